This is an optimization exercise on Yosys and OpenROAD, whose aim is a short achievable clock period and few clock cycles, not a production implementation. Where RTL was checked, it was by simulation tests only, not by an equivalence proof against the original. The runs stand in the order in which they began. Some may have run side by side, so a run need not build on the results above it, and the first need not be the original design. Not every run is shown, and edits may drop behaviour that the tests do not exercise. Function not checked in runs 2, 3 and 5: the RTL went through the layout flow alone. No activity file was given, so power comes from the tool's default toggle rates.

[flow/design.v]
`timescale 1ns/1ns
module mux2x1( a, b, out, sel );
    input a, b, sel;
    output out;
    assign out = sel ? a : b;
endmodule
module mux2( sel, a, b, out );
    parameter bitwidth = 32 ;
    input  sel; 
    input  [bitwidth-1:0] a, b;
    output [bitwidth-1:0] out;
    assign out = sel ? a : b;
endmodule
module mux3( sel, a, b, c, out );
    parameter bitwidth = 32 ;
    input  [1:0]  sel; 
    input  [bitwidth-1:0] a, b, c;
    output [bitwidth-1:0] out;
    assign out = sel == 0 ? a : sel == 1 ? b : c;
endmodule
module add32(a, b, result);
    input  [31:0] a, b;
    output [31:0] result;
    assign result = a + b;
endmodule
module sign_extend( immed_in, ext_immed_out );
	input  [15:0] immed_in;
	output [31:0] ext_immed_out;
	assign ext_immed_out = { { 16{immed_in[15]} }, immed_in };
endmodule
module reg32(clk, rst, d_in, d_out );
    input  clk, rst;
    input  [31:0] d_in;
    output reg [31:0] d_out;
    always @(posedge clk) begin
        if (rst)
            d_out <= 32'b0;
      else 
            d_out <= d_in;
    end
endmodule
module ALU_Slice( a, b, cin, cout, inv, ctl, out );
    input a, b, cin, inv;
    input [2:0] ctl;
    output cout, out;
    wire and_out, or_out, fa_out;
    wire bx, e1, e2, e3;
    parameter ALU_add = 3'b010;
    parameter ALU_sub = 3'b110;
    parameter ALU_and = 3'b000;
    parameter ALU_or = 3'b001;
    parameter ALU_slt = 3'b111;
    and (and_out, a, b);
    or (or_out, a, b);
    xor (bx, b, inv);
    xor (e1, a, bx);
    and (e2, a, bx);
    and (e3, e1, cin);
    or (cout, e2, e3);
    xor (fa_out, e1, cin);
    assign out = ctl[1] ? fa_out : (ctl[0] ? or_out : and_out);
endmodule
`timescale 1ns/1ns
module Shifter( a, b, result );
    input [31:0] a, b;
    output [31:0] result;     
    wire[31:0] w[0:5];
    assign w[0] = a;
    genvar i, j;
    for( i = 0 ; i < 5 ; i = i + 1 ) begin
        for( j = 2**i-1 ; j >= 0 ; j = j - 1 )  
            mux2x1 mux( .a(1'b0), .b(w[i][j]), .out(w[i+1][j]), .sel(b[i]) );
        for( j = 2**i ; j < 32 ; j = j + 1 )
            mux2x1 mux( .a(w[i][j-2**i]), .b(w[i][j]), .out(w[i+1][j]), .sel(b[i]) );
    end
    assign result = w[5] ;  
endmodule
module ALU( ctl, a, b, result, zero );
    input [2:0]   ctl ;
    input [31:0]  a, b ;
    output [31:0] result ;
    output zero ;
    wire [31:0] c, ALUOut, ShifterOut;
    wire inv;
    parameter ALU_sll = 3'b011;
    parameter ALU_add = 3'b010;
    parameter ALU_sub = 3'b110;
    parameter ALU_and = 3'b000;
    parameter ALU_or = 3'b001;
    parameter ALU_slt = 3'b111;
    assign inv = (ctl == ALU_sub || ctl == ALU_slt);
    genvar i;
    ALU_Slice slice( .a(a[0]), .b(b[0]), .cin(inv), .cout(c[0]), .ctl(ctl), .out(ALUOut[0]), .inv(inv) );
    for(i = 1 ; i<32 ; i=i+1)
        ALU_Slice slice( .a(a[i]), .b(b[i]), .cin(c[i-1]), .cout(c[i]), .ctl(ctl), .out(ALUOut[i]), .inv(inv) );
    Shifter shifter( .a(a), .b(b), .result(ShifterOut) );
    assign result = ( ctl == ALU_sll ? ShifterOut :
                      ctl == ALU_slt ? {31'b0, ALUOut[31]} : ALUOut); 
    assign zero = (result == 32'b0);
endmodule
module alu_ctl(ALUOp, Funct, ALUOperation, DIVU, ALUSEL);
    input  [1:0] ALUOp;
    input  [5:0] Funct;
    output reg DIVU;
    output reg [1:0] ALUSEL;
    output reg [2:0] ALUOperation;
    parameter F_sll = 6'd0;
    parameter F_mfhi = 6'd10;
    parameter F_mflo = 6'd12;
    parameter F_divu = 6'd27;
    parameter F_add = 6'd32;
    parameter F_sub = 6'd34;
    parameter F_and = 6'd36;
    parameter F_or = 6'd37;
    parameter F_slt = 6'd42;
    parameter ALU_sll = 3'b011;
    parameter ALU_add = 3'b010;
    parameter ALU_sub = 3'b110;
    parameter ALU_and = 3'b000;
    parameter ALU_or = 3'b001;
    parameter ALU_slt = 3'b111;
    always @(*) begin
        ALUSEL = 2;
        DIVU = 1'b0;
        ALUOperation = ALU_and;
        case (ALUOp)
        2'b00 : ALUOperation = ALU_add;
        2'b01 : ALUOperation = ALU_sub;
        2'b11 : ALUOperation = ALU_or ;
        2'b10 : case (Funct)
                F_sll : ALUOperation = ALU_sll;
                F_add : ALUOperation = ALU_add;
                F_sub : ALUOperation = ALU_sub;
                F_and : ALUOperation = ALU_and;
                F_or : ALUOperation = ALU_or;
                F_slt : ALUOperation = ALU_slt;
                F_divu: DIVU = 1;
                F_mfhi: ALUSEL = 0;
                F_mflo: ALUSEL = 1;
                default : ALUOperation = ALU_and;
                endcase
        default ALUOperation = ALU_and;
        endcase
    end
endmodule
module control( opcode, RegDst, ALUSrc, MemtoReg, RegWrite, 
                MemRead, MemWrite, Branch, Jump, ALUOp, bne);
    input  [5:0] opcode;
    output reg RegDst, ALUSrc, MemtoReg, RegWrite, MemRead, MemWrite, Branch, Jump, bne;
    output reg [1:0] ALUOp;
    parameter R_FORMAT = 6'd0;
    parameter LW = 6'd35;
    parameter SW = 6'd43;
    parameter BEQ = 6'd4;
    parameter BNE = 6'd5;    
    parameter ORI = 6'd13;
	parameter J = 6'd2;
	parameter NOP = 6'd63;
    always @(*) begin
        case ( opcode )
            R_FORMAT : 
            begin
                RegDst = 1'b1; ALUSrc = 1'b0; MemtoReg = 1'b0; RegWrite = 1'b1; MemRead = 1'b0; 
                MemWrite = 1'b0; Branch = 1'b0; Jump = 1'b0; ALUOp = 2'b10; bne = 1'd0 ;
            end
            LW :
            begin
                RegDst = 1'b0; ALUSrc = 1'b1; MemtoReg = 1'b1; RegWrite = 1'b1; MemRead = 1'b1; 
                MemWrite = 1'b0; Branch = 1'b0; Jump = 1'b0; ALUOp = 2'b00; bne = 1'd0 ;
            end
            SW :
            begin
                RegDst = 1'b0; ALUSrc = 1'b1; MemtoReg = 1'b0; RegWrite = 1'b0; MemRead = 1'b0; 
                MemWrite = 1'b1; Branch = 1'b0; Jump = 1'b0; ALUOp = 2'b00; bne = 1'd0;
            end
            ORI :
            begin
                RegDst = 1'b0; ALUSrc = 1'b1; MemtoReg = 1'b0; RegWrite = 1'b1; MemRead = 1'b0; 
                MemWrite = 1'b0; Branch = 1'b0; Jump = 1'b0; ALUOp = 2'b11; bne = 1'd0;
            end
            BEQ :
            begin
                RegDst = 1'b0; ALUSrc = 1'b0; MemtoReg = 1'b0; RegWrite = 1'b0; MemRead = 1'b0; 
                MemWrite = 1'b0; Branch = 1'b1; Jump = 1'b0; ALUOp = 2'b01; bne = 1'd0;
            end
            BNE :
            begin
                RegDst = 1'b0; ALUSrc = 1'b0; MemtoReg = 1'b0; RegWrite = 1'b0; MemRead = 1'b0; 
                MemWrite = 1'b0; Branch = 1'b1; Jump = 1'b0; ALUOp = 2'b01; bne = 1'd1 ;
            end
            J :
            begin
                RegDst = 1'b0; ALUSrc = 1'b0; MemtoReg = 1'b0; RegWrite = 1'b0; MemRead = 1'b0; 
                MemWrite = 1'b0; Branch = 1'b0; Jump = 1'b1; ALUOp = 2'b01; bne = 1'd0 ;
            end
            NOP :
            begin
                RegDst=1'b0; ALUSrc=1'b0; MemtoReg=1'b0; RegWrite=1'b0; MemRead=1'b0; 
                MemWrite=1'b0; Branch=1'b0; Jump = 1'b0; ALUOp = 2'b00;  bne = 1'd0 ;
            end
            default
            begin
                RegDst=1'b0; ALUSrc=1'b0; MemtoReg=1'b0; RegWrite=1'b0; MemRead=1'b0; 
                MemWrite=1'b0; Branch=1'b0; Jump = 1'b0; ALUOp = 2'b00;  bne = 1'd0 ;
            end
        endcase
    end
endmodule
module Divider( clk, rst, a, b, result );
    input  clk, rst ;
    input  [31:0] a ;
    input  [31:0] b ;
    output [63:0] result ;
    reg [31:0] REM;
    reg [31:0] QUO;
    reg [31:0] div;
    reg [5:0]  counter;
    wire [32:0] part;
    wire [32:0] diff;
    assign part = {REM, QUO[31]};
    assign diff = part - {1'b0, div};
    always @( posedge clk ) begin
        if ( rst ) begin
            REM <= 32'd0;
            QUO <= a;
            div <= b;
            counter <= 6'd32;
        end
        else if ( counter != 6'd0 ) begin
            if ( part >= {1'b0, div} ) begin
                REM <= diff[31:0];
                QUO <= {QUO[30:0], 1'b1};
            end
            else begin
                REM <= part[31:0];
                QUO <= {QUO[30:0], 1'b0};
            end
            counter <= counter - 6'd1;
        end
    end
    assign result = {REM, QUO};
endmodule
module HiLo( clk, DivAns, HiOut, LoOut );
    input clk ;
    input [63:0] DivAns ;
    output [31:0] HiOut, LoOut ;
    reg [63:0] REM;
    always@( posedge clk )
        REM <= DivAns;
    assign HiOut = REM[63:32];
    assign LoOut = REM[31:0];
endmodule
module Hazard( clk, rst, stay, instr, instr_out );
    input clk, rst;
    input [31:0] instr;
    output [31:0] instr_out;
    output stay;
    reg [5:0] counter;
    reg [5:0] bubbles;
    wire [5:0] opcode;
    wire [5:0] funct;
    wire issue;
    assign opcode = instr[31:26];
    assign funct = instr[5:0];
    parameter instr_NOP = 32'hFC000000;
    always @(*) begin
        if (opcode == 6'd2 || opcode == 6'd4 || opcode == 6'd5)       
            bubbles = 6'd3;
        else if (opcode == 6'd0 && funct == 6'd27)                   
            bubbles = 6'd34;
        else if (opcode == 6'd0 || opcode == 6'd35 || opcode == 6'd13)  
            bubbles = 6'd3;
        else
            bubbles = 6'd0;
    end
    assign issue = (counter == 6'd0);
    assign instr_out = issue ? instr : instr_NOP;
    assign stay = ~issue;
    always @(posedge clk) begin
        if (rst)
            counter <= 6'd0;
        else if (issue)
            counter <= bubbles;
        else
            counter <= counter - 6'd1;
    end
endmodule
module reg_file(clk, RegWrite, RN1, RN2, WN, WD, RD1, RD2);
    input  clk, RegWrite;
    input  [4:0] RN1, RN2, WN;
    input  [31:0] WD;
    output [31:0] RD1, RD2; 
    wire[4:0] RN1, RN2;
    reg [31:0] RD1, RD2;
    reg [31:0] file_array[31:1];
    always @(*) begin
      RD1 = (RN1 == 5'd0) ? 32'd0 : file_array[RN1];
    end
    always @(*) begin
      RD2 = (RN2 == 5'd0) ? 32'd0 : file_array[RN2];
    end
    always @(posedge clk)
        if(RegWrite && WN != 0)
            file_array[WN] <= WD;
endmodule 
module reg_IF_ID( clk, rst, pc_incr, instr, pc_incr_out, instr_out );  
	input   clk, rst ;
	input  [31:0] pc_incr, instr;
    output reg [31:0] pc_incr_out, instr_out;
	always @(posedge clk)begin
		if (rst) begin
			pc_incr_out <= 32'd0;
			instr_out <= 32'd0;
		end
		else begin
			pc_incr_out <= pc_incr;
			instr_out <= instr;
		end
	end
endmodule
module reg_ID_EX( opcode, clk, rst, RegDst, ALUSrc, ALUOp, MemRead, MemWrite, Branch, MemtoReg, RegWrite, bne,
                  rfile_rd1, rfile_rd2, ext_immed, rt, rd, pc_incr,
                   opcode_out, RegDst_out, ALUSrc_out, ALUOp_out, MemRead_out, MemWrite_out, Branch_out, MemtoReg_out,RegWrite_out, bne_out,
                  rfile_rd1_out , rfile_rd2_out, ext_immed_out, rt_out, rd_out, pc_incr_out );
  input clk, rst, RegDst, ALUSrc, MemRead, MemWrite, Branch, MemtoReg, RegWrite, bne;
  input [1:0]  ALUOp;
  input [4:0]  rt, rd ;
  input [31:0] ext_immed, rfile_rd1, rfile_rd2, pc_incr ;  
  input[5:0] opcode;
  output reg [5:0] opcode_out;
  output reg RegDst_out, ALUSrc_out, MemRead_out, MemWrite_out, Branch_out, MemtoReg_out, RegWrite_out, bne_out;  
  output reg [1:0]  ALUOp_out;
  output reg [4:0] rt_out, rd_out ;
  output reg [31:0] ext_immed_out, rfile_rd1_out, rfile_rd2_out, pc_incr_out ;
    always @(posedge clk) begin
		if (rst) begin
			pc_incr_out <= 32'd0;
      opcode_out <= 6'd0;
            RegDst_out <= RegDst;
            ALUSrc_out <= 0;
            ALUOp_out <= 2'd0;
            MemWrite_out <=0;
            Branch_out <= 0;
            MemRead_out <= 0;
            MemtoReg_out <= 0;
            RegWrite_out <= 0;
            ext_immed_out <= 32;
            rt_out <= 5'd0;
            rd_out <= 5'd0;
            rfile_rd1_out <= 32'd0;
            rfile_rd2_out <= 32'd0;
            bne_out <= 1'd0;
		end
        else begin
  opcode_out <= opcode;
            RegDst_out <= RegDst;
            ALUSrc_out <= ALUSrc;
            ALUOp_out <= ALUOp;
            MemRead_out <= MemRead;
            MemWrite_out <= MemWrite;
            Branch_out <= Branch;
            MemtoReg_out <= MemtoReg;
            RegWrite_out <= RegWrite;
            ext_immed_out <= ext_immed;
            rt_out <= rt;
            rd_out <= rd;
            rfile_rd1_out <= rfile_rd1;
            rfile_rd2_out <= rfile_rd2;
            pc_incr_out <= pc_incr;  
            bne_out <= bne;
        end
	end
endmodule
module reg_EX_MEM( opcode, funct, clk,reset, 
                   RW, MtoR, MR, MW, Branch, bne,  
                   ext_immed, zero, aluANS, rd2, WN,b_tgt,   
                   opcode_out, funct_out, RW_out, MtoR_out, MR_out, MW_out, Branch_out, bne_out,  
                   ext_immed_out, zero_out, aluANS_out, rd2_out, WN_out, b_tgt_out );  
	input  clk,reset, bne;
	input RW, MtoR, MR, MW, Branch ;
  input[31:0] ext_immed, aluANS, rd2, b_tgt ;
  input[4:0] WN;
  input[5:0] funct, opcode ;
	input zero;
  output reg [5:0] funct_out, opcode_out ;
	output  RW_out, MtoR_out, MR_out, MW_out, Branch_out, bne_out;
    output[31:0] ext_immed_out, aluANS_out, rd2_out, b_tgt_out ;
    output[4:0] WN_out;
	output zero_out;
	reg  RW_out, MtoR_out, MR_out, MW_out, Branch_out;
	reg[31:0] ext_immed_out, aluANS_out, rd2_out, b_tgt_out;
  reg[4:0] WN_out;
  reg zero_out, bne_out ;  
    always @( posedge clk ) begin  
        opcode_out <= 5'd0;
        if(reset) begin
      funct_out <= 5'd0;
			ext_immed_out <=32'd0;
			zero_out <=1'd0;
			aluANS_out <=32'd0;
			rd2_out <=32'd0;
			WN_out <=5'd0;
			RW_out <=1'd0;
			MtoR_out <=1'd0;
			MR_out <=1'd0;
			MW_out <=1'd0;
            Branch_out <= 32'd0;
            bne_out <= 1'd0;
            b_tgt_out <= 1'd0;
		end
		else begin
      opcode_out <= opcode;
      funct_out <= funct;
			ext_immed_out<= ext_immed;
			zero_out<=zero;
			aluANS_out<=aluANS;
			rd2_out<=rd2;
			WN_out<=WN;
			RW_out<=RW;
			MtoR_out<=MtoR;
			MR_out<=MR;
			MW_out<=MW;
			Branch_out<=Branch;
            bne_out <= bne;
            b_tgt_out <= b_tgt;
		end
	end
endmodule
module reg_MEM_WB( opcode, funct, clk, rst, regWrite, memtoReg, dataMemrd, ALU_result, WN,
                   opcode_out, funct_out, regWrite_out, memtoReg_out, dataMemrd_out, ALU_result_out, WN_out) ;
    input clk, rst, regWrite, memtoReg ;
    input [4:0] WN;
    input [31:0] dataMemrd, ALU_result; 
  input[5:0] funct, opcode;
    output regWrite_out, memtoReg_out ;
    output [4:0] WN_out ;
    output [31:0] dataMemrd_out, ALU_result_out ;
  output reg [5:0] funct_out, opcode_out;
    reg  regWrite_out, memtoReg_out ;
    reg [4:0] WN_out ;
    reg [31:0] dataMemrd_out, ALU_result_out ;
    always@(posedge clk )begin
        if ( rst ) begin
          opcode_out <= 5'd0;
          funct_out <= 5'd0;
            regWrite_out <= 0;
            memtoReg_out <= 0; 
            dataMemrd_out <= 32'd0;
            ALU_result_out <= 32'd0;
            WN_out <= 5'd0;
        end 
        else begin
          opcode_out <= opcode;
            funct_out <= funct;
            regWrite_out <= regWrite;
            memtoReg_out <= memtoReg;
            dataMemrd_out <= dataMemrd;
            ALU_result_out <= ALU_result;
            WN_out <= WN;
        end
    end  
endmodule
    module mips_pipeline(clk, rst, imem_addr, imem_rdata, dmem_addr, dmem_wdata, dmem_we, dmem_rdata);
    input clk, rst;
    output [31:0] imem_addr;
    input  [31:0] imem_rdata;
    output [31:0] dmem_addr, dmem_wdata;
    output dmem_we;
    input  [31:0] dmem_rdata;
    wire [31:0] pc, pc_incr, ID_pc_incr, pc_next, dmem_rdata_w, jump_addr, branch_addr, wd;
    wire [31:0] instr, ID_instr, IF_instr;
    wire [31:0] alu_b, b_tgt, EX_b_tgt;
    wire RegWrite, Branch, PCSrc, RegDst, MemtoReg, MemRead, MemWrite, ALUSrc, Zero, Jump, bne, ID_RegWrite;
    wire [1:0] ALUOp;
    wire [2:0] Operation;
    reg32 PC( .clk(clk), .rst(rst), .d_in(pc_next), .d_out(pc) );
    wire stay;
    wire[31:0] pc_add;
    assign imem_addr = pc;
    assign IF_instr = imem_rdata;
    Hazard hazard( .clk(clk), .rst(rst), .stay(stay), .instr(IF_instr), .instr_out(instr) );
    add32 PCADD( .a(pc), .b(32'd4), .result(pc_incr) );  
    mux2 #(32) STMUX( .sel(stay), .a(pc), .b(pc_incr), .out(pc_add) );
    mux2 #(32) PCMUX( .sel(PCSrc), .a(b_tgt), .b(pc_add), .out(branch_addr) );
    mux2 #(32) JMUX( .sel(Jump), .a(jump_addr), .b(branch_addr), .out(pc_next) );
      reg_IF_ID REG_IF_ID( .clk(clk), .rst(rst), .pc_incr(pc_incr), .instr(instr), .pc_incr_out(ID_pc_incr),   .instr_out(ID_instr));
    wire [1:0] EX_ALUOp;
    wire [5:0] opcode;
    wire [4:0] rs, rt, rd, wn;
    wire [15:0] immed;
    wire [25:0] jumpoffset;
    wire [31:0] ext_immed, EX_pc_incr, EX_instr;
    wire [31:0] rd1, rd2;
    wire ID_MemWrite, EX_RegDst, EX_ALUSrc, EX_MemRead, EX_MemWrite, EX_Branch, EX_MemtoReg, EX_RegWrite;
    assign opcode = ID_instr[31:26];
    assign rs = ID_instr[25:21];
    assign rt = ID_instr[20:16];
    assign rd = ID_instr[15:11];
    assign immed = ID_instr[15:0];
    assign jumpoffset = ID_instr[25:0];
    assign jump_addr = { ID_pc_incr[31:28], jumpoffset, 2'b00 };
    sign_extend SignExtend( .immed_in(immed), .ext_immed_out(ext_immed) );
	reg_file RegFile( .clk(clk), .RegWrite(RegWrite), .RN1(rs), .RN2(rt), .WN(wn), 
					  .WD(wd), .RD1(rd1), .RD2(rd2) );
    control CTL(.opcode(opcode), .RegDst(RegDst), .ALUSrc(ALUSrc), .MemtoReg(MemtoReg), 
                .RegWrite(ID_RegWrite), .MemRead(MemRead), .MemWrite(ID_MemWrite), .Branch(Branch), 
              .Jump(Jump), .ALUOp(ALUOp), .bne(bne));
      wire [5:0] EX_opcode;
    wire EX_bne;
    wire [4:0]  EX_wn, EX_rd, EX_rt;
    wire [31:0] EX_ext_immed, EX_rd1, EX_rd2;
      reg_ID_EX REG_ID_EX(.opcode(opcode), .clk(clk), .rst(rst), .RegDst(RegDst), .ALUSrc(ALUSrc), .ALUOp(ALUOp), .MemRead(MemRead), .MemWrite(ID_MemWrite), .Branch(Branch), .MemtoReg(MemtoReg), .RegWrite(ID_RegWrite), .bne(bne), .rfile_rd1(rd1), .rfile_rd2(rd2), .ext_immed(ext_immed), .rt(rt), .rd(rd), .pc_incr(ID_pc_incr),
                         .opcode_out(EX_opcode),.RegDst_out(EX_RegDst), .ALUSrc_out(EX_ALUSrc), .ALUOp_out(EX_ALUOp), 
                         .MemRead_out(EX_MemRead), .MemWrite_out(EX_MemWrite), .Branch_out(EX_Branch),     
                         .MemtoReg_out(EX_MemtoReg),.RegWrite_out(EX_RegWrite), 
                        .bne_out(EX_bne) , .rfile_rd1_out(EX_rd1), .rfile_rd2_out(EX_rd2),   .ext_immed_out(EX_ext_immed), 
                         .rt_out(EX_rt), .rd_out(EX_rd), .pc_incr_out(EX_pc_incr) );
    wire MEM_zero, MEM_bne, DIVU ;
    wire [1:0] ALUSEL;
    wire [5:0] MEM_funct, funct, MEM_opcode;
    wire [4:0] MEM_shamt, shamt, MEM_wn;
    wire [31:0] MEM_ext_immed, MEM_pc_incr, MEM_instr;  
    wire [31:0] MEM_rd1, MEM_rd2, MEM_aluANS, MEM_result ;  
    wire MEM_RegDst, MEM_ALUSrc, MEM_MemRead, MEM_MemWrite, MEM_Branch, MEM_MemtoReg;
    wire [63:0] div_out ;
    wire [31:0] hi, lo, alu_out;
    wire [31:0] result, b_offset; 
    assign funct = EX_ext_immed[5:0]; 
    assign shamt = EX_ext_immed[10:6];
    assign b_offset = EX_ext_immed << 2;  
      add32 BRADD( .a(EX_pc_incr), .b(b_offset), .result(EX_b_tgt) ); 
    mux2 #(32) ALUMUX( .sel(EX_ALUSrc), .a(EX_ext_immed), .b(EX_rd2), .out(alu_b) );  
    alu_ctl ALUCTL( .ALUOp(EX_ALUOp), .Funct(funct), .ALUOperation(Operation), .DIVU(DIVU), .ALUSEL(ALUSEL) );  
    Divider divider( .clk(clk), .rst(DIVU), .a(EX_rd1), .b(EX_rd2), .result(div_out) );
    HiLo HILO( .clk(clk), .DivAns(div_out), .HiOut(hi), .LoOut(lo) );
      ALU alu( .ctl(Operation), .a(EX_rd1), .b(alu_b), .result(alu_out), .zero(Zero)); 
      mux3 ALURMUX( .sel(ALUSEL), .a(hi), .b(lo), .c(alu_out), .out(result) );     
      mux2 #(5)  RFMUX( .sel(EX_RegDst), .a(EX_rd), .b(EX_rt), .out(EX_wn) );  
      reg_EX_MEM REG_EX_MEM( .opcode(EX_opcode), .funct(funct),  .clk (clk) , .reset(rst), .RW(EX_RegWrite), .MtoR(EX_MemtoReg), .MR(EX_MemRead), .MW(EX_MemWrite),.Branch(EX_Branch), .bne(EX_bne), .ext_immed(EX_ext_immed), .zero(Zero), .rd2(EX_rd2), .WN(EX_wn), .aluANS(result), .b_tgt(EX_b_tgt), 
                            .opcode_out(MEM_opcode), .funct_out(MEM_funct), .RW_out(MEM_RegWrite), .MtoR_out(MEM_MemtoReg), .MR_out(MEM_MemRead), .MW_out(MEM_MemWrite), .Branch_out(MEM_Branch), .bne_out(MEM_bne),                       .ext_immed_out(MEM_ext_immed), .zero_out(MEM_zero), .aluANS_out(MEM_result), .rd2_out(MEM_rd2), .WN_out(MEM_wn), .b_tgt_out(b_tgt) ) ;
    wire[5:0]  WB_opcode;
    wire[31:0] WB_dataMemrd, WB_result;
    wire WB_Branch, WB_MemtoReg, MEM_cmp;
    wire [4:0] MUX;
      wire [5:0] WB_funct;
    xor (MEM_cmp, MEM_bne, MEM_zero);
    and BRAND(PCSrc, MEM_cmp, MEM_Branch);
      assign dmem_addr = MEM_result;
      assign dmem_wdata = MEM_rd2;
      assign dmem_we = MEM_MemWrite;
      assign dmem_rdata_w = dmem_rdata;
      reg_MEM_WB REG_MEM_WB( .opcode(MEM_opcode), .funct(MEM_funct), .clk(clk), .rst(rst), .regWrite(MEM_RegWrite), .memtoReg(MEM_MemtoReg), .dataMemrd(dmem_rdata_w), .ALU_result(MEM_result), .WN(MEM_wn), .opcode_out(WB_opcode), .funct_out(WB_funct), .regWrite_out(RegWrite), .memtoReg_out(WB_MemtoReg), .dataMemrd_out(WB_dataMemrd), .ALU_result_out(WB_result), .WN_out(wn) ) ;
    mux2 #(32) WRMUX(  .sel(WB_MemtoReg), .a(WB_dataMemrd), .b(WB_result), .out(wd) );  
endmodule
[flow/run.sh]
#!/bin/bash
# synth_recipe.tcl (not shown) runs the flow's synth.tcl, then flattens the netlist and writes it again
# the make line also repeats each setting of config.mk as NAME=value (left out here)
make -C /OpenROAD-flow-scripts/flow DESIGN_CONFIG=/design/flow/config.mk WORK_HOME=/design/flow/orfs CLKGATE_MAP_FILE= SYNTH_SCRIPT=/design/flow/synth_recipe.tcl finish
[flow/config.mk]
export PLATFORM = sky130hd
export DESIGN_NAME = mips_pipeline
export DESIGN_NICKNAME = mips_pipeline
export VERILOG_FILES = /design/flow/design.v
export SDC_FILE = /design/flow/constraint.sdc
export NUM_CORES = 4
export LEC_CHECK = 0
export CAP_MARGIN = 20
export CORE_MARGIN = 2
export CORE_UTILIZATION = 40
export PLACE_DENSITY = 0.6
export SLEW_MARGIN = 20
[flow/constraint.sdc]
create_clock -name core_clock -period 15.0 [get_ports {clk}]
set_input_delay 3.0000 -clock core_clock [delete_from_list [all_inputs] [get_ports {clk}]]
set_output_delay 3.0000 -clock core_clock [all_outputs]
set_load 0.01 [all_outputs]
==> results.txt, run 1 <==
The run finished with no timing, DRC or antenna violations. The total of buffers placed on input and output ports is 162. The die area came out at 182000 µm². The top cell type's share of synthesized area is 0.4440. The number of antenna violations at the first check in global routing came out at 5. The number of max-capacitance violations reported is 0. The max-slew violation count is 0.

The number of post-CTS setup repair buffers came out at 0. The worst hold path cell count came out at 0. The via count of the first global-routing pass came out at 44900.

The number of H-tree levels came out at 4. The slew of the pin with the lowest slew margin came out at 1.190 ns. Clock tree synthesis found a total of 1564 sinks. The count of pins on the block boundary is 163. The initial DRC count came out at 4808. The number of hold violations in the final report came to 0. The leading register cell type out of synthesis is sky130_fd_sc_hd__edfxtp_1. The HPWL after detailed placement is 138100 µm.

The headroom to the max-slew limit is 0.1843. The count of flip-flops with a built-in enable after synthesis is 1056. After clock tree synthesis, the clock-pin slew on the worst setup and hold paths is 0.06 ns. The via total after detailed routing came out at 45430. The worst setup path is launched from a register. In this run the critical register-to-register path is captured at REG_EX_MEM.aluANS_out[0]$_SDFF_PP0_.

The summed instance area of the synthesized netlist came out at 71420 µm². In the synthesized netlist, the number of instances is 5028. The number of cells on the worst reg-to-reg path is 42. The total congestion overflow came out at 0.

The data arrival at the endpoint of the critical path came out at 15.22 ns. The total routing usage reported by global routing came out at 0.2482. The filler cell count is 15460. The largest fanout of any net on the critical path came out at 2. The number of remaining DRC errors came out at 0.

In this run the power spent charging and discharging nets is 0.004119 W. In this run the critical register-to-register path is launched from REG_ID_EX.ALUOp_out[0]$_SDFF_PP0_. The placement-stage worst setup slack came out at -0.3909 ns. For the worst-skew pair, the clock arrives at the later sink with an insertion delay of 0.84 ns.

The ratio of cells with drive above 1 in the final layout is 0.1885. The path with the worst hold slack has its endpoint at HILO.REM[3]$_DFF_P_. For flop-to-flop paths, the worst setup slack is 0.47 ns. The per-instance average area after synthesis came out at 14.21 µm². The launch instance of the worst min-delay path is divider.QUO[3]$_DFFE_PP_.

After detailed routing, the average wire length per cell comes to 29.70 µm. Dividing the final minimum period by the clock period gives 0.9684. The vertical die dimension came out at 426.6 µm. Grouping stages by cell kind, the critical path spends the most delay in adder cells. The worst IR drop on VDD is 0.1110 mV.

The register with the most flip-flops in the layout has 992 of them. The weighted congestion at the end of routability-driven global placement came out at 0.9219. The final hold slack is 0.3512 ns. The smallest clock period supported by the final layout is computed as 14.53 ns. The portion of total power attributed to sequential cells is 0.430.

The min-delay analysis places its worst path in the category register to register. STA classifies the critical path endpoint as a register. In this run the power density over the cells is 158.1 nW/µm². Setup violations remaining at the end of the flow were counted as 0.

The largest net degree at the start of global routing came out at 174. After the flow finishes, the layout carries non-filler instances totaling 7618. The critical path is of the register to register type. The biggest area contributor in the post-synthesis netlist is sky130_fd_sc_hd__edfxtp_1. Of the synthesized area, sequential elements account for 0.5864.

Yosys printed 13 warnings. The number of buffer and inverter instances along the worst setup path came out at 0. The cell internal power dissipation is 0.008747 W. Of the total power, the share spent switching nets is 0.3201. Setup repair after global routing left no endpoint under its margin. The slowest library cell on the worst path is sky130_fd_sc_hd__or4_4.

Based on the critical path, the design can be clocked at up to 68.84 MHz. The number of detailed-route iterations in the first pass is 8. The via-per-instance ratio came out at 5.964. The final worst-path setup slack came out at 0.4738 ns. The first global-routing pass estimated 324400 µm of wire. The count of nets left with antenna violations once routing finished came out at 0. Data on the critical path is required at its endpoint by 15.69 ns.

The site row count came out at 155. The unique cell type count in the Yosys netlist is 85. The core box area came out at 177800 µm². Ranked by total cell area, the synthesized netlist is headed by sky130_fd_sc_hd__edfxtp_1, sky130_fd_sc_hd__mux4_2, sky130_fd_sc_hd__dfxtp_1. Between clock sinks in the finished design, the worst skew comes to 0.05628 ns.

The maximum single-stage delay on the critical path came out at 0.56 ns. The aggregate routed wire length is 226200 µm. TritonCTS built the clock tree. By instance count, the cell type seen most on the critical path is sky130_fd_sc_hd__fa_2. After detailed placement, the design holds a cell count of 7314. The root buffer cell is sky130_fd_sc_hd__clkbuf_16. The part of the total power dissipated in combinational logic came out at 0.255. The post-layout net count came out at 5291. For this run, asynchronously set or reset flops after synthesis account for 0.

The post-synthesis register bit count came out at 1564. The initial cell density of the core came out at 0.4016. In this run the static leakage power is 26.77 nW. The clock network fraction of total power came out at 0.315. TritonCTS created 164 clock buffers. Relative to the synthesized area, the layout overhead comes to 13.90%. The horizontal die dimension came out at 426.6 µm. The maximum number of buffers from clock root to sink came out at 3.
[power by group through the flow]
stage | registers [W] | logic, W | clock network [W]
6_report | 0.00554 | 0.00328 | 0.00405
2_1_floorplan | 0.00535 | 0.00225 | 0
4_1_cts | 0.00553 | 0.00326 | 0.00410
3_3_place_gp | 0.00562 | 0.00323 | 0
5_1_grt | 0.00557 | 0.00353 | 0.00427
3_5_place_dp | 0.00561 | 0.00325 | 0
[repair_timing]
| item | CTS | global route |
|---|---|---|
| setup endpoints to repair | 3 | 3 |
| hold buffers | 0 | 0 |
| cloned | 0 | 0 |
| resized for setup | 8 | 9 |
| pin swaps | 3 | 4 |
[per-stage QoR]
stage          total power [W]  instance area (µm²)  setup TNS [ns]  utilization
2_1_floorplan         0.007596                71490               0            -
3_3_place_gp          0.008853                75980         -0.7051       0.4272
3_5_place_dp          0.008860                75980         -0.9800       0.4272
4_1_cts                0.01290                81300               0       0.4572
5_1_grt                0.01337                81340               0       0.4574
6_report               0.01287                81350               0       0.4574
[cell type report]
type                            count  area, µm²  area share
Multi-Input combinational cell   3034      28330      0.3482
Clock inverter                     68      739.5    0.009090
Tap cell                         2355       2947     0.03622
Timing Repair Buffer              274       2517     0.03095
Inverter                           87      326.6    0.004014
Sequential cell                  1564      41920      0.5153
Antenna cell                        5      12.51   0.0001538
Clock buffer                      231       4561     0.05606
[cell families (layout without fill, tap and decap cells)]
group | after synthesis | count (layout) | synth area share
mux | 841 | 841 | 0.2072
flops | 1564 | 1564 | 0.5864
buf+inv | 430 | 660 | 0.02326
fa+ha+maj | 118 | 118 | 0.02340
other cells | 0 | 5 | 0
compound gates | 722 | 722 | 0.06496
xor+xnor | 135 | 135 | 0.01655
simple gates | 1218 | 1218 | 0.07823
[worst reg2reg max path: cells and delay by family (launching register included)]
kind / cells / cell delay [ns]
fa+ha+maj: 30 / 12.05
simple gates: 4 / 0.78
compound gates: 3 / 0.45
xor+xnor: 3 / 0.42
mux: 2 / 0.41
flops: 1 / 0.31
[synth_stat cells, types with 72 or more instances]
cell type and number:
sky130_fd_sc_hd__a21oi_1 239, sky130_fd_sc_hd__buf_1 72, sky130_fd_sc_hd__clkbuf_1 253, sky130_fd_sc_hd__dfxtp_1 508
sky130_fd_sc_hd__edfxtp_1 1056, sky130_fd_sc_hd__inv_1 86, sky130_fd_sc_hd__mux2i_1 295, sky130_fd_sc_hd__mux4_2 505
sky130_fd_sc_hd__nand2_1 307, sky130_fd_sc_hd__nor2_1 476, sky130_fd_sc_hd__nor2b_1 163, sky130_fd_sc_hd__o21ai_0 128
sky130_fd_sc_hd__xnor2_1 74
[how the worst max path moves through the flow]
stage / start / endpoint / slack [ns] / cells after the start
6_report: REG_ID_EX.ALUOp_out[0]$_SDFF_PP0_ / REG_EX_MEM.aluANS_out[0]$_SDFF_PP0_ / 0.47 / 42
5_1_grt: REG_ID_EX.ALUOp_out[0]$_SDFF_PP0_ / REG_EX_MEM.zero_out$_SDFF_PP0_ / 0.04 / 42
4_1_cts: REG_ID_EX.ALUOp_out[0]$_SDFF_PP0_ / REG_EX_MEM.zero_out$_SDFF_PP0_ / 0.05 / 42
3_5_place_dp: REG_ID_EX.ALUOp_out[0]$_SDFF_PP0_ / REG_EX_MEM.zero_out$_SDFF_PP0_ / -0.39 / 40
3_3_place_gp: REG_ID_EX.ALUOp_out[0]$_SDFF_PP0_ / REG_EX_MEM.zero_out$_SDFF_PP0_ / -0.28 / 40
2_1_floorplan: REG_ID_EX.ALUSrc_out$_SDFF_PP0_ / REG_EX_MEM.zero_out$_SDFF_PP0_ / 0.05 / 44
[routing by layer]
layer / global-route usage / up-vias / routed length, µm
met3: 0.04160 / 458 / 15640
li1: - / 19550 / -
met4: 0.1020 / 4 / 9950
met1: 0.3325 / 23620 / 92110
met5: 0 / - / 27
met2: 0.4016 / 1807 / 108500
[cells in the final DEF (no fill, tap or decap), types with 39 or more instances in the layout]
cell type                         count
sky130_fd_sc_hd__inv_1               84
sky130_fd_sc_hd__ha_1                68
sky130_fd_sc_hd__clkdlybuf4s50_1    161
sky130_fd_sc_hd__a21oi_1            239
sky130_fd_sc_hd__mux2i_1            294
sky130_fd_sc_hd__nor2_1             442
sky130_fd_sc_hd__o211ai_1            44
sky130_fd_sc_hd__edfxtp_1          1056
sky130_fd_sc_hd__clkbuf_16          168
sky130_fd_sc_hd__nor2b_1            162
sky130_fd_sc_hd__buf_4              108
sky130_fd_sc_hd__nor3_1              47
sky130_fd_sc_hd__clkbuf_1            51
sky130_fd_sc_hd__a211oi_1            63
sky130_fd_sc_hd__dfxtp_1            496
sky130_fd_sc_hd__xnor2_1             73
sky130_fd_sc_hd__nand2_1            306
sky130_fd_sc_hd__mux2_2              39
sky130_fd_sc_hd__xor2_1              60
sky130_fd_sc_hd__nand3_1             61
sky130_fd_sc_hd__o21ai_0            127
sky130_fd_sc_hd__mux4_2             505
sky130_fd_sc_hd__a221oi_1            41
Testbench counts, summed over its fixed seeds: cycles 447,743.
==> inputs of run 2 (changes only) <==
==> flow/design.v (replaced) <==
module Divider(clk, rst, start, a, b, busy, hi, lo);
    parameter STEPS = 2;
    localparam N = 16 / STEPS;
    input clk, rst, start;
    input [31:0] a, b;
    output reg busy;
    output [31:0] hi, lo;
    reg [31:0] R, Q, D;
    reg [33:0] D3;
    reg [4:0]  cnt;
    reg [31:0] r, q;
    reg [33:0] x;
    reg [34:0] s1, s2, s3;
    integer i;
    always @(*) begin
        r = R;
        q = Q;
        for (i = 0; i < STEPS; i = i + 1) begin
            x  = {r, q[31:30]};
            s1 = {1'b0, x} - {3'b0, D};
            s2 = {1'b0, x} - {2'b0, D, 1'b0};
            s3 = {1'b0, x} - {1'b0, D3};
            if (!s3[34])      begin r = s3[31:0]; q = {q[29:0], 2'd3}; end
            else if (!s2[34]) begin r = s2[31:0]; q = {q[29:0], 2'd2}; end
            else if (!s1[34]) begin r = s1[31:0]; q = {q[29:0], 2'd1}; end
            else              begin r = x[31:0];  q = {q[29:0], 2'd0}; end
        end
    end
    always @(posedge clk) begin
        if (rst)
            busy <= 1'b0;
        else if (start)
            busy <= 1'b1;
        else if (busy && cnt == 5'd1)
            busy <= 1'b0;
        if (start) begin
            R   <= 32'd0;
            Q   <= a;
            D   <= b;
            D3  <= {2'b0, b} + {1'b0, b, 1'b0};
            cnt <= N;
        end
        else if (busy) begin
            R   <= r;
            Q   <= q;
            cnt <= cnt - 5'd1;
        end
    end
    assign hi = R;
    assign lo = Q;
endmodule
module mips_pipeline(clk, rst, imem_addr, imem_rdata, dmem_addr, dmem_wdata, dmem_we, dmem_rdata);
    input clk, rst;
    output [31:0] imem_addr;
    input  [31:0] imem_rdata;
    output [31:0] dmem_addr, dmem_wdata;
    output dmem_we;
    input  [31:0] dmem_rdata;
    reg  [31:2] pc;
    reg         id_valid;
    reg  [31:0] id_instr;
    reg  [31:2] id_pc4;
    reg         ex_we, ex_lw, ex_sw, ex_beq, ex_bne, ex_pred, ex_divu;
    reg  [4:0]  ex_dst;
    reg  [31:0] ex_a, ex_b, ex_t;
    reg         ex_fa_mem, ex_fa_wb, ex_fb_mem, ex_fb_wb, ex_ft_mem, ex_ft_wb;
    reg         ex_op_add, ex_op_sub, ex_op_and, ex_op_or, ex_op_slt, ex_op_sll;
    reg  [31:2] ex_alt;
    reg         mem_we, mem_lw, mem_sw;
    reg  [4:0]  mem_dst;
    reg  [31:0] mem_res, mem_st;
    reg         wb_we;
    reg  [4:0]  wb_dst;
    reg  [31:0] wb_val;
    reg  [31:0] rf [1:31];
    wire [31:2] pc4 = pc + 30'd1;
    assign imem_addr = {pc, 2'b00};
    wire [5:0]  op  = id_instr[31:26];
    wire [4:0]  rs  = id_instr[25:21];
    wire [4:0]  rt  = id_instr[20:16];
    wire [4:0]  rd  = id_instr[15:11];
    wire [5:0]  fn  = id_instr[5:0];
    wire [31:0] simm = {{16{id_instr[15]}}, id_instr[15:0]};
    wire is_r   = (op == 6'd0);
    wire r_sll  = is_r & (fn == 6'd0);
    wire r_mfhi = is_r & (fn == 6'd10);
    wire r_mflo = is_r & (fn == 6'd12);
    wire r_divu = is_r & (fn == 6'd27);
    wire r_add  = is_r & (fn == 6'd32);
    wire r_sub  = is_r & (fn == 6'd34);
    wire r_and  = is_r & (fn == 6'd36);
    wire r_or   = is_r & (fn == 6'd37);
    wire r_slt  = is_r & (fn == 6'd42);
    wire i_j    = (op == 6'd2);
    wire i_beq  = (op == 6'd4);
    wire i_bne  = (op == 6'd5);
    wire i_ori  = (op == 6'd13);
    wire i_lw   = (op == 6'd35);
    wire i_sw   = (op == 6'd43);
    wire r_alu   = r_sll | r_add | r_sub | r_and | r_or | r_slt;
    wire wr_rd   = r_alu | r_mfhi | r_mflo;
    wire wr_rt   = i_ori | i_lw;
    wire [4:0] dst = wr_rd ? rd : rt;
    wire id_we   = id_valid & (wr_rd | wr_rt) & (dst != 5'd0);
    wire use_rs  = r_alu | r_divu | i_ori | i_lw | i_sw | i_beq | i_bne;
    wire use_rt  = r_alu | r_divu | i_sw | i_beq | i_bne;
    wire use_imm = i_ori | i_lw | i_sw;
    wire is_br   = i_beq | i_bne;
    wire pred    = is_br & id_instr[15];             
    wire [31:0] rf_rs = (rs == 5'd0) ? 32'd0 : (wb_we && wb_dst == rs) ? wb_val : rf[rs];
    wire [31:0] rf_rt = (rt == 5'd0) ? 32'd0 : (wb_we && wb_dst == rt) ? wb_val : rf[rt];
    wire fa_mem = use_rs & ex_we  & (ex_dst  == rs);
    wire fa_wb  = use_rs & mem_we & (mem_dst == rs) & ~fa_mem;
    wire ft_mem = use_rt & ex_we  & (ex_dst  == rt);
    wire ft_wb  = use_rt & mem_we & (mem_dst == rt) & ~ft_mem;
    wire        div_busy;
    wire [31:0] hi, lo;
    wire load_use = ex_lw & ((use_rs & ex_dst == rs) | (use_rt & ex_dst == rt));
    wire div_wait = (r_mfhi | r_mflo) & (div_busy | ex_divu);
    wire stall    = id_valid & (load_use | div_wait);
    wire [31:2] br_target = id_pc4 + simm[29:0];
    wire [31:2] id_target = i_j ? {id_pc4[31:28], id_instr[25:0]} : br_target;
    wire id_redirect = id_valid & (i_j | pred);
    wire [31:0] a = ex_fa_mem ? mem_res : ex_fa_wb ? wb_val : ex_a;
    wire [31:0] b = ex_fb_mem ? mem_res : ex_fb_wb ? wb_val : ex_b;
    wire [31:0] t = ex_ft_mem ? mem_res : ex_ft_wb ? wb_val : ex_t;
    wire [31:0] sum  = a + b;
    wire [31:0] diff = a - b;
    wire [31:0] shl  = a << b[4:0];
    wire [31:0] res  = ({32{ex_op_add}} & sum)
                     | ({32{ex_op_sub}} & diff)
                     | ({32{ex_op_and}} & (a & b))
                     | ({32{ex_op_or}}  & (a | b))
                     | ({32{ex_op_sll}} & shl)
                     | {31'd0, ex_op_slt & diff[31]};
    wire eq = (a == t);
    wire mispredict = ((ex_beq & eq) | (ex_bne & ~eq)) ^ ex_pred & (ex_beq | ex_bne);
    Divider divider(.clk(clk), .rst(rst), .start(ex_divu), .a(a), .b(t),
                    .busy(div_busy), .hi(hi), .lo(lo));
    assign dmem_addr  = mem_res;
    assign dmem_wdata = mem_st;
    assign dmem_we    = mem_sw;
    always @(posedge clk) begin
        if (rst)
            pc <= 30'd0;
        else if (mispredict)
            pc <= ex_alt;
        else if (stall)
            pc <= pc;
        else if (id_redirect)
            pc <= id_target;
        else
            pc <= pc4;
        if (rst || mispredict || (id_redirect && !stall))
            id_valid <= 1'b0;
        else if (!stall) begin
            id_valid <= 1'b1;
            id_instr <= imem_rdata;
            id_pc4   <= pc4;
        end
        if (rst || mispredict || stall || !id_valid) begin
            ex_we <= 1'b0; ex_lw <= 1'b0; ex_sw <= 1'b0;
            ex_beq <= 1'b0; ex_bne <= 1'b0; ex_divu <= 1'b0;
        end
        else begin
            ex_we <= id_we; ex_lw <= i_lw; ex_sw <= i_sw;
            ex_beq <= i_beq; ex_bne <= i_bne; ex_divu <= r_divu;
        end
        ex_pred   <= pred;
        ex_dst    <= dst;
        ex_a      <= r_mfhi ? hi : r_mflo ? lo : rf_rs;
        ex_b      <= use_imm ? simm : rf_rt;
        ex_t      <= rf_rt;
        ex_fa_mem <= fa_mem;
        ex_fa_wb  <= fa_wb;
        ex_fb_mem <= ft_mem & ~use_imm;
        ex_fb_wb  <= ft_wb & ~use_imm;
        ex_ft_mem <= ft_mem;
        ex_ft_wb  <= ft_wb;
        ex_op_add <= r_add | i_lw | i_sw;
        ex_op_sub <= r_sub;
        ex_op_and <= r_and;
        ex_op_or  <= r_or | i_ori | r_mfhi | r_mflo;
        ex_op_slt <= r_slt;
        ex_op_sll <= r_sll;
        ex_alt    <= pred ? id_pc4 : br_target;
        if (rst) begin
            mem_we <= 1'b0; mem_lw <= 1'b0; mem_sw <= 1'b0;
        end
        else begin
            mem_we <= ex_we; mem_lw <= ex_lw; mem_sw <= ex_sw;
        end
        mem_dst <= ex_dst;
        mem_res <= res;
        mem_st  <= t;
        if (rst)
            wb_we <= 1'b0;
        else
            wb_we <= mem_we;
        wb_dst <= mem_dst;
        wb_val <= mem_lw ? dmem_rdata : mem_res;
        if (wb_we)
            rf[wb_dst] <= wb_val;
    end
endmodule
==> run 2 against run 1 <==
Effect of this change:
- synthesized cell count up 37%
- cell count up 30%
- wire length up 32%
- hold slack better by 0.040 ns
- die area up 19%
- global-route usage up 2.3 points
- critical endpoint is now divider.R[21]$_SDFFE_PP0P_
- largest power group unchanged
==> results.txt, run 2 <==
The leakage power total came out at 34.08 nW (was 26.77 nW). The global-route wire length before repair came out at 428700 µm (was 324400 µm). The number of H-tree levels is 4 (unchanged).

The maximum number of buffers from clock root to sink is 3 (unchanged). The count of pins on the block boundary is 163 (unchanged). The cell total after placement came out at 9606 (was 7314).

The area growth from synthesis to layout is 12.63% (was 13.90%). The number of buffers inserted for hold repair after clock tree synthesis is 0 (unchanged). Most area-consuming cells after synthesis: sky130_fd_sc_hd__edfxtp_1, sky130_fd_sc_hd__mux4_2, sky130_fd_sc_hd__dfxtp_1 (unchanged). The weighted congestion at the end of routability-driven global placement came to 0.9845 (was 0.9219).

The startpoint kind of the worst setup timing path is a register (unchanged). The root buffer cell was sky130_fd_sc_hd__clkbuf_16 (unchanged). The largest net degree at the start of global routing is 150 (was 174). The most common cell after layout, fill and taps aside is sky130_fd_sc_hd__edfxtp_1 (unchanged). The required arrival time at the worst endpoint is 15.69 ns (about the same).

The number of sinks handled by clock tree synthesis is 1490 (was 1564). The dominant cell type by area after synthesis was sky130_fd_sc_hd__edfxtp_1 (unchanged). The aggregate routed wire length came out at 299700 µm (was 226200 µm). The worst IR drop on VDD is 0.1329 mV (was 0.1110 mV). The wire length per cell after detailed routing came out at 30.21 µm (was 29.70 µm). The post-route cell area is 95820 µm² (was 81350 µm²). The final critical-path share of the clock period came out at 0.5897 (was 0.9684). The vertical die dimension came out at 465.2 µm (was 426.6 µm).

The depth of the most critical reg-to-reg path was 26 (was 42). The post-synthesis register bit count came to 1490 (was 1564). The path class of the lowest-slack min-delay path is register to register (unchanged). The final instance count without filler cells came out at 9922 (was 7618). The worst hold path cell count is 0 (unchanged).

The remaining antenna violation count came out at 0 (unchanged). The share of the yosys chip area belonging to registers came to 0.4860 (was 0.5864). The number of post-CTS setup repair buffers came out at 0 (unchanged). The total setup violations reported at the end of the flow was 0 (unchanged). The cell area reported after detailed placement is 90310 µm² (was 75980 µm²). The worst setup skew after layout was 0.06075 ns (was 0.05628 ns). The initial DRC count came out at 8018 (was 4808). The via total after detailed routing is 62060 (was 45430). The total power density per cell area was 128.5 nW/µm² (was 158.1 nW/µm²). The headroom to the max-slew limit was 0.1902 (was 0.1843). Status: timing/DRC/antenna clean (unchanged). The number of gates resized after cts came out at 0 (was 8). The horizontal die dimension came to 465.2 µm (was 426.6 µm). The synthesis warning total is 2 (was 13).

The via-per-instance ratio is 6.255 (was 5.964). The clock period minus worst slack came out at 8.846 ns (was 14.53 ns). The initial cell density of the core came out at 0.4019 (was 0.4016). The total congestion overflow came out at 0 (unchanged).

The number of hold violations in the final report came out at 0 (unchanged). The aggregate negative setup slack came to 0 ns (unchanged). The filler cell count is 18980 (was 15460). The proportion of synthesized flip-flops having asynchronous set or reset is 0 (unchanged).

The number of detailed-route iterations in the first pass is 6 (was 8). The critical path endpoint category is a register (unchanged). The most repeated cell in the gate-level netlist after synthesis is sky130_fd_sc_hd__edfxtp_1 (unchanged). The post-layout net count came out at 7384 (was 5291).

The site row count came out at 169 (was 155). The unique cell type count in the Yosys netlist came out at 94 (was 85). The slew of the pin with the lowest slew margin came out at 1.207 ns (was 1.190 ns). The max-slew violation count came out at 0 (unchanged). The number of buffers created by CTS is 166 (was 164).

The via count of the first global-routing pass came to 59900 (was 44900). The count of flip-flops with a built-in enable after synthesis came out at 1151 (was 1056). The number of antenna violations at the first check in global routing came to 17 (was 5). The clock transition time at the flip-flop clock pins of the worst setup and hold paths came out at 0.06 ns (about the same). The CTS tree is yes (unchanged).

The flip-flop count of the largest register, all copies and words added came out at 992 (unchanged). Top cells by count, synth: sky130_fd_sc_hd__edfxtp_1, sky130_fd_sc_hd__mux4_2, sky130_fd_sc_hd__nand2_1 (was sky130_fd_sc_hd__edfxtp_1, sky130_fd_sc_hd__dfxtp_1, sky130_fd_sc_hd__mux4_2). The largest fanout of any net on the critical path was 29 (was 2). The highest clock frequency the design can meet is 113.1 MHz (was 68.84 MHz). The critical path start-end classification is register to register (unchanged). The number of remaining DRC errors came to 0 (unchanged). Setup repair after global routing missed its margin: false (unchanged). The core box area came to 211700 µm² (was 177800 µm²).

The worst-skew pair later-pin latency is 0.84 ns (about the same). The summed instance area of the synthesized netlist came to 85080 µm² (was 71420 µm²). The ratio of cells with drive above 1 in the final layout is 0.1712 (was 0.1885). The number of standard cells after synthesis was 6864 (was 5028). The top cell type's share of synthesized area came to 0.4063 (was 0.4440).

The number of max-capacitance violations reported is 0 (unchanged). The HPWL after detailed placement came out at 199000 µm (was 138100 µm). The data arrival at the endpoint of the critical path was 9.54 ns (was 15.22 ns).

The total routing usage reported by global routing came out at 0.2710 (was 0.2482). The die area is 216400 µm² (was 182000 µm²). The per-instance average area after synthesis was 12.39 µm² (was 14.21 µm²). The leading register cell type out of synthesis is sky130_fd_sc_hd__edfxtp_1 (unchanged). Commonest cells after routing, fill and taps aside: sky130_fd_sc_hd__edfxtp_1, sky130_fd_sc_hd__mux4_2, sky130_fd_sc_hd__nand2_1 (was sky130_fd_sc_hd__edfxtp_1, sky130_fd_sc_hd__mux4_2, sky130_fd_sc_hd__dfxtp_1). The total of buffers placed on input and output ports came out at 160 (was 162).
run 2: power breakdown:
group          switching (W)  internal [W]
combinational        0.00197       0.00113
clock                0.00180       0.00235
sequential          0.000199       0.00486
total                0.00397       0.00835
run 2: worst paths after layout:
path | startpoint | to | slack [ns]
hold / removal | ex_dst[1]$_DFF_P_ | mem_dst[1]$_DFF_P_ | 0.39
setup reg to reg | divider.Q[30]$_DFFE_PN_ | divider.R[21]$_SDFFE_PP0P_ | 6.15
setup / recovery | divider.Q[30]$_DFFE_PN_ | divider.R[21]$_SDFFE_PP0P_ | 6.15
hold reg to reg | ex_dst[1]$_DFF_P_ | mem_dst[1]$_DFF_P_ | 0.39
run 2: cell families (layout without fill, tap and decap cells):
kind of cell    Yosys count  count (layout)  share of synthesized area
compound gates         1670            1670                     0.1276
flops                  1490            1490                     0.4860
simple gates           1434            1434                    0.07502
mux                     955             955                     0.1963
buf+inv                 646             874                    0.02925
fa+ha+maj               365             365                    0.05456
xor+xnor                303             303                    0.03119
other cells               1              10                 0.00004408
run 2: layer usage:
| metal | track usage | part of all wire |
|---|---|---|
| met1 | 0.3754 | 0.41 |
| met2 | 0.4136 | 0.45 |
| met3 | 0.05425 | 0.098 |
| met4 | 0.1173 | 0.046 |
| met5 | 0 | 0.00018 |
run 2: final cells by class:
| class | instances | area (µm²) | area share |
|---|---|---|---|
| Antenna cell | 8 | 20.02 | 0.0002089 |
| Clock buffer | 207 | 4423 | 0.04616 |
| Clock inverter | 101 | 1064 | 0.01110 |
| Inverter | 239 | 898.4 | 0.009375 |
| Multi-Input combinational cell | 4729 | 41590 | 0.4341 |
| Sequential cell | 1490 | 41400 | 0.4321 |
| Tap cell | 2821 | 3530 | 0.03684 |
| Timing Repair Buffer | 327 | 2888 | 0.03014 |
run 2: per-stage QoR:
stage                     hold WS (ns)  utilization  setup slack (ns)  power, W
final                           0.3913       0.4527             6.154   0.01232
after global routing            0.4071       0.4527             5.770   0.01273
after CTS                       0.3901       0.4526             6.342   0.01229
after detailed placement        0.3826       0.4267             6.400  0.008162
after global placement          0.3907       0.4266             6.426  0.008132
after floorplan                 0.3730            -             8.338  0.006960
run 2: worst max-delay path, stage by stage, from the launching register on:
cell and delay [ns]:
sky130_fd_sc_hd__edfxtp_1 0.45, sky130_fd_sc_hd__inv_1 0.09, sky130_fd_sc_hd__ha_1 0.25, sky130_fd_sc_hd__fa_1 0.24, sky130_fd_sc_hd__nor2b_1 0.07, sky130_fd_sc_hd__o31a_1 0.32
sky130_fd_sc_hd__o41ai_4 0.39, sky130_fd_sc_hd__o21ai_2 0.16, sky130_fd_sc_hd__o21a_1 0.29, sky130_fd_sc_hd__o2111a_1 0.28, sky130_fd_sc_hd__nor2_1 0.83, sky130_fd_sc_hd__o21ai_0 0.19
sky130_fd_sc_hd__o21ai_0 0.20, sky130_fd_sc_hd__mux2i_1 0.20, sky130_fd_sc_hd__ha_1 0.40, sky130_fd_sc_hd__o21ai_0 0.23, sky130_fd_sc_hd__a21oi_1 0.14, sky130_fd_sc_hd__o2111ai_1 0.44
sky130_fd_sc_hd__a21oi_1 0.24, sky130_fd_sc_hd__o21ai_0 0.43, sky130_fd_sc_hd__o211ai_1 0.34, sky130_fd_sc_hd__nand3_1 0.19, sky130_fd_sc_hd__a31o_2 0.17, sky130_fd_sc_hd__nand2_2 0.55
sky130_fd_sc_hd__nor2_2 1.11, sky130_fd_sc_hd__o211ai_1 0.19, sky130_fd_sc_hd__a311oi_1 0.29
==> inputs of run 3 (changes only) <==
--- a/flow/design.v
+++ b/flow/design.v
@@ -60,6 +60,11 @@
     reg         id_valid;
     reg  [31:0] id_instr;
     reg  [31:2] id_pc4;
+    reg         id_bp;           
+    reg  [3:0]  btb_v;
+    reg  [31:2] btb_tag [0:3];
+    reg  [31:2] btb_tgt [0:3];
+    reg  [1:0]  btb_ptr;
     reg         ex_we, ex_lw, ex_sw, ex_beq, ex_bne, ex_pred, ex_divu;
     reg  [4:0]  ex_dst;
     reg  [31:0] ex_a, ex_b, ex_t;
@@ -75,6 +80,17 @@
     reg  [31:0] rf [1:31];
     wire [31:2] pc4 = pc + 30'd1;
     assign imem_addr = {pc, 2'b00};
+    reg  [3:0]  btb_hit_i;
+    reg  [31:2] btb_pc;
+    integer k;
+    always @(*) begin
+        btb_pc = 30'd0;
+        for (k = 0; k < 4; k = k + 1) begin
+            btb_hit_i[k] = btb_v[k] & (btb_tag[k] == pc);
+            btb_pc = btb_pc | ({30{btb_hit_i[k]}} & btb_tgt[k]);
+        end
+    end
+    wire btb_hit = |btb_hit_i;
     wire [5:0]  op  = id_instr[31:26];
     wire [4:0]  rs  = id_instr[25:21];
     wire [4:0]  rt  = id_instr[20:16];
@@ -120,7 +136,9 @@
     wire stall    = id_valid & (load_use | div_wait);
     wire [31:2] br_target = id_pc4 + simm[29:0];
     wire [31:2] id_target = i_j ? {id_pc4[31:28], id_instr[25:0]} : br_target;
-    wire id_redirect = id_valid & (i_j | pred);
+    wire id_taken    = i_j | pred;
+    wire id_redirect = id_valid & (id_taken ^ id_bp);
+    wire [31:2] id_next = id_bp ? id_pc4 : id_target;
     wire [31:0] a = ex_fa_mem ? mem_res : ex_fa_wb ? wb_val : ex_a;
     wire [31:0] b = ex_fb_mem ? mem_res : ex_fb_wb ? wb_val : ex_b;
     wire [31:0] t = ex_ft_mem ? mem_res : ex_ft_wb ? wb_val : ex_t;
@@ -148,15 +166,28 @@
         else if (stall)
             pc <= pc;
         else if (id_redirect)
-            pc <= id_target;
+            pc <= id_next;
+        else if (btb_hit)
+            pc <= btb_pc;
         else
             pc <= pc4;
+        if (rst) begin
+            btb_v   <= 4'd0;
+            btb_ptr <= 2'd0;
+        end
+        else if (id_redirect && id_taken && !stall && !mispredict) begin
+            btb_v[btb_ptr]   <= 1'b1;
+            btb_tag[btb_ptr] <= id_pc4 - 30'd1;
+            btb_tgt[btb_ptr] <= id_target;
+            btb_ptr          <= btb_ptr + 2'd1;
+        end
         if (rst || mispredict || (id_redirect && !stall))
             id_valid <= 1'b0;
         else if (!stall) begin
             id_valid <= 1'b1;
             id_instr <= imem_rdata;
             id_pc4   <= pc4;
+            id_bp    <= btb_hit;
         end
         if (rst || mispredict || stall || !id_valid) begin
             ex_we <= 1'b0; ex_lw <= 1'b0; ex_sw <= 1'b0;
==> flow/flow/run.sh (new file) <==
#!/bin/bash
set -euo pipefail
bash standard.sh SETUP_SLACK_MARGIN=${FLOW_SETUP_MARGIN:-11} finish > standard_flow.log 2>&1
==> flow/standard.sh (new file) <==
#!/bin/bash
# synth_recipe.tcl (not shown) runs the flow's synth.tcl, then flattens the netlist and writes it again
# the make line also repeats each setting of config.mk as NAME=value (left out here)
make -C /OpenROAD-flow-scripts/flow DESIGN_CONFIG=/design/flow/config.mk WORK_HOME=/design/flow/orfs CLKGATE_MAP_FILE= SYNTH_SCRIPT=/design/flow/synth_recipe.tcl "${@:-finish}"
--- a/flow/config.mk
+++ b/flow/config.mk
@@ -5,6 +5,7 @@
 export SDC_FILE = /design/flow/constraint.sdc
 export NUM_CORES = 4
 export LEC_CHECK = 0
+export ABC_CLOCK_PERIOD_IN_PS = 4000
 export CAP_MARGIN = 20
 export CORE_MARGIN = 2
 export CORE_UTILIZATION = 40
removed: flow/run.sh
==> run 3 against run 2 <==
Effect of this change:
- still clean on timing, DRC and antenna
- wire length increased by 28%
- sequential cell count increased by 247
- setup slack improved by 2.4 ns
- critical endpoint is now divider.R[25]$_SDFFE_PP0P_
- largest power group unchanged
- highest routed layer unchanged
==> results.txt, run 3 <==
The total routing usage reported by global routing is 0.3040 (was 0.2710). The top cell type's share of synthesized area came out at 0.4326 (was 0.4063). The worst IR drop on VDD was 0.1092 mV (was 0.1329 mV). The via total after detailed routing is 74010 (was 62060). The number of buffers inserted for hold repair after clock tree synthesis was 0 (unchanged). The unique cell type count in the Yosys netlist is 115 (was 94).

The ratio of cells with drive above 1 in the final layout was 0.2855 (was 0.1712). The remaining antenna violation count came out at 0 (unchanged). The flip-flop count of the largest register, all copies and words added came out at 992 (unchanged). The required arrival time at the worst endpoint is 15.75 ns (was 15.69 ns).

Most area-consuming cells after synthesis: sky130_fd_sc_hd__edfxtp_1, sky130_fd_sc_hd__mux4_2, sky130_fd_sc_hd__dfxtp_1 (unchanged). The count of flip-flops with a built-in enable after synthesis is 1392 (was 1151). The largest net degree at the start of global routing is 136 (was 150).

The highest clock frequency the design can meet came out at 155.9 MHz (was 113.1 MHz). The horizontal die dimension came out at 495.5 µm (was 465.2 µm). The met2 layer wire length in the routed design is 174100 µm (was 134200 µm). The number of standard cells after synthesis came out at 7758 (was 6864). The post-synthesis register bit count came out at 1737 (was 1490).

The slowest library cell on the worst path was sky130_fd_sc_hd__edfxtp_1 (was sky130_fd_sc_hd__nor2_2). The share of the yosys chip area belonging to registers is 0.5040 (was 0.4860). The area growth from synthesis to layout is 22.63% (was 12.63%). The leading register cell type out of synthesis is sky130_fd_sc_hd__edfxtp_1 (unchanged).

The summed instance area of the synthesized netlist came to 96640 µm² (was 85080 µm²). The data arrival at the endpoint of the critical path came to 7.16 ns (was 9.54 ns). The aggregate routed wire length came out at 383000 µm (was 299700 µm).

The most repeated cell in the gate-level netlist after synthesis is sky130_fd_sc_hd__edfxtp_1 (unchanged). Setup repair after global routing missed its margin: true (was false). The global-route wire length before repair came out at 533200 µm (was 428700 µm). The total power density per cell area is 124.6 nW/µm² (was 128.5 nW/µm²). The initial cell density of the core came out at 0.4021 (was 0.4019). The most used cell along the critical path is sky130_fd_sc_hd__a21oi_4 (was sky130_fd_sc_hd__o21ai_0). The critical path start-end classification is register to register (unchanged). The proportion of synthesized flip-flops having asynchronous set or reset came out at 0 (unchanged). The number of detailed-route iterations in the first pass came out at 6 (unchanged).

The die area came to 245500 µm² (was 216400 µm²). The maximum single-stage delay on the critical path came out at 0.47 ns (was 1.11 ns). Status: timing/DRC/antenna clean (unchanged). The headroom to the max-slew limit is 0.2326 (was 0.1902).

The final hold slack came to 0.3993 ns (was 0.3913 ns). The max-slew violation count is 0 (unchanged). The number of buffers created by CTS is 189 (was 166). The most common cell after layout, fill and taps aside was sky130_fd_sc_hd__edfxtp_1 (unchanged). The leakage power total is 42.51 nW (was 34.08 nW). The post-layout net count came out at 8753 (was 7384). The HPWL after detailed placement came out at 240700 µm (was 199000 µm). The synthesis warning total came out at 2 (unchanged). The total of buffers placed on input and output ports is 160 (unchanged).

The core box area is 240300 µm² (was 211700 µm²). The wire length per cell after detailed routing came out at 32.78 µm (was 30.21 µm). Commonest cells after routing, fill and taps aside: sky130_fd_sc_hd__edfxtp_1, sky130_fd_sc_hd__mux4_2, sky130_fd_sc_hd__nand2_1 (unchanged). The largest fanout of any net on the critical path came out at 6 (was 29).

The initial DRC count is 9789 (was 8018). The vertical die dimension is 495.5 µm (was 465.2 µm). The aggregate negative setup slack came out at 0 ns (unchanged). The post-route met1 wirelength came out at 146100 µm (was 122300 µm).

The number of max-capacitance violations reported is 0 (unchanged). The met3 wire length is 37120 µm (was 29510 µm). The final critical-path share of the clock period is 0.4275 (was 0.5897). The total setup violations reported at the end of the flow came out at 0 (unchanged). The dominant cell type by area after synthesis is sky130_fd_sc_hd__edfxtp_1 (unchanged).

The number of antenna violations at the first check in global routing came out at 24 (was 17). The number of H-tree levels is 4 (unchanged). The slew of the pin with the lowest slew margin was 1.151 ns (was 1.207 ns). The area taken by multi-input logic gates was 48880 µm² (was 41590 µm²).

The clock transition time at the flip-flop clock pins of the worst setup and hold paths is 0.06 ns (about the same). The via-per-instance ratio is 6.335 (was 6.255). The area used by sequential logic in the layout came to 49100 µm² (was 41400 µm²). The filler cell count came out at 20720 (was 18980). Top cells by count, synth: sky130_fd_sc_hd__edfxtp_1, sky130_fd_sc_hd__mux4_2, sky130_fd_sc_hd__nor2_1 (was sky130_fd_sc_hd__edfxtp_1, sky130_fd_sc_hd__mux4_2, sky130_fd_sc_hd__nand2_1). The maximum number of buffers from clock root to sink is 3 (unchanged). The CTS tree is yes (unchanged). The worst setup skew after layout is 0.1052 ns (was 0.06075 ns). The number of buffer and inverter instances along the worst setup path came to 6 (was 1). The number of sinks handled by clock tree synthesis is 1737 (was 1490). The clock period minus worst slack came to 6.412 ns (was 8.846 ns). The via count of the first global-routing pass was 70950 (was 59900).

The worst-skew pair later-pin latency came out at 0.92 ns (was 0.84 ns). The root buffer cell is sky130_fd_sc_hd__clkbuf_16 (unchanged). The number of remaining DRC errors came out at 0 (unchanged). The kind of cell adding the most delay to the critical path is compound AO/OA/AOI/OAI gates (unchanged).

The count of pins on the block boundary came out at 163 (unchanged). The total congestion overflow is 0 (unchanged). The per-instance average area after synthesis came out at 12.46 µm² (was 12.39 µm²). The critical path endpoint category is a register (unchanged).

The weighted congestion at the end of routability-driven global placement is 0.9681 (was 0.9845). The startpoint kind of the worst setup timing path was a register (unchanged). The number of hold violations in the final report is 0 (unchanged).

The site row count came out at 180 (was 169). The highest routing layer actually used is met5 (unchanged). The path class of the lowest-slack min-delay path is register to register (unchanged).
-- run 3: cell type report --
type / instances / share of cell area
antenna: 13 / 0.0002745
clock buffer: 228 / 0.04280
clock inverter: 130 / 0.01221
inverter: 289 / 0.009608
multi-input combinational: 5285 / 0.4124
sequential: 1737 / 0.4144
tap: 3185 / 0.03363
timing repair buffer: 813 / 0.07459
timing repair inverter: 2 / 0.00008447
-- run 3: cell families (layout without fill, tap and decap cells) --
group | Yosys count | in the layout | share of synthesized area
and+or+nand+nor | 1697 | 1714 | 0.08122
other | 1 | 15 | 0.00003881
buffers and inverters | 754 | 1462 | 0.03044
DFF | 1737 | 1737 | 0.5040
xor gates and xnor gates | 431 | 431 | 0.03906
muxes | 960 | 960 | 0.1721
AOI/OAI and AO/OA | 1808 | 1808 | 0.1244
adders and majority gates | 370 | 370 | 0.04868
-- run 3: worst register-to-register path: cells and delay by family, from the launching register on --
| family | cells | cell delay, ns |
|---|---|---|
| DFF | 1 | 0.47 |
| buffers and inverters | 6 | 0.83 |
| and+or+nand+nor | 4 | 0.45 |
| xor gates and xnor gates | 1 | 0.13 |
| adders and majority gates | 3 | 0.77 |
| AOI/OAI and AO/OA | 16 | 3.68 |
-- run 3: final timing paths --
check                     startpoint                         end  slack [ns]  cells past startpoint
max          divider.Q[31]$_DFFE_PN_  divider.R[25]$_SDFFE_PP0P_        8.59                     30
min               mem_dst[3]$_DFF_P_           wb_dst[3]$_DFF_P_        0.40                      0
max reg2reg  divider.Q[31]$_DFFE_PN_  divider.R[25]$_SDFFE_PP0P_        8.59                     30
min reg2reg       mem_dst[3]$_DFF_P_           wb_dst[3]$_DFF_P_        0.40                      0
-- run 3: timing repair --
| item | CTS | global route |
|---|---|---|
| gates cloned | 38 | 10 |
| hold endpoints to repair | 0 | 0 |
| buffers inserted | 295 | 132 |
| endpoints found under the setup margin | 672 | 526 |
| resized for setup | 1206 | 277 |
| pin swaps | 157 | 168 |
-- run 3: metal layers --
metal | global-route usage | vias up
met1 | 0.3973 | 37460
met3 | 0.05932 | 990
li1 | - | 31240
met4 | 0.1692 | 12
met5 | 0 | -
met2 | 0.4751 | 4300
-- run 3: where the power goes --
group,internal (W),switching [W],leakage (nW)
clock,0.00274,0.00213,3.16
sequential,0.00564,0.000268,15.6
combinational,0.00162,0.00236,23.7
total,0.0100,0.00476,42.5
-- run 3: through the flow --
stage	util	area, µm²	total power (W)	instances	setup WS, ns
global placement	0.4271	102600	0.009036	10830	6.886
global route	0.4931	118500	0.01518	11680	8.512
detailed placement	0.4273	102700	0.009064	10840	6.828
CTS	0.4813	115700	0.01444	11530	8.843
finish	0.4931	118500	0.01476	11680	8.588
floorplan	-	97290	0.007789	7759	9.517
==> inputs of run 4 (changes only) <==
--- a/flow/design.v
+++ b/flow/design.v
@@ -1,5 +1,5 @@
 module Divider(clk, rst, start, a, b, busy, hi, lo);
-    parameter STEPS = 2;
+    parameter STEPS = 1;
     localparam N = 16 / STEPS;
     input clk, rst, start;
     input [31:0] a, b;
==> run 4 against run 3 <==
Effect of this change:
- critical endpoint is now imem_addr[6]
- cell count fell by 9.8%
- first-iteration DRC count decreased by 14%
- sequential share of layout area up 3.4 points
- global-route usage decreased by 2.9 points
- clock-buffer cell count is 15 lower
- synthesized area down 5.1%
- final area down 7.5%
- setup slack better by 2.0 ns
- register-to-register slack improved by 2.3 ns
- hold slack got worse by 0.0080 ns
==> results.txt, run 4 <==
The total congestion overflow came to 0 (unchanged). The unique cell type count in the Yosys netlist was 115 (unchanged). The area growth from synthesis to layout came out at 19.55% (was 22.63%). The wire length per cell after detailed routing came out at 31.50 µm (was 32.78 µm). The max-slew violation count was 0 (unchanged). Setup repair after global routing missed its margin: true (unchanged).

The area taken by multi-input logic gates is 42450 µm² (was 48880 µm²). The share of the yosys chip area belonging to registers came out at 0.5314 (was 0.5040). The count of flip-flops with a built-in enable after synthesis was 1392 (unchanged). The per-instance average area after synthesis came out at 13.16 µm² (was 12.46 µm²). The horizontal die dimension is 482.7 µm (was 495.5 µm).

The worst hold path cell count came to 0 (unchanged). The initial DRC count came out at 8412 (was 9789). The startpoint kind of the worst setup timing path is a register (unchanged). The total routing usage reported by global routing is 0.2747 (was 0.3040). The summed instance area of the synthesized netlist came out at 91660 µm² (was 96640 µm²).

The number of remaining DRC errors was 0 (unchanged). The number of max-capacitance violations reported is 0 (unchanged). The highest clock frequency the design can meet came to 226.3 MHz (was 155.9 MHz). The number of detailed-route iterations in the first pass is 9 (was 6). The number of H-tree levels is 4 (unchanged). The required arrival time at the worst endpoint is 12.00 ns (was 15.75 ns).

The number of hold violations in the final report is 0 (unchanged). The number of standard cells after synthesis came out at 6963 (was 7758). The weighted congestion at the end of routability-driven global placement came out at 0.9522 (was 0.9681). The number of buffers inserted for hold repair after clock tree synthesis is 0 (unchanged). The worst-skew pair later-pin latency came to 0.87 ns (was 0.92 ns).

The largest net degree at the start of global routing came to 126 (was 136). The die area is 233000 µm² (was 245500 µm²). The maximum number of buffers from clock root to sink was 3 (unchanged). The most common cell after layout, fill and taps aside was sky130_fd_sc_hd__edfxtp_1 (unchanged).

The CTS tree is yes (unchanged). The dominant cell type by area after synthesis is sky130_fd_sc_hd__edfxtp_1 (unchanged). The total power consumption of the routed design is 0.01458 W (was 0.01476 W). The total power density per cell area came out at 133.0 nW/µm² (was 124.6 nW/µm²). The core box area is 227700 µm² (was 240300 µm²). The area used by sequential logic in the layout came to 49140 µm² (was 49100 µm²). The global-route wire length before repair was 461300 µm (was 533200 µm). The initial cell density of the core was 0.4025 (was 0.4021).

The leading register cell type out of synthesis is sky130_fd_sc_hd__edfxtp_1 (unchanged). The final critical-path share of the clock period came to 0.2946 (was 0.4275). The aggregate negative setup slack is 0 ns (unchanged).

The clock period minus worst slack is 4.419 ns (was 6.412 ns). The top cell type's share of synthesized area is 0.4560 (was 0.4326). The final instance count without filler cells came out at 10540 (was 11680). The path class of the lowest-slack min-delay path is register to register (unchanged). The aggregate routed wire length was 331900 µm (was 383000 µm). The synthesis warning total came to 2 (unchanged). The ratio of cells with drive above 1 in the final layout came to 0.2742 (was 0.2855). The post-synthesis register bit count is 1737 (unchanged). The total setup violations reported at the end of the flow is 0 (unchanged). The HPWL after detailed placement is 203500 µm (was 240700 µm). The count of pins on the block boundary came to 163 (unchanged). The site row count came out at 175 (was 180). The number of buffers created by CTS came out at 184 (was 189). Commonest cells after routing, fill and taps aside: sky130_fd_sc_hd__edfxtp_1, sky130_fd_sc_hd__mux4_2, sky130_fd_sc_hd__nand2_1 (unchanged). The root buffer cell was sky130_fd_sc_hd__clkbuf_16 (unchanged). The number of antenna violations at the first check in global routing came out at 10 (was 24). The slew of the pin with the lowest slew margin came out at 1.169 ns (was 1.151 ns). The largest fanout of any net on the critical path was 5 (was 6).

The headroom to the max-slew limit is 0.2126 (was 0.2326). The critical path endpoint category is a primary output (was register). The post-route cell area came out at 109600 µm² (was 118500 µm²).

The depth of the most critical reg-to-reg path is 15 (was 30). The total of buffers placed on input and output ports was 160 (unchanged). The via total after detailed routing came to 65790 (was 74010).

Top cells by count, synth: sky130_fd_sc_hd__edfxtp_1, sky130_fd_sc_hd__mux4_2, sky130_fd_sc_hd__nand2_1 (was sky130_fd_sc_hd__edfxtp_1, sky130_fd_sc_hd__mux4_2, sky130_fd_sc_hd__nor2_1). The vertical die dimension was 482.7 µm (was 495.5 µm). The via count of the first global-routing pass is 63130 (was 70950). The clock transition time at the flip-flop clock pins of the worst setup and hold paths was 0.06 ns (about the same). The proportion of synthesized flip-flops having asynchronous set or reset came to 0 (unchanged).

The remaining antenna violation count came out at 0 (unchanged). The cell total after placement came out at 9838 (was 10840). The most repeated cell in the gate-level netlist after synthesis was sky130_fd_sc_hd__edfxtp_1 (unchanged). The via-per-instance ratio was 6.244 (was 6.335). The flip-flop count of the largest register, all copies and words added is 992 (unchanged). The worst IR drop on VDD came out at 0.08980 mV (was 0.1092 mV).

Status: timing/DRC/antenna clean (unchanged). The leakage power total came out at 38.23 nW (was 42.51 nW). The post-layout net count was 7705 (was 8753). The filler cell count is 19570 (was 20720).

The number of sinks handled by clock tree synthesis came to 1737 (unchanged). Most area-consuming cells after synthesis: sky130_fd_sc_hd__edfxtp_1, sky130_fd_sc_hd__mux4_2, sky130_fd_sc_hd__dfxtp_1 (unchanged). The worst setup skew after layout is 0.07677 ns (was 0.1052 ns). The data arrival at the endpoint of the critical path is 1.42 ns (was 7.16 ns). The critical path start-end classification is register to primary output (was register to register). The cell area reported after detailed placement came to 96660 µm² (was 102700 µm²).
==> run 4: area by class of cell <==
cell class              instances  share of cell area
clock buffers                 213             0.04358
diodes                          4          0.00009134
flip-flops and latches       1737              0.4484
clock inverters               127             0.01311
inverters                     248            0.008780
well taps                    3009             0.03436
repair inverters                1          0.00006851
multi-input cells            4556              0.3874
repair buffers                641             0.06428
==> run 4: path summary, 6_finish.rpt <==
| check | start | slack (ns) | end |
|---|---|---|---|
| worst min register to register | mem_dst[3]$_DFF_P_ | 0.39 | wb_dst[3]$_DFF_P_ |
| worst min-delay path | mem_dst[3]$_DFF_P_ | 0.39 | wb_dst[3]$_DFF_P_ |
| worst max-delay path | pc[6]$_SDFFE_PP0P_ | 10.58 | imem_addr[6] |
| worst max register to register | ex_fb_wb$_DFF_P_ | 10.91 | mem_res[31]$_DFF_P_ |
==> run 4: worst max-delay path, cell delays in order (launching register included) <==
cell                      delay [ns]
sky130_fd_sc_hd__dfxtp_2        0.32
sky130_fd_sc_hd__buf_8          0.13
sky130_fd_sc_hd__buf_6          0.12
==> run 4: layer usage <==
metal,part of all wire,GRT usage,vias to the layer above
met3,0.092,0.04577,713
met4,0.052,0.1225,2
met2,0.47,0.4383,3673
li1,-,-,27880
met5,0.000060,0,-
met1,0.39,0.3695,33520
==> run 4: through the flow <==
stage / hold WS (ns) / utilization / setup slack, ns
final: 0.3914 / 0.4812 / 10.58
after floorplan: 0.3730 / - / 10.84
after global placement: 0.3858 / 0.4245 / 9.219
after detailed placement: 0.3857 / 0.4245 / 9.331
after global routing: 0.4019 / 0.4812 / 10.55
after CTS: 0.3904 / 0.4691 / 10.52
==> run 4: what timing repair did <==
action / 4_1_cts / 5_1_grt
cloned: 29 / 24
setup buffers: 176 / 124
setup endpoints to repair: 611 / 497
pin swaps: 59 / 101
resized for setup: 982 / 267
==> run 4: logic make-up (layout without fill, tap and decap cells) <==
logic type               Yosys count  after routing  synth area share
buffers and inverters            690           1230           0.03127
other                              1              6        0.00004091
flip-flops                      1737           1737            0.5314
AO/OA/AOI/OAI                   1450           1450            0.1048
adder cells (fa/ha/maj)          270            270           0.03743
AND/OR/NAND/NOR                 1479           1498           0.07632
XOR/XNOR                         393            393           0.03763
multiplexers                     943            943            0.1811
==> run 4: power breakdown <==
part / internal (W) / leakage, nW / switching (W)
clock network: 0.00268 / 3.00 / 0.00202
logic: 0.00171 / 19.5 / 0.00234
registers: 0.00553 / 15.7 / 0.000285
total: 0.00992 / 38.2 / 0.00465
Testbench counts for the RTL of run 4, summed over its fixed seeds: cycles 134,033.
==> inputs of run 5 (changes only) <==
--- a/flow/design.v
+++ b/flow/design.v
@@ -60,11 +60,7 @@
     reg         id_valid;
     reg  [31:0] id_instr;
     reg  [31:2] id_pc4;
-    reg         id_bp;           
-    reg  [3:0]  btb_v;
-    reg  [31:2] btb_tag [0:3];
-    reg  [31:2] btb_tgt [0:3];
-    reg  [1:0]  btb_ptr;
+    reg         id_pred;         
     reg         ex_we, ex_lw, ex_sw, ex_beq, ex_bne, ex_pred, ex_divu;
     reg  [4:0]  ex_dst;
     reg  [31:0] ex_a, ex_b, ex_t;
@@ -80,17 +76,11 @@
     reg  [31:0] rf [1:31];
     wire [31:2] pc4 = pc + 30'd1;
     assign imem_addr = {pc, 2'b00};
-    reg  [3:0]  btb_hit_i;
-    reg  [31:2] btb_pc;
-    integer k;
-    always @(*) begin
-        btb_pc = 30'd0;
-        for (k = 0; k < 4; k = k + 1) begin
-            btb_hit_i[k] = btb_v[k] & (btb_tag[k] == pc);
-            btb_pc = btb_pc | ({30{btb_hit_i[k]}} & btb_tgt[k]);
-        end
-    end
-    wire btb_hit = |btb_hit_i;
+    wire [5:0]  f_op    = imem_rdata[31:26];
+    wire        f_j     = (f_op == 6'd2);
+    wire        f_pred  = ((f_op == 6'd4) | (f_op == 6'd5)) & imem_rdata[15];
+    wire [31:2] f_btgt  = pc4 + {{14{imem_rdata[15]}}, imem_rdata[15:0]};
+    wire [31:2] f_next  = f_j ? {pc4[31:28], imem_rdata[25:0]} : f_pred ? f_btgt : pc4;
     wire [5:0]  op  = id_instr[31:26];
     wire [4:0]  rs  = id_instr[25:21];
     wire [4:0]  rt  = id_instr[20:16];
@@ -122,7 +112,7 @@
     wire use_rt  = r_alu | r_divu | i_sw | i_beq | i_bne;
     wire use_imm = i_ori | i_lw | i_sw;
     wire is_br   = i_beq | i_bne;
-    wire pred    = is_br & id_instr[15];             
+    wire pred    = id_pred;
     wire [31:0] rf_rs = (rs == 5'd0) ? 32'd0 : (wb_we && wb_dst == rs) ? wb_val : rf[rs];
     wire [31:0] rf_rt = (rt == 5'd0) ? 32'd0 : (wb_we && wb_dst == rt) ? wb_val : rf[rt];
     wire fa_mem = use_rs & ex_we  & (ex_dst  == rs);
@@ -135,10 +125,6 @@
     wire div_wait = (r_mfhi | r_mflo) & (div_busy | ex_divu);
     wire stall    = id_valid & (load_use | div_wait);
     wire [31:2] br_target = id_pc4 + simm[29:0];
-    wire [31:2] id_target = i_j ? {id_pc4[31:28], id_instr[25:0]} : br_target;
-    wire id_taken    = i_j | pred;
-    wire id_redirect = id_valid & (id_taken ^ id_bp);
-    wire [31:2] id_next = id_bp ? id_pc4 : id_target;
     wire [31:0] a = ex_fa_mem ? mem_res : ex_fa_wb ? wb_val : ex_a;
     wire [31:0] b = ex_fb_mem ? mem_res : ex_fb_wb ? wb_val : ex_b;
     wire [31:0] t = ex_ft_mem ? mem_res : ex_ft_wb ? wb_val : ex_t;
@@ -165,29 +151,15 @@
             pc <= ex_alt;
         else if (stall)
             pc <= pc;
-        else if (id_redirect)
-            pc <= id_next;
-        else if (btb_hit)
-            pc <= btb_pc;
         else
-            pc <= pc4;
-        if (rst) begin
-            btb_v   <= 4'd0;
-            btb_ptr <= 2'd0;
-        end
-        else if (id_redirect && id_taken && !stall && !mispredict) begin
-            btb_v[btb_ptr]   <= 1'b1;
-            btb_tag[btb_ptr] <= id_pc4 - 30'd1;
-            btb_tgt[btb_ptr] <= id_target;
-            btb_ptr          <= btb_ptr + 2'd1;
-        end
-        if (rst || mispredict || (id_redirect && !stall))
+            pc <= f_next;
+        if (rst || mispredict)
             id_valid <= 1'b0;
         else if (!stall) begin
             id_valid <= 1'b1;
             id_instr <= imem_rdata;
             id_pc4   <= pc4;
-            id_bp    <= btb_hit;
+            id_pred  <= f_pred;
         end
         if (rst || mispredict || stall || !id_valid) begin
             ex_we <= 1'b0; ex_lw <= 1'b0; ex_sw <= 1'b0;
--- a/flow/config.mk
+++ b/flow/config.mk
@@ -8,6 +8,8 @@
 export ABC_CLOCK_PERIOD_IN_PS = 4000
 export CAP_MARGIN = 20
 export CORE_MARGIN = 2
-export CORE_UTILIZATION = 40
-export PLACE_DENSITY = 0.6
+export CORE_UTILIZATION = 65
+export CTS_CLUSTER_DIAMETER = 80
+export CTS_CLUSTER_SIZE = 30
+export PLACE_DENSITY = 0.75
 export SLEW_MARGIN = 20
==> run 5 against run 4 <==
Effect of this change:
- still clean on timing, DRC and antenna
- maximum frequency is 13% lower
- combinational power is 33% lower
- sequential power is 14% lower
- global-route usage is 17 points higher
==> results.txt, run 5 <==
The compound-cell area share of the yosys netlist came out at 0.1171 (was 0.1048). The die area was 128400 µm² (was 233000 µm²). The post-route met1 wirelength came out at 96530 µm (was 129900 µm). The number of detailed-route iterations in the first pass is 6 (was 9).

The aggregate negative setup slack came out at 0 ns (unchanged). Commonest cells after routing, fill and taps aside: sky130_fd_sc_hd__edfxtp_1, sky130_fd_sc_hd__mux4_2, sky130_fd_sc_hd__nand2_1 (unchanged). The worst IR drop on VDD came out at 0.09520 mV (was 0.08980 mV). The top cell type's share of synthesized area came out at 0.4239 (was 0.4560). The leading register cell type out of synthesis is sky130_fd_sc_hd__edfxtp_1 (unchanged).

The slowest library cell on the worst path is sky130_fd_sc_hd__or4_1 (was sky130_fd_sc_hd__dfxtp_2). Setup repair after global routing missed its margin: true (unchanged). The critical path start-end classification is input port to register (was register to primary output). The slew of the pin with the lowest slew margin came to 1.208 ns (was 1.169 ns). The met3 wire length is 34280 µm (was 30400 µm). The total congestion overflow is 0 (unchanged).

The terminating pin of the worst hold path is wb_dst[2]$_DFF_P_ (was wb_dst[3]$_DFF_P_). The via-per-instance ratio is 7.414 (was 6.244). The aggregate routed wire length is 287700 µm (was 331900 µm). Top cells by count, synth: sky130_fd_sc_hd__edfxtp_1, sky130_fd_sc_hd__mux4_2, sky130_fd_sc_hd__nor2_1 (was sky130_fd_sc_hd__edfxtp_1, sky130_fd_sc_hd__mux4_2, sky130_fd_sc_hd__nand2_1). The maximum number of buffers from clock root to sink is 3 (unchanged). The dominant cell type by area after synthesis is sky130_fd_sc_hd__edfxtp_1 (unchanged).

The summed instance area of the synthesized netlist is 81610 µm² (was 91660 µm²). The data arrival at the endpoint of the critical path is 5.67 ns (was 1.42 ns). The number of remaining DRC errors is 0 (unchanged).

Critical-path cell list: buf_8, ha_4, fa_2, a211oi_4, o21ai_2, nand4bb_1, a21oi_2, a211o_1, a31oi_4, a21oi_2, or4_1, a32o_1 (was buf_8, buf_6). The combinational family with the most area after synthesis was multiplexers (unchanged). The capture point of the worst reg-to-reg path is pc[31]$_SDFFE_PP0P_ (was mem_res[31]$_DFF_P_). The net switching power is 0.003313 W (was 0.004653 W).

The initial DRC count is 8990 (was 8412). The core box area came out at 125100 µm² (was 227700 µm²). The cell total after placement came out at 7906 (was 9838). The leakage power total is 33.44 nW (was 38.23 nW).

Status: timing/DRC/antenna clean (unchanged). The required arrival time at the worst endpoint is 15.60 ns (was 12.00 ns). The highest clock frequency the design can meet came out at 197.1 MHz (was 226.3 MHz). The worst setup skew after layout is 0.08595 ns (was 0.07677 ns).

The headroom to the max-slew limit came out at 0.1859 (was 0.2126). The site row count came out at 130 (was 175). The remaining antenna violation count came to 0 (unchanged).

The vertical die dimension is 358.3 µm (was 482.7 µm). The number of buffers inserted for hold repair after clock tree synthesis came out at 0 (unchanged). The critical path endpoint category is a register (was primary output). The post-layout net count is 6937 (was 7705). The clock transition time at the flip-flop clock pins of the worst setup and hold paths came out at 0.11 ns (was 0.06 ns).

The via total after detailed routing came out at 61380 (was 65790). The count of flip-flops with a built-in enable after synthesis is 1152 (was 1392). The count of pins on the block boundary is 163 (unchanged).

The synthesized-area fraction occupied by xor and xnor cells was 0.02544 (was 0.03763). The total of buffers placed on input and output ports is 160 (unchanged). The number of sinks handled by clock tree synthesis came out at 1491 (was 1737).

The max-slew violation count is 0 (unchanged). The ratio of cells with drive above 1 in the final layout came out at 0.2597 (was 0.2742). The largest net degree at the start of global routing came to 117 (was 126). The portion of total power attributed to sequential cells is 0.489 (was 0.399). The clock network fraction of total power is 0.244 (was 0.323).

The worst-skew pair later-pin latency is 0.76 ns (was 0.87 ns). The met2 layer wire length in the routed design came out at 131400 µm (was 154400 µm). The total power density per cell area came to 110.0 nW/µm² (was 133.0 nW/µm²).

The share of the yosys chip area belonging to registers came to 0.5071 (was 0.5314). In this design, the critical path's most frequently occurring cell is sky130_fd_sc_hd__a21oi_2. Most area-consuming cells after synthesis: sky130_fd_sc_hd__edfxtp_1, sky130_fd_sc_hd__mux4_2, sky130_fd_sc_hd__dfxtp_1 (unchanged). The number of H-tree levels was 3 (was 4). The most common cell after layout, fill and taps aside is sky130_fd_sc_hd__edfxtp_1 (unchanged). The proportion of synthesized flip-flops having asynchronous set or reset is 0 (unchanged). The worst hold path cell count is 0 (unchanged). The total setup violations reported at the end of the flow came to 0 (unchanged). The post-route cell area is 92540 µm² (was 109600 µm²). The net switching share of the total power came out at 0.3255 (was 0.3192). The kind of cell adding the most delay to the critical path was compound AO/OA/AOI/OAI gates (was flip-flops). The clock period minus worst slack was 5.073 ns (was 4.419 ns). The post-synthesis register bit count came out at 1491 (was 1737).

The global-route wire length before repair was 405500 µm (was 461300 µm). The simple-gate share of the synthesized area is 0.07056 (was 0.07632). The number of buffers created by CTS was 76 (was 184). The fraction of the core area covered by cells at the end of the flow is 0.7398 (was 0.4812). The startpoint of the worst register-to-register path is pc[2]$_SDFFE_PP0P_ (was ex_fb_wb$_DFF_P_).

The highest routing layer actually used was met5 (unchanged). The number of antenna violations at the first check in global routing is 9 (was 10). The slack of the worst reg-to-reg path is 10.52 ns (was 10.91 ns). The unique cell type count in the Yosys netlist was 102 (was 115). The via count of the first global-routing pass is 59030 (was 63130). The flip-flop count of the largest register, all copies and words added came out at 992 (unchanged).

The cell area reported after detailed placement was 85360 µm² (was 96660 µm²). The maximum single-stage delay on the critical path came out at 0.40 ns (was 0.32 ns). The wire length per cell after detailed routing is 34.75 µm (was 31.50 µm). The depth of the most critical reg-to-reg path is 15 (unchanged). The start point of the critical path was imem_rdata[0] (was pc[6]$_SDFFE_PP0P_). The final instance count without filler cells is 8279 (was 10540). The number of hold violations in the final report came to 0 (unchanged).

The horizontal die dimension is 358.3 µm (was 482.7 µm). The final critical-path share of the clock period is 0.3382 (was 0.2946). The HPWL after detailed placement was 178300 µm (was 203500 µm). The launch instance of the worst min-delay path was mem_dst[2]$_DFF_P_ (was mem_dst[3]$_DFF_P_).

The multiplexer fraction of the synthesized cell area came out at 0.2031 (was 0.1811). The most repeated cell in the gate-level netlist after synthesis is sky130_fd_sc_hd__edfxtp_1 (unchanged). The number of buffer and inverter instances along the worst setup path is 1 (was 2). The area growth from synthesis to layout came to 13.39% (was 19.55%). The number of standard cells after synthesis is 6345 (was 6963). The per-instance average area after synthesis came out at 12.86 µm² (was 13.16 µm²). The synthesis warning total came out at 2 (unchanged).

The CTS tree is yes (unchanged). The part of the total power dissipated in combinational logic is 0.267 (was 0.279). The adder-cell share of the synthesized area came to 0.04597 (was 0.03743). The largest fanout of any net on the critical path was 3 (was 5). The cell internal power dissipation is 0.006866 W (was 0.009923 W). The initial cell density of the core came out at 0.6524 (was 0.4025). The startpoint kind of the worst setup timing path is an input port (was register).

The path class of the lowest-slack min-delay path is register to register (unchanged). The total routing usage reported by global routing is 0.4405 (was 0.2747). The weighted congestion at the end of routability-driven global placement is 1.025 (was 0.9522). The root buffer cell was sky130_fd_sc_hd__clkbuf_16 (unchanged). The number of max-capacitance violations reported was 0 (unchanged).
## run 5: layout make-up
cell class                      count  area (µm²)
Clock buffer                       82        1924
Inverter                          252        1008
Timing Repair inverter              3       31.28
Antenna cell                        7       17.52
Timing Repair Buffer              535        5374
Clock inverter                     42       528.0
Multi-Input combinational cell   4217       39810
Sequential cell                  1491       41780
Fill cell                        7970       32550
Tap cell                         1650        2064
## run 5: layer usage
layer | GRT usage | vias up
met4 | 0.3204 | 12
met5 | 0 | -
li1 | - | 25140
met3 | 0.1012 | 1155
met1 | 0.5514 | 30250
met2 | 0.6790 | 4819
## run 5: worst max path at each step
stage                                      to  depth (start not counted)
after floorplan           pc[30]$_SDFFE_PP0P_                         11
after global placement    pc[30]$_SDFFE_PP0P_                          9
after detailed placement  pc[30]$_SDFFE_PP0P_                         12
after CTS                 pc[30]$_SDFFE_PP0P_                         12
after global routing      pc[30]$_SDFFE_PP0P_                         12
final                     pc[30]$_SDFFE_PP0P_                         12
## run 5: power by group through the flow
| stage | clock network (W) | logic, W | registers, W |
|---|---|---|---|
| floorplan | 0 | 0.00149 | 0.00497 |
| global placement | 0 | 0.00220 | 0.00508 |
| detailed placement | 0 | 0.00223 | 0.00508 |
| CTS | 0.00248 | 0.00244 | 0.00497 |
| global route | 0.00260 | 0.00285 | 0.00498 |
| finish | 0.00249 | 0.00272 | 0.00497 |
## run 5: stage by stage
step	worst slack [ns]	hold WS (ns)	total power [W]
CTS	10.03	0.4028	0.009889
global placement	8.601	0.3859	0.007280
global route	9.853	0.4142	0.01043
finish	9.927	0.4045	0.01018
floorplan	9.649	0.3730	0.006457
detailed placement	8.553	0.3844	0.007305
## run 5: what timing repair did
action                                  CTS  global route
cloned                                   13             4
hold endpoints to repair                  0             0
resized for setup                       973           221
buffers inserted                        138            87
endpoints found under the setup margin  347           269
pin swaps                                81           119
## run 5: kinds of logic (layout without fill, tap and decap cells)
logic type / Yosys count / after routing
xor+xnor: 237 / 237
mux: 956 / 956
buf+inv: 638 / 914
compound gates: 1460 / 1460
flops: 1491 / 1491
other cells: 1 / 9
fa+ha+maj: 295 / 295
simple gates: 1267 / 1267
==> inputs of run 6 (changes only) <==
==> flow/design.v (replaced) <==
module add32 #(parameter W = 32) (a, b, cin, s, co);
    input  [W-1:0] a, b;
    input          cin;
    output [W-1:0] s;
    output         co;
    reg [W-1:0] p, G, P;
    integer i, d;
    always @(*) begin
        p = a ^ b;
        G = a & b;
        P = p;
        G[0] = G[0] | (p[0] & cin);
        for (d = 1; d < W; d = d * 2)
            for (i = W - 1; i >= d; i = i - 1) begin
                G[i] = G[i] | (P[i] & G[i - d]);
                P[i] = P[i] & P[i - d];
            end
    end
    assign s  = p ^ {G[W-2:0], cin};
    assign co = G[W-1];
endmodule
module Divider(clk, rst, start, a, b, busy, hi, lo);
    input clk, rst, start;
    input [31:0] a, b;
    output reg busy;
    output [31:0] hi, lo;
    reg [31:0] R;
    reg [32:0] Q;
    reg [34:0] M1, M3, M5, M7;
    reg [3:0]  cnt;
    reg        prep;
    wire [34:0] m [1:7];
    assign m[1] = M1;
    assign m[2] = {M1[33:0], 1'b0};
    assign m[3] = M3;
    assign m[4] = {M1[32:0], 2'b0};
    assign m[5] = M5;
    assign m[6] = {M3[33:0], 1'b0};
    assign m[7] = M7;
    wire [34:0] x = {R, Q[32:30]};
    wire [34:0] diff [1:7];
    wire [7:1]  cout;
    genvar gk;
    generate
        for (gk = 1; gk < 8; gk = gk + 1) begin : step
            add32 #(35) SUB(.a(x), .b(~m[gk]), .cin(1'b1), .s(diff[gk]), .co(cout[gk]));
        end
    endgenerate
    reg  [7:0]  ge;
    reg  [31:0] r_n;
    reg  [2:0]  q_n;
    integer k;
    always @(*) begin
        ge[0] = 1'b1;
        for (k = 1; k < 8; k = k + 1)
            ge[k] = cout[k];           
        r_n = ge[1] ? 32'd0 : x[31:0];
        q_n = 3'd0;
        for (k = 1; k < 8; k = k + 1) begin
            if (ge[k] & ~((k < 7) ? ge[k + 1] : 1'b0)) begin
                r_n = r_n | diff[k][31:0];
                q_n = q_n | k[2:0];
            end
        end
    end
    always @(posedge clk) begin
        if (rst)
            busy <= 1'b0;
        else if (start)
            busy <= 1'b1;
        else if (busy && cnt == 4'd1)
            busy <= 1'b0;
        if (start) begin
            R    <= 32'd0;
            Q    <= {1'b0, a};
            M1   <= {3'd0, b};
            cnt  <= 4'd12;
            prep <= 1'b1;
        end
        else if (busy) begin
            if (prep) begin
                M3   <= M1 + {M1[33:0], 1'b0};
                M5   <= M1 + {M1[32:0], 2'b0};
                M7   <= {M1[31:0], 3'b0} - M1;
                prep <= 1'b0;
            end
            else begin
                R <= r_n;
                Q <= {Q[29:0], q_n};
            end
            cnt <= cnt - 4'd1;
        end
    end
    assign hi = R;
    assign lo = Q[31:0];
endmodule
module mips_pipeline(clk, rst, imem_addr, imem_rdata, dmem_addr, dmem_wdata, dmem_we, dmem_rdata);
    input clk, rst;
    output [31:0] imem_addr;
    input  [31:0] imem_rdata;
    output [31:0] dmem_addr, dmem_wdata;
    output dmem_we;
    input  [31:0] dmem_rdata;
    localparam D_ALUR = 0, D_MFHI = 1, D_MFLO = 2, D_DIVU = 3, D_ORI = 4, D_LW = 5, D_SW = 6,
               D_BEQ = 7, D_BNE = 8, D_J = 9, D_ADD = 10, D_SUB = 11, D_AND = 12, D_OR = 13,
               D_SLT = 14, D_SLL = 15, D_URS = 16, D_URT = 17, D_IMM = 18, D_WR = 19;
    function [19:0] dec;
        input [31:0] w;
        reg [5:0] op, fn;
        reg r, sll, mfhi, mflo, divu, add, sub, aand, oor, slt, ori, lw, sw, beq, bne, j, alur;
        begin
            op = w[31:26];
            fn = w[5:0];
            r    = (op == 6'd0);
            sll  = r & (fn == 6'd0);
            mfhi = r & (fn == 6'd10);
            mflo = r & (fn == 6'd12);
            divu = r & (fn == 6'd27);
            add  = r & (fn == 6'd32);
            sub  = r & (fn == 6'd34);
            aand = r & (fn == 6'd36);
            oor  = r & (fn == 6'd37);
            slt  = r & (fn == 6'd42);
            j    = (op == 6'd2);
            beq  = (op == 6'd4);
            bne  = (op == 6'd5);
            ori  = (op == 6'd13);
            lw   = (op == 6'd35);
            sw   = (op == 6'd43);
            alur = sll | add | sub | aand | oor | slt;
            dec = 20'd0;
            dec[D_ALUR] = alur;
            dec[D_MFHI] = mfhi;
            dec[D_MFLO] = mflo;
            dec[D_DIVU] = divu;
            dec[D_ORI]  = ori;
            dec[D_LW]   = lw;
            dec[D_SW]   = sw;
            dec[D_BEQ]  = beq;
            dec[D_BNE]  = bne;
            dec[D_J]    = j;
            dec[D_ADD]  = add | lw | sw;
            dec[D_SUB]  = sub;
            dec[D_AND]  = aand;
            dec[D_OR]   = oor | ori | mfhi | mflo;
            dec[D_SLT]  = slt;
            dec[D_SLL]  = sll;
            dec[D_URS]  = alur | divu | ori | lw | sw | beq | bne;
            dec[D_URT]  = alur | divu | sw | beq | bne;
            dec[D_IMM]  = ori | lw | sw;
            dec[D_WR]   = alur | mfhi | mflo | ori | lw;
        end
    endfunction
    function [4:0] dstof;
        input [31:0] w;
        input [19:0] d;
        begin
            if (!d[D_WR])
                dstof = 5'd0;
            else if (d[D_ORI] | d[D_LW])
                dstof = w[20:16];
            else
                dstof = w[15:11];
        end
    endfunction
    localparam [29:0] PF_WIN = 30'd16;
    reg  [31:2] pc, fa;
    reg         flush_q;
    reg         fq_v;           
    reg  [31:2] fq_a;
    reg  [31:0] fq_w;
    reg  [31:0] pc_oh0, pc_oh1;     
    reg  [31:0] ic_v;
    reg  [31:7] ic_tag  [0:31];
    reg  [31:0] ic_data [0:31];
    reg  [31:2] ic_tgt  [0:31];     
    reg  [12:0] ic_pd   [0:31];     
    localparam P_URS = 5, P_URT = 6, P_OK1 = 7, P_MEM = 8, P_BR = 9, P_P = 10, P_J = 11, P_WR = 12;
    reg         id_v0, id_v1, id_p0, id_p1;
    reg  [31:0] id_i0, id_i1;
    reg  [31:2] id_pc1, id_pc2;
    reg         ex_we0, ex_lw0, ex_sw, ex_beq0, ex_bne0, ex_p0, ex_divu;
    reg         ex_we1, ex_lw1, ex_beq1, ex_bne1, ex_p1, ex_mem1;
    reg  [31:0] ex_ma, ex_mimm, ex_ms;    
    reg  [3:0]  ex_fma, ex_fms;
    reg  [4:0]  ex_dst0, ex_dst1;
    reg  [31:0] ex_a0, ex_b0, ex_t0, ex_a1, ex_b1, ex_t1;
    reg  [3:0]  ex_fa0, ex_fb0, ex_ft0, ex_fa1, ex_fb1, ex_ft1;
    reg  [5:0]  ex_op0, ex_op1;      
    reg  [31:2] ex_alt;         
    reg         mem_we0, mem_lw0, mem_sw, mem_we1, mem_lw1;
    reg  [4:0]  mem_dst0, mem_dst1;
    reg  [31:0] mem_res0, mem_res1, mem_addr, mem_st;
    reg         wb_we0, wb_we1;
    reg  [4:0]  wb_dst0, wb_dst1;
    reg  [31:0] wb_val0, wb_val1;
    reg  [31:0] rf [1:31];
    wire [31:2] pc4 = pc + 30'd1;
    wire [31:2] pc8 = pc + 30'd2;
    assign imem_addr = {fa, 2'b00};
    reg  [31:0] w0, w1;
    reg  [31:2] tg0, tg1;
    reg  [12:0] pd0, pd1;
    reg         hit0, hit1;
    integer e;
    always @(*) begin
        w0 = 32'd0; w1 = 32'd0; tg0 = 30'd0; tg1 = 30'd0; hit0 = 1'b0; hit1 = 1'b0;
        pd0 = 13'd0; pd1 = 13'd0;
        for (e = 0; e < 32; e = e + 1) begin
            w0   = w0  | ({32{pc_oh0[e]}} & ic_data[e]);
            w1   = w1  | ({32{pc_oh1[e]}} & ic_data[e]);
            tg0  = tg0 | ({30{pc_oh0[e]}} & ic_tgt[e]);
            tg1  = tg1 | ({30{pc_oh1[e]}} & ic_tgt[e]);
            pd0  = pd0 | ({13{pc_oh0[e]}} & ic_pd[e]);
            pd1  = pd1 | ({13{pc_oh1[e]}} & ic_pd[e]);
            hit0 = hit0 | (pc_oh0[e] & ic_v[e] & (ic_tag[e] == pc[31:7]));
            hit1 = hit1 | (pc_oh1[e] & ic_v[e] & (ic_tag[e] == pc[31:7]));
        end
        hit1 = hit1 & ~pc_oh0[31];
    end
    wire        fm0  = (fa == pc);
    wire        have0 = hit0;
    wire        have1 = hit1;
    wire [5:0]  fa_ahead = fa[7:2] - pc[7:2];
    wire [31:2] fa_adv   = fa_ahead[5] ? pc : (fa_ahead < PF_WIN[5:0]) ? fa + 30'd1 : fa;
    wire        ctl0 = pd0[P_J] | pd0[P_P];             
    wire        dep  = pd0[P_WR] &
                       ((pd1[P_URS] & (w1[25:21] == pd0[4:0])) |
                        (pd1[P_URT] & (w1[20:16] == pd0[4:0])) |
                        (pd1[4:0] == pd0[4:0]));
    wire        pair = have0 & have1 & ~ctl0 & pd1[P_OK1] & ~(pd0[P_MEM] & pd1[P_MEM]) &
                       ~(pd0[P_BR] & pd1[P_BR]) & ~dep;
    wire        f_p0 = pd0[P_P];
    wire        f_p1 = pd1[P_P];
    wire        f_jump = pair ? pd1[P_J] : pd0[P_J];
    wire [31:2] f_next = pair ? ((pd1[P_J] | pd1[P_P]) ? tg1 : pc8) : (ctl0 ? tg0 : pc4);
    wire [31:2] alt  = ex_alt;
    wire        ahit0 = ic_v[alt[6:2]] & (ic_tag[alt[6:2]] == alt[31:7]);
    wire [19:0] fd = dec(fq_w);
    wire [4:0]  fdst = dstof(fq_w, fd);
    wire [12:0] f_pd;
    assign f_pd[4:0]   = fdst;
    assign f_pd[P_URS] = fd[D_URS];
    assign f_pd[P_URT] = fd[D_URT];
    assign f_pd[P_OK1] = fd[D_ALUR] | fd[D_ORI] | fd[D_BEQ] | fd[D_BNE] | fd[D_J] | fd[D_LW] | fd[D_SW];
    assign f_pd[P_MEM] = fd[D_LW] | fd[D_SW];
    assign f_pd[P_BR]  = fd[D_BEQ] | fd[D_BNE];
    assign f_pd[P_P]   = (fd[D_BEQ] | fd[D_BNE]) & fq_w[15];
    assign f_pd[P_J]   = fd[D_J];
    assign f_pd[P_WR]  = (fdst != 5'd0);
    wire [31:2] fa4 = fq_a + 30'd1;
    wire [15:0] ft_lo;
    wire        ft_c;
    add32 #(16) FTADD(.a(fa4[17:2]), .b(fq_w[15:0]), .cin(1'b0), .s(ft_lo), .co(ft_c));
    wire [13:0] ft_hi = fa4[31:18];
    wire [13:0] ft_hp, ft_hm;
    wire        ft_cp, ft_cm;
    add32 #(14) FTINC(.a(ft_hi), .b(14'd0), .cin(1'b1), .s(ft_hp), .co(ft_cp));
    add32 #(14) FTDEC(.a(ft_hi), .b(14'h3fff), .cin(1'b0), .s(ft_hm), .co(ft_cm));
    wire [13:0] ft_hi_n = (fq_w[15] == ft_c) ? ft_hi : ft_c ? ft_hp : ft_hm;
    wire [31:2] f_tgt = (fq_w[31:26] == 6'd2) ? {fa4[31:28], fq_w[25:0]} : {ft_hi_n, ft_lo};
    wire [19:0] d0 = dec(id_i0);
    wire [19:0] d1 = dec(id_i1);
    wire [4:0]  dst0 = dstof(id_i0, d0);
    wire [4:0]  dst1 = dstof(id_i1, d1);
    wire [4:0]  rs0 = id_i0[25:21], rt0 = id_i0[20:16];
    wire [4:0]  rs1 = id_i1[25:21], rt1 = id_i1[20:16];
    wire [31:0] simm0 = {{16{id_i0[15]}}, id_i0[15:0]};
    wire [31:0] simm1 = {{16{id_i1[15]}}, id_i1[15:0]};
    wire        urs0 = d0[D_URS], urt0 = d0[D_URT], urs1 = d1[D_URS], urt1 = d1[D_URT];
    function [31:0] rdp;
        input [4:0] r;
        begin
            if (r == 5'd0)
                rdp = 32'd0;
            else if (wb_we1 && wb_dst1 == r)
                rdp = wb_val1;
            else if (wb_we0 && wb_dst0 == r)
                rdp = wb_val0;
            else
                rdp = rf[r];
        end
    endfunction
    function [3:0] fsel;
        input [4:0] r;
        input u;
        reg x1, x0, m1, m0;
        begin
            x1 = u & ex_we1 & (ex_dst1 == r);
            x0 = u & ex_we0 & (ex_dst0 == r) & ~x1;
            m1 = u & mem_we1 & (mem_dst1 == r) & ~x1 & ~x0;
            m0 = u & mem_we0 & (mem_dst0 == r) & ~x1 & ~x0 & ~m1;
            fsel = {x1, x0, m1, m0};
        end
    endfunction
    wire [3:0] fa0 = fsel(rs0, urs0);
    wire [3:0] ft0 = fsel(rt0, urt0);
    wire [3:0] fa1 = fsel(rs1, urs1);
    wire [3:0] ft1 = fsel(rt1, urt1);
    wire        div_busy;
    wire [31:0] hi, lo;
    function reads;
        input [4:0] r;
        begin
            reads = (urs0 & rs0 == r) | (urt0 & rt0 == r) |
                    (id_v1 & ((urs1 & rs1 == r) | (urt1 & rt1 == r)));
        end
    endfunction
    wire load_use = (ex_lw0 & reads(ex_dst0)) | (ex_lw1 & reads(ex_dst1));
    wire msel1    = id_v1 & (d1[D_LW] | d1[D_SW]);      
    wire div_wait = (d0[D_MFHI] | d0[D_MFLO]) & (div_busy | ex_divu);
    wire stall    = id_v0 & ~flush_q & (load_use | div_wait);
    wire we0 = id_v0 & (dst0 != 5'd0);
    wire we1 = id_v1 & (dst1 != 5'd0);
    function [31:0] fwd;
        input [3:0] s;
        input [31:0] v;
        begin
            fwd = ({32{s[3]}} & mem_res1) | ({32{s[2]}} & mem_res0) |
                  ({32{s[1]}} & wb_val1)  | ({32{s[0]}} & wb_val0)  |
                  ({32{~|s}} & v);
        end
    endfunction
    function [31:0] alu;
        input [5:0] o;
        input [31:0] a, b, sum, diff;
        begin
            alu = ({32{o[5]}} & sum) |
                  ({32{o[4]}} & diff) |
                  ({32{o[3]}} & (a & b)) |
                  ({32{o[2]}} & (a | b)) |
                  {31'd0, o[1] & diff[31]} |
                  ({32{o[0]}} & (a << b[4:0]));
        end
    endfunction
    wire [31:0] a0 = fwd(ex_fa0, ex_a0);
    wire [31:0] b0 = fwd(ex_fb0, ex_b0);
    wire [31:0] t0 = fwd(ex_ft0, ex_t0);
    wire [31:0] a1 = fwd(ex_fa1, ex_a1);
    wire [31:0] b1 = fwd(ex_fb1, ex_b1);
    wire [31:0] t1 = fwd(ex_ft1, ex_t1);
    wire [31:0] ma = fwd(ex_fma, ex_ma);
    wire [31:0] ms = fwd(ex_fms, ex_ms);
    wire [31:0] maddr, sum0, diff0, sum1, diff1;
    wire        co_m, co_s0, co_d0, co_s1, co_d1;
    add32 AGU  (.a(ma), .b(ex_mimm), .cin(1'b0), .s(maddr), .co(co_m));
    add32 ADD0 (.a(a0), .b(b0),  .cin(1'b0), .s(sum0),  .co(co_s0));
    add32 SUB0 (.a(a0), .b(~b0), .cin(1'b1), .s(diff0), .co(co_d0));
    add32 ADD1 (.a(a1), .b(b1),  .cin(1'b0), .s(sum1),  .co(co_s1));
    add32 SUB1 (.a(a1), .b(~b1), .cin(1'b1), .s(diff1), .co(co_d1));
    wire [31:0] res0 = alu(ex_op0, a0, b0, sum0, diff0);
    wire [31:0] res1 = alu(ex_op1, a1, b1, sum1, diff1);
    wire eq0 = (a0 == t0);
    wire eq1 = (a1 == t1);
    wire mp0 = ~flush_q & (ex_beq0 | ex_bne0) & (((ex_beq0 & eq0) | (ex_bne0 & ~eq0)) ^ ex_p0);
    wire mp1 = ~flush_q & (ex_beq1 | ex_bne1) & (((ex_beq1 & eq1) | (ex_bne1 & ~eq1)) ^ ex_p1);
    wire mispredict = mp0 | mp1;
    Divider divider(.clk(clk), .rst(rst), .start(ex_divu & ~flush_q), .a(a0), .b(t0),
                    .busy(div_busy), .hi(hi), .lo(lo));
    assign dmem_addr  = mem_addr;
    assign dmem_wdata = mem_st;
    assign dmem_we    = mem_sw;
    wire [31:2] pc_n = rst ? 30'd0 : mispredict ? alt : (!stall && have0) ? f_next : pc;
    wire [31:0] pc_noh = 32'd1 << pc_n[6:2];
    always @(posedge clk) begin
        flush_q <= ~rst & mispredict;
        pc     <= pc_n;
        pc_oh0 <= pc_noh;
        pc_oh1 <= {pc_noh[30:0], pc_noh[31]};
        if (rst)
            fa <= 30'd0;
        else if (mispredict)
            fa <= ahit0 ? fa_adv : alt;
        else if (!stall && have0 && f_jump)
            fa <= f_next;
        else if (!have0 && !fm0 && !(fq_v && fq_a == pc))
            fa <= pc;
        else
            fa <= fa_adv;
        if (rst)
            ic_v <= 32'd0;
        else if (fq_v)
            ic_v[fq_a[6:2]] <= 1'b1;
        ic_tag[fq_a[6:2]]  <= fq_a[31:7];
        ic_data[fq_a[6:2]] <= fq_w;
        ic_tgt[fq_a[6:2]]  <= f_tgt;
        ic_pd[fq_a[6:2]]   <= f_pd;
        fq_v <= ~rst;
        fq_a <= fa;
        fq_w <= imem_rdata;
        if (rst) begin
            id_v0 <= 1'b0;
            id_v1 <= 1'b0;
        end
        else if (!stall) begin
            id_v0  <= have0;
            id_v1  <= pair;
            id_i0  <= w0;
            id_i1  <= w1;
            id_p0  <= f_p0;
            id_p1  <= f_p1;
            id_pc1 <= pc4;
            id_pc2 <= pc8;
        end
        if (rst || flush_q || stall || !id_v0) begin
            ex_we0 <= 1'b0; ex_lw0 <= 1'b0; ex_sw <= 1'b0;
            ex_beq0 <= 1'b0; ex_bne0 <= 1'b0; ex_divu <= 1'b0;
        end
        else begin
            ex_we0 <= we0; ex_lw0 <= d0[D_LW]; ex_sw <= d0[D_SW] | (id_v1 & d1[D_SW]);
            ex_beq0 <= d0[D_BEQ]; ex_bne0 <= d0[D_BNE]; ex_divu <= d0[D_DIVU];
        end
        if (rst || flush_q || stall || !id_v1) begin
            ex_we1 <= 1'b0; ex_lw1 <= 1'b0; ex_beq1 <= 1'b0; ex_bne1 <= 1'b0;
        end
        else begin
            ex_we1 <= we1; ex_lw1 <= d1[D_LW]; ex_beq1 <= d1[D_BEQ]; ex_bne1 <= d1[D_BNE];
        end
        ex_mem1 <= msel1;
        ex_ma   <= msel1 ? rdp(rs1) : rdp(rs0);
        ex_fma  <= msel1 ? fa1 : fa0;
        ex_mimm <= msel1 ? simm1 : simm0;
        ex_ms   <= msel1 ? rdp(rt1) : rdp(rt0);
        ex_fms  <= msel1 ? ft1 : ft0;
        ex_p0   <= id_p0;
        ex_p1   <= id_p1;
        ex_dst0 <= dst0;
        ex_dst1 <= dst1;
        ex_a0   <= d0[D_MFHI] ? hi : d0[D_MFLO] ? lo : rdp(rs0);
        ex_b0   <= d0[D_IMM] ? simm0 : rdp(rt0);
        ex_t0   <= rdp(rt0);
        ex_a1   <= rdp(rs1);
        ex_b1   <= d1[D_IMM] ? simm1 : rdp(rt1);
        ex_t1   <= rdp(rt1);
        ex_fa0  <= fa0;
        ex_fb0  <= d0[D_IMM] ? 4'd0 : ft0;
        ex_ft0  <= ft0;
        ex_fa1  <= fa1;
        ex_fb1  <= d1[D_IMM] ? 4'd0 : ft1;
        ex_ft1  <= ft1;
        ex_op0  <= {d0[D_ADD], d0[D_SUB], d0[D_AND], d0[D_OR], d0[D_SLT], d0[D_SLL]};
        ex_op1  <= {d1[D_ADD], d1[D_SUB], d1[D_AND], d1[D_OR], d1[D_SLT], d1[D_SLL]};
        if (id_v1 & (d1[D_BEQ] | d1[D_BNE]))
            ex_alt <= id_p1 ? id_pc2 : id_pc2 + simm1[29:0];
        else
            ex_alt <= id_p0 ? id_pc1 : id_pc1 + simm0[29:0];
        if (rst) begin
            mem_we0 <= 1'b0; mem_sw <= 1'b0; mem_we1 <= 1'b0;
        end
        else begin
            mem_we0 <= ex_we0 & ~flush_q;
            mem_sw  <= ex_sw & ~flush_q & ~(mp0 & ex_mem1);
            mem_we1 <= ex_we1 & ~flush_q & ~mp0;
        end
        mem_lw0  <= ex_lw0;
        mem_lw1  <= ex_lw1;
        mem_addr <= maddr;
        mem_dst0 <= ex_dst0;
        mem_dst1 <= ex_dst1;
        mem_res0 <= res0;
        mem_res1 <= res1;
        mem_st   <= ms;
        if (rst) begin
            wb_we0 <= 1'b0; wb_we1 <= 1'b0;
        end
        else begin
            wb_we0 <= mem_we0; wb_we1 <= mem_we1;
        end
        wb_dst0 <= mem_dst0;
        wb_dst1 <= mem_dst1;
        wb_val0 <= mem_lw0 ? dmem_rdata : mem_res0;
        wb_val1 <= mem_lw1 ? dmem_rdata : mem_res1;
        if (wb_we0)
            rf[wb_dst0] <= wb_val0;
        if (wb_we1)
            rf[wb_dst1] <= wb_val1;
    end
endmodule
--- a/flow/config.mk
+++ b/flow/config.mk
@@ -8,8 +8,7 @@
 export ABC_CLOCK_PERIOD_IN_PS = 4000
 export CAP_MARGIN = 20
 export CORE_MARGIN = 2
-export CORE_UTILIZATION = 65
-export CTS_CLUSTER_DIAMETER = 80
-export CTS_CLUSTER_SIZE = 30
-export PLACE_DENSITY = 0.75
+export CORE_UTILIZATION = 30
+export PLACE_DENSITY = 0.5
 export SLEW_MARGIN = 20
+export SYNTH_HIERARCHICAL = 1
==> run 6 against run 5 <==
Effect of this change:
- die area grew to 8.0 times the previous value
- final area grew to 4.0 times the previous value
- wire length grew to 5.7 times the previous value
- core utilization is 37 points lower
- register-to-register slack worse by 0.62 ns
- sequential cell count is 3829 higher
- largest power group is now combinational logic
- combinational power grew to 8.4 times the previous value
- clock skew is 0.063 ns higher
- clock power grew to 6.3 times the previous value
==> results.txt, run 6 <==
The per-instance average area after synthesis was 12.42 µm² (was 12.86 µm²). The leakage power total came out at 128.3 nW (was 33.44 nW). The initial cell density of the core came to 0.3005 (was 0.6524). The number of sinks handled by clock tree synthesis is 5320 (was 1491). The startpoint of the worst register-to-register path is ex_fa1[2]$_DFF_P_ (was pc[2]$_SDFFE_PP0P_).

The global-route wire length before repair was 2147000 µm (was 405500 µm). The site row count came to 370 (was 130). The via total after detailed routing is 259100 (was 61380).

The number of H-tree levels is 6 (was 3). The total setup violations reported at the end of the flow came out at 0 (unchanged). The flip-flop count of the largest register, all copies and words added came out at 1024 (was 992). The total power consumption of the routed design is 0.05744 W (was 0.01018 W). The number of remaining DRC errors is 0 (unchanged). The maximum number of buffers from clock root to sink is 5 (was 3). The slew of the pin with the lowest slew margin came out at 1.340 ns (was 1.208 ns). The total routing usage reported by global routing came to 0.3027 (was 0.4405). The horizontal die dimension is 1012 µm (was 358.3 µm). The number of detailed-route iterations in the first pass was 12 (was 6).

The number of hold violations in the final report is 0 (unchanged). The count of pins on the block boundary is 163 (unchanged). The data arrival at the endpoint of the critical path is 6.16 ns (was 5.67 ns). The weighted congestion at the end of routability-driven global placement came out at 0.9964 (was 1.025). The cell area reported after detailed placement came out at 323800 µm² (was 85360 µm²). The worst setup skew after layout is 0.1486 ns (was 0.08595 ns).

Setup repair after global routing missed its margin: true (unchanged). The total power density per cell area is 154.4 nW/µm² (was 110.0 nW/µm²). The CTS tree is yes (unchanged).

The post-route cell area is 372100 µm² (was 92540 µm²). The ratio of cells with drive above 1 in the final layout is 0.2867 (was 0.2597). The number of standard cells after synthesis came out at 24520 (was 6345). The clock period minus worst slack is 5.103 ns (was 5.073 ns). The required arrival time at the worst endpoint is 16.05 ns (was 15.60 ns). The capture point of the worst reg-to-reg path is pc_oh1[0]$_SDFF_PN0_ (was pc[31]$_SDFFE_PP0P_). The path class of the lowest-slack min-delay path is register to register (unchanged). The largest fanout of any net on the critical path is 8 (was 3). The aggregate negative setup slack came out at 0 ns (unchanged). The critical path start-end classification is register to register (was input port to register). The aggregate routed wire length was 1631000 µm (was 287700 µm). The headroom to the max-slew limit came out at 0.1001 (was 0.1859).

The startpoint kind of the worst setup timing path is a register (was input port). The met3 wire length came out at 223700 µm (was 34280 µm). The worst IR drop on VDD came to 0.1672 mV (was 0.09520 mV). The worst hold path cell count is 0 (unchanged). The post-layout net count is 25960 (was 6937). The clock transition time at the flip-flop clock pins of the worst setup and hold paths came out at 0.06 ns (was 0.11 ns). Commonest cells after routing, fill and taps aside: sky130_fd_sc_hd__edfxtp_1, sky130_fd_sc_hd__a22oi_1, sky130_fd_sc_hd__mux4_2 (was sky130_fd_sc_hd__edfxtp_1, sky130_fd_sc_hd__mux4_2, sky130_fd_sc_hd__nand2_1). The met2 layer wire length in the routed design came out at 682100 µm (was 131400 µm). The core box area came out at 1013000 µm² (was 125100 µm²). The start point of the critical path was ex_fa1[2]$_DFF_P_ (was imem_rdata[0]). The critical path endpoint category was a register (unchanged). The final worst-path setup slack came out at 9.897 ns (was 9.927 ns).

The highest clock frequency the design can meet is 196.0 MHz (was 197.1 MHz). The area growth from synthesis to layout is 22.19% (was 13.39%). The depth of the most critical reg-to-reg path is 18 (was 15).

The max-slew violation count came out at 0 (unchanged). The termination of the worst setup path was pc_oh1[0]$_SDFF_PN0_ (was pc[30]$_SDFFE_PP0P_). The via count of the first global-routing pass was 239800 (was 59030). The slowest library cell on the worst path is sky130_fd_sc_hd__nand4_1 (was sky130_fd_sc_hd__or4_1). The initial DRC count is 46690 (was 8990).

The number of buffers created by CTS is 614 (was 76). The most common cell after layout, fill and taps aside is sky130_fd_sc_hd__edfxtp_1 (unchanged). The die area came out at 1023000 µm² (was 128400 µm²). The placement-stage worst setup slack came out at 7.816 ns (was 8.553 ns). Status: timing/DRC/antenna clean (unchanged). The number of antenna violations at the first check in global routing came out at 165 (was 9).

The filler cell count came out at 96570 (was 7970). The total congestion overflow is 0 (unchanged). The final hold slack came out at 0.4018 ns (was 0.4045 ns).

The final critical-path share of the clock period came to 0.3402 (was 0.3382). The highest routing layer actually used is met5 (unchanged). The HPWL after detailed placement was 972300 µm (was 178300 µm). The largest net degree at the start of global routing came out at 82 (was 117).

Critical-path cell list: buf_12, nor4_4, buf_6, buf_6, buf_16, a211o_4, xor2_4, nand4_1, nor4_4, nand4_1, mux2i_2, a21oi_4, buf_12, buf_8, a211o_1, a21oi_4, nand3_4, nor4b_4 (was buf_8, ha_4, fa_2, a211oi_4, o21ai_2, nand4bb_1, a21oi_2, a211o_1, a31oi_4, a21oi_2, or4_1, a32o_1). The summed instance area of the synthesized netlist is 304500 µm² (was 81610 µm²). The vertical die dimension is 1012 µm (was 358.3 µm). The number of max-capacitance violations reported is 0 (unchanged).

The post-route met1 wirelength is 589200 µm (was 96530 µm). The slack of the worst reg-to-reg path is 9.90 ns (was 10.52 ns). The maximum single-stage delay on the critical path came out at 0.75 ns (was 0.40 ns). The remaining antenna violation count came out at 0 (unchanged).

The total of buffers placed on input and output ports came out at 160 (unchanged). The root buffer cell is sky130_fd_sc_hd__clkbuf_16 (unchanged). The wire length per cell after detailed routing came out at 41.47 µm (was 34.75 µm).

The synthesis warning total came out at 12 (was 2). The via-per-instance ratio is 6.588 (was 7.414). The worst-skew pair later-pin latency came out at 1.15 ns (was 0.76 ns).
[run 6: layout make-up]
cell class                      instances  area [µm²]  share of cell area
Inverter                              550        2120            0.005696
Tap cell                            13390       16760             0.04503
Clock inverter                        304        3426            0.009207
Timing Repair inverter                  3       17.52          0.00004708
Sequential cell                      5320      152100              0.4086
Clock buffer                          794       16810             0.04517
Antenna cell                          192       480.5            0.001291
Timing Repair Buffer                 2223       27680             0.07439
Multi-Input combinational cell      16550      152800              0.4105
[run 6: where the power goes]
group / internal [W] / switching (W) / total, W
clock network: 0.00896 / 0.00677 / 0.0157
logic: 0.00861 / 0.0143 / 0.0229
registers: 0.0175 / 0.00130 / 0.0188
total: 0.0351 / 0.0224 / 0.0574
[run 6: critical path: cells and delay by family (launching register included)]
family / cells / cell delay, ns
buffers and inverters: 6 / 0.85
xor gates and xnor gates: 1 / 0.22
muxes: 1 / 0.55
AOI/OAI and AO/OA: 4 / 1.03
and+or+nand+nor: 6 / 2.00
DFF: 1 / 0.42
[run 6: worst min-delay path by stage]
stage / startpoint / end
floorplan: ex_lw1$_SDFF_PP0_ / mem_lw1$_DFF_P_
global placement: ex_lw1$_SDFF_PP0_ / mem_lw1$_DFF_P_
detailed placement: ex_lw1$_SDFF_PP0_ / mem_lw1$_DFF_P_
CTS: ex_lw1$_SDFF_PP0_ / mem_lw1$_DFF_P_
global route: ex_lw1$_SDFF_PP0_ / mem_lw1$_DFF_P_
finish: ex_lw1$_SDFF_PP0_ / mem_lw1$_DFF_P_
[run 6: metrics by stage]
step,cells,utilization
CTS,38890,0.3620
detailed placement,36790,0.3195
global route,39200,0.3669
global placement,36770,0.3192
finish,39330,0.3672
floorplan,24580,-
[run 6: layer usage]
| layer | vias up | track usage |
|---|---|---|
| met3 | 5632 | 0.1026 |
| met4 | 92 | 0.1937 |
| met2 | 22520 | 0.4446 |
| met1 | 131100 | 0.3809 |
| met5 | - | 0 |
| li1 | 99730 | - |
[run 6: timing repair]
action | in CTS | in global routing
hold buffers | 0 | 0
cloned | 182 | 21
endpoints found under the setup margin | 1923 | 1121
hold endpoints to repair | 0 | 0
pin swaps | 428 | 293
gates resized for setup | 2657 | 468
setup buffers | 821 | 225
Testbench counts for the RTL of run 6, summed over its fixed seeds: cycles 94,241.
==> inputs of run 7 (changes only) <==
--- a/flow/design.v
+++ b/flow/design.v
@@ -361,7 +361,13 @@
     assign dmem_wdata = mem_st;
     assign dmem_we    = mem_sw;
     wire [31:2] pc_n = rst ? 30'd0 : mispredict ? alt : (!stall && have0) ? f_next : pc;
-    wire [31:0] pc_noh = 32'd1 << pc_n[6:2];
+    wire [31:0] oh_pc4 = pc_oh1;
+    wire [31:0] oh_pc8 = {pc_oh1[30:0], pc_oh1[31]};
+    wire [31:0] oh_tg0 = 32'd1 << tg0[6:2];
+    wire [31:0] oh_tg1 = 32'd1 << tg1[6:2];
+    wire [31:0] oh_alt = 32'd1 << alt[6:2];
+    wire [31:0] oh_fnx = pair ? ((pd1[P_J] | pd1[P_P]) ? oh_tg1 : oh_pc8) : (ctl0 ? oh_tg0 : oh_pc4);
+    wire [31:0] pc_noh = rst ? 32'd1 : mispredict ? oh_alt : (!stall && have0) ? oh_fnx : pc_oh0;
     always @(posedge clk) begin
         flush_q <= ~rst & mispredict;
         pc     <= pc_n;
--- a/flow/config.mk
+++ b/flow/config.mk
@@ -8,7 +8,7 @@
 export ABC_CLOCK_PERIOD_IN_PS = 4000
 export CAP_MARGIN = 20
 export CORE_MARGIN = 2
-export CORE_UTILIZATION = 30
-export PLACE_DENSITY = 0.5
+export CORE_UTILIZATION = 38
+export PLACE_DENSITY = 0.55
 export SLEW_MARGIN = 20
 export SYNTH_HIERARCHICAL = 1
==> run 7 against run 6 <==
Effect of this change:
- die area down 21%
- register-to-register slack improved by 0.64 ns
- largest cell class is now sequential cells
- still clean
- hold slack improved by 0.0070 ns
- synthesized area shrank 0.38%
- final area shrank 2.6%
- sequential power about the same
==> results.txt, run 7 <==
The filler cell count is 71330 (was 96570). The number of buffers created by CTS came out at 614 (unchanged). The number of sinks handled by clock tree synthesis is 5320 (unchanged). The total setup violations reported at the end of the flow came to 0 (unchanged). The remaining antenna violation count is 0 (unchanged). The slew of the pin with the lowest slew margin is 1.311 ns (was 1.340 ns).

The global-route wire length before repair is 2040000 µm (was 2147000 µm). The number of detailed-route iterations in the first pass came to 13 (was 12). The headroom to the max-slew limit came out at 0.1240 (was 0.1001). The weighted congestion at the end of routability-driven global placement is 1.016 (was 0.9964).

The synthesis warning total is 12 (unchanged). The clock transition time at the flip-flop clock pins of the worst setup and hold paths came out at 0.06 ns (about the same). The vertical die dimension came out at 897.5 µm (was 1012 µm).

The HPWL after detailed placement is 919300 µm (was 972300 µm). The via-per-instance ratio came to 7.074 (was 6.588). The net switching share of the total power was 0.3776 (was 0.3892). The portion of total power attributed to sequential cells is 0.340 (was 0.328). The startpoint kind of the worst setup timing path is a register (unchanged). The critical path start-end classification is register to primary output (was register to register).

The part of the total power dissipated in combinational logic came out at 0.373 (was 0.399). Commonest cells after routing, fill and taps aside: sky130_fd_sc_hd__edfxtp_1, sky130_fd_sc_hd__a22oi_1, sky130_fd_sc_hd__mux4_2 (unchanged). The cell internal power dissipation is 0.03420 W (was 0.03508 W). The maximum single-stage delay on the critical path is 0.35 ns (was 0.75 ns). The CTS tree is yes (unchanged). The total power consumption of the routed design came out at 0.05495 W (was 0.05744 W). The highest clock frequency the design can meet came to 206.7 MHz (was 196.0 MHz). The site row count came out at 328 (was 370).

The total power density per cell area was 151.6 nW/µm² (was 154.4 nW/µm²). The final worst-path setup slack came to 10.16 ns (was 9.897 ns). The placement-stage worst setup slack came out at 8.322 ns (was 7.816 ns).

Setup repair after global routing missed its margin: true (unchanged). The worst IR drop on VDD was 0.1927 mV (was 0.1672 mV). The post-layout net count is 25720 (was 25960). The worst-skew pair later-pin latency came out at 1.21 ns (was 1.15 ns). The number of remaining DRC errors came to 0 (unchanged). The initial DRC count is 45950 (was 46690). The max-slew violation count was 0 (unchanged).

The total congestion overflow came to 0 (unchanged). The number of buffers inserted for hold repair after clock tree synthesis is 0 (unchanged). The total of buffers placed on input and output ports came out at 160 (unchanged). The largest net degree at the start of global routing is 88 (was 82). The count of pins on the block boundary is 163 (unchanged).

The slowest library cell on the worst path is sky130_fd_sc_hd__dfxtp_2 (was sky130_fd_sc_hd__nand4_1). The final critical-path share of the clock period came out at 0.3226 (was 0.3402). The leakage power total came out at 125.8 nW (was 128.3 nW). The number of H-tree levels came to 6 (unchanged). The die area is 805500 µm² (was 1023000 µm²). The number of antenna violations at the first check in global routing came out at 152 (was 165). The core box area is 796600 µm² (was 1013000 µm²). The number of max-capacitance violations reported is 0 (unchanged). The clock period minus worst slack came out at 4.839 ns (was 5.103 ns). The number of hold violations in the final report came to 0 (unchanged). Critical-path cell list: buf_8, buf_6 (was buf_12, nor4_4, buf_6, buf_6, buf_16, a211o_4, xor2_4, nand4_1, nor4_4, nand4_1, mux2i_2, a21oi_4, buf_12, buf_8, a211o_1, a21oi_4, nand3_4, nor4b_4). The slack of the worst reg-to-reg path came out at 10.54 ns (was 9.90 ns). The per-instance average area after synthesis is 12.33 µm² (was 12.42 µm²). The aggregate routed wire length came out at 1537000 µm (was 1631000 µm). The aggregate negative setup slack is 0 ns (unchanged).

The critical path endpoint category is a primary output (was register). The clock network fraction of total power came to 0.286 (was 0.274). The most common cell after layout, fill and taps aside is sky130_fd_sc_hd__edfxtp_1 (unchanged). The worst setup skew after layout came out at 0.09894 ns (was 0.1486 ns).

The number of buffer and inverter instances along the worst setup path came out at 2 (was 6). The number of standard cells after synthesis came out at 24610 (was 24520). The horizontal die dimension is 897.5 µm (was 1012 µm).

The via count of the first global-routing pass came out at 238000 (was 239800). The ratio of cells with drive above 1 in the final layout came out at 0.2713 (was 0.2867). The wire length per cell after detailed routing came to 42.43 µm (was 41.47 µm). The path class of the lowest-slack min-delay path is register to register (unchanged). The via total after detailed routing is 256300 (was 259100).

The flip-flop count of the largest register, all copies and words added is 1024 (unchanged). The kind of cell adding the most delay to the critical path is flip-flops (was simple AND/OR/NAND/NOR gates). Status: timing/DRC/antenna clean (unchanged). The total routing usage reported by global routing is 0.3606 (was 0.3027). The data arrival at the endpoint of the critical path came to 1.84 ns (was 6.16 ns). The area growth from synthesis to layout is 19.45% (was 22.19%). The required arrival time at the worst endpoint was 12.00 ns (was 16.05 ns). The summed instance area of the synthesized netlist is 303400 µm² (was 304500 µm²).

The initial cell density of the core came out at 0.3809 (was 0.3005). The root buffer cell is sky130_fd_sc_hd__clkbuf_16 (unchanged). The maximum number of buffers from clock root to sink is 4 (was 5). The net switching power came to 0.02075 W (was 0.02236 W).

The largest fanout of any net on the critical path was 2 (was 8).
-- run 7: per-stage QoR --
stage / hold slack, ns / utilization / cell area, µm² / instances
final: 0.4088 / 0.4550 / 362400 / 36220
after detailed placement: 0.3917 / 0.3992 / 318000 / 33900
after global routing: 0.4112 / 0.4547 / 362200 / 36150
after floorplan: 0.3290 / - / 304200 / 24670
after global placement: 0.3916 / 0.3989 / 317700 / 33900
after CTS: 0.3955 / 0.4473 / 356300 / 35800
-- run 7: worst reg2reg max path, delay by kind of cell (launching register included) --
kind / cells / cell delay (ns)
XOR/XNOR: 1 / 0.23
buffers and inverters: 12 / 1.80
AND/OR/NAND/NOR: 4 / 1.05
flip-flops: 1 / 0.35
AO/OA/AOI/OAI: 4 / 0.98
-- run 7: timing repair --
item,CTS,global route
gates resized for setup,2344,587
endpoints found under the hold margin,0,0
endpoints found under the setup margin,2011,1049
cloned,120,33
pin swaps,349,293
buffers inserted,653,248
-- run 7: layout make-up --
| type | count | area, µm² | area share |
|---|---|---|---|
| flip-flops and latches | 5320 | 152100 | 0.4196 |
| multi-input cells | 16530 | 150100 | 0.4142 |
| repair buffers | 1978 | 23620 | 0.06518 |
| clock buffers | 775 | 16590 | 0.04577 |
| well taps | 10560 | 13210 | 0.03646 |
| clock inverters | 350 | 4101 | 0.01132 |
| inverters | 575 | 2322 | 0.006408 |
| diodes | 136 | 340.3 | 0.0009391 |
| repair inverters | 5 | 32.53 | 0.00008977 |
-- run 7: final timing paths --
check / start / to / cells after the start
hold / removal: mem_dst1[1]$_DFF_P_ / wb_dst1[1]$_DFF_P_ / 0
hold reg to reg: mem_dst1[1]$_DFF_P_ / wb_dst1[1]$_DFF_P_ / 0
setup reg to reg: ex_ft1[2]$_DFF_P_ / pc_oh1[2]$_SDFFE_PP0P_ / 21
setup / recovery: fa[11]$_SDFF_PP0_ / imem_addr[11] / 2
-- run 7: power groups by stage --
stage / Sequential [W] / Combinational [W] / Clock [W]
global route: 0.0187 / 0.0209 / 0.0163
global placement: 0.0190 / 0.0162 / 0
floorplan: 0.0182 / 0.0101 / 0
detailed placement: 0.0190 / 0.0162 / 0
finish: 0.0187 / 0.0205 / 0.0157
CTS: 0.0186 / 0.0187 / 0.0158
-- run 7: routing by layer --
layer  track usage  vias up  share of wire
met5      0.005873        -         0.0011
met4        0.2500      120          0.088
met3        0.1298     5795           0.14
met2        0.5170    22890           0.41
met1        0.4530   128600           0.35
li1              -    98880              -
Testbench counts for the RTL of run 7, summed over its fixed seeds: cycles 94,241.
==> inputs of run 8 (changes only) <==
--- a/flow/config.mk
+++ b/flow/config.mk
@@ -8,7 +8,7 @@
 export ABC_CLOCK_PERIOD_IN_PS = 4000
 export CAP_MARGIN = 20
 export CORE_MARGIN = 2
-export CORE_UTILIZATION = 38
-export PLACE_DENSITY = 0.55
+export CORE_UTILIZATION = 30
+export PLACE_DENSITY = 0.5
 export SLEW_MARGIN = 20
 export SYNTH_HIERARCHICAL = 1
==> run 8 against run 7 <==
Effect of this change:
- still clean on timing, DRC and antenna
- maximum frequency increased by 0.53%
- critical path depth unchanged
- hold slack got worse by 0.028 ns
- clock-buffer cell count increased by 40
- synthesized cell count unchanged
- sequential share of layout area decreased by 0.78 points
- register-to-register slack got worse by 0.10 ns
- die area increased by 27%
- setup slack improved by 0.026 ns
- critical endpoint unchanged
==> results.txt, run 8 <==
Status: timing/DRC/antenna clean (unchanged). The ratio of cells with drive above 1 in the final layout is 0.2775 (was 0.2713). The die area came out at 1019000 µm² (was 805500 µm²). The number of standard cells after synthesis came out at 24610 (unchanged). The capture point of the worst reg-to-reg path was fa[9]$_SDFF_PP0_ (was pc_oh1[2]$_SDFFE_PP0P_). The number of max-capacitance violations reported came to 0 (unchanged).

The via-per-instance ratio is 6.580 (was 7.074). The final hold slack is 0.3804 ns (was 0.4088 ns). The number of antenna violations at the first check in global routing came to 185 (was 152).

The via count of the first global-routing pass is 238000 (about the same). The wire length per cell after detailed routing came out at 40.90 µm (was 42.43 µm). The number of buffer and inverter instances along the worst setup path is 2 (unchanged).

The net switching power came to 0.02098 W (was 0.02075 W). The core box area came out at 1009000 µm² (was 796600 µm²). The initial DRC count is 44630 (was 45950). The CTS tree is yes (unchanged). The aggregate negative setup slack is 0 ns (unchanged). The HPWL after detailed placement is 941800 µm (was 919300 µm). The number of H-tree levels came out at 6 (unchanged). The area used by sequential logic in the layout came to 152100 µm² (about the same). The maximum number of buffers from clock root to sink is 5 (was 4). The leakage power total came out at 127.3 nW (was 125.8 nW). The largest net degree at the start of global routing came to 86 (was 88).

The maximum single-stage delay on the critical path was 0.35 ns (about the same). The critical path endpoint category was a primary output (unchanged). The clock transition time at the flip-flop clock pins of the worst setup and hold paths is 0.06 ns (about the same). The summed instance area of the synthesized netlist came out at 303400 µm² (unchanged). The weighted congestion at the end of routability-driven global placement came out at 0.9880 (was 1.016).

The synthesis warning total came out at 12 (unchanged). The number of detailed-route iterations in the first pass is 8 (was 13). The worst hold path cell count is 0 (unchanged).

The number of remaining DRC errors came out at 0 (unchanged). The startpoint of the worst register-to-register path is wb_val1[19]$_DFF_P_ (was ex_ft1[2]$_DFF_P_). The depth of the most critical reg-to-reg path was 16 (was 21). The horizontal die dimension is 1010 µm (was 897.5 µm). The worst-skew pair later-pin latency is 1.17 ns (was 1.21 ns).

The total setup violations reported at the end of the flow was 0 (unchanged). The worst IR drop on VDD came to 0.1503 mV (was 0.1927 mV). The site row count came out at 369 (was 328). The post-layout net count is 25840 (was 25720). The start point of the critical path was fa[11]$_SDFF_PP0_ (unchanged). The fraction of the core area covered by cells at the end of the flow came out at 0.3660 (was 0.4550).

The net switching share of the total power came out at 0.3761 (was 0.3776). The total congestion overflow was 0 (unchanged). The critical path start-end classification was register to primary output (unchanged). The launch instance of the worst min-delay path is mem_dst1[3]$_DFF_P_ (was mem_dst1[1]$_DFF_P_). The clock period minus worst slack was 4.813 ns (was 4.839 ns). The cell internal power dissipation came out at 0.03481 W (was 0.03420 W). The highest clock frequency the design can meet is 207.8 MHz (was 206.7 MHz). The kind of cell adding the most delay to the critical path is flip-flops (unchanged).

Commonest cells after routing, fill and taps aside: sky130_fd_sc_hd__edfxtp_1, sky130_fd_sc_hd__a22oi_1, sky130_fd_sc_hd__mux4_2 (unchanged). The slack of the worst reg-to-reg path is 10.44 ns (was 10.54 ns). The total power density per cell area is 151.1 nW/µm² (was 151.6 nW/µm²). The number of hold violations in the final report came out at 0 (unchanged). The final worst-path setup slack came out at 10.19 ns (was 10.16 ns). The root buffer cell is sky130_fd_sc_hd__clkbuf_16 (unchanged). The data arrival at the endpoint of the critical path came out at 1.81 ns (was 1.84 ns). The slowest library cell on the worst path was sky130_fd_sc_hd__dfxtp_2 (unchanged). The via total after detailed routing was 257500 (was 256300). The total routing usage reported by global routing is 0.2971 (was 0.3606). The aggregate routed wire length is 1601000 µm (was 1537000 µm). The remaining antenna violation count was 0 (unchanged). The largest fanout of any net on the critical path is 2 (unchanged). The startpoint kind of the worst setup timing path was a register (unchanged). Critical-path cell list: buf_12, buf_8 (was buf_8, buf_6). The area taken by multi-input logic gates is 151400 µm² (was 150100 µm²). The number of buffers inserted for hold repair after clock tree synthesis came out at 0 (unchanged).

The total stage count of the critical path was 2 (unchanged). The clock network fraction of total power came to 0.285 (was 0.286). The slew of the pin with the lowest slew margin came out at 1.327 ns (was 1.311 ns). The per-instance average area after synthesis is 12.33 µm² (unchanged).

The number of sinks handled by clock tree synthesis came to 5320 (unchanged). Setup repair after global routing missed its margin: true (unchanged). The count of pins on the block boundary is 163 (unchanged). The initial cell density of the core is 0.3007 (was 0.3809). The global-route wire length before repair came out at 2109000 µm (was 2040000 µm). The most common cell after layout, fill and taps aside is sky130_fd_sc_hd__edfxtp_1 (unchanged). The worst setup skew after layout is 0.1617 ns (was 0.09894 ns). The flip-flop count of the largest register, all copies and words added came out at 1024 (unchanged). The filler cell count came out at 96370 (was 71330). The terminating pin of the worst hold path is wb_dst1[3]$_DFF_P_ (was wb_dst1[1]$_DFF_P_). The total of buffers placed on input and output ports is 160 (unchanged).

The vertical die dimension came out at 1010 µm (was 897.5 µm). The path class of the lowest-slack min-delay path is register to register (unchanged). The portion of total power attributed to sequential cells came out at 0.335 (was 0.340). The final critical-path share of the clock period came out at 0.3209 (was 0.3226). The part of the total power dissipated in combinational logic is 0.381 (was 0.373). The placement-stage worst setup slack is 8.575 ns (was 8.322 ns).

The total power consumption of the routed design is 0.05579 W (was 0.05495 W). The number of buffers created by CTS came out at 629 (was 614). The max-slew violation count came out at 0 (unchanged).

The headroom to the max-slew limit is 0.1122 (was 0.1240). The required arrival time at the worst endpoint is 12.00 ns (about the same). The area growth from synthesis to layout is 21.71% (was 19.45%).
## run 8: changes by cell type in the layout (fill, tap and decap cells not counted), moves of 23 or more
cell	change
sky130_fd_sc_hd__bufbuf_16	+24
sky130_fd_sc_hd__buf_12	+66
sky130_fd_sc_hd__nand3_1	-29
sky130_fd_sc_hd__xnor2_2	+23
sky130_fd_sc_hd__diode_2	+23
sky130_fd_sc_hd__xnor2_1	-33
## run 8: layout make-up
cell class,instances,area share
inverters,575,0.006340
clock inverters,299,0.008624
repair buffers,2073,0.06967
repair inverters,10,0.0003964
multi-input cells,16530,0.4101
clock buffers,815,0.04674
diodes,159,0.001078
flip-flops and latches,5320,0.4118
well taps,13360,0.04526
## run 8: power groups by stage
stage,Sequential [W],Combinational [W],Clock (W)
after floorplan,0.0182,0.0101,0
after global placement,0.0190,0.0163,0
after detailed placement,0.0190,0.0163,0
after CTS,0.0186,0.0193,0.0159
after global routing,0.0187,0.0217,0.0165
final,0.0187,0.0212,0.0159
## run 8: worst max-delay path by stage
stage	to
after CTS	imem_addr[25]
after global routing	imem_addr[11]
final	imem_addr[11]
after floorplan	ic_data[10][0]$_DFFE_PP_
after detailed placement	fa[11]$_SDFF_PP0_
after global placement	fa[2]$_SDFF_PP0_
## run 8: what timing repair did
| action | in CTS | in global routing |
|---|---|---|
| gates resized for setup | 2433 | 742 |
| pin swaps | 340 | 429 |
| setup endpoints to repair | 1993 | 1535 |
| endpoints found under the hold margin | 0 | 0 |
| buffers inserted | 726 | 252 |
| cloned | 155 | 34 |
## run 8: routing by layer
layer / wire length, µm / GRT usage / up-vias / share of wire
li1: - / - / 99190 / -
met1: 583700 / 0.3740 / 130300 / 0.36
met2: 662200 / 0.4286 / 22400 / 0.41
met3: 225500 / 0.1114 / 5513 / 0.14
met4: 127600 / 0.1874 / 114 / 0.080
met5: 1641 / 0.009257 / - / 0.0010
## run 8: per-stage QoR
step	cell area, µm²	instances
floorplan	304200	24670
global placement	321400	36690
CTS	362100	38690
finish	369300	39140
detailed placement	321600	36690
global route	368900	39010

==> afterwards: timing with drivers on the ports <==
How much do the figures lean on ideal ports? The routed layouts below were timed once more, with nothing changed but the port constraints. Step 1: set_driving_cell puts a clkbuf_16 on clk and a buf_2 on each other input, an assumption about the parent block. Step 2 times the ports against the registers' clock, not the clock port: input delays grow and output delays shrink by t, the midpoint of the rising clock arrivals with the driver on. Three values: ideal ports, drivers, drivers and shift; two values: the first two.
run	shift t [ns]	setup WS [ns]	clock arrival spread, ns
run 1	0.904	0.474 / 0.474 / 0.474	0.056 / 0.056
run 2	0.909	6.154 / 6.154 / 6.154	0.065 / 0.064
run 3	0.961	8.588 / 8.588 / 8.588	0.106 / 0.106
run 4	0.919	10.581 / 10.494 / 10.175	0.094 / 0.094
run 5	0.800	9.927 / 9.972 / 9.172	0.088 / 0.088
run 6	1.244	9.897 / 9.897 / 9.720	0.152 / 0.151
run 7	1.308	10.161 / 10.011 / 9.921	0.107 / 0.107
run 8	1.223	10.187 / 10.050 / 9.638	0.161 / 0.162
After both steps every run listed still meets setup and hold. The setup slack of run 5, which loses most, moves by +0.045 ns with the drivers and by -0.755 ns with both steps.
